This is an optimization exercise on Yosys and OpenROAD, whose aim is small area and few clock cycles, not a production implementation. In this exercise RTL edits were held to simulation tests only and were not proved equivalent to the original. Order is by start time. A run may have started before the one above it ended, and the first run may already hold edits. Some runs may be left out. An edit can pass the tests and still lose a function that they never use. Power figures rest on the tool's default switching activity, not on a simulated workload.

File: flow/design.v
module GPR(
    input clk, reset,
    input [4:0] read1, read2, write,
    input [31:0] write_data,
    input write_enable,
    output [31:0] read_data1, read_data2
);
    reg [31:0] registers [0:31];  
    assign read_data1 = (reset) ? 32'b0 : registers[read1];
    assign read_data2 = (reset) ? 32'b0 : registers[read2];
    integer i;
    always @(posedge clk or posedge reset) begin
        if (reset) begin
            for (i = 0; i < 32; i = i + 1) begin
                registers[i] <= 32'b0;
            end
        end else if (write_enable && write != 5'b0) begin
            registers[write] <= write_data;
        end
    end
endmodule
module FPR(
    input clk, reset,
    input [4:0] read1, read2, write,
    input [31:0] write_data,
    input write_enable,
    output [31:0] read_data1, read_data2
);
    reg [31:0] registers [0:31];  
    assign read_data1 = (reset) ? 32'b0 : registers[read1];
    assign read_data2 = (reset) ? 32'b0 : registers[read2];
    integer i;
    always @(posedge clk or posedge reset) begin
        if (reset) begin
            for (i = 0; i < 32; i = i + 1) begin
                registers[i] <= 32'b0;
            end
        end else if (write_enable && write != 5'b0) begin
            registers[write] <= write_data;
        end
    end
endmodule
module ALU (
    input  [31:0] A,       
    input  [31:0] B,       
    input  [4:0]  ALUOp,   
    output reg [31:0] result,  
    output reg branch          
);
  localparam ALU_ADD   = 5'b00000;   
  localparam ALU_SUB   = 5'b00001;   
  localparam ALU_AND   = 5'b00010;   
  localparam ALU_OR    = 5'b00011;   
  localparam ALU_XOR   = 5'b00100;   
  localparam ALU_NOT   = 5'b00101;   
  localparam ALU_SLL   = 5'b00110;   
  localparam ALU_SRL   = 5'b00111;   
  localparam ALU_SRA   = 5'b01000;   
  localparam ALU_BEQ   = 5'b01001;   
  localparam ALU_BNE   = 5'b01010;   
  localparam ALU_BGT   = 5'b01011;   
  localparam ALU_BGTE   = 5'b01100;   
  localparam ALU_BLE   = 5'b01101;   
  localparam ALU_BLEQ   = 5'b01110;   
  localparam ALU_BLEU  = 5'b01111;   
  localparam ALU_BGTU  = 5'b10000;   
  localparam ALU_SLT   = 5'b10001;   
  localparam ALU_SEQ   = 5'b10010;   
  localparam ALU_LUI   = 5'b10011;   
  always @(*) begin
    result = 32'b0;
    branch = 1'b0;
    case (ALUOp)
      ALU_ADD:     result = A + B;
      ALU_SUB:     result = A - B;
      ALU_AND:     result = A & B;
      ALU_OR:      result = A | B;
      ALU_XOR:     result = A ^ B;
      ALU_NOT:     result = ~A;  
      ALU_SLL:     result = A << B[4:0];
      ALU_SRL:     result = A >> B[4:0];          
      ALU_SRA:     result = $signed(A) >>> B[4:0];  
      ALU_BEQ:     branch = (A == B);
      ALU_BNE:     branch = (A != B);
      ALU_BGT:     branch = ($signed(A) > $signed(B));
      ALU_BGTE:    branch = ($signed(A) >= $signed(B));
      ALU_BLE:     branch = ($signed(A) < $signed(B));
      ALU_BLEQ:    branch = ($signed(A) <= $signed(B));
      ALU_BLEU:    branch = (A < B);    
      ALU_BGTU:    branch = (A > B);    
      ALU_SLT:     result = ($signed(A) < $signed(B)) ? 32'b1 : 32'b0;
      ALU_SEQ:     result = (A == B) ? 32'b1 : 32'b0;
      ALU_LUI:     result = {B[15:0], A[15:0]};
      default: begin
        result = 32'b0;
        branch = 1'b0;
      end
    endcase
  end
endmodule
module FPU_Add (
    input  [31:0] A,     
    input  [31:0] B,     
    output reg [31:0] result
);
  reg         signA, signB, signRes;
  reg  [7:0]  expA, expB, expRes;
  reg  [22:0] fracA, fracB;
  reg  [23:0] normA, normB;
  reg  [24:0] mantA, mantB, mantSum, mantRes;
  reg  [4:0]  leadingZeros;
  integer     shift;
  function [4:0] countLeadingZeros;
    input [24:0] value;
    begin
      casex (value)
        25'b1xxxxxxxxxxxxxxxxxxxxxxxx: countLeadingZeros = 5'd0;
        25'b01xxxxxxxxxxxxxxxxxxxxxx: countLeadingZeros = 5'd1;
        25'b001xxxxxxxxxxxxxxxxxxxxx: countLeadingZeros = 5'd2;
        25'b0001xxxxxxxxxxxxxxxxxxxx: countLeadingZeros = 5'd3;
        25'b00001xxxxxxxxxxxxxxxxxxx: countLeadingZeros = 5'd4;
        25'b000001xxxxxxxxxxxxxxxxxx: countLeadingZeros = 5'd5;
        25'b0000001xxxxxxxxxxxxxxxxx: countLeadingZeros = 5'd6;
        25'b00000001xxxxxxxxxxxxxxxx: countLeadingZeros = 5'd7;
        25'b000000001xxxxxxxxxxxxxxx: countLeadingZeros = 5'd8;
        25'b0000000001xxxxxxxxxxxxxx: countLeadingZeros = 5'd9;
        25'b00000000001xxxxxxxxxxxxx: countLeadingZeros = 5'd10;
        25'b000000000001xxxxxxxxxxxx: countLeadingZeros = 5'd11;
        25'b0000000000001xxxxxxxxxxx: countLeadingZeros = 5'd12;
        25'b00000000000001xxxxxxxxxx: countLeadingZeros = 5'd13;
        25'b000000000000001xxxxxxxxx: countLeadingZeros = 5'd14;
        25'b0000000000000001xxxxxxxx: countLeadingZeros = 5'd15;
        25'b00000000000000001xxxxxxx: countLeadingZeros = 5'd16;
        25'b000000000000000001xxxxxx: countLeadingZeros = 5'd17;
        25'b0000000000000000001xxxxx: countLeadingZeros = 5'd18;
        25'b00000000000000000001xxxx: countLeadingZeros = 5'd19;
        25'b000000000000000000001xxx: countLeadingZeros = 5'd20;
        25'b0000000000000000000001xx: countLeadingZeros = 5'd21;
        25'b00000000000000000000001x: countLeadingZeros = 5'd22;
        25'b000000000000000000000001: countLeadingZeros = 5'd23;
        default: countLeadingZeros = 5'd24;  
      endcase
    end
  endfunction
  always @(*) begin
    shift = 0;
    leadingZeros = 5'd0;
    signA = A[31]; expA = A[30:23]; fracA = A[22:0]; normA = {1'b1, fracA};
    signB = B[31]; expB = B[30:23]; fracB = B[22:0]; normB = {1'b1, fracB};
    if(expA >= expB) begin
      shift = expA - expB;
      mantA = {1'b0, normA};
      mantB = {1'b0, normB} >> shift;
      expRes = expA;
    end else begin
      shift = expB - expA;
      mantA = {1'b0, normA} >> shift;
      mantB = {1'b0, normB};
      expRes = expB;
    end
    if(signA == signB) begin
      mantSum = mantA + mantB;
      signRes = signA;
    end else begin
      if(mantA >= mantB) begin
        mantSum = mantA - mantB;
        signRes = signA;
      end else begin
        mantSum = mantB - mantA;
        signRes = signB;
      end
    end
    if(mantSum[24]) begin
      mantRes = mantSum >> 1;
      expRes = expRes + 1;
    end else begin
      leadingZeros = countLeadingZeros(mantSum);
      mantRes = mantSum << leadingZeros;
      expRes = (expRes > leadingZeros) ? expRes - leadingZeros : 0;
    end
    result = (mantSum == 0) ? 32'b0 : {signRes, expRes, mantRes[22:0]};
  end
endmodule
module FPU_Sub (
    input  [31:0] A,     
    input  [31:0] B,     
    output [31:0] result
);
  wire [31:0] B_neg;
  assign B_neg = {~B[31], B[30:0]};   
  FPU_Add add_inst (
    .A(A),
    .B(B_neg),
    .result(result)
  );
endmodule
module FPU_Compare (
    input  [31:0] A,
    input  [31:0] B,
    input  [2:0]  COMP_TYPE,  
    output reg    cc        
);
  reg        signA, signB;
  reg [7:0]  expA, expB;
  reg [22:0] fracA, fracB;
  reg        isZeroA, isZeroB;
  reg        isNaNA, isNaNB;
  integer cmp;  
  always @(*) begin
    signA = A[31];
    expA  = A[30:23];
    fracA = A[22:0];
    signB = B[31];
    expB  = B[30:23];
    fracB = B[22:0];
    isZeroA = (expA == 8'd0) && (fracA == 23'd0);
    isZeroB = (expB == 8'd0) && (fracB == 23'd0);
    isNaNA = (expA == 8'hFF) && (fracA != 0);
    isNaNB = (expB == 8'hFF) && (fracB != 0);
    if (isNaNA || isNaNB) begin
      cmp = 2;  
    end
    else if (isZeroA && isZeroB) begin
      cmp = 0;  
    end
    else if (signA != signB) begin
      cmp = (signA) ? -1 : 1;
    end
    else begin
      if (expA > expB)
        cmp = (signA == 0) ? 1 : -1;   
      else if (expA < expB)
        cmp = (signA == 0) ? -1 : 1;
      else begin
        if (fracA > fracB)
          cmp = (signA == 0) ? 1 : -1;
        else if (fracA < fracB)
          cmp = (signA == 0) ? -1 : 1;
        else
          cmp = 0;
      end
    end
    if (cmp == 2) begin
      cc = 1'b0;
    end
    else begin
      case (COMP_TYPE)
        3'd0: cc = (cmp == 0);           
        3'd1: cc = (cmp <= 0);           
        3'd2: cc = (cmp < 0);            
        3'd3: cc = (cmp >= 0);           
        3'd4: cc = (cmp > 0);            
        default: cc = 1'b0;
      endcase
    end
  end
endmodule
module FPU_Mov (
    input  [31:0] A,   
    output [31:0] result   
);
  assign result = A;
endmodule
module FPU (
    input  [31:0] A,
    input  [31:0] B,
    input  [3:0]  FPUOp,   
    output reg [31:0] result,
    output reg cc         
);
  wire [31:0] add_out, sub_out, mov_out;
  FPU_Add add_inst (
    .A(A),
    .B(B),
    .result(add_out)
  );
  FPU_Sub sub_inst (
    .A(A),
    .B(B),
    .result(sub_out)
  );
  FPU_Mov mov_inst (
    .A(A),
    .result(mov_out)
  );
  reg [2:0] comp_mode;
  wire compare_cc;
  FPU_Compare cmp_inst_eq (.A(A), .B(B), .COMP_TYPE(comp_mode) ,.cc(compare_cc));
  always @(*) begin
    comp_mode = 3'b000;
    cc = 1'b0;
    result = 32'b0;
    case (FPUOp)
      4'b0000: begin  
        result = add_out;
      end
      4'b0001: begin  
        result = sub_out;
      end
      4'b0010: begin  
        comp_mode = 3'b000; 
        cc = compare_cc;
        result = A;
      end
      4'b0011: begin  
        comp_mode = 3'b001;
        cc = compare_cc; 
        result = A;
      end
      4'b0100: begin  
        comp_mode = 3'b010; 
        cc = compare_cc; 
        result = A;
      end
      4'b0101: begin  
        comp_mode = 3'b011;
        cc = compare_cc; 
        result = A;
      end
      4'b0110: begin  
        comp_mode = 3'b100;
        cc = compare_cc; 
        result = A;
      end
      4'b0111: begin  
        result = mov_out;
      end
      default: begin
      end
    endcase
  end
endmodule
module control(
    input clk,
    input reset,
    input [5:0] opcode,
    input [5:0] funct,
    output reg [4:0] ALUOp,
    output reg ALUSrc,
    output reg MAUen,
    output reg [1:0] MAUOp,
    output reg RegDst,
    output reg RegWrite,
    output reg [1:0] MemToReg,
    output reg MemRead,
    output reg MemWrite,
    output reg Branch,
    output reg [1:0] Jump,
    output reg [3:0] FPUOp,
    output reg FPWrite,
    output reg FPWriteData,
    output reg Shift,
    output reg done
);
    always @(*) begin
        if (reset) begin
            ALUOp <= 5'b00000;
            ALUSrc <= 1'b0;
            MAUen <= 1'b0;
            MAUOp <= 2'b00;
            RegWrite <= 1'b0;
            RegDst <= 1'b0;
            MemToReg <= 2'b00;
            MemRead <= 1'b0;
            MemWrite <= 1'b0;
            Branch <= 1'b0;
            Jump <= 2'b00;
            FPUOp <= 4'b0000;
            FPWrite <= 1'b0;
            FPWriteData <= 1'b0;
            Shift <= 1'b0;
            done <= 0;
        end else begin
            ALUOp <= 5'b00000;
            ALUSrc <= 1'b0;
            MAUen <= 1'b0;
            MAUOp <= 2'b00;
            RegWrite <= 1'b0;
            RegDst <= 1'b0;
            MemToReg <= 2'b00;
            MemRead <= 1'b0;
            MemWrite <= 1'b0;
            Branch <= 1'b0;
            Jump <= 2'b00;
            FPUOp <= 4'b0000;
            FPWrite <= 1'b0;
            FPWriteData <= 1'b0;
            Shift <= 1'b0;
            done <= 1'b0;
            case (opcode)
                6'd0: begin
                    case (funct)
                        6'd0: begin  
                            ALUOp <= 5'b00110;  
                            ALUSrc <= 1'b1;
                            MAUen <= 1'b0;
                            RegWrite <= 1'b1;
                            RegDst <= 1'b1;  
                            MemToReg <= 2'b00;  
                            MemRead <= 1'b0;
                            MemWrite <= 1'b0;
                            Branch <= 1'b0;
                            Jump <= 2'b00;
                            FPUOp <= 4'b0000;
                            FPWrite <= 1'b0;
                            Shift <= 1'b1;  
                        end
                        6'd1: begin  
                            ALUOp <= 5'b00111;
                            ALUSrc <= 1'b1;
                            MAUen <= 1'b0;
                            RegWrite <= 1'b1;
                            RegDst <= 1'b1;  
                            MemToReg <= 2'b00;  
                            MemRead <= 1'b0;
                            MemWrite <= 1'b0;
                            Branch <= 1'b0;
                            Jump <= 2'b00;
                            FPUOp <= 4'b0000;
                            FPWrite <= 1'b0;
                            Shift <= 1'b1;  
                        end
                        6'd2: begin  
                            ALUOp <= 5'b00110;
                            ALUSrc <= 1'b1;
                            MAUen <= 1'b0;
                            RegWrite <= 1'b1;
                            RegDst <= 1'b1;  
                            MemToReg <= 2'b00;  
                            MemRead <= 1'b0;
                            MemWrite <= 1'b0;
                            Branch <= 1'b0;
                            Jump <= 2'b00;
                            FPUOp <= 4'b0000;
                            FPWrite <= 1'b0;
                            Shift <= 1'b1;  
                        end
                        6'd3: begin  
                            ALUOp <= 5'b01000;
                            ALUSrc <= 1'b1;
                            MAUen <= 1'b0;
                            RegWrite <= 1'b1;
                            RegDst <= 1'b1;  
                            MemToReg <= 2'b00;  
                            MemRead <= 1'b0;
                            MemWrite <= 1'b0;
                            Branch <= 1'b0;
                            Jump <= 2'b00;
                            FPUOp <= 4'b0000;
                            FPWrite <= 1'b0;
                            Shift <= 1'b1;  
                        end
                        6'd8: begin  
                            ALUOp <= 5'b00000;
                            ALUSrc <= 1'b0;
                            MAUen <= 1'b0;
                            RegWrite <= 1'b0;
                            MemRead <= 1'b0;
                            MemWrite <= 1'b0;
                            Branch <= 1'b0;
                            Jump <= 2'b10;  
                            FPUOp <= 4'b0000;
                            FPWrite <= 1'b0;
                            Shift <= 1'b0;
                        end
                        6'd28: begin  
                            ALUOp <= 5'b00000;
                            ALUSrc <= 1'b0;
                            MAUen <= 1'b1;
                            MAUOp <= 2'b00;  
                            RegWrite <= 1'b0;
                            MemRead <= 1'b0;
                            MemWrite <= 1'b0;
                            Branch <= 1'b0;
                            Jump <= 2'b00;
                            FPUOp <= 4'b0000;
                            FPWrite <= 1'b0;
                            Shift <= 1'b0;
                        end
                        6'd29: begin  
                            ALUOp <= 5'b00000;
                            ALUSrc <= 1'b0;
                            MAUen <= 1'b1;
                            MAUOp <= 2'b01;  
                            RegWrite <= 1'b0;
                            MemRead <= 1'b0;
                            MemWrite <= 1'b0;
                            Branch <= 1'b0;
                            Jump <= 2'b00;
                            FPUOp <= 4'b0000;
                            FPWrite <= 1'b0;
                            Shift <= 1'b0;
                        end
                        6'd30: begin  
                            ALUOp <= 5'b00000;
                            ALUSrc <= 1'b0;
                            MAUen <= 1'b1;
                            MAUOp <= 2'b10;  
                             RegWrite <= 1'b0;
                            MemRead <= 1'b0;
                            MemWrite <= 1'b0;
                            Branch <= 1'b0;
                            Jump <= 2'b00;
                            FPUOp <= 4'b0000;
                            FPWrite <= 1'b0;
                            Shift <= 1'b0;
                        end
                        6'd32: begin  
                            ALUOp <= 5'b00000;  
                            ALUSrc <= 1'b0;
                            MAUen <= 1'b0;
                            RegWrite <= 1'b1;   
                            RegDst <= 1'b1;  
                            MemToReg <= 2'b00;  
                            MemRead <= 1'b0;
                            MemWrite <= 1'b0;
                            Branch <= 1'b0;
                            Jump <= 2'b00;
                            FPUOp <= 4'b0000;
                            FPWrite <= 1'b0;
                            Shift <= 1'b0;
                        end
                        6'd33: begin  
                            ALUOp <= 5'b00000;  
                            ALUSrc <= 1'b0;
                            MAUen <= 1'b0;
                            RegWrite <= 1'b1;
                            RegDst <= 1'b1;  
                            MemToReg <= 2'b00;  
                            MemRead <= 1'b0;
                            MemWrite <= 1'b0;
                            Branch <= 1'b0;
                            Jump <= 2'b00;
                            FPUOp <= 4'b0000;
                            FPWrite <= 1'b0;
                            Shift <= 1'b1;  
                        end
                        6'd34: begin  
                            ALUOp <= 5'b00001;  
                            ALUSrc <= 1'b0;
                            MAUen <= 1'b0;
                            RegWrite <= 1'b1;
                            RegDst <= 1'b1;  
                            MemToReg <= 2'b00;  
                            MemRead <= 1'b0;
                            MemWrite <= 1'b0;
                            Branch <= 1'b0;
                            Jump <= 2'b00;
                            FPUOp <= 4'b0000;
                            FPWrite <= 1'b0;
                            Shift <= 1'b1;  
                        end
                        6'd35: begin  
                            ALUOp <= 5'b00001;  
                            ALUSrc <= 1'b0;
                            MAUen <= 1'b0;
                            RegWrite <= 1'b1;
                            RegDst <= 1'b1;  
                            MemToReg <= 2'b00;  
                            MemRead <= 1'b0;
                            MemWrite <= 1'b0;
                            Branch <= 1'b0;
                            Jump <= 2'b00;
                            FPUOp <= 4'b0000;
                            FPWrite <= 1'b0;
                            Shift <= 1'b1;  
                        end
                        6'd36: begin  
                            ALUOp <= 5'b00010;  
                            ALUSrc <= 1'b0;
                            MAUen <= 1'b0;
                            RegWrite <= 1'b1;
                            RegDst <= 1'b1;  
                            MemToReg <= 2'b00;  
                            MemRead <= 1'b0;
                            MemWrite <= 1'b0;
                            Branch <= 1'b0;
                            Jump <= 2'b00;
                            FPUOp <= 4'b0000;
                            FPWrite <= 1'b0;
                            Shift <= 1'b1;  
                        end
                        6'd37: begin  
                            ALUOp <= 5'b00011;  
                            ALUSrc <= 1'b0;
                            MAUen <= 1'b0;
                            RegWrite <= 1'b1;
                            RegDst <= 1'b1;  
                            MemToReg <= 2'b00;  
                            MemRead <= 1'b0;
                            MemWrite <= 1'b0;
                            Branch <= 1'b0;
                            Jump <= 2'b00;
                            FPUOp <= 4'b0000;
                            FPWrite <= 1'b0;
                            Shift <= 1'b1;  
                        end
                        6'd38: begin  
                            ALUOp <= 5'b00100;  
                            ALUSrc <= 1'b0;
                            MAUen <= 1'b0;
                            RegWrite <= 1'b1;
                            RegDst <= 1'b1;  
                            MemToReg <= 2'b00;  
                            MemRead <= 1'b0;
                            MemWrite <= 1'b0;
                            Branch <= 1'b0;
                            Jump <= 2'b00;
                            FPUOp <= 4'b0000;
                            FPWrite <= 1'b0;
                            Shift <= 1'b1;  
                        end
                        6'd39: begin  
                            ALUOp <= 5'b00101;  
                            ALUSrc <= 1'b0;
                            MAUen <= 1'b0;
                            RegWrite <= 1'b1;
                            RegDst <= 1'b1;  
                            MemToReg <= 2'b00;  
                            MemRead <= 1'b0;
                            MemWrite <= 1'b0;
                            Branch <= 1'b0;
                            Jump <= 2'b00;
                            FPUOp <= 4'b0000;
                            FPWrite <= 1'b0;
                            Shift <= 1'b1;  
                        end
                        6'd42: begin  
                            ALUOp <= 5'b10001;  
                            ALUSrc <= 1'b0;
                            MAUen <= 1'b0;
                            RegWrite <= 1'b1;
                            RegDst <= 1'b1;  
                            MemToReg <= 2'b00;  
                            MemRead <= 1'b0;
                            MemWrite <= 1'b0;
                            Branch <= 1'b0;
                            Jump <= 2'b00;
                            FPUOp <= 4'b0000;
                            FPWrite <= 1'b0;
                            Shift <= 1'b1;  
                        end
                    endcase
                end
                6'd1: begin
                    ALUOp <= 5'b00000;  
                    ALUSrc <= 1'b0;
                    MAUen <= 1'b0;
                    MemRead <= 1'b0;
                    MemWrite <= 1'b0;
                    Branch <= 1'b0;
                    Jump <= 2'b00;
                    Shift <= 1'b0;
                    if(funct != 6'd8) begin
                        RegWrite <= 1'b0;
                    end
                    else begin
                        RegWrite <= 1'b1;
                        RegDst <= 1'b1;  
                        MemToReg <= 2'b10;  
                    end
                    case (funct)
                        6'd0: begin  
                        FPUOp <= 4'b0000;  
                        FPWrite <= 1'b1;
                        FPWriteData <= 1'b0;  
                        end
                        6'd1: begin  
                        FPUOp <= 4'b0001;  
                        FPWrite <= 1'b1;
                        FPWriteData <= 1'b0;  
                        end
                        6'd6: begin  
                        FPUOp <= 4'b0111;  
                        FPWrite <= 1'b1;
                        FPWriteData <= 1'b0;  
                        end
                        6'd8: begin  
                        FPUOp <= 4'b0111;  
                        FPWrite <= 1'b0;  
                        end
                        6'd9: begin  
                        FPUOp <= 4'b0000;  
                        FPWrite <= 1'b1;
                        FPWriteData <= 1'b1;  
                        end
                        6'd24: begin  
                        FPUOp <= 4'b0010;  
                        FPWrite <= 1'b0;
                        end
                        6'd25: begin  
                        FPUOp <= 4'b0011;  
                        FPWrite <= 1'b0;
                        end
                        6'd26: begin  
                        FPUOp <= 4'b0100;  
                        FPWrite <= 1'b0;
                        end
                        6'd27: begin  
                        FPUOp <= 4'b0101;  
                        FPWrite <= 1'b0;
                        end
                        6'd28: begin  
                        FPUOp <= 4'b0110;  
                        FPWrite <= 1'b0;
                        end
                    endcase
                end
                6'd2: begin  
                    ALUOp <= 5'b00000;  
                    ALUSrc <= 1'b0;
                    MAUen <= 1'b0;
                    RegWrite <= 1'b0;
                    MemRead <= 1'b0;
                    MemWrite <= 1'b0;
                    Branch <= 1'b0;
                    Jump <= 2'b01;  
                    FPUOp <= 4'b0000;
                    FPWrite <= 1'b0;
                    Shift <= 1'b0;
                end
                6'd3: begin  
                    ALUOp <= 5'b00000;  
                    ALUSrc <= 1'b0;
                    MAUen <= 1'b0;
                    RegWrite <= 1'b1;
                    RegDst <= 1'b0;
                    MemToReg <= 2'b11;
                    MemRead <= 1'b0;
                    MemWrite <= 1'b0;
                    Branch <= 1'b0;
                    Jump <= 2'b01;  
                    FPUOp <= 4'b0000;
                    FPWrite <= 1'b0;
                    Shift <= 1'b0;
                end
                6'd8: begin  
                    ALUOp <= 5'b00000;  
                    ALUSrc <= 1'b1;
                    MAUen <= 1'b0;
                    RegWrite <= 1'b1;
                    RegDst <= 1'b0;
                    MemToReg <= 2'b00;
                    MemRead <= 1'b0;
                    MemWrite <= 1'b0;
                    Branch <= 1'b0;
                    Jump <= 2'b00;
                    FPUOp <= 4'b0000;
                    FPWrite <= 1'b0;
                    Shift <= 1'b0;
                end
                6'd9: begin  
                    ALUOp <= 5'b00000;  
                    ALUSrc <= 1'b1;
                    MAUen <= 1'b0;
                    RegWrite <= 1'b1;
                    RegDst <= 1'b0;
                    MemToReg <= 2'b00;
                    MemRead <= 1'b0;
                    MemWrite <= 1'b0;
                    Branch <= 1'b0;
                    Jump <= 2'b00;
                    FPUOp <= 4'b0000;
                    FPWrite <= 1'b0;
                    Shift <= 1'b0;
                end
                6'd10: begin  
                    ALUOp <= 5'b10001;  
                    ALUSrc <= 1'b1;
                    MAUen <= 1'b0;
                    RegWrite <= 1'b1;
                    RegDst <= 1'b0;
                    MemToReg <= 2'b00;
                    MemRead <= 1'b0;
                    MemWrite <= 1'b0;
                    Branch <= 1'b0;
                    Jump <= 2'b00;
                    FPUOp <= 4'b0000;
                    FPWrite <= 1'b0;
                    Shift <= 1'b0;
                end
                6'd11: begin  
                    ALUOp <= 5'b10010;  
                    ALUSrc <= 1'b1;
                    MAUen <= 1'b0;
                    RegWrite <= 1'b1;
                    RegDst <= 1'b0;
                    MemToReg <= 2'b00;
                    MemRead <= 1'b0;
                    MemWrite <= 1'b0;
                    Branch <= 1'b0;
                    Jump <= 2'b00;
                    FPUOp <= 4'b0000;
                    FPWrite <= 1'b0;
                    Shift <= 1'b0;
                end
                6'd12: begin  
                    ALUOp <= 5'b00010;  
                    ALUSrc <= 1'b1;
                    MAUen <= 1'b0;
                    RegWrite <= 1'b1;
                    RegDst <= 1'b0;
                    MemToReg <= 2'b00;
                    MemRead <= 1'b0;
                    MemWrite <= 1'b0;
                    Branch <= 1'b0;
                    Jump <= 2'b00;
                    FPUOp <= 4'b0000;
                    FPWrite <= 1'b0;
                    Shift <= 1'b0;
                end
                6'd13: begin  
                    ALUOp <= 5'b00011;  
                    ALUSrc <= 1'b1;
                    MAUen <= 1'b0;
                    RegWrite <= 1'b1;
                    RegDst <= 1'b0;
                    MemToReg <= 2'b00;
                    MemRead <= 1'b0;
                    MemWrite <= 1'b0;
                    Branch <= 1'b0;
                    Jump <= 2'b00;
                    FPUOp <= 4'b0000;
                    FPWrite <= 1'b0;
                    Shift <= 1'b0;
                end
                6'd14: begin  
                    ALUOp <= 5'b00100;  
                    ALUSrc <= 1'b1;
                    MAUen <= 1'b0;
                    RegWrite <= 1'b1;
                    RegDst <= 1'b0;
                    MemToReg <= 2'b00;
                    MemRead <= 1'b0;
                    MemWrite <= 1'b0;
                    Branch <= 1'b0;
                    Jump <= 2'b00;
                    FPUOp <= 4'b0000;
                    FPWrite <= 1'b0;
                    Shift <= 1'b0;
                end
                6'd15: begin  
                    ALUOp <= 5'b10011;  
                    ALUSrc <= 1'b1;
                    MAUen <= 1'b0;
                    RegWrite <= 1'b1;
                    RegDst <= 1'b0;
                    MemToReg <= 2'b00;
                    MemRead <= 1'b0;
                    MemWrite <= 1'b0;
                    Branch <= 1'b0;
                    Jump <= 2'b00;
                    FPUOp <= 4'b0000;
                    FPWrite <= 1'b0;
                    Shift <= 1'b0;
                end
                6'd24: begin  
                    ALUOp <= 5'b01001;  
                    ALUSrc <= 1'b0;
                    MAUen <= 1'b0;
                    RegWrite <= 1'b0;
                    MemRead <= 1'b0;
                    MemWrite <= 1'b0;
                    Branch <= 1'b1;
                    Jump <= 2'b00;
                    FPUOp <= 4'b0000;
                    FPWrite <= 1'b0;
                    Shift <= 1'b0;
                end
                6'd25: begin  
                    ALUOp <= 5'b01010;  
                    ALUSrc <= 1'b0;
                    MAUen <= 1'b0;
                    RegWrite <= 1'b0;
                    MemRead <= 1'b0;
                    MemWrite <= 1'b0;
                    Branch <= 1'b1;
                    Jump <= 2'b00;
                    FPUOp <= 4'b0000;
                    FPWrite <= 1'b0;
                    Shift <= 1'b0;
                end
                6'd26: begin  
                    ALUOp <= 5'b01011;  
                    ALUSrc <= 1'b0;
                    MAUen <= 1'b0;
                    RegWrite <= 1'b0;
                    MemRead <= 1'b0;
                    MemWrite <= 1'b0;
                    Branch <= 1'b1;
                    Jump <= 2'b00;
                    FPUOp <= 4'b0000;
                    FPWrite <= 1'b0;
                    Shift <= 1'b0;
                end
                6'd27: begin  
                    ALUOp <= 5'b01100;  
                    ALUSrc <= 1'b0;
                    MAUen <= 1'b0;
                    RegWrite <= 1'b0;
                    MemRead <= 1'b0;
                    MemWrite <= 1'b0;
                    Branch <= 1'b1;
                    Jump <= 2'b00;
                    FPUOp <= 4'b0000;
                    FPWrite <= 1'b0;
                    Shift <= 1'b0;
                end
                6'd28: begin  
                    ALUOp <= 5'b01101;  
                    ALUSrc <= 1'b0;
                    MAUen <= 1'b0;
                    RegWrite <= 1'b0;
                    MemRead <= 1'b0;
                    MemWrite <= 1'b0;
                    Branch <= 1'b1;
                    Jump <= 2'b00;
                    FPUOp <= 4'b0000;
                    FPWrite <= 1'b0;
                    Shift <= 1'b0;
                end
                6'd29: begin  
                    ALUOp <= 5'b01110;  
                    ALUSrc <= 1'b0;
                    MAUen <= 1'b0;
                    RegWrite <= 1'b0;
                    MemRead <= 1'b0;
                    MemWrite <= 1'b0;
                    Branch <= 1'b1;
                    Jump <= 2'b00;
                    FPUOp <= 4'b0000;
                    FPWrite <= 1'b0;
                    Shift <= 1'b0;
                end
                6'd30: begin  
                    ALUOp <= 5'b01111;  
                    ALUSrc <= 1'b0;
                    MAUen <= 1'b0;
                    RegWrite <= 1'b0;
                    MemRead <= 1'b0;
                    MemWrite <= 1'b0;
                    Branch <= 1'b1;
                    Jump <= 2'b00;
                    FPUOp <= 4'b0000;
                    FPWrite <= 1'b0;
                    Shift <= 1'b0;
                end
                6'd31: begin  
                    ALUOp <= 5'b10000;  
                    ALUSrc <= 1'b0;
                    MAUen <= 1'b0;
                    RegWrite <= 1'b0;
                    MemRead <= 1'b0;
                    MemWrite <= 1'b0;
                    Branch <= 1'b1;
                    Jump <= 2'b00;
                    FPUOp <= 4'b0000;
                    FPWrite <= 1'b0;
                    Shift <= 1'b0;
                end
                6'd35: begin  
                    ALUOp <= 5'b00000;  
                    ALUSrc <= 1'b1;
                    MAUen <= 1'b0;
                    RegWrite <= 1'b1;
                    RegDst <= 1'b0;
                    MemToReg <= 2'b01;
                    MemRead <= 1'b1;
                    MemWrite <= 1'b0;
                    Branch <= 1'b0;
                    Jump <= 2'b00;
                    FPUOp <= 4'b0000;
                    FPWrite <= 1'b0;
                    Shift <= 1'b0;
                end
                6'd43: begin  
                    ALUOp <= 5'b00000;  
                    ALUSrc <= 1'b1;
                    MAUen <= 1'b0;
                    RegWrite <= 1'b0;
                    MemRead <= 1'b0;
                    MemWrite <= 1'b1;
                    Branch <= 1'b0;
                    Jump <= 2'b00;
                    FPUOp <= 4'b0000;
                    FPWrite <= 1'b0;
                    Shift <= 1'b0;
                end
                6'd63: begin  
                    done <= 1;
                end
            endcase
         end
      end
endmodule
module datapath(
    input clk,
    input rst,
    output [9:0] imem_addr,
    input [31:0] imem_rdata,
    output [9:0] dmem_addr,
    output [31:0] dmem_wdata,
    output dmem_we,
    input [31:0] dmem_rdata,
    output done
);
    reg [31:0] PC;
    wire [31:0] Instruction;
    wire [31:0] PCNext;
    always @(posedge clk or posedge rst) begin
        if (rst) begin
            PC <= 32'b0;
        end else begin
            if (done) begin
                PC <= PC;
            end else begin
                PC <= PCNext;
            end
        end
    end
    assign imem_addr = PC[9:0];
    assign Instruction = imem_rdata;
    wire [4:0] ALUOp;
    wire ALUSrc, MAUen, RegDst, RegWrite, MemRead, MemWrite , Branch, FPWrite, FPWriteData, Shift;
    wire [1:0] MAUOp, MemToReg, Jump;
    wire [3:0] FPUOp;
    control ctrl(
        .clk(clk),
        .reset(rst),
        .opcode(Instruction[31:26]),
        .funct(Instruction[5:0]),
        .ALUOp(ALUOp),
        .ALUSrc(ALUSrc),
        .MAUen(MAUen),
        .MAUOp(MAUOp),
        .RegDst(RegDst),
        .RegWrite(RegWrite),
        .MemToReg(MemToReg),
        .MemRead(MemRead),
        .MemWrite(MemWrite),
        .Branch(Branch),
        .Jump(Jump),
        .FPUOp(FPUOp),
        .FPWrite(FPWrite),
        .FPWriteData(FPWriteData),
        .Shift(Shift),
        .done(done)
    );
    wire [31:0] GPRWrite;
    MUX2to1 mux1(
        .a({27'b0, Instruction[20:16]}),
        .b({27'b0, Instruction[15:11]}),
        .sel(RegDst),
        .out(GPRWrite)
    );
    wire [31:0] GPRRead1, GPRRead2, GPRWriteData;
    GPR gpr(
        .clk(clk),
        .reset(rst),
        .read1(Instruction[25:21]),
        .read2(Instruction[20:16]),
        .write(GPRWrite[4:0]),
        .write_data(GPRWriteData),
        .write_enable(RegWrite),
        .read_data1(GPRRead1),
        .read_data2(GPRRead2)
    );
    wire [31:0] ShiftSelect;
    MUX2to1 mux2(
        .a({16'b0, Instruction[15:0]}),
        .b({27'b0, Instruction[10:6]}),
        .sel(Shift),
        .out(ShiftSelect)
    );
    wire [31:0] ShiftExtended;
    SignExtender16to32 sign_extender(
        .in(ShiftSelect[15:0]),
        .out(ShiftExtended)
    );
    wire [31:0] ALUIn2;
    MUX2to1 mux3(
        .a(GPRRead2),
        .b(ShiftExtended),
        .sel(ALUSrc),
        .out(ALUIn2)
    );
    wire [31:0] ALUResult;
    wire branch;
    ALU alu(
        .A(GPRRead1),
        .B(ALUIn2),
        .ALUOp(ALUOp),
        .result(ALUResult),
        .branch(branch)
    );
    assign dmem_addr = ALUResult[9:0];
    assign dmem_wdata = GPRRead2;
    assign dmem_we = MemWrite;
    wire [31:0] MemReadData;
    assign MemReadData = dmem_rdata;
    wire [31:0] FPUResult;
    wire [31:0] PCPlus4;
    Adder adder1(
        .a(PC),
        .b(32'd1),
        .sum(PCPlus4)
    );
    MUX4to1 mux4(
        .a(ALUResult),
        .b(MemReadData),
        .c(FPUResult),
        .d(PCPlus4),
        .sel(MemToReg),
        .out(GPRWriteData)
    );
    wire [31:0] FPRRead1, FPRRead2;
    wire [31:0] FPRWriteData;
    MUX2to1 mux5(
        .a(FPUResult),
        .b(ALUResult),
        .sel(FPWriteData),
        .out(FPRWriteData)
    );
    FPR fpr(
        .clk(clk),
        .reset(rst),
        .read1(Instruction[25:21]),
        .read2(Instruction[20:16]),
        .write(Instruction[15:11]),
        .write_data(FPRWriteData),
        .write_enable(FPWrite),
        .read_data1(FPRRead1),
        .read_data2(FPRRead2)
    );
    wire cc;
    FPU fpu(
        .A(FPRRead1),
        .B(FPRRead2),
        .FPUOp(FPUOp),
        .cc(cc),
        .result(FPUResult)
    );
    wire [31:0] JumpAddress;
    assign JumpAddress = {PCPlus4[31:26], Instruction[25:0]};
    wire [31:0] BranchAddress;
    Adder adder2(
        .a(PCPlus4),
        .b(ShiftExtended),
        .sum(BranchAddress)
    );
    wire [31:0] BranchTarget;
    MUX2to1 mux6(
        .a(PCPlus4),
        .b(BranchAddress),
        .sel((Branch && branch)),
        .out(BranchTarget)
    );
    MUX4to1 mux7(
        .a(BranchTarget),
        .b(JumpAddress),
        .c(ALUResult),
        .d(PCPlus4),
        .sel(Jump),
        .out(PCNext)
    );
endmodule
module Adder(
    input [31:0] a, b,
    output [31:0] sum
);
    assign sum = a + b;
endmodule
module MUX2to1(
    input [31:0] a, b,
    input sel,
    output [31:0] out
);
    assign out = (sel) ? b : a;
endmodule
module MUX4to1(
    input [31:0] a, b, c, d,
    input [1:0] sel,
    output [31:0] out
);
    assign out = (sel == 2'b00) ? a :
                 (sel == 2'b01) ? b :
                 (sel == 2'b10) ? c : d;
endmodule
module SignExtender16to32(
    input [15:0] in,
    output [31:0] out
);
    assign out = { {16{in[15]}}, in };
endmodule
File: flow/run.sh
#!/bin/bash
# synth_recipe.tcl (not shown) runs the flow's synth.tcl, then flattens the netlist and writes it again
# the make line also repeats each setting of config.mk as NAME=value (left out here)
make -C /OpenROAD-flow-scripts/flow DESIGN_CONFIG=/design/flow/config.mk WORK_HOME=/design/flow/orfs CLKGATE_MAP_FILE= SYNTH_SCRIPT=/design/flow/synth_recipe.tcl finish
File: flow/config.mk
export PLATFORM = sky130hd
export DESIGN_NAME = datapath
export DESIGN_NICKNAME = datapath
export VERILOG_FILES = /design/flow/design.v
export SDC_FILE = /design/flow/constraint.sdc
export NUM_CORES = 8
export LEC_CHECK = 0
export CAP_MARGIN = 40
export CORE_MARGIN = 2
export CORE_UTILIZATION = 35
export SLEW_MARGIN = 30
File: flow/constraint.sdc
create_clock -name core_clock -period 25.0 [get_ports {clk}]
set_input_delay 5.0000 -clock core_clock [delete_from_list [all_inputs] [get_ports {clk}]]
set_output_delay 5.0000 -clock core_clock [all_outputs]
set_load 0.01 [all_outputs]
==> summary.md, run 1 <==
| Metric | Value |
|---|---|
| Status | `no timing/DRC/antenna violations` |
| Gpl congestion | `between 1 and 1.5` |
| I/O Buffers | `119` |
| Min Tclk post-route | `21.58 ns` |
| Post-Place Worst Slack | `approximately 3.2 ns` |
| Yosys warnings | `10` |
| Final setup violation count | `0` |
| Worst EP required | `around 26 ns` |
| Io pins | `120` |
| Setup bufs post-CTS | `0` |
| Final worst slack | `3.42 ns` |
| Vias | `between 100k and 150k` |
| Pin count of the biggest net entering global routing | `170` |
| Async SR Flop Fraction | `100%` |
| Fmax | `about 46 MHz` |
| Clock root buffer | `clkbuf_16` |
| Main synth FF type | `dfrtp_1` |
| Cell taking the most area after synthesis | `dfrtp_1` |
| Vias per cell | `6.93` |
| Hold buffers post-CTS | `0` |
| Most frequent cells in the layout | `3,073 x nand2_1, 2,080 x dfrtp_1, 1,900 x o21ai_0, 1,870 x a22oi_1, 733 x nor2_1` |
| Dpl hpwl | `475,000 um` |
| Die ar. | `367,000 um2` |
| CTS Buf Count | `222` |
| Die Ht | `606 um` |
| H-Tree Depth | `4` |
| Synthesized flop and latch total | `between 2,000 and 2,500` |
| GR Layer Usage met2 | `51.7%` |
| CP Launch Type | `primary input` |
| Sink Count | `2,080` |
| Final hold viol count | `0` |
| CP Class | `primary input to flip-flop` |
| RSZ-0062 raised after global routing | `no` |
| Cells after DPL | `roughly 20,000` |
| DRT antenna net count | `0` |
| Mapped Cells | `about 15,000` |
| Max_cap viols | `0` |
| Core Box Area | `360,000 um2` |
| Worst slew margin | `between 20% and 30%` |
| Die X | `slightly above 600 um` |
| Vias in the first global route | `126,000` |
| Share of layout cells above drive strength 1 | `a little under an eighth` |
| Filler cells | `36,200` |
| Row count | `220` |
| Worst-skew pair later-pin latency | `0.99 ns` |
| Post-synth top area share | `41.1%` |
| Worst clock skew | `0.0514 ns` |
| Synth area leaders | `dfrtp_1 41%, a22oi_1 11%, nand2_1 9.3%, o21ai_0 7.6%, clkbuf_1 3.1%` |
| HP Class | `flip-flop to flip-flop` |
| Cell Area, Synth | `127,000 um2` |
| Fin util | `roughly two fifths` |
| Post-synth EDFFs | `0` |
| Finished Layout Cells | `20,100` |
| Clk buf depth | `4` |
| Area Growth Syn to Fin | `14.2%` |
| Register area share after synthesis | `41.1%` |
| Commonest non-fill, non-tap cell in the layout | `nand2_1` |
| Net count, final | `15,400` |
| Initial Util | `35.2%` |
| Max Slew Vio Count | `0` |
| Max incr delay on CP | `0.89 ns` |
| PwrDens | `63.2 nW/um2` |
| Tightest Pin Transition | `1.06 ns` |
| Leakage | `0.0622 uW` |
| Met3 Usage GRT | `between 10% and 20%` |
| Max FO, Critical Path | `31` |
| Synth unique cells | `135` |
| Max IR drop VDD | `between 0.05 and 0.06 mV` |
| Worst hold slack | `around 0.40 ns` |
| DR DRC count | `0` |
| Antenna violations before repair | `60` |
| Syn_area_per_cell | `between 8 and 9 um2` |
| Busiest grt layer | `met2` |
| DRT iter0 DRCs | `27,200` |
| GR Layer Usage met1 | `slightly below 50%` |
| Most used cell, CP | `o21ai_0` |
| Worst setup EP type | `flip-flop` |
| WL per Instance | `roughly 37 um` |
| Worst Path Arrival | `22.39 ns` |
| First-pass DRT Iterations | `14` |
| CTS tree | `yes` |
| First-pass GRT wire length | `1,020,000 um` |
| Worst-path clk slew | `approximately 0.060 ns` |
| Syn_nets | `approximately 16,000` |
| GRT overflow | `0` |
| CTS resizes | `0` |
| Post-Route WL | `741,000 um` |
| CP max stage cell | `nor2_4` |
| Final worst path period share | `between 80% and 90%` |
| Tot GR Track Use | `39.0%` |
| Post-Route Setup TNS | `0 ns` |
state kept, by name, indices dropped and copies added (netlist names):
register,flops
gpr.registers,1024
fpr.registers,1024
PC,32
metal layers:
metal  routed length (um)  vias up
met5                  703        -
met4                72700       50
met3               121000     4035
met2               280000    13300
met1               266000    66300
li1                     -    55400
final timing paths:
| path | start | end | slack [ns] | cells after the start |
|---|---|---|---|---|
| hold / removal | fpr.registers[0][22] | fpr.registers[0][22] | 0.40 | 0 |
| hold reg to reg | fpr.registers[0][22] | fpr.registers[0][22] | 0.40 | 0 |
| min in group asynchronous | rst | PC[2] | 4.56 | 3 |
| setup reg to reg | fpr.registers[12][30] | gpr.registers[27][28] | 9.90 | 53 |
| max in group asynchronous | rst | fpr.registers[27][17] | 16.57 | 12 |
| setup / recovery | imem_rdata[22] | gpr.registers[27][28] | 3.42 | 58 |
stage by stage:
step           total power, uW  instance area (um2)
6_report                  9140               145000
5_1_grt                   9350               145000
4_1_cts                   9010               144000
3_5_place_dp              5490               136000
3_3_place_gp              5480               134000
2_1_floorplan             4790               127000
worst max-delay path: cells and delay by family:
family,cells,cell delay (ns)
simple gates,21,6.16
compound gates,22,5.57
buf+inv,9,2.77
fa+ha+maj,5,2.08
xor+xnor,1,0.69
cells by family after synthesis:
| group | synth area share (%) |
|---|---|
| AND/OR/NAND/NOR | 17.6 |
| buffers and inverters | 5.26 |
| multiplexers | 3.87 |
| AO/OA/AOI/OAI | 28.9 |
| adder cells (fa/ha/maj) | 2.38 |
| XOR/XNOR | 0.954 |
| flip-flops | 41.1 |
synth_stat cells (60+ instances only):
cell type / number
mux2_2: 237
a221oi_1: 60
a22oi_1: 1870
mux2i_1: 203
nand4_1: 140
buf_1: 195
o22ai_1: 69
a211oi_1: 189
a21o_1: 69
nand2b_1: 61
nor3_1: 262
inv_1: 250
buf_2: 81
dfrtp_1: 2080
o211ai_1: 74
nand3_1: 216
or3_1: 103
nor2_1: 795
a21oi_1: 534
a31oi_1: 62
o21ai_0: 1922
ha_1: 225
o21ai_1: 212
nor4_1: 151
nand2_1: 3140
clkbuf_1: 1042
and3_1: 64
xnor2_1: 103
power by group:
group | leakage, uW | switching (uW) | internal (uW) | total [uW]
clock | 0.00378 | 1550 | 2040 | 3600
combinational | 0.0295 | 1400 | 650 | 2050
sequential | 0.0289 | 68.7 | 3430 | 3490
total | 0.0622 | 3020 | 6120 | 9140
cell type report:
cell class              instances  area, um2  area share, %
multi-input cells           11600      69900           48.3
flip-flops and latches       2080      52000           36.0
repair buffers                844       7960           5.50
clock buffers                 308       6470           4.48
well taps                    4773       5970           4.13
clock inverters                87       1180          0.814
inverters                     266       1010          0.699
diodes                         72        180          0.125
Testbench counts, summed over its fixed seeds: cycles 77,863.
==> run 2: too many edits to list; what changed since run 1 <==
flow/design.v: 1194 -> 1663 lines; modules unchanged: 0
  datapath: edited, 171 -> 47 lines
  exec_unit: new, 1179 lines, shown in part
  fadd: new, 354 lines, not shown
  regfile: new, 55 lines
  rf_nand22: new, 3 lines
  k_inv: new, 1 line
  k_nand2: new, 1 line
  k_nand3: new, 1 line
  k_nand4: new, 1 line
  k_nor2: new, 1 line
  k_and2: new, 1 line
  k_and3: new, 1 line
  k_and4: new, 1 line
  k_or2: new, 1 line
  k_nand2b: new, 1 line
  k_a21o: new, 1 line
  k_a22o: new, 1 line
  k_a22oi: new, 1 line
  k_a222oi: new, 3 lines
  k_mux2i: new, 1 line
  k_xor2: new, 1 line
  k_xnor2: new, 1 line
  k_ha: new, 1 line
  k_fa: new, 4 lines
  k_dff: new, 1 line
  removed: GPR, FPR, ALU, FPU_Add, FPU_Sub, FPU_Compare, FPU_Mov, FPU, control, Adder, MUX2to1, MUX4to1, SignExtender16to32
==> module datapath as of run 2 <==
module datapath(
    input clk,
    input rst,
    output [9:0] imem_addr,
    input [31:0] imem_rdata,
    output [9:0] dmem_addr,
    output [31:0] dmem_wdata,
    output dmem_we,
    input [31:0] dmem_rdata,
    output done
);
    reg [31:0] IR;       
    reg [31:0] PC;
    reg        run;      
    reg        IRfp;     
    wire [31:0] A, B, wdata, wdatb, PCnext;
    wire [5:0]  ra, rb, waddr;
    wire        we;
    regfile rf(
        .clk(clk), .rst(rst),
        .ra(ra), .rb(rb),
        .we(we), .wa(waddr), .wda(wdata), .wdb(wdatb),
        .da(A), .db(B)
    );
    assign ra = {IRfp, IR[25:21]};
    assign rb = {IRfp, IR[20:16]};
    assign dmem_wdata = B;
    exec_unit ex(
        .IR(IR), .PC(PC), .run(run), .A(A), .B(B), .dmem_rdata(dmem_rdata),
        .we(we), .waddr(waddr), .wdata(wdata), .wdatb(wdatb), .PCnext(PCnext),
        .dmem_addr(dmem_addr), .dmem_we(dmem_we), .done(done)
    );
    always @(posedge clk or posedge rst) begin
        if (rst) begin
            PC  <= 32'd0;
            run <= 1'b0;
        end else begin
            PC  <= PCnext;
            run <= 1'b1;
        end
    end
    always @(posedge clk) begin
        IR   <= imem_rdata;
        IRfp <= (imem_rdata[31:26] == 6'd1) & (imem_rdata[5:0] != 6'd9);
    end
    assign imem_addr = PCnext[9:0];
endmodule
==> module exec_unit as of run 2, first 49 of 1179 lines <==
module exec_unit(
    input  [31:0] IR,
    input  [31:0] PC,
    input         run,
    input  [31:0] A,
    input  [31:0] B,
    input  [31:0] dmem_rdata,
    output        we,
    output [5:0]  waddr,
    output [31:0] wdata,       
    output [31:0] wdatb,       
    output [31:0] PCnext,
    output [9:0]  dmem_addr,
    output        dmem_we,
    output        done
);
    wire [5:0]  op    = IR[31:26];
    wire [4:0]  rs    = IR[25:21];
    wire [4:0]  rt    = IR[20:16];
    wire [4:0]  rd    = IR[15:11];
    wire [4:0]  sh    = IR[10:6];
    wire [5:0]  funct = IR[5:0];
    wire [15:0] imm   = IR[15:0];
    wire [31:0] simm  = {{16{imm[15]}}, imm};
    wire op_r    = (op == 6'd0);
    wire op_f    = (op == 6'd1);
    wire op_j    = (op == 6'd2);
    wire op_jal  = (op == 6'd3);
    wire op_immi = (op[5:3] == 3'b001);           
    wire op_br   = (op[5:3] == 3'b011);           
    wire op_lw   = (op == 6'd35);
    wire op_sw   = (op == 6'd43);
    wire op_halt = (op == 6'd63);
    wire r_shift = op_r & (funct[5:2] == 4'b0000);                     
    wire r_alu   = op_r & ((funct[5:3] == 3'b100) | (funct == 6'd42));  
    wire r_jr    = op_r & (funct == 6'd8);
    wire r_add   = op_r & (funct[5:2] == 4'b1000);                     
    wire r_and   = op_r & (funct == 6'd36);
    wire r_or    = op_r & (funct == 6'd37);
    wire r_xor   = op_r & (funct == 6'd38);
    wire r_not   = op_r & (funct == 6'd39);
    wire r_slt   = op_r & (funct == 6'd42);
    wire sh_left = ~funct[0];                     
    wire sh_ar   = funct[1] & funct[0];           
    wire i_add   = op_immi & (op[2:1] == 2'b00);  
    wire i_slt   = (op == 6'd10);
    wire i_seq   = (op == 6'd11);
    wire i_and   = (op == 6'd12);
    wire i_or    = (op == 6'd13);
==> module regfile as of run 2 <==
module regfile(
    input clk, rst,
    input [5:0] ra, rb,
    input we,
    input [5:0] wa,
    input [31:0] wda,        
    input [31:0] wdb,        
    output [31:0] da, db
);
    localparam N = 62;
    wire [N-1:0] sa, sb, sat, sbt, sw, swt, swn, swk;
    wire [31:0] q [0:N-1];
    wire rstn = ~rst;
    wire [7:0] whi, wlo, ahi, alo, bhi, blo;
    genvar r, b, k;
    generate for (k = 0; k < 8; k = k + 1) begin : pre
        assign whi[k] = we & rstn & (wa[5:3] == k);
        assign wlo[k] = (wa[2:0] == k);
        assign ahi[k] = (ra[5:3] == k);
        assign alo[k] = (ra[2:0] == k);
        assign bhi[k] = (rb[5:3] == k);
        assign blo[k] = (rb[2:0] == k);
    end endgenerate
    generate for (r = 0; r < N; r = r + 1) begin : row
        localparam [5:0] IDX = (r < 31) ? r + 1 : r + 2;
        k_nand2 en(.a(whi[IDX >> 3]), .b(wlo[IDX & 7]), .y(swt[r]));
        k_inv enb(.a(swt[r]), .y(sw[r]));              
        k_nand2 hld(.a(swt[r]), .b(rstn), .y(swk[r]));
        k_inv hldb(.a(swk[r]), .y(swn[r]));            
        k_nand2 ra_(.a(ahi[IDX >> 3]), .b(alo[IDX & 7]), .y(sat[r]));
        k_inv rab(.a(sat[r]), .y(sa[r]));
        k_nand2 rb_(.a(bhi[IDX >> 3]), .b(blo[IDX & 7]), .y(sbt[r]));
        k_inv rbb(.a(sbt[r]), .y(sb[r]));
        for (b = 0; b < 32; b = b + 1) begin : c
            wire d;
            k_a22o h(.a1(q[r][b]), .a2(swn[r]), .b1((r < 31) ? wda[b] : wdb[b]), .b2(sw[r]), .y(d));
            k_dff f(.clk(clk), .d(d), .q(q[r][b]));
        end
    end endgenerate
    generate for (b = 0; b < 32; b = b + 1) begin : col
        wire [21:0] ya, yb;
        for (k = 0; k < 20; k = k + 1) begin : g3
            k_a222oi pa(.a1(q[3*k][b]), .a2(sa[3*k]), .b1(q[3*k+1][b]), .b2(sa[3*k+1]),
                        .c1(q[3*k+2][b]), .c2(sa[3*k+2]), .y(ya[k]));
            k_a222oi pb(.a1(q[3*k][b]), .a2(sb[3*k]), .b1(q[3*k+1][b]), .b2(sb[3*k+1]),
                        .c1(q[3*k+2][b]), .c2(sb[3*k+2]), .y(yb[k]));
        end
        k_nand2 pa60(.a(q[60][b]), .b(sa[60]), .y(ya[20]));
        k_nand2 pa61(.a(q[61][b]), .b(sa[61]), .y(ya[21]));
        k_nand2 pb60(.a(q[60][b]), .b(sb[60]), .y(yb[20]));
        k_nand2 pb61(.a(q[61][b]), .b(sb[61]), .y(yb[21]));
        rf_nand22 oa(.y(ya), .o(da[b]));
        rf_nand22 ob(.y(yb), .o(db[b]));
    end endgenerate
endmodule
==> module rf_nand22 as of run 2 <==
module rf_nand22(input [21:0] y, output o);
    assign o = ~&y;
endmodule
==> module k_inv as of run 2 <==
module k_inv(input a, output y); assign y = ~a; endmodule
==> module k_nand2 as of run 2 <==
module k_nand2(input a, input b, output y); assign y = ~(a & b); endmodule
==> module k_nand3 as of run 2 <==
module k_nand3(input a, input b, input c, output y); assign y = ~(a & b & c); endmodule
==> module k_nand4 as of run 2 <==
module k_nand4(input a, input b, input c, input d, output y); assign y = ~(a & b & c & d); endmodule
==> module k_nor2 as of run 2 <==
module k_nor2(input a, input b, output y); assign y = ~(a | b); endmodule
==> module k_and2 as of run 2 <==
module k_and2(input a, input b, output y); assign y = a & b; endmodule
==> module k_and3 as of run 2 <==
module k_and3(input a, input b, input c, output y); assign y = a & b & c; endmodule
==> module k_and4 as of run 2 <==
module k_and4(input a, input b, input c, input d, output y); assign y = a & b & c & d; endmodule
==> module k_or2 as of run 2 <==
module k_or2(input a, input b, output y); assign y = a | b; endmodule
==> module k_nand2b as of run 2 <==
module k_nand2b(input an, input b, output y); assign y = an | ~b; endmodule
==> module k_a21o as of run 2 <==
module k_a21o(input a1, input a2, input b1, output y); assign y = (a1 & a2) | b1; endmodule
==> module k_a22o as of run 2 <==
module k_a22o(input a1, input a2, input b1, input b2, output y); assign y = (a1 & a2) | (b1 & b2); endmodule
==> module k_a22oi as of run 2 <==
module k_a22oi(input a1, input a2, input b1, input b2, output y); assign y = ~((a1 & a2) | (b1 & b2)); endmodule
==> module k_a222oi as of run 2 <==
module k_a222oi(input a1, input a2, input b1, input b2, input c1, input c2, output y);
    assign y = ~((a1 & a2) | (b1 & b2) | (c1 & c2));
endmodule
==> module k_mux2i as of run 2 <==
module k_mux2i(input a0, input a1, input s, output y); assign y = ~(s ? a1 : a0); endmodule
==> module k_xor2 as of run 2 <==
module k_xor2(input a, input b, output y); assign y = a ^ b; endmodule
==> module k_xnor2 as of run 2 <==
module k_xnor2(input a, input b, output y); assign y = ~(a ^ b); endmodule
==> module k_ha as of run 2 <==
module k_ha(input a, input b, output s, output co); assign s = a ^ b; assign co = a & b; endmodule
==> module k_fa as of run 2 <==
module k_fa(input a, input b, input c, output s, output co);
    assign s = a ^ b ^ c;
    assign co = (a & b) | (c & (a ^ b));
endmodule
==> module k_dff as of run 2 <==
module k_dff(input clk, input d, output reg q); always @(posedge clk) q <= d; endmodule
--- a/flow/config.mk
+++ b/flow/config.mk
@@ -6,6 +6,13 @@
 export NUM_CORES = 8
 export LEC_CHECK = 0
-export CAP_MARGIN = 40
+export CAP_MARGIN = 5
 export CORE_MARGIN = 2
-export CORE_UTILIZATION = 35
-export SLEW_MARGIN = 30
+export CORE_UTILIZATION = 58
+export CTS_BUF_LIST = sky130_fd_sc_hd__clkbuf_8
+export CTS_CLUSTER_DIAMETER = 50
+export CTS_CLUSTER_SIZE = 14
+export GPL_TIMING_DRIVEN = 0
+export PLACE_DENSITY = 0.63
+export SLEW_MARGIN = 5
+export SYNTH_HIERARCHICAL = 1
+export SYNTH_MINIMUM_KEEP_SIZE = 0
==> run 2 against run 1 <==
Compared with the run above:
- now fails the layout checks on capacitance limit, slew limit
- worst setup slack gained 0.43 ns
- global-route usage grew 14 points
- register-to-register slack lost 6.1 ns
- synthesized cell count shrank 49%
- hold slack gained 0.11 ns
- count of clock-buffer cells in the layout shrank 104
- first-iteration DRC count shrank 9.5%
- largest power group is now sequential cells
==> summary.md, run 2 <==
| Metric | Value |
|---|---|
| Core Box Area | `152,000 um2 (-58%)` |
| Post-Route Setup TNS | `0 ns (unchanged)` |
| CTS tree | `yes` |
| Clock root buffer | `clkbuf_8` |
| Max_cap viols | `14 (+14)` |
| Status | `failed layout checks` |
| Post-Route WL | `446,000 um (-40%)` |
| Commonest non-fill, non-tap cell in the layout | `a22o_1` |
| Power share of the clock group | `35.1% (-4.3 points)` |
| Highest routed layer | `met5` |
| Final worst path period share | `84.6% (-1.7 points)` |
| Max IR drop VDD | `0.0572 mV (+4.5%)` |
| Leakage | `0.0373 uW (-40%)` |
| Worst-skew pair later-pin latency | `1.01 ns (+0.02 ns)` |
| Max FO, Critical Path | `32 (+3.2%)` |
| Gpl congestion | `1.12 (+9.4%)` |
| CP bufs+invs | `6 (-3)` |
| Number of flip-flops in the largest register | `1,984` |
| Syn_nets | `8,074 (-49%)` |
| Vias | `92,200 (-34%)` |
| CTS resizes | `0 (unchanged)` |
| Cell taking the most area after synthesis | `dfxtp_1` |
| Yosys warnings | `11 (+1)` |
| Die ar. | `157,000 um2 (-57%)` |
| Switching share of power | `27.2% (-5.9 points)` |
| CP Launch Type | `flip-flop` |
| Worst setup EP type | `flip-flop` |
| Async SR Flop Fraction | `1.61% (-98 points)` |
| RSZ-0062 raised after global routing | `no` |
| GRT overflow | `0 (unchanged)` |
| Setup bufs post-CTS | `0 (unchanged)` |
| CP max stage cell | `nor4_1` |
| Worst EP required | `25.84 ns (+0.03 ns)` |
| DRT iter0 DRCs | `24,600 (-9.5%)` |
| Worst slew margin | `-10.3% (-39 points)` |
| DR DRC count | `0 (unchanged)` |
| DRT antenna net count | `0 (unchanged)` |
| Tot GR Track Use | `53.5% (+14 points)` |
| Hold Startpoint | `rf.row[61].c[9].f.q` |
| H-Tree Depth | `4 (unchanged)` |
| Synth area leaders | `dfxtp_1 45%, a22o_1 20%, a222oi_1 16%, mux2i_1 2.7%, nand4_1 2.3%` |
| Sequential share of power | `56.8% (+19 points)` |
| Vias in the first global route | `83,300 (-34%)` |
| Cell Area, Synth | `89,100 um2 (-30%)` |
| Most flops, register | `rf.row.c.f.q` |
| Fin util | `65.0% (+25 points)` |
| Io pins | `120 (unchanged)` |
| Metal-1 WL | `152,000 um (-43%)` |
| CTS Buf Count | `184 (-17%)` |
| Min Tclk post-route | `21.15 ns (-0.427 ns)` |
| Pin count of the biggest net entering global routing | `49 (-71%)` |
| Area Growth Syn to Fin | `11.2%` |
| WL per Instance | `42.8 um (+16%)` |
| PwrDens | `59.0 nW/um2 (-6.6%)` |
| Final hold viol count | `0 (unchanged)` |
| Die X | `396 um (-35%)` |
| Main synth FF type | `dfxtp_1` |
| Worst-path clk slew | `0.09 ns (+0.03 ns)` |
| Count leader, synth | `a22o_1` |
| Tightest Pin Transition | `1.64 ns (+0.577 ns)` |
| Post-synth top area share | `45.3% (+4.2 points)` |
| Net count, final | `8,510 (-45%)` |
| Max Slew Vio Count | `139 (+139)` |
| Flop-to-flop setup slack | `3.85 ns (-6.05 ns)` |
| Crit path from | `IR[19]` |
| I/O Buffers | `119 (unchanged)` |
| Syn_area_per_cell | `11.3 um2 (+37%)` |
| First-pass GRT wire length | `616,000 um (-39%)` |
| Met3 wire length | `89,100 um (-26%)` |
| Failing Checks | `capacitance limit, slew limit` |
| HP Class | `flip-flop to flip-flop` |
| Register area share after synthesis | `46.3% (+5.2 points)` |
| Max incr delay on CP | `1.25 ns (+0.36 ns)` |
| Most used cell, CP | `a21o_1` |
| Final setup violation count | `0 (unchanged)` |
| Mapped Cells | `7,869 (-49%)` |
| Total Power | `5850 uW (-36%)` |
| Sink Count | `2,050 (-1.4%)` |
| Synth unique cells | `70 (-48%)` |
| Routed wl met2 | `171,000 um (-39%)` |
| Post-synth EDFFs | `0 (unchanged)` |
| CP Class | `flip-flop to flip-flop` |
| Top flop regs | `rf.row.c.f.q (1984), IR (32), PC (32)` |
| Dpl hpwl | `267,000 um (-44%)` |
| Antenna violations before repair | `24 (-60%)` |
| Clk buf depth | `3 (-1)` |
| Top post-synthesis cells by count | `2,059 x a22o_1, 2,017 x dfxtp_1, 1,464 x a222oi_1, 472 x nand2_1, 358 x inv_1` |
| Top Family by Delay on Critical Path | `compound AO/OA/AOI/OAI gates` |
| Hold buffers post-CTS | `0 (unchanged)` |
| Psw | `1590 uW (-47%)` |
| Cell-internal power | `4260 uW (-30%)` |
| Worst clock skew | `0.0837 ns (+0.0323 ns)` |
| Initial Util | `58.5% (+23 points)` |
| Origin of the critical flop-to-flop path | `IR[19]` |
| Comb power frac | `8.2% (-14 points)` |
| Row count | `143 (-35%)` |
| Vias per cell | `8.84 (+28%)` |
| Die Ht | `396 um (-35%)` |
| Worst Path Arrival | `21.99 ns (-0.40 ns)` |
| First-pass DRT Iterations | `22 (+8)` |
| Share of layout cells above drive strength 1 | `9.77% (-2.0 points)` |
| Most frequent cells in the layout | `2,059 x a22o_1, 2,016 x dfxtp_1, 1,464 x a222oi_1, 472 x nand2_1, 331 x nand4_1` |
| Synthesized flop and latch total | `2,050 (-1.4%)` |
| Fmax | `47.3 MHz (+2.0%)` |
[run 2: changes by cell type after synthesis, sizes merged, moves of 285 or more]
cell    delta
a22oi   -1854
clkbuf  -1038
nand2   -2670
buf      -285
dfrtp   -2047
a21oi    -523
nor2     -742
a222oi  +1452
dfxtp   +2017
o21ai   -2148
a22o    +2022
[run 2: final cells by class]
| cell class | instances | area [um2] |
|---|---|---|
| Fill cell | 12200 | 53200 |
| Tap cell | 2030 | 2540 |
| Multi-Input combinational cell | 5409 | 46700 |
| Inverter | 359 | 1350 |
| Sequential cell | 2050 | 41200 |
| Buffer | 51 | 353 |
| Clock buffer | 204 | 2810 |
| Clock inverter | 74 | 682 |
| Timing Repair Buffer | 250 | 3370 |
| Antenna cell | 10 | 25.0 |
[run 2: through the flow]
step           cell area [um2]  setup slack (ns)  cells  hold WS [ns]
5_1_grt                  99000              3.93  10400         0.526
4_1_cts                  98400              5.43  10400         0.517
3_5_place_dp             94900              5.46  10100         0.492
2_1_floorplan            89100              5.83   7869         0.477
6_report                 99000              3.85  10400         0.516
3_3_place_gp             92800            -0.940  10000         0.487
[run 2: power by group through the flow]
stage | Sequential [uW] | Combinational, uW | Clock [uW]
finish | 3320 | 478 | 2050
global route | 3320 | 485 | 2140
CTS | 3320 | 442 | 2020
detailed placement | 3390 | 440 | 0
global placement | 3390 | 414 | 0
floorplan | 3380 | 239 | 0
[run 2: path summary, 6_finish.rpt]
path                                   endpoint  cells after the start
min reg2reg                 rf.row[61].c[9].f.q                      1
min in group asynchronous                PC[25]                      2
min                         rf.row[61].c[9].f.q                      1
max                        rf.row[59].c[18].f.q                     61
max reg2reg                rf.row[59].c[18].f.q                     61
max in group asynchronous                 PC[1]                      2
[run 2: kinds of logic after synthesis]
family                   share of synthesized area, %
AO/OA/AOI/OAI                                    38.2
AND/OR/NAND/NOR                                  7.02
flip-flops                                       46.3
XOR/XNOR                                         1.49
multiplexers                                     2.81
adder cells (fa/ha/maj)                          2.35
other                                         0.00421
buffers and inverters                            1.91
[run 2: per-module statistics from Yosys, one instance, submodules excluded, excerpt]
| module | times used | cells inside | cell area (um2) |
|---|---|---|---|
| k_inv | 336 | 1 | 3.75 |
| k_and3 | 24 | 1 | 6.26 |
| fadd | 1 | 186 | 1280 |
| k_a22oi | 16 | 1 | 12.5 |
| k_nor2 | 10 | 1 | 3.75 |
| k_mux2i | 237 | 1 | 10.0 |
| k_or2 | 6 | 1 | 6.26 |
[run 2: layer usage]
layer	global-route usage, %	up-vias
met5	2.34	-
met4	31.1	35
met3	31.2	1949
met2	71.2	9365
met1	65.8	44900
li1	-	36000
Testbench counts for the RTL of run 2, summed over its fixed seeds: cycles 77,903.
==> run 3: changes to the inputs <==
--- a/flow/config.mk
+++ b/flow/config.mk
@@ -6,5 +6,5 @@
 export NUM_CORES = 8
 export LEC_CHECK = 0
-export CAP_MARGIN = 5
+export CAP_MARGIN = 10
 export CORE_MARGIN = 2
 export CORE_UTILIZATION = 58
@@ -14,5 +14,5 @@
 export GPL_TIMING_DRIVEN = 0
 export PLACE_DENSITY = 0.63
-export SLEW_MARGIN = 5
+export SLEW_MARGIN = 10
 export SYNTH_HIERARCHICAL = 1
 export SYNTH_MINIMUM_KEEP_SIZE = 0
==> run 3 against run 2 <==
Compared with the run above:
- design area up 1.5%
- die area unchanged
- highest routed layer unchanged
- via count up 0.29%
- the layout still fails its checks (capacitance limit, slew limit)
- wire length up 0.17%
- fmax up 2.7%
- sequential power about the same
- worst setup slack better by 0.55 ns
==> summary.md, run 3 <==
| Metric | Value |
|---|---|
| Fmax | `48.6 MHz (+2.7%)` |
| Setup bufs post-CTS | `0 (unchanged)` |
| Clock root buffer | `clkbuf_8` |
| Worst setup EP type | `flip-flop` |
| Core Box Area | `152,000 um2 (unchanged)` |
| CTS resizes | `0 (unchanged)` |
| Worst-skew pair later-pin latency | `1.04 ns (+0.03 ns)` |
| Worst-path clk slew | `0.09 ns (about the same)` |
| Async SR Flop Fraction | `1.61% (unchanged)` |
| Sink Count | `2,050 (unchanged)` |
| CP Launch Type | `flip-flop` |
| Post-synth EDFFs | `0 (unchanged)` |
| Post-Route WL | `447,000 um (+0.17%)` |
| Synthesized flop and latch total | `2,050 (unchanged)` |
| Synth unique cells | `70 (unchanged)` |
| First-pass GRT wire length | `618,000 um (+0.36%)` |
| Final worst slack | `4.40 ns (+0.554 ns)` |
| Min-Delay Endpoint | `rf.row[61].c[3].f.q` |
| Die Ht | `396 um (unchanged)` |
| Post-Place Worst Slack | `6.00 ns (+0.548 ns)` |
| HP Class | `flip-flop to flip-flop` |
| CTS Buf Count | `184 (unchanged)` |
| Failing Checks | `capacitance limit, slew limit` |
| Most flops, register | `rf.row.c.f.q` |
| Hold buffers post-CTS | `0 (unchanged)` |
| Net count, final | `8,584 (+0.87%)` |
| Commonest non-fill, non-tap cell in the layout | `a22o_1` |
| Initial Util | `58.5% (unchanged)` |
| Worst hold slack | `0.518 ns (+0.00238 ns)` |
| Dpl hpwl | `278,000 um (+4.1%)` |
| Gpl congestion | `1.12 (unchanged)` |
| Status | `failed layout checks` |
| WL per Instance | `42.5 um (-0.57%)` |
| Syn_nets | `8,074 (unchanged)` |
| Most frequent cells in the layout | `2,059 x a22o_1, 2,016 x dfxtp_1, 1,464 x a222oi_1, 472 x nand2_1, 331 x nand4_1` |
| Number of flip-flops in the largest register | `1,984 (unchanged)` |
| Pin count of the biggest net entering global routing | `46 (-6.1%)` |
| Final worst path period share | `82.4% (-2.2 points)` |
| Worst clock skew | `0.0838 ns (+0.0000759 ns)` |
| Final setup violation count | `0 (unchanged)` |
| CTS tree | `yes` |
| Cell Area, Synth | `89,100 um2 (unchanged)` |
| Mapped Cells | `7,869 (unchanged)` |
| Worst slew margin | `-3.53% (+6.8 points)` |
| Final hold viol count | `0 (unchanged)` |
| Max FO, Critical Path | `32 (unchanged)` |
| Clk buf depth | `3 (unchanged)` |
| Top flop regs | `rf.row.c.f.q (1984), IR (32), PC (32)` |
| GRT overflow | `0 (unchanged)` |
| Leakage | `0.0379 uW (+1.7%)` |
| Post-synth top area share | `45.3% (unchanged)` |
| Worst Path Arrival | `21.48 ns (-0.51 ns)` |
| Count leader, synth | `a22o_1` |
| Finished Layout Cells | `10,500 (+0.75%)` |
| Worst r2r dst | `rf.row[44].c[27].f.q` |
| Worst EP required | `25.89 ns (+0.05 ns)` |
| Flop-to-flop setup slack | `4.40 ns (+0.55 ns)` |
| Max_cap viols | `2 (-12)` |
| Crit path from | `IR[19]` |
| Yosys warnings | `11 (unchanged)` |
| DR DRC count | `0 (unchanged)` |
| Hold Crit Depth | `1 (unchanged)` |
| Cells after DPL | `10,200 (+0.93%)` |
| Vias in the first global route | `84,400 (+1.2%)` |
| Top post-synthesis cells by count | `2,059 x a22o_1, 2,017 x dfxtp_1, 1,464 x a222oi_1, 472 x nand2_1, 358 x inv_1` |
| Syn_area_per_cell | `11.3 um2 (unchanged)` |
| Antenna violations before repair | `30 (+25%)` |
| H-Tree Depth | `4 (unchanged)` |
| First-pass DRT Iterations | `23 (+4.5%)` |
| Row count | `143 (unchanged)` |
| Vias | `92,500 (+0.29%)` |
| I/O Buffers | `119 (unchanged)` |
| CP max stage cell | `nor4_1` |
| CP Class | `flip-flop to flip-flop` |
| Reg2reg path depth | `65 (+6.6%)` |
| Share of layout cells above drive strength 1 | `10.9% (+1.1 points)` |
| Register area share after synthesis | `46.3% (unchanged)` |
| Tot GR Track Use | `53.7% (+0.22 points)` |
| DRT antenna net count | `0 (unchanged)` |
| Max incr delay on CP | `1.36 ns (+0.11 ns)` |
| Cell taking the most area after synthesis | `dfxtp_1` |
| Min Tclk post-route | `20.60 ns (-0.554 ns)` |
| DRT iter0 DRCs | `25,500 (+3.3%)` |
| RSZ-0062 raised after global routing | `no` |
| Io pins | `120 (unchanged)` |
| Die X | `396 um (unchanged)` |
| Hold Startpoint | `rf.row[61].c[3].f.q` |
| Synth area leaders | `dfxtp_1 45%, a22o_1 20%, a222oi_1 16%, mux2i_1 2.7%, nand4_1 2.3%` |
| Most used cell, CP | `a21o_1` |
| PwrDens | `58.6 nW/um2 (-0.74%)` |
| Vias per cell | `8.80 (-0.45%)` |
| Max Slew Vio Count | `2 (-99%)` |
| Die ar. | `157,000 um2 (unchanged)` |
| Origin of the critical flop-to-flop path | `IR[19]` |
| Area Growth Syn to Fin | `12.9%` |
| Tightest Pin Transition | `1.54 ns (-0.102 ns)` |
| Main synth FF type | `dfxtp_1` |
| Max IR drop VDD | `0.0562 mV (-1.8%)` |
## run 3: logic make-up after synthesis
logic type	count (synthesis)	synth area share [%]
flops	2050	46.3
mux	247	2.81
fa+ha+maj	140	2.35
simple gates	1180	7.02
compound gates	3693	38.2
xor+xnor	148	1.49
other cells	1	0.00421
buf+inv	410	1.91
## run 3: routing by layer
metal  wire length [um]  vias to the layer above  GRT usage [%]  share of wire (%)
met5               1010                        -           3.36               0.22
met4              35900                       38           33.2                8.0
met3              88200                     1919           30.9                 20
met2             171000                     9364           71.5                 38
met1             151000                    45000           65.5                 34
li1                   -                    36200              -                  -
## run 3: worst max path at each step
stage                                       to  slack [ns]  depth (start not counted)
after floorplan            rf.row[0].c[25].f.q        5.83                         57
after global placement    rf.row[13].c[25].f.q       -0.94                         58
after detailed placement   rf.row[8].c[26].f.q        6.00                         64
after CTS                  rf.row[8].c[26].f.q        5.94                         64
after global routing      rf.row[45].c[27].f.q        4.33                         65
final                     rf.row[44].c[27].f.q        4.40                         65
## run 3: worst max-delay path, delay by kind of cell, from the launching register on
family	cells	cell delay (ns)
AO/OA/AOI/OAI	34	8.77
XOR/XNOR	4	0.86
multiplexers	5	1.27
buffers and inverters	6	2.00
flip-flops	1	0.92
adder cells (fa/ha/maj)	5	1.28
AND/OR/NAND/NOR	11	5.24
## run 3: per-module statistics from Yosys (local to each module, per instance), excerpt
module	cells inside	copies in the design	cell area, um2
k_fa	1	45	20.0
k_inv	1	336	3.75
k_and3	1	24	6.26
k_nand3	1	26	5.00
k_dff	1	1984	20.0
k_xnor2	1	35	8.76
## run 3: final cells by class
class	instances	area (um2)
flip-flops and latches	2050	41200
fillers	12000	51700
clock buffers	201	2770
multi-input cells	5409	46700
well taps	2030	2540
repair buffers	324	4740
inverters	359	1350
plain buffers	51	353
clock inverters	70	806
diodes	21	52.6
## run 3: stage by stage
stage / area [um2] / setup TNS, ns / utilization (%) / power (uW)
after CTS: 100000 / 0 / 65.9 / 5840
after global routing: 101000 / 0 / 66.0 / 6000
after global placement: 92800 / -555.20 / 61.0 / 3810
after floorplan: 89100 / 0 / - / 3620
final: 101000 / 0 / 66.0 / 5890
after detailed placement: 96800 / 0 / 63.6 / 3850
## run 3: where the power goes
group / total [uW] / internal, uW / switching, uW
clock network: 2080 / 872 / 1210
logic: 490 / 150 / 340
registers: 3320 / 3280 / 34.0
==> run 4: changes to the inputs <==
==> flow/flow/run.sh (new file) <==
#!/bin/bash
set -euo pipefail
export BUFFER_PORTS_ARGS="-buffer_cell sky130_fd_sc_hd__buf_1"
sed -E 's/(CAP|SLEW)_MARGIN=[0-9.]+/\1_MARGIN=0/g' standard.sh > standard_m0.sh
bash standard_m0.sh cts > flow_to_cts.log 2>&1
bash standard.sh > flow_finish.log 2>&1
==> flow/standard.sh (new file) <==
#!/bin/bash
# synth_recipe.tcl (not shown) runs the flow's synth.tcl, then flattens the netlist and writes it again
# the make line also repeats each setting of config.mk as NAME=value (left out here)
make -C /OpenROAD-flow-scripts/flow DESIGN_CONFIG=/design/flow/config.mk WORK_HOME=/design/flow/orfs CLKGATE_MAP_FILE= SYNTH_SCRIPT=/design/flow/synth_recipe.tcl "${@:-finish}"
==> flow/config.mk (replaced) <==
export PLATFORM = sky130hd
export DESIGN_NAME = datapath
export DESIGN_NICKNAME = datapath
export VERILOG_FILES = /design/flow/design.v
export SDC_FILE = /design/flow/constraint.sdc
export NUM_CORES = 8
export LEC_CHECK = 0
export CAP_MARGIN = 15
export CORE_MARGIN = 2
export CORE_UTILIZATION = 58
export CTS_BUF_LIST = sky130_fd_sc_hd__clkbuf_8
export CTS_CLUSTER_DIAMETER = 70
export CTS_CLUSTER_SIZE = 16
export GPL_TIMING_DRIVEN = 0
export PLACE_DENSITY = 0.63
export SLEW_MARGIN = 15
export SYNTH_HIERARCHICAL = 1
export SYNTH_MINIMUM_KEEP_SIZE = 0
removed: flow/run.sh
==> run 4 against run 3 <==
Compared with the run above:
- fails the layout checks on capacitance limit
- largest cell class unchanged
- area after synthesis stayed put
- total power is 6.1% lower
- final cell count is 1.7% lower
- clock power is 16% lower
- first-iteration DRC count is 2.2% higher
- hold slack better by 0.0037 ns
- global-route usage is 0.23 points higher
- fmax is 0.16% lower
- worst setup slack worse by 0.033 ns
- sequential cell count stayed put
- synthesized cell count stayed put
- register-to-register slack worse by 0.03 ns
- critical path type unchanged
==> summary.md, run 4 <==
| Metric | Value |
|---|---|
| Die X | `396 um (unchanged)` |
| Final worst path period share | `82.5% (+0.13 points)` |
| Total Power | `5530 uW (-6.1%)` |
| Synth unique cells | `70 (unchanged)` |
| Antenna violations before repair | `30 (unchanged)` |
| Async SR Flop Fraction | `1.61% (unchanged)` |
| Area Growth Syn to Fin | `9.25%` |
| Worst-skew pair later-pin latency | `1.06 ns (+0.02 ns)` |
| First-pass DRT Iterations | `20 (-13%)` |
| Yosys warnings | `11 (unchanged)` |
| Most flops, register | `rf.row.c.f.q` |
| Syn_area_per_cell | `11.3 um2 (unchanged)` |
| Vias in the first global route | `84,300 (-0.089%)` |
| Max FO, Critical Path | `32 (unchanged)` |
| Io pins | `120 (unchanged)` |
| Post-Synth Simple-Gate Area | `7.02% (unchanged)` |
| Net count, final | `8,474 (-1.3%)` |
| DRT iter0 DRCs | `26,000 (+2.2%)` |
| Dpl hpwl | `270,000 um (-3.0%)` |
| Max IR drop VDD | `0.0598 mV (+6.6%)` |
| Mux share of post-synthesis cell area | `2.81% (unchanged)` |
| Tot GR Track Use | `53.9% (+0.23 points)` |
| Synth Area in Compound Gates | `38.2% (unchanged)` |
| Clock root buffer | `clkbuf_8` |
| Worst EP required | `25.86 ns (-0.03 ns)` |
| Cell taking the most area after synthesis | `dfxtp_1` |
| Adder-Cell Fraction of Synth Area | `2.35% (unchanged)` |
| Final hold viol count | `0 (unchanged)` |
| Worst setup EP type | `flip-flop` |
| CP Class | `flip-flop to flip-flop` |
| Top post-synthesis cells by count | `2,059 x a22o_1, 2,017 x dfxtp_1, 1,464 x a222oi_1, 472 x nand2_1, 358 x inv_1` |
| I/O Buffers | `119 (unchanged)` |
| DRT antenna net count | `0 (unchanged)` |
| Worst clock skew | `0.102 ns (+0.0184 ns)` |
| Worst Path Arrival | `21.49 ns (about the same)` |
| Post-Synth XOR/XNOR Area | `1.49% (unchanged)` |
| H-Tree Depth | `4 (unchanged)` |
| Failing Checks | `capacitance limit` |
| Most frequent cells in the layout | `2,059 x a22o_1, 2,016 x dfxtp_1, 1,464 x a222oi_1, 472 x nand2_1, 331 x nand4_1` |
| Sink Count | `2,050 (unchanged)` |
| Count leader, synth | `a22o_1` |
| Setup bufs post-CTS | `0 (unchanged)` |
| Leakage | `0.0365 uW (-3.7%)` |
| Main combinational cell family by area after synthesis | `compound AO/OA/AOI/OAI gates` |
| CTS resizes | `0 (unchanged)` |
| Pin count of the biggest net entering global routing | `51 (+11%)` |
| Share of layout cells above drive strength 1 | `9.23% (-1.7 points)` |
| Post-synth EDFFs | `0 (unchanged)` |
| Vias | `92,100 (-0.41%)` |
| Status | `failed layout checks` |
| Most used cell, CP | `a21o_1` |
| Fin area | `97,300 um2 (-3.2%)` |
| Power share of the clock group | `31.7% (-3.7 points)` |
| CTS Buf Count | `153 (-17%)` |
| Number of flip-flops in the largest register | `1,984 (unchanged)` |
| Row count | `143 (unchanged)` |
| Worst-path clk slew | `0.10 ns (about the same)` |
| Filler cells | `12,300 (+2.5%)` |
| Hold buffers post-CTS | `0 (unchanged)` |
| WL per Instance | `43.3 um (+1.8%)` |
| CP Launch Type | `flip-flop` |
| Main synth FF type | `dfxtp_1` |
| Top Family by Delay on Critical Path | `compound AO/OA/AOI/OAI gates` |
| Synth area leaders | `dfxtp_1 45%, a22o_1 20%, a222oi_1 16%, mux2i_1 2.7%, nand4_1 2.3%` |
| Psw | `1520 uW (-3.9%)` |
| Post-Route WL | `448,000 um (+0.16%)` |
| Max incr delay on CP | `1.08 ns (-0.28 ns)` |
| Max Slew Vio Count | `3 (+1)` |
| Post-synth top area share | `45.3% (unchanged)` |
| CP max stage cell | `nor4_2` |
| Placed cell areas | `94,400 um2 (-2.5%)` |
| First-pass GRT wire length | `620,000 um (+0.34%)` |
| Top flop regs | `rf.row.c.f.q (1984), IR (32), PC (32)` |
| Max_cap viols | `2 (unchanged)` |
| Initial Util | `58.5% (unchanged)` |
| Cell Area, Synth | `89,100 um2 (unchanged)` |
| Synthesized flop and latch total | `2,050 (unchanged)` |
| Register area share after synthesis | `46.3% (unchanged)` |
| Final setup violation count | `0 (unchanged)` |
| Worst slew margin | `-5.58% (-2.0 points)` |
| Core Box Area | `152,000 um2 (unchanged)` |
| Tightest Pin Transition | `1.57 ns (+0.0305 ns)` |
| Final worst slack | `4.37 ns (-0.0326 ns)` |
| CTS tree | `yes` |
| Fmax | `48.5 MHz (-0.16%)` |
| Worst hold slack | `0.522 ns (+0.00368 ns)` |
| Min Tclk post-route | `20.63 ns (+0.0326 ns)` |
| Die Ht | `396 um (unchanged)` |
| Cell-internal power | `4010 uW (-6.9%)` |
| PwrDens | `56.9 nW/um2 (-3.0%)` |
| Syn_nets | `8,074 (unchanged)` |
| Die ar. | `157,000 um2 (unchanged)` |
| Sequential share of power | `60.0% (+3.7 points)` |
| RSZ-0062 raised after global routing | `no` |
| GRT overflow | `0 (unchanged)` |
| HP Class | `flip-flop to flip-flop` |
| Commonest non-fill, non-tap cell in the layout | `a22o_1` |
| DR DRC count | `0 (unchanged)` |
| Mapped Cells | `7,869 (unchanged)` |
| Post-Place Worst Slack | `5.13 ns (-0.878 ns)` |
| Post-Route Setup TNS | `0 ns (unchanged)` |
| Comb power frac | `8.3% (about the same)` |
| Gpl congestion | `1.07 (-5.0%)` |
| Clk buf depth | `3 (unchanged)` |
| CP bufs+invs | `6 (unchanged)` |
| Switching share of power | `27.6% (+0.64 points)` |
| Vias per cell | `8.91 (+1.3%)` |
-- run 4: cell counts after synthesis --
No cell type changed its count.
-- run 4: logic make-up (layout without fill, tap and decap cells) --
kind of cell               after synthesis  count (layout)
muxes                                  247             247
and+or+nand+nor                       1180            1180
buffers and inverters                  410             843
other                                    1              10
AOI/OAI and AO/OA                     3693            3693
xor gates and xnor gates               148             148
adders and majority gates              140             140
DFF                                   2050            2050
-- run 4: path summary, 6_finish.rpt --
path                                      start              endpoint  slack [ns]  cells past startpoint
setup / recovery                         IR[19]  rf.row[41].c[25].f.q        4.37                     63
hold / removal             rf.row[60].c[21].f.q  rf.row[60].c[21].f.q        0.52                      1
setup reg to reg                         IR[19]  rf.row[41].c[25].f.q        4.37                     63
hold reg to reg            rf.row[60].c[21].f.q  rf.row[60].c[21].f.q        0.52                      1
max in group asynchronous                   rst                PC[29]       20.13                      2
min in group asynchronous                   rst                PC[13]        4.30                      2
-- run 4: worst reg2reg max path, delay by kind of cell (launching register included) --
kind | cells | cell delay [ns]
multiplexers | 5 | 1.40
buffers and inverters | 6 | 1.99
flip-flops | 1 | 0.91
AND/OR/NAND/NOR | 11 | 4.88
adder cells (fa/ha/maj) | 4 | 1.17
XOR/XNOR | 4 | 0.90
AO/OA/AOI/OAI | 33 | 9.24
-- run 4: per-layer routing --
metal | share of wire [%] | track usage [%] | vias up
met5 | 0.079 | 0.985 | -
met4 | 7.9 | 32.3 | 32
met3 | 20 | 28.7 | 1972
met2 | 38 | 72.1 | 9587
met1 | 34 | 67.6 | 44600
li1 | - | - | 35900
-- run 4: cell type report --
type	instances	area [um2]	share of cell area [%]
well taps	2030	2540	2.61
flip-flops and latches	2050	41200	42.3
clock buffers	153	2110	2.16
inverters	359	1350	1.39
clock inverters	35	379	0.390
plain buffers	51	353	0.363
multi-input cells	5409	46700	48.0
repair buffers	245	2620	2.69
diodes	9	22.5	0.0231
-- run 4: modules after synthesis (local to each module, per instance), a selection --
| module | flip-flops and latches | area [um2] | times used |
|---|---|---|---|
| datapath | 66 | 1530 | 1 |
| k_a222oi | 0 | 10.0 | 1464 |
| k_fa | 0 | 20.0 | 45 |
| k_mux2i | 0 | 10.0 | 237 |
| k_nand2 | 0 | 3.75 | 440 |
| k_nand2b | 0 | 6.26 | 5 |
| k_nand3 | 0 | 5.00 | 26 |
| k_nor2 | 0 | 3.75 | 10 |
| k_xnor2 | 0 | 8.76 | 35 |
| regfile | 0 | 370 | 1 |
| rf_nand22 | 0 | 46.3 | 64 |
-- run 4: power by group through the flow --
stage          Sequential, uW  Clock [uW]  Combinational (uW)
2_1_floorplan            3380           0                 239
3_3_place_gp             3390           0                 397
3_5_place_dp             3390           0                 424
4_1_cts                  3320        1720                 426
5_1_grt                  3320        1850                 465
6_report                 3320        1750                 459
-- run 4: stage by stage --
stage,utilization [%],instances
5_1_grt,63.9,10300
3_3_place_gp,60.5,10000
3_5_place_dp,62.0,10100
2_1_floorplan,-,7869
6_report,63.9,10300
4_1_cts,63.6,10300
==> run 5: changes to the inputs <==
--- a/flow/design.v
+++ b/flow/design.v
@@ -32,13 +32,9 @@
     );
     always @(posedge clk or posedge rst) begin
-        if (rst) begin
-            PC  <= 32'd0;
-            run <= 1'b0;
-        end else begin
-            PC  <= PCnext;
-            run <= 1'b1;
-        end
+        if (rst) run <= 1'b0;
+        else run <= 1'b1;
     end
     always @(posedge clk) begin
+        PC   <= PCnext;
         IR   <= imem_rdata;
         IRfp <= (imem_rdata[31:26] == 6'd1) & (imem_rdata[5:0] != 6'd9);
@@ -239,116 +235,46 @@
     k_a21o u_a21o_10(.a1(p[10]), .a2(c[10]), .b1(g[10]), .y(c[11]));
     k_xor2 u_xor2_10(.a(p[10]), .b(c[10]), .y(sum[10]));
-    assign c0[12] = g[11];
-    k_or2 u_or2_0(.a(p[11]), .b(g[11]), .y(c1[12]));
-    assign s0[11] = p[11];
-    k_inv u_inv_0(.a(p[11]), .y(s1[11]));
-    k_a21o u_a21o_11(.a1(p[12]), .a2(c0[12]), .b1(g[12]), .y(c0[13]));
-    k_a21o u_a21o_12(.a1(p[12]), .a2(c1[12]), .b1(g[12]), .y(c1[13]));
-    k_xor2 u_xor2_11(.a(p[12]), .b(c0[12]), .y(s0[12]));
-    k_xor2 u_xor2_12(.a(p[12]), .b(c1[12]), .y(s1[12]));
-    k_a21o u_a21o_13(.a1(p[13]), .a2(c0[13]), .b1(g[13]), .y(c0[14]));
-    k_a21o u_a21o_14(.a1(p[13]), .a2(c1[13]), .b1(g[13]), .y(c1[14]));
-    k_xor2 u_xor2_13(.a(p[13]), .b(c0[13]), .y(s0[13]));
-    k_xor2 u_xor2_14(.a(p[13]), .b(c1[13]), .y(s1[13]));
-    k_a21o u_a21o_15(.a1(p[14]), .a2(c0[14]), .b1(g[14]), .y(c0[15]));
-    k_a21o u_a21o_16(.a1(p[14]), .a2(c1[14]), .b1(g[14]), .y(c1[15]));
-    k_xor2 u_xor2_15(.a(p[14]), .b(c0[14]), .y(s0[14]));
-    k_xor2 u_xor2_16(.a(p[14]), .b(c1[14]), .y(s1[14]));
-    k_a21o u_a21o_17(.a1(p[15]), .a2(c0[15]), .b1(g[15]), .y(c0[16]));
-    k_a21o u_a21o_18(.a1(p[15]), .a2(c1[15]), .b1(g[15]), .y(c1[16]));
-    k_xor2 u_xor2_17(.a(p[15]), .b(c0[15]), .y(s0[15]));
-    k_xor2 u_xor2_18(.a(p[15]), .b(c1[15]), .y(s1[15]));
-    k_a21o u_a21o_19(.a1(p[16]), .a2(c0[16]), .b1(g[16]), .y(c0[17]));
-    k_a21o u_a21o_20(.a1(p[16]), .a2(c1[16]), .b1(g[16]), .y(c1[17]));
-    k_xor2 u_xor2_19(.a(p[16]), .b(c0[16]), .y(s0[16]));
-    k_xor2 u_xor2_20(.a(p[16]), .b(c1[16]), .y(s1[16]));
-    k_a21o u_a21o_21(.a1(p[17]), .a2(c0[17]), .b1(g[17]), .y(c0[18]));
-    k_a21o u_a21o_22(.a1(p[17]), .a2(c1[17]), .b1(g[17]), .y(c1[18]));
-    k_xor2 u_xor2_21(.a(p[17]), .b(c0[17]), .y(s0[17]));
-    k_xor2 u_xor2_22(.a(p[17]), .b(c1[17]), .y(s1[17]));
-    k_a21o u_a21o_23(.a1(p[18]), .a2(c0[18]), .b1(g[18]), .y(c0[19]));
-    k_a21o u_a21o_24(.a1(p[18]), .a2(c1[18]), .b1(g[18]), .y(c1[19]));
-    k_xor2 u_xor2_23(.a(p[18]), .b(c0[18]), .y(s0[18]));
-    k_xor2 u_xor2_24(.a(p[18]), .b(c1[18]), .y(s1[18]));
-    k_a21o u_a21o_25(.a1(p[19]), .a2(c0[19]), .b1(g[19]), .y(c0[20]));
-    k_a21o u_a21o_26(.a1(p[19]), .a2(c1[19]), .b1(g[19]), .y(c1[20]));
-    k_xor2 u_xor2_25(.a(p[19]), .b(c0[19]), .y(s0[19]));
-    k_xor2 u_xor2_26(.a(p[19]), .b(c1[19]), .y(s1[19]));
-    k_a21o u_a21o_27(.a1(p[20]), .a2(c0[20]), .b1(g[20]), .y(c0[21]));
-    k_a21o u_a21o_28(.a1(p[20]), .a2(c1[20]), .b1(g[20]), .y(c1[21]));
-    k_xor2 u_xor2_27(.a(p[20]), .b(c0[20]), .y(s0[20]));
-    k_xor2 u_xor2_28(.a(p[20]), .b(c1[20]), .y(s1[20]));
-    k_a21o u_a21o_29(.a1(p[21]), .a2(c0[21]), .b1(g[21]), .y(c0[22]));
-    k_a21o u_a21o_30(.a1(p[21]), .a2(c1[21]), .b1(g[21]), .y(c1[22]));
-    k_xor2 u_xor2_29(.a(p[21]), .b(c0[21]), .y(s0[21]));
-    k_xor2 u_xor2_30(.a(p[21]), .b(c1[21]), .y(s1[21]));
-    wire c11n;
-    k_inv u_inv_1(.a(c[11]), .y(c11n));
-    k_a22o u_a22o_0(.a1(s1[11]), .a2(c[11]), .b1(s0[11]), .b2(c11n), .y(sum[11]));
-    k_a22o u_a22o_1(.a1(s1[12]), .a2(c[11]), .b1(s0[12]), .b2(c11n), .y(sum[12]));
-    k_a22o u_a22o_2(.a1(s1[13]), .a2(c[11]), .b1(s0[13]), .b2(c11n), .y(sum[13]));
-    k_a22o u_a22o_3(.a1(s1[14]), .a2(c[11]), .b1(s0[14]), .b2(c11n), .y(sum[14]));
-    k_a22o u_a22o_4(.a1(s1[15]), .a2(c[11]), .b1(s0[15]), .b2(c11n), .y(sum[15]));
-    k_a22o u_a22o_5(.a1(s1[16]), .a2(c[11]), .b1(s0[16]), .b2(c11n), .y(sum[16]));
-    k_a22o u_a22o_6(.a1(s1[17]), .a2(c[11]), .b1(s0[17]), .b2(c11n), .y(sum[17]));
-    k_a22o u_a22o_7(.a1(s1[18]), .a2(c[11]), .b1(s0[18]), .b2(c11n), .y(sum[18]));
-    k_a22o u_a22o_8(.a1(s1[19]), .a2(c[11]), .b1(s0[19]), .b2(c11n), .y(sum[19]));
-    k_a22o u_a22o_9(.a1(s1[20]), .a2(c[11]), .b1(s0[20]), .b2(c11n), .y(sum[20]));
-    k_a22o u_a22o_10(.a1(s1[21]), .a2(c[11]), .b1(s0[21]), .b2(c11n), .y(sum[21]));
-    k_a22o u_a22o_11(.a1(c1[22]), .a2(c[11]), .b1(c0[22]), .b2(c11n), .y(c[22]));
-    assign c0[23] = g[22];
-    k_or2 u_or2_1(.a(p[22]), .b(g[22]), .y(c1[23]));
-    assign s0[22] = p[22];
-    k_inv u_inv_2(.a(p[22]), .y(s1[22]));
-    k_a21o u_a21o_31(.a1(p[23]), .a2(c0[23]), .b1(g[23]), .y(c0[24]));
-    k_a21o u_a21o_32(.a1(p[23]), .a2(c1[23]), .b1(g[23]), .y(c1[24]));
-    k_xor2 u_xor2_31(.a(p[23]), .b(c0[23]), .y(s0[23]));
-    k_xor2 u_xor2_32(.a(p[23]), .b(c1[23]), .y(s1[23]));
-    k_a21o u_a21o_33(.a1(p[24]), .a2(c0[24]), .b1(g[24]), .y(c0[25]));
-    k_a21o u_a21o_34(.a1(p[24]), .a2(c1[24]), .b1(g[24]), .y(c1[25]));
-    k_xor2 u_xor2_33(.a(p[24]), .b(c0[24]), .y(s0[24]));
-    k_xor2 u_xor2_34(.a(p[24]), .b(c1[24]), .y(s1[24]));
-    k_a21o u_a21o_35(.a1(p[25]), .a2(c0[25]), .b1(g[25]), .y(c0[26]));
-    k_a21o u_a21o_36(.a1(p[25]), .a2(c1[25]), .b1(g[25]), .y(c1[26]));
-    k_xor2 u_xor2_35(.a(p[25]), .b(c0[25]), .y(s0[25]));
-    k_xor2 u_xor2_36(.a(p[25]), .b(c1[25]), .y(s1[25]));
-    k_a21o u_a21o_37(.a1(p[26]), .a2(c0[26]), .b1(g[26]), .y(c0[27]));
-    k_a21o u_a21o_38(.a1(p[26]), .a2(c1[26]), .b1(g[26]), .y(c1[27]));
-    k_xor2 u_xor2_37(.a(p[26]), .b(c0[26]), .y(s0[26]));
-    k_xor2 u_xor2_38(.a(p[26]), .b(c1[26]), .y(s1[26]));
-    k_a21o u_a21o_39(.a1(p[27]), .a2(c0[27]), .b1(g[27]), .y(c0[28]));
-    k_a21o u_a21o_40(.a1(p[27]), .a2(c1[27]), .b1(g[27]), .y(c1[28]));
-    k_xor2 u_xor2_39(.a(p[27]), .b(c0[27]), .y(s0[27]));
-    k_xor2 u_xor2_40(.a(p[27]), .b(c1[27]), .y(s1[27]));
-    k_a21o u_a21o_41(.a1(p[28]), .a2(c0[28]), .b1(g[28]), .y(c0[29]));
-    k_a21o u_a21o_42(.a1(p[28]), .a2(c1[28]), .b1(g[28]), .y(c1[29]));
-    k_xor2 u_xor2_41(.a(p[28]), .b(c0[28]), .y(s0[28]));
-    k_xor2 u_xor2_42(.a(p[28]), .b(c1[28]), .y(s1[28]));
-    k_a21o u_a21o_43(.a1(p[29]), .a2(c0[29]), .b1(g[29]), .y(c0[30]));
-    k_a21o u_a21o_44(.a1(p[29]), .a2(c1[29]), .b1(g[29]), .y(c1[30]));
-    k_xor2 u_xor2_43(.a(p[29]), .b(c0[29]), .y(s0[29]));
-    k_xor2 u_xor2_44(.a(p[29]), .b(c1[29]), .y(s1[29]));
-    k_a21o u_a21o_45(.a1(p[30]), .a2(c0[30]), .b1(g[30]), .y(c0[31]));
-    k_a21o u_a21o_46(.a1(p[30]), .a2(c1[30]), .b1(g[30]), .y(c1[31]));
-    k_xor2 u_xor2_45(.a(p[30]), .b(c0[30]), .y(s0[30]));
-    k_xor2 u_xor2_46(.a(p[30]), .b(c1[30]), .y(s1[30]));
-    k_a21o u_a21o_47(.a1(p[31]), .a2(c0[31]), .b1(g[31]), .y(c0[32]));
-    k_a21o u_a21o_48(.a1(p[31]), .a2(c1[31]), .b1(g[31]), .y(c1[32]));
-    k_xor2 u_xor2_47(.a(p[31]), .b(c0[31]), .y(s0[31]));
-    k_xor2 u_xor2_48(.a(p[31]), .b(c1[31]), .y(s1[31]));
-    wire c22n;
-    k_inv u_inv_3(.a(c[22]), .y(c22n));
-    k_a22o u_a22o_12(.a1(s1[22]), .a2(c[22]), .b1(s0[22]), .b2(c22n), .y(sum[22]));
-    k_a22o u_a22o_13(.a1(s1[23]), .a2(c[22]), .b1(s0[23]), .b2(c22n), .y(sum[23]));
-    k_a22o u_a22o_14(.a1(s1[24]), .a2(c[22]), .b1(s0[24]), .b2(c22n), .y(sum[24]));
-    k_a22o u_a22o_15(.a1(s1[25]), .a2(c[22]), .b1(s0[25]), .b2(c22n), .y(sum[25]));
-    k_a22o u_a22o_16(.a1(s1[26]), .a2(c[22]), .b1(s0[26]), .b2(c22n), .y(sum[26]));
-    k_a22o u_a22o_17(.a1(s1[27]), .a2(c[22]), .b1(s0[27]), .b2(c22n), .y(sum[27]));
-    k_a22o u_a22o_18(.a1(s1[28]), .a2(c[22]), .b1(s0[28]), .b2(c22n), .y(sum[28]));
-    k_a22o u_a22o_19(.a1(s1[29]), .a2(c[22]), .b1(s0[29]), .b2(c22n), .y(sum[29]));
-    k_a22o u_a22o_20(.a1(s1[30]), .a2(c[22]), .b1(s0[30]), .b2(c22n), .y(sum[30]));
-    k_a22o u_a22o_21(.a1(s1[31]), .a2(c[22]), .b1(s0[31]), .b2(c22n), .y(sum[31]));
-    k_a22o u_a22o_22(.a1(c1[31]), .a2(c[22]), .b1(c0[31]), .b2(c22n), .y(c[31]));
-    k_a22o u_a22o_23(.a1(c1[32]), .a2(c[22]), .b1(c0[32]), .b2(c22n), .y(c[32]));
+    k_a21o u_a21o_11(.a1(p[11]), .a2(c[11]), .b1(g[11]), .y(c[12]));
+    k_xor2 u_xor2_11(.a(p[11]), .b(c[11]), .y(sum[11]));
+    k_a21o u_a21o_12(.a1(p[12]), .a2(c[12]), .b1(g[12]), .y(c[13]));
+    k_xor2 u_xor2_12(.a(p[12]), .b(c[12]), .y(sum[12]));
+    k_a21o u_a21o_13(.a1(p[13]), .a2(c[13]), .b1(g[13]), .y(c[14]));
+    k_xor2 u_xor2_13(.a(p[13]), .b(c[13]), .y(sum[13]));
+    k_a21o u_a21o_14(.a1(p[14]), .a2(c[14]), .b1(g[14]), .y(c[15]));
+    k_xor2 u_xor2_14(.a(p[14]), .b(c[14]), .y(sum[14]));
+    k_a21o u_a21o_15(.a1(p[15]), .a2(c[15]), .b1(g[15]), .y(c[16]));
+    k_xor2 u_xor2_15(.a(p[15]), .b(c[15]), .y(sum[15]));
+    k_a21o u_a21o_16(.a1(p[16]), .a2(c[16]), .b1(g[16]), .y(c[17]));
+    k_xor2 u_xor2_16(.a(p[16]), .b(c[16]), .y(sum[16]));
+    k_a21o u_a21o_17(.a1(p[17]), .a2(c[17]), .b1(g[17]), .y(c[18]));
+    k_xor2 u_xor2_17(.a(p[17]), .b(c[17]), .y(sum[17]));
+    k_a21o u_a21o_18(.a1(p[18]), .a2(c[18]), .b1(g[18]), .y(c[19]));
+    k_xor2 u_xor2_18(.a(p[18]), .b(c[18]), .y(sum[18]));
+    k_a21o u_a21o_19(.a1(p[19]), .a2(c[19]), .b1(g[19]), .y(c[20]));
+    k_xor2 u_xor2_19(.a(p[19]), .b(c[19]), .y(sum[19]));
+    k_a21o u_a21o_20(.a1(p[20]), .a2(c[20]), .b1(g[20]), .y(c[21]));
+    k_xor2 u_xor2_20(.a(p[20]), .b(c[20]), .y(sum[20]));
+    k_a21o u_a21o_21(.a1(p[21]), .a2(c[21]), .b1(g[21]), .y(c[22]));
+    k_xor2 u_xor2_21(.a(p[21]), .b(c[21]), .y(sum[21]));
+    k_a21o u_a21o_22(.a1(p[22]), .a2(c[22]), .b1(g[22]), .y(c[23]));
+    k_xor2 u_xor2_22(.a(p[22]), .b(c[22]), .y(sum[22]));
+    k_a21o u_a21o_23(.a1(p[23]), .a2(c[23]), .b1(g[23]), .y(c[24]));
+    k_xor2 u_xor2_23(.a(p[23]), .b(c[23]), .y(sum[23]));
+    k_a21o u_a21o_24(.a1(p[24]), .a2(c[24]), .b1(g[24]), .y(c[25]));
+    k_xor2 u_xor2_24(.a(p[24]), .b(c[24]), .y(sum[24]));
+    k_a21o u_a21o_25(.a1(p[25]), .a2(c[25]), .b1(g[25]), .y(c[26]));
+    k_xor2 u_xor2_25(.a(p[25]), .b(c[25]), .y(sum[25]));
+    k_a21o u_a21o_26(.a1(p[26]), .a2(c[26]), .b1(g[26]), .y(c[27]));
+    k_xor2 u_xor2_26(.a(p[26]), .b(c[26]), .y(sum[26]));
+    k_a21o u_a21o_27(.a1(p[27]), .a2(c[27]), .b1(g[27]), .y(c[28]));
+    k_xor2 u_xor2_27(.a(p[27]), .b(c[27]), .y(sum[27]));
+    k_a21o u_a21o_28(.a1(p[28]), .a2(c[28]), .b1(g[28]), .y(c[29]));
+    k_xor2 u_xor2_28(.a(p[28]), .b(c[28]), .y(sum[28]));
+    k_a21o u_a21o_29(.a1(p[29]), .a2(c[29]), .b1(g[29]), .y(c[30]));
+    k_xor2 u_xor2_29(.a(p[29]), .b(c[29]), .y(sum[29]));
+    k_a21o u_a21o_30(.a1(p[30]), .a2(c[30]), .b1(g[30]), .y(c[31]));
+    k_xor2 u_xor2_30(.a(p[30]), .b(c[30]), .y(sum[30]));
+    k_a21o u_a21o_31(.a1(p[31]), .a2(c[31]), .b1(g[31]), .y(c[32]));
+    k_xor2 u_xor2_31(.a(p[31]), .b(c[31]), .y(sum[31]));
     wire eq  = &p;
     wire lts = (A[31] ^ ~B2n[31]) ? A[31] : sum[31];
@@ -584,5 +510,5 @@
     wire [31:0] PCbr;
     wire [32:1] pci;
-    k_inv u_inv_4(.a(PC[0]), .y(PC1[0]));
+    k_inv u_inv_0(.a(PC[0]), .y(PC1[0]));
     assign pci[1] = PC[0];
     k_ha u_ha_32(.a(PC[1]), .b(pci[1]), .s(PC1[1]), .co(pci[2]));
@@ -619,5 +545,5 @@
     wire [32:1] pcb;
     k_xnor2 u_xnor2_32(.a(PC[0]), .b(simm[0]), .y(PCbr[0]));
-    k_or2 u_or2_2(.a(PC[0]), .b(simm[0]), .y(pcb[1]));
+    k_or2 u_or2_0(.a(PC[0]), .b(simm[0]), .y(pcb[1]));
     k_fa u_fa_0(.a(PC[1]), .b(simm[1]), .c(pcb[1]), .s(PCbr[1]), .co(pcb[2]));
     k_fa u_fa_1(.a(PC[2]), .b(simm[2]), .c(pcb[2]), .s(PCbr[2]), .co(pcb[3]));
@@ -676,6 +602,6 @@
     wire ao1_x;
     k_and4 u_and4_0(.a(ao1_0), .b(ao1_1), .c(ao1_2), .d(ao1_3), .y(ao1_x));
-    k_inv u_inv_5(.a(ao1_x), .y(wdata[0]));
-    k_inv u_inv_6(.a(ao1_x), .y(wdatb[0]));
+    k_inv u_inv_1(.a(ao1_x), .y(wdata[0]));
+    k_inv u_inv_2(.a(ao1_x), .y(wdatb[0]));
     wire ao2_0;
     k_a222oi u_a222oi_59(.a1(sum[1]), .a2(s_sum), .b1(p[1]), .b2(s_xlo), .c1(g[1]), .c2(s_g), .y(ao2_0));
@@ -686,6 +612,6 @@
     wire ao2_x;
     k_and3 u_and3_0(.a(ao2_0), .b(ao2_1), .c(ao2_2), .y(ao2_x));
-    k_inv u_inv_7(.a(ao2_x), .y(wdata[1]));
-    k_inv u_inv_8(.a(ao2_x), .y(wdatb[1]));
+    k_inv u_inv_3(.a(ao2_x), .y(wdata[1]));
+    k_inv u_inv_4(.a(ao2_x), .y(wdatb[1]));
     wire ao3_0;
     k_a222oi u_a222oi_62(.a1(sum[2]), .a2(s_sum), .b1(p[2]), .b2(s_xlo), .c1(g[2]), .c2(s_g), .y(ao3_0));
@@ -696,6 +622,6 @@
     wire ao3_x;
     k_and3 u_and3_1(.a(ao3_0), .b(ao3_1), .c(ao3_2), .y(ao3_x));
-    k_inv u_inv_9(.a(ao3_x), .y(wdata[2]));
-    k_inv u_inv_10(.a(ao3_x), .y(wdatb[2]));
+    k_inv u_inv_5(.a(ao3_x), .y(wdata[2]));
+    k_inv u_inv_6(.a(ao3_x), .y(wdatb[2]));
     wire ao4_0;
     k_a222oi u_a222oi_65(.a1(sum[3]), .a2(s_sum), .b1(p[3]), .b2(s_xlo), .c1(g[3]), .c2(s_g), .y(ao4_0));
@@ -706,6 +632,6 @@
     wire ao4_x;
     k_and3 u_and3_2(.a(ao4_0), .b(ao4_1), .c(ao4_2), .y(ao4_x));
-    k_inv u_inv_11(.a(ao4_x), .y(wdata[3]));
-    k_inv u_inv_12(.a(ao4_x), .y(wdatb[3]));
+    k_inv u_inv_7(.a(ao4_x), .y(wdata[3]));
+    k_inv u_inv_8(.a(ao4_x), .y(wdatb[3]));
     wire ao5_0;
     k_a222oi u_a222oi_68(.a1(sum[4]), .a2(s_sum), .b1(p[4]), .b2(s_xlo), .c1(g[4]), .c2(s_g), .y(ao5_0));
@@ -716,6 +642,6 @@
     wire ao5_x;
     k_and3 u_and3_3(.a(ao5_0), .b(ao5_1), .c(ao5_2), .y(ao5_x));
-    k_inv u_inv_13(.a(ao5_x), .y(wdata[4]));
-    k_inv u_inv_14(.a(ao5_x), .y(wdatb[4]));
+    k_inv u_inv_9(.a(ao5_x), .y(wdata[4]));
+    k_inv u_inv_10(.a(ao5_x), .y(wdatb[4]));
     wire ao6_0;
     k_a222oi u_a222oi_71(.a1(sum[5]), .a2(s_sum), .b1(p[5]), .b2(s_xlo), .c1(g[5]), .c2(s_g), .y(ao6_0));
@@ -726,6 +652,6 @@
     wire ao6_x;
     k_and3 u_and3_4(.a(ao6_0), .b(ao6_1), .c(ao6_2), .y(ao6_x));
-    k_inv u_inv_15(.a(ao6_x), .y(wdata[5]));
-    k_inv u_inv_16(.a(ao6_x), .y(wdatb[5]));
+    k_inv u_inv_11(.a(ao6_x), .y(wdata[5]));
+    k_inv u_inv_12(.a(ao6_x), .y(wdatb[5]));
     wire ao7_0;
     k_a222oi u_a222oi_74(.a1(sum[6]), .a2(s_sum), .b1(p[6]), .b2(s_xlo), .c1(g[6]), .c2(s_g), .y(ao7_0));
@@ -736,6 +662,6 @@
     wire ao7_x;
     k_and3 u_and3_5(.a(ao7_0), .b(ao7_1), .c(ao7_2), .y(ao7_x));
-    k_inv u_inv_17(.a(ao7_x), .y(wdata[6]));
-    k_inv u_inv_18(.a(ao7_x), .y(wdatb[6]));
+    k_inv u_inv_13(.a(ao7_x), .y(wdata[6]));
+    k_inv u_inv_14(.a(ao7_x), .y(wdatb[6]));
     wire ao8_0;
     k_a222oi u_a222oi_77(.a1(sum[7]), .a2(s_sum), .b1(p[7]), .b2(s_xlo), .c1(g[7]), .c2(s_g), .y(ao8_0));
@@ -746,6 +672,6 @@
     wire ao8_x;
     k_and3 u_and3_6(.a(ao8_0), .b(ao8_1), .c(ao8_2), .y(ao8_x));
-    k_inv u_inv_19(.a(ao8_x), .y(wdata[7]));
-    k_inv u_inv_20(.a(ao8_x), .y(wdatb[7]));
+    k_inv u_inv_15(.a(ao8_x), .y(wdata[7]));
+    k_inv u_inv_16(.a(ao8_x), .y(wdatb[7]));
     wire ao9_0;
     k_a222oi u_a222oi_80(.a1(sum[8]), .a2(s_sum), .b1(p[8]), .b2(s_xlo), .c1(g[8]), .c2(s_g), .y(ao9_0));
@@ -756,6 +682,6 @@
     wire ao9_x;
     k_and3 u_and3_7(.a(ao9_0), .b(ao9_1), .c(ao9_2), .y(ao9_x));
-    k_inv u_inv_21(.a(ao9_x), .y(wdata[8]));
-    k_inv u_inv_22(.a(ao9_x), .y(wdatb[8]));
+    k_inv u_inv_17(.a(ao9_x), .y(wdata[8]));
+    k_inv u_inv_18(.a(ao9_x), .y(wdatb[8]));
     wire ao10_0;
     k_a222oi u_a222oi_83(.a1(sum[9]), .a2(s_sum), .b1(p[9]), .b2(s_xlo), .c1(g[9]), .c2(s_g), .y(ao10_0));
@@ -766,6 +692,6 @@
     wire ao10_x;
     k_and3 u_and3_8(.a(ao10_0), .b(ao10_1), .c(ao10_2), .y(ao10_x));
-    k_inv u_inv_23(.a(ao10_x), .y(wdata[9]));
-    k_inv u_inv_24(.a(ao10_x), .y(wdatb[9]));
+    k_inv u_inv_19(.a(ao10_x), .y(wdata[9]));
+    k_inv u_inv_20(.a(ao10_x), .y(wdatb[9]));
     wire ao11_0;
     k_a222oi u_a222oi_86(.a1(sum[10]), .a2(s_sum), .b1(p[10]), .b2(s_xlo), .c1(g[10]), .c2(s_g), .y(ao11_0));
@@ -776,6 +702,6 @@
     wire ao11_x;
     k_and3 u_and3_9(.a(ao11_0), .b(ao11_1), .c(ao11_2), .y(ao11_x));
-    k_inv u_inv_25(.a(ao11_x), .y(wdata[10]));
-    k_inv u_inv_26(.a(ao11_x), .y(wdatb[10]));
+    k_inv u_inv_21(.a(ao11_x), .y(wdata[10]));
+    k_inv u_inv_22(.a(ao11_x), .y(wdatb[10]));
     wire ao12_0;
     k_a222oi u_a222oi_89(.a1(sum[11]), .a2(s_sum), .b1(p[11]), .b2(s_xlo), .c1(g[11]), .c2(s_g), .y(ao12_0));
@@ -786,6 +712,6 @@
     wire ao12_x;
     k_and3 u_and3_10(.a(ao12_0), .b(ao12_1), .c(ao12_2), .y(ao12_x));
-    k_inv u_inv_27(.a(ao12_x), .y(wdata[11]));
-    k_inv u_inv_28(.a(ao12_x), .y(wdatb[11]));
+    k_inv u_inv_23(.a(ao12_x), .y(wdata[11]));
+    k_inv u_inv_24(.a(ao12_x), .y(wdatb[11]));
     wire ao13_0;
     k_a222oi u_a222oi_92(.a1(sum[12]), .a2(s_sum), .b1(p[12]), .b2(s_xlo), .c1(g[12]), .c2(s_g), .y(ao13_0));
@@ -796,6 +722,6 @@
     wire ao13_x;
     k_and3 u_and3_11(.a(ao13_0), .b(ao13_1), .c(ao13_2), .y(ao13_x));
-    k_inv u_inv_29(.a(ao13_x), .y(wdata[12]));
-    k_inv u_inv_30(.a(ao13_x), .y(wdatb[12]));
+    k_inv u_inv_25(.a(ao13_x), .y(wdata[12]));
+    k_inv u_inv_26(.a(ao13_x), .y(wdatb[12]));
     wire ao14_0;
     k_a222oi u_a222oi_95(.a1(sum[13]), .a2(s_sum), .b1(p[13]), .b2(s_xlo), .c1(g[13]), .c2(s_g), .y(ao14_0));
@@ -806,6 +732,6 @@
     wire ao14_x;
     k_and3 u_and3_12(.a(ao14_0), .b(ao14_1), .c(ao14_2), .y(ao14_x));
-    k_inv u_inv_31(.a(ao14_x), .y(wdata[13]));
-    k_inv u_inv_32(.a(ao14_x), .y(wdatb[13]));
+    k_inv u_inv_27(.a(ao14_x), .y(wdata[13]));
+    k_inv u_inv_28(.a(ao14_x), .y(wdatb[13]));
     wire ao15_0;
     k_a222oi u_a222oi_98(.a1(sum[14]), .a2(s_sum), .b1(p[14]), .b2(s_xlo), .c1(g[14]), .c2(s_g), .y(ao15_0));
@@ -816,6 +742,6 @@
     wire ao15_x;
     k_and3 u_and3_13(.a(ao15_0), .b(ao15_1), .c(ao15_2), .y(ao15_x));
-    k_inv u_inv_33(.a(ao15_x), .y(wdata[14]));
-    k_inv u_inv_34(.a(ao15_x), .y(wdatb[14]));
+    k_inv u_inv_29(.a(ao15_x), .y(wdata[14]));
+    k_inv u_inv_30(.a(ao15_x), .y(wdatb[14]));
     wire ao16_0;
     k_a222oi u_a222oi_101(.a1(sum[15]), .a2(s_sum), .b1(p[15]), .b2(s_xlo), .c1(g[15]), .c2(s_g), .y(ao16_0));
@@ -826,6 +752,6 @@
     wire ao16_x;
     k_and3 u_and3_14(.a(ao16_0), .b(ao16_1), .c(ao16_2), .y(ao16_x));
-    k_inv u_inv_35(.a(ao16_x), .y(wdata[15]));
-    k_inv u_inv_36(.a(ao16_x), .y(wdatb[15]));
+    k_inv u_inv_31(.a(ao16_x), .y(wdata[15]));
+    k_inv u_inv_32(.a(ao16_x), .y(wdatb[15]));
     wire ao17_0;
     k_a222oi u_a222oi_104(.a1(sum[16]), .a2(s_sum), .b1(p[16]), .b2(s_xhi), .c1(g[16]), .c2(s_g), .y(ao17_0));
@@ -838,6 +764,6 @@
     wire ao17_x;
     k_and4 u_and4_1(.a(ao17_0), .b(ao17_1), .c(ao17_2), .d(ao17_3), .y(ao17_x));
-    k_inv u_inv_37(.a(ao17_x), .y(wdata[16]));
-    k_inv u_inv_38(.a(ao17_x), .y(wdatb[16]));
+    k_inv u_inv_33(.a(ao17_x), .y(wdata[16]));
+    k_inv u_inv_34(.a(ao17_x), .y(wdatb[16]));
     wire ao18_0;
     k_a222oi u_a222oi_107(.a1(sum[17]), .a2(s_sum), .b1(p[17]), .b2(s_xhi), .c1(g[17]), .c2(s_g), .y(ao18_0));
@@ -850,6 +776,6 @@
     wire ao18_x;
     k_and4 u_and4_2(.a(ao18_0), .b(ao18_1), .c(ao18_2), .d(ao18_3), .y(ao18_x));
-    k_inv u_inv_39(.a(ao18_x), .y(wdata[17]));
-    k_inv u_inv_40(.a(ao18_x), .y(wdatb[17]));
+    k_inv u_inv_35(.a(ao18_x), .y(wdata[17]));
+    k_inv u_inv_36(.a(ao18_x), .y(wdatb[17]));
     wire ao19_0;
     k_a222oi u_a222oi_110(.a1(sum[18]), .a2(s_sum), .b1(p[18]), .b2(s_xhi), .c1(g[18]), .c2(s_g), .y(ao19_0));
@@ -862,6 +788,6 @@
     wire ao19_x;
     k_and4 u_and4_3(.a(ao19_0), .b(ao19_1), .c(ao19_2), .d(ao19_3), .y(ao19_x));
-    k_inv u_inv_41(.a(ao19_x), .y(wdata[18]));
-    k_inv u_inv_42(.a(ao19_x), .y(wdatb[18]));
+    k_inv u_inv_37(.a(ao19_x), .y(wdata[18]));
+    k_inv u_inv_38(.a(ao19_x), .y(wdatb[18]));
     wire ao20_0;
     k_a222oi u_a222oi_113(.a1(sum[19]), .a2(s_sum), .b1(p[19]), .b2(s_xhi), .c1(g[19]), .c2(s_g), .y(ao20_0));
@@ -874,6 +800,6 @@
     wire ao20_x;
     k_and4 u_and4_4(.a(ao20_0), .b(ao20_1), .c(ao20_2), .d(ao20_3), .y(ao20_x));
-    k_inv u_inv_43(.a(ao20_x), .y(wdata[19]));
-    k_inv u_inv_44(.a(ao20_x), .y(wdatb[19]));
+    k_inv u_inv_39(.a(ao20_x), .y(wdata[19]));
+    k_inv u_inv_40(.a(ao20_x), .y(wdatb[19]));
     wire ao21_0;
     k_a222oi u_a222oi_116(.a1(sum[20]), .a2(s_sum), .b1(p[20]), .b2(s_xhi), .c1(g[20]), .c2(s_g), .y(ao21_0));
@@ -886,6 +812,6 @@
     wire ao21_x;
     k_and4 u_and4_5(.a(ao21_0), .b(ao21_1), .c(ao21_2), .d(ao21_3), .y(ao21_x));
-    k_inv u_inv_45(.a(ao21_x), .y(wdata[20]));
-    k_inv u_inv_46(.a(ao21_x), .y(wdatb[20]));
+    k_inv u_inv_41(.a(ao21_x), .y(wdata[20]));
+    k_inv u_inv_42(.a(ao21_x), .y(wdatb[20]));
     wire ao22_0;
     k_a222oi u_a222oi_119(.a1(sum[21]), .a2(s_sum), .b1(p[21]), .b2(s_xhi), .c1(g[21]), .c2(s_g), .y(ao22_0));
@@ -898,6 +824,6 @@
     wire ao22_x;
     k_and4 u_and4_6(.a(ao22_0), .b(ao22_1), .c(ao22_2), .d(ao22_3), .y(ao22_x));
-    k_inv u_inv_47(.a(ao22_x), .y(wdata[21]));
-    k_inv u_inv_48(.a(ao22_x), .y(wdatb[21]));
+    k_inv u_inv_43(.a(ao22_x), .y(wdata[21]));
+    k_inv u_inv_44(.a(ao22_x), .y(wdatb[21]));
     wire ao23_0;
     k_a222oi u_a222oi_122(.a1(sum[22]), .a2(s_sum), .b1(p[22]), .b2(s_xhi), .c1(g[22]), .c2(s_g), .y(ao23_0));
@@ -910,6 +836,6 @@
     wire ao23_x;
     k_and4 u_and4_7(.a(ao23_0), .b(ao23_1), .c(ao23_2), .d(ao23_3), .y(ao23_x));
-    k_inv u_inv_49(.a(ao23_x), .y(wdata[22]));
-    k_inv u_inv_50(.a(ao23_x), .y(wdatb[22]));
+    k_inv u_inv_45(.a(ao23_x), .y(wdata[22]));
+    k_inv u_inv_46(.a(ao23_x), .y(wdatb[22]));
     wire ao24_0;
     k_a222oi u_a222oi_125(.a1(sum[23]), .a2(s_sum), .b1(p[23]), .b2(s_xhi), .c1(g[23]), .c2(s_g), .y(ao24_0));
@@ -920,6 +846,6 @@
     wire ao24_x;
     k_and3 u_and3_15(.a(ao24_0), .b(ao24_1), .c(ao24_2), .y(ao24_x));
-    k_inv u_inv_51(.a(ao24_x), .y(wdata[23]));
-    k_inv u_inv_52(.a(ao24_x), .y(wdatb[23]));
+    k_inv u_inv_47(.a(ao24_x), .y(wdata[23]));
+    k_inv u_inv_48(.a(ao24_x), .y(wdatb[23]));
     wire ao25_0;
     k_a222oi u_a222oi_128(.a1(sum[24]), .a2(s_sum), .b1(p[24]), .b2(s_xhi), .c1(g[24]), .c2(s_g), .y(ao25_0));
@@ -930,6 +856,6 @@
     wire ao25_x;
     k_and3 u_and3_16(.a(ao25_0), .b(ao25_1), .c(ao25_2), .y(ao25_x));
-    k_inv u_inv_53(.a(ao25_x), .y(wdata[24]));
-    k_inv u_inv_54(.a(ao25_x), .y(wdatb[24]));
+    k_inv u_inv_49(.a(ao25_x), .y(wdata[24]));
+    k_inv u_inv_50(.a(ao25_x), .y(wdatb[24]));
     wire ao26_0;
     k_a222oi u_a222oi_131(.a1(sum[25]), .a2(s_sum), .b1(p[25]), .b2(s_xhi), .c1(g[25]), .c2(s_g), .y(ao26_0));
@@ -940,6 +866,6 @@
     wire ao26_x;
     k_and3 u_and3_17(.a(ao26_0), .b(ao26_1), .c(ao26_2), .y(ao26_x));
-    k_inv u_inv_55(.a(ao26_x), .y(wdata[25]));
-    k_inv u_inv_56(.a(ao26_x), .y(wdatb[25]));
+    k_inv u_inv_51(.a(ao26_x), .y(wdata[25]));
+    k_inv u_inv_52(.a(ao26_x), .y(wdatb[25]));
     wire ao27_0;
     k_a222oi u_a222oi_134(.a1(sum[26]), .a2(s_sum), .b1(p[26]), .b2(s_xhi), .c1(g[26]), .c2(s_g), .y(ao27_0));
@@ -950,6 +876,6 @@
     wire ao27_x;
     k_and3 u_and3_18(.a(ao27_0), .b(ao27_1), .c(ao27_2), .y(ao27_x));
-    k_inv u_inv_57(.a(ao27_x), .y(wdata[26]));
-    k_inv u_inv_58(.a(ao27_x), .y(wdatb[26]));
+    k_inv u_inv_53(.a(ao27_x), .y(wdata[26]));
+    k_inv u_inv_54(.a(ao27_x), .y(wdatb[26]));
     wire ao28_0;
     k_a222oi u_a222oi_137(.a1(sum[27]), .a2(s_sum), .b1(p[27]), .b2(s_xhi), .c1(g[27]), .c2(s_g), .y(ao28_0));
@@ -960,6 +886,6 @@
     wire ao28_x;
     k_and3 u_and3_19(.a(ao28_0), .b(ao28_1), .c(ao28_2), .y(ao28_x));
-    k_inv u_inv_59(.a(ao28_x), .y(wdata[27]));
-    k_inv u_inv_60(.a(ao28_x), .y(wdatb[27]));
+    k_inv u_inv_55(.a(ao28_x), .y(wdata[27]));
+    k_inv u_inv_56(.a(ao28_x), .y(wdatb[27]));
     wire ao29_0;
     k_a222oi u_a222oi_140(.a1(sum[28]), .a2(s_sum), .b1(p[28]), .b2(s_xhi), .c1(g[28]), .c2(s_g), .y(ao29_0));
@@ -970,6 +896,6 @@
     wire ao29_x;
     k_and3 u_and3_20(.a(ao29_0), .b(ao29_1), .c(ao29_2), .y(ao29_x));
-    k_inv u_inv_61(.a(ao29_x), .y(wdata[28]));
-    k_inv u_inv_62(.a(ao29_x), .y(wdatb[28]));
+    k_inv u_inv_57(.a(ao29_x), .y(wdata[28]));
+    k_inv u_inv_58(.a(ao29_x), .y(wdatb[28]));
     wire ao30_0;
     k_a222oi u_a222oi_143(.a1(sum[29]), .a2(s_sum), .b1(p[29]), .b2(s_xhi), .c1(g[29]), .c2(s_g), .y(ao30_0));
@@ -980,6 +906,6 @@
     wire ao30_x;
     k_and3 u_and3_21(.a(ao30_0), .b(ao30_1), .c(ao30_2), .y(ao30_x));
-    k_inv u_inv_63(.a(ao30_x), .y(wdata[29]));
-    k_inv u_inv_64(.a(ao30_x), .y(wdatb[29]));
+    k_inv u_inv_59(.a(ao30_x), .y(wdata[29]));
+    k_inv u_inv_60(.a(ao30_x), .y(wdatb[29]));
     wire ao31_0;
     k_a222oi u_a222oi_146(.a1(sum[30]), .a2(s_sum), .b1(p[30]), .b2(s_xhi), .c1(g[30]), .c2(s_g), .y(ao31_0));
@@ -990,6 +916,6 @@
     wire ao31_x;
     k_and3 u_and3_22(.a(ao31_0), .b(ao31_1), .c(ao31_2), .y(ao31_x));
-    k_inv u_inv_65(.a(ao31_x), .y(wdata[30]));
-    k_inv u_inv_66(.a(ao31_x), .y(wdatb[30]));
+    k_inv u_inv_61(.a(ao31_x), .y(wdata[30]));
+    k_inv u_inv_62(.a(ao31_x), .y(wdatb[30]));
     wire ao32_0;
     k_a222oi u_a222oi_149(.a1(sum[31]), .a2(s_sum), .b1(p[31]), .b2(s_xhi), .c1(g[31]), .c2(s_g), .y(ao32_0));
@@ -1000,12 +926,12 @@
     wire ao32_x;
     k_and3 u_and3_23(.a(ao32_0), .b(ao32_1), .c(ao32_2), .y(ao32_x));
-    k_inv u_inv_67(.a(ao32_x), .y(wdata[31]));
-    k_inv u_inv_68(.a(ao32_x), .y(wdatb[31]));
-    wire hold  = ~run | op_halt;
+    k_inv u_inv_63(.a(ao32_x), .y(wdata[31]));
+    k_inv u_inv_64(.a(ao32_x), .y(wdatb[31]));
+    wire hold  = run & op_halt;
     wire jmp   = op_j | op_jal;
-    wire s_br  = ~hold & op_br & taken;
-    wire s_jr  = ~hold & r_jr;
-    wire s_j   = ~hold & jmp;
-    wire s_inc = ~hold & ~jmp & ~r_jr & ~(op_br & taken);
+    wire s_br  = run & ~op_halt & op_br & taken;
+    wire s_jr  = run & ~op_halt & r_jr;
+    wire s_j   = run & ~op_halt & jmp;
+    wire s_inc = run & ~op_halt & ~jmp & ~r_jr & ~(op_br & taken);
     wire s_incj = s_inc | s_j;
     wire ao33_0;
@@ -1248,22 +1174,22 @@
     wire [22:0] xf;      
     wire [7:0]  ex;      
-    k_inv u_inv_69(.a(a[23]), .y(ean[0]));
-    k_inv u_inv_70(.a(b[23]), .y(ebn[0]));
-    k_inv u_inv_71(.a(a[24]), .y(ean[1]));
-    k_inv u_inv_72(.a(b[24]), .y(ebn[1]));
-    k_inv u_inv_73(.a(a[25]), .y(ean[2]));
-    k_inv u_inv_74(.a(b[25]), .y(ebn[2]));
-    k_inv u_inv_75(.a(a[26]), .y(ean[3]));
-    k_inv u_inv_76(.a(b[26]), .y(ebn[3]));
-    k_inv u_inv_77(.a(a[27]), .y(ean[4]));
-    k_inv u_inv_78(.a(b[27]), .y(ebn[4]));
-    k_inv u_inv_79(.a(a[28]), .y(ean[5]));
-    k_inv u_inv_80(.a(b[28]), .y(ebn[5]));
-    k_inv u_inv_81(.a(a[29]), .y(ean[6]));
-    k_inv u_inv_82(.a(b[29]), .y(ebn[6]));
-    k_inv u_inv_83(.a(a[30]), .y(ean[7]));
-    k_inv u_inv_84(.a(b[30]), .y(ebn[7]));
+    k_inv u_inv_65(.a(a[23]), .y(ean[0]));
+    k_inv u_inv_66(.a(b[23]), .y(ebn[0]));
+    k_inv u_inv_67(.a(a[24]), .y(ean[1]));
+    k_inv u_inv_68(.a(b[24]), .y(ebn[1]));
+    k_inv u_inv_69(.a(a[25]), .y(ean[2]));
+    k_inv u_inv_70(.a(b[25]), .y(ebn[2]));
+    k_inv u_inv_71(.a(a[26]), .y(ean[3]));
+    k_inv u_inv_72(.a(b[26]), .y(ebn[3]));
+    k_inv u_inv_73(.a(a[27]), .y(ean[4]));
+    k_inv u_inv_74(.a(b[27]), .y(ebn[4]));
+    k_inv u_inv_75(.a(a[28]), .y(ean[5]));
+    k_inv u_inv_76(.a(b[28]), .y(ebn[5]));
+    k_inv u_inv_77(.a(a[29]), .y(ean[6]));
+    k_inv u_inv_78(.a(b[29]), .y(ebn[6]));
+    k_inv u_inv_79(.a(a[30]), .y(ean[7]));
+    k_inv u_inv_80(.a(b[30]), .y(ebn[7]));
     k_xnor2 u_xnor2_33(.a(a[23]), .b(ebn[0]), .y(dab[0]));
-    k_or2 u_or2_3(.a(a[23]), .b(ebn[0]), .y(cab[1]));
+    k_or2 u_or2_1(.a(a[23]), .b(ebn[0]), .y(cab[1]));
     k_fa u_fa_31(.a(a[24]), .b(ebn[1]), .c(cab[1]), .s(dab[1]), .co(cab[2]));
     k_fa u_fa_32(.a(a[25]), .b(ebn[2]), .c(cab[2]), .s(dab[2]), .co(cab[3]));
@@ -1274,5 +1200,5 @@
     k_fa u_fa_37(.a(a[30]), .b(ebn[7]), .c(cab[7]), .s(dab[7]), .co(cab[8]));
     k_xnor2 u_xnor2_34(.a(b[23]), .b(ean[0]), .y(dba[0]));
-    k_or2 u_or2_4(.a(b[23]), .b(ean[0]), .y(cba[1]));
+    k_or2 u_or2_2(.a(b[23]), .b(ean[0]), .y(cba[1]));
     k_fa u_fa_38(.a(b[24]), .b(ean[1]), .c(cba[1]), .s(dba[1]), .co(cba[2]));
     k_fa u_fa_39(.a(b[25]), .b(ean[2]), .c(cba[2]), .s(dba[2]), .co(cba[3]));
@@ -1282,48 +1208,48 @@
     k_fa u_fa_43(.a(b[29]), .b(ean[6]), .c(cba[6]), .s(dba[6]), .co(cba[7]));
     k_fa u_fa_44(.a(b[30]), .b(ean[7]), .c(cba[7]), .s(dba[7]), .co(cba[8]));
-    k_inv u_inv_85(.a(cab[8]), .y(dsel));
+    k_inv u_inv_81(.a(cab[8]), .y(dsel));
     assign dseln = cab[8];
     wire [7:0] dd;
-    k_a22o u_a22o_24(.a1(dba[0]), .a2(dsel), .b1(dab[0]), .b2(dseln), .y(dd[0]));
-    k_a22o u_a22o_25(.a1(dba[1]), .a2(dsel), .b1(dab[1]), .b2(dseln), .y(dd[1]));
-    k_a22o u_a22o_26(.a1(dba[2]), .a2(dsel), .b1(dab[2]), .b2(dseln), .y(dd[2]));
-    k_a22o u_a22o_27(.a1(dba[3]), .a2(dsel), .b1(dab[3]), .b2(dseln), .y(dd[3]));
-    k_a22o u_a22o_28(.a1(dba[4]), .a2(dsel), .b1(dab[4]), .b2(dseln), .y(dd[4]));
-    k_a22o u_a22o_29(.a1(dba[5]), .a2(dsel), .b1(dab[5]), .b2(dseln), .y(dd[5]));
-    k_a22o u_a22o_30(.a1(dba[6]), .a2(dsel), .b1(dab[6]), .b2(dseln), .y(dd[6]));
-    k_a22o u_a22o_31(.a1(dba[7]), .a2(dsel), .b1(dab[7]), .b2(dseln), .y(dd[7]));
+    k_a22o u_a22o_0(.a1(dba[0]), .a2(dsel), .b1(dab[0]), .b2(dseln), .y(dd[0]));
+    k_a22o u_a22o_1(.a1(dba[1]), .a2(dsel), .b1(dab[1]), .b2(dseln), .y(dd[1]));
+    k_a22o u_a22o_2(.a1(dba[2]), .a2(dsel), .b1(dab[2]), .b2(dseln), .y(dd[2]));
+    k_a22o u_a22o_3(.a1(dba[3]), .a2(dsel), .b1(dab[3]), .b2(dseln), .y(dd[3]));
+    k_a22o u_a22o_4(.a1(dba[4]), .a2(dsel), .b1(dab[4]), .b2(dseln), .y(dd[4]));
+    k_a22o u_a22o_5(.a1(dba[5]), .a2(dsel), .b1(dab[5]), .b2(dseln), .y(dd[5]));
+    k_a22o u_a22o_6(.a1(dba[6]), .a2(dsel), .b1(dab[6]), .b2(dseln), .y(dd[6]));
+    k_a22o u_a22o_7(.a1(dba[7]), .a2(dsel), .b1(dab[7]), .b2(dseln), .y(dd[7]));
     assign d = dd[4:0];
     assign dbig = dd[7] | dd[6] | dd[5];
-    k_a22o u_a22o_32(.a1(b[0]), .a2(swap), .b1(a[0]), .b2(swapn), .y(xf[0]));
-    k_a22o u_a22o_33(.a1(b[1]), .a2(swap), .b1(a[1]), .b2(swapn), .y(xf[1]));
-    k_a22o u_a22o_34(.a1(b[2]), .a2(swap), .b1(a[2]), .b2(swapn), .y(xf[2]));
-    k_a22o u_a22o_35(.a1(b[3]), .a2(swap), .b1(a[3]), .b2(swapn), .y(xf[3]));
-    k_a22o u_a22o_36(.a1(b[4]), .a2(swap), .b1(a[4]), .b2(swapn), .y(xf[4]));
-    k_a22o u_a22o_37(.a1(b[5]), .a2(swap), .b1(a[5]), .b2(swapn), .y(xf[5]));
-    k_a22o u_a22o_38(.a1(b[6]), .a2(swap), .b1(a[6]), .b2(swapn), .y(xf[6]));
-    k_a22o u_a22o_39(.a1(b[7]), .a2(swap), .b1(a[7]), .b2(swapn), .y(xf[7]));
-    k_a22o u_a22o_40(.a1(b[8]), .a2(swap), .b1(a[8]), .b2(swapn), .y(xf[8]));
-    k_a22o u_a22o_41(.a1(b[9]), .a2(swap), .b1(a[9]), .b2(swapn), .y(xf[9]));
-    k_a22o u_a22o_42(.a1(b[10]), .a2(swap), .b1(a[10]), .b2(swapn), .y(xf[10]));
-    k_a22o u_a22o_43(.a1(b[11]), .a2(swap), .b1(a[11]), .b2(swapn), .y(xf[11]));
-    k_a22o u_a22o_44(.a1(b[12]), .a2(swap), .b1(a[12]), .b2(swapn), .y(xf[12]));
-    k_a22o u_a22o_45(.a1(b[13]), .a2(swap), .b1(a[13]), .b2(swapn), .y(xf[13]));
-    k_a22o u_a22o_46(.a1(b[14]), .a2(swap), .b1(a[14]), .b2(swapn), .y(xf[14]));
-    k_a22o u_a22o_47(.a1(b[15]), .a2(swap), .b1(a[15]), .b2(swapn), .y(xf[15]));
-    k_a22o u_a22o_48(.a1(b[16]), .a2(swap), .b1(a[16]), .b2(swapn), .y(xf[16]));
-    k_a22o u_a22o_49(.a1(b[17]), .a2(swap), .b1(a[17]), .b2(swapn), .y(xf[17]));
-    k_a22o u_a22o_50(.a1(b[18]), .a2(swap), .b1(a[18]), .b2(swapn), .y(xf[18]));
-    k_a22o u_a22o_51(.a1(b[19]), .a2(swap), .b1(a[19]), .b2(swapn), .y(xf[19]));
-    k_a22o u_a22o_52(.a1(b[20]), .a2(swap), .b1(a[20]), .b2(swapn), .y(xf[20]));
-    k_a22o u_a22o_53(.a1(b[21]), .a2(swap), .b1(a[21]), .b2(swapn), .y(xf[21]));
-    k_a22o u_a22o_54(.a1(b[22]), .a2(swap), .b1(a[22]), .b2(swapn), .y(xf[22]));
-    k_a22o u_a22o_55(.a1(b[23]), .a2(swap), .b1(a[23]), .b2(swapn), .y(ex[0]));
-    k_a22o u_a22o_56(.a1(b[24]), .a2(swap), .b1(a[24]), .b2(swapn), .y(ex[1]));
-    k_a22o u_a22o_57(.a1(b[25]), .a2(swap), .b1(a[25]), .b2(swapn), .y(ex[2]));
-    k_a22o u_a22o_58(.a1(b[26]), .a2(swap), .b1(a[26]), .b2(swapn), .y(ex[3]));
-    k_a22o u_a22o_59(.a1(b[27]), .a2(swap), .b1(a[27]), .b2(swapn), .y(ex[4]));
-    k_a22o u_a22o_60(.a1(b[28]), .a2(swap), .b1(a[28]), .b2(swapn), .y(ex[5]));
-    k_a22o u_a22o_61(.a1(b[29]), .a2(swap), .b1(a[29]), .b2(swapn), .y(ex[6]));
-    k_a22o u_a22o_62(.a1(b[30]), .a2(swap), .b1(a[30]), .b2(swapn), .y(ex[7]));
+    k_a22o u_a22o_8(.a1(b[0]), .a2(swap), .b1(a[0]), .b2(swapn), .y(xf[0]));
+    k_a22o u_a22o_9(.a1(b[1]), .a2(swap), .b1(a[1]), .b2(swapn), .y(xf[1]));
+    k_a22o u_a22o_10(.a1(b[2]), .a2(swap), .b1(a[2]), .b2(swapn), .y(xf[2]));
+    k_a22o u_a22o_11(.a1(b[3]), .a2(swap), .b1(a[3]), .b2(swapn), .y(xf[3]));
+    k_a22o u_a22o_12(.a1(b[4]), .a2(swap), .b1(a[4]), .b2(swapn), .y(xf[4]));
+    k_a22o u_a22o_13(.a1(b[5]), .a2(swap), .b1(a[5]), .b2(swapn), .y(xf[5]));
+    k_a22o u_a22o_14(.a1(b[6]), .a2(swap), .b1(a[6]), .b2(swapn), .y(xf[6]));
+    k_a22o u_a22o_15(.a1(b[7]), .a2(swap), .b1(a[7]), .b2(swapn), .y(xf[7]));
+    k_a22o u_a22o_16(.a1(b[8]), .a2(swap), .b1(a[8]), .b2(swapn), .y(xf[8]));
+    k_a22o u_a22o_17(.a1(b[9]), .a2(swap), .b1(a[9]), .b2(swapn), .y(xf[9]));
+    k_a22o u_a22o_18(.a1(b[10]), .a2(swap), .b1(a[10]), .b2(swapn), .y(xf[10]));
+    k_a22o u_a22o_19(.a1(b[11]), .a2(swap), .b1(a[11]), .b2(swapn), .y(xf[11]));
+    k_a22o u_a22o_20(.a1(b[12]), .a2(swap), .b1(a[12]), .b2(swapn), .y(xf[12]));
+    k_a22o u_a22o_21(.a1(b[13]), .a2(swap), .b1(a[13]), .b2(swapn), .y(xf[13]));
+    k_a22o u_a22o_22(.a1(b[14]), .a2(swap), .b1(a[14]), .b2(swapn), .y(xf[14]));
+    k_a22o u_a22o_23(.a1(b[15]), .a2(swap), .b1(a[15]), .b2(swapn), .y(xf[15]));
+    k_a22o u_a22o_24(.a1(b[16]), .a2(swap), .b1(a[16]), .b2(swapn), .y(xf[16]));
+    k_a22o u_a22o_25(.a1(b[17]), .a2(swap), .b1(a[17]), .b2(swapn), .y(xf[17]));
+    k_a22o u_a22o_26(.a1(b[18]), .a2(swap), .b1(a[18]), .b2(swapn), .y(xf[18]));
+    k_a22o u_a22o_27(.a1(b[19]), .a2(swap), .b1(a[19]), .b2(swapn), .y(xf[19]));
+    k_a22o u_a22o_28(.a1(b[20]), .a2(swap), .b1(a[20]), .b2(swapn), .y(xf[20]));
+    k_a22o u_a22o_29(.a1(b[21]), .a2(swap), .b1(a[21]), .b2(swapn), .y(xf[21]));
+    k_a22o u_a22o_30(.a1(b[22]), .a2(swap), .b1(a[22]), .b2(swapn), .y(xf[22]));
+    k_a22o u_a22o_31(.a1(b[23]), .a2(swap), .b1(a[23]), .b2(swapn), .y(ex[0]));
+    k_a22o u_a22o_32(.a1(b[24]), .a2(swap), .b1(a[24]), .b2(swapn), .y(ex[1]));
+    k_a22o u_a22o_33(.a1(b[25]), .a2(swap), .b1(a[25]), .b2(swapn), .y(ex[2]));
+    k_a22o u_a22o_34(.a1(b[26]), .a2(swap), .b1(a[26]), .b2(swapn), .y(ex[3]));
+    k_a22o u_a22o_35(.a1(b[27]), .a2(swap), .b1(a[27]), .b2(swapn), .y(ex[4]));
+    k_a22o u_a22o_36(.a1(b[28]), .a2(swap), .b1(a[28]), .b2(swapn), .y(ex[5]));
+    k_a22o u_a22o_37(.a1(b[29]), .a2(swap), .b1(a[29]), .b2(swapn), .y(ex[6]));
+    k_a22o u_a22o_38(.a1(b[30]), .a2(swap), .b1(a[30]), .b2(swapn), .y(ex[7]));
     assign sign = swap ? sb_ : a[31];
     wire eff_sub = a[31] ^ sb_;
@@ -1356,88 +1282,88 @@
     k_ha u_ha_84(.a(xf[21]), .b(mzx[21]), .s(mp[21]), .co(mg[21]));
     k_ha u_ha_85(.a(xf[22]), .b(mzx[22]), .s(mp[22]), .co(mg[22]));
-    k_a21o u_a21o_49(.a1(mp[0]), .a2(mc[0]), .b1(mg[0]), .y(mc[1]));
-    k_xor2 u_xor2_49(.a(mp[0]), .b(mc[0]), .y(s[0]));
-    k_a21o u_a21o_50(.a1(mp[1]), .a2(mc[1]), .b1(mg[1]), .y(mc[2]));
-    k_xor2 u_xor2_50(.a(mp[1]), .b(mc[1]), .y(s[1]));
-    k_a21o u_a21o_51(.a1(mp[2]), .a2(mc[2]), .b1(mg[2]), .y(mc[3]));
-    k_xor2 u_xor2_51(.a(mp[2]), .b(mc[2]), .y(s[2]));
-    k_a21o u_a21o_52(.a1(mp[3]), .a2(mc[3]), .b1(mg[3]), .y(mc[4]));
-    k_xor2 u_xor2_52(.a(mp[3]), .b(mc[3]), .y(s[3]));
-    k_a21o u_a21o_53(.a1(mp[4]), .a2(mc[4]), .b1(mg[4]), .y(mc[5]));
-    k_xor2 u_xor2_53(.a(mp[4]), .b(mc[4]), .y(s[4]));
-    k_a21o u_a21o_54(.a1(mp[5]), .a2(mc[5]), .b1(mg[5]), .y(mc[6]));
-    k_xor2 u_xor2_54(.a(mp[5]), .b(mc[5]), .y(s[5]));
-    k_a21o u_a21o_55(.a1(mp[6]), .a2(mc[6]), .b1(mg[6]), .y(mc[7]));
-    k_xor2 u_xor2_55(.a(mp[6]), .b(mc[6]), .y(s[6]));
-    k_a21o u_a21o_56(.a1(mp[7]), .a2(mc[7]), .b1(mg[7]), .y(mc[8]));
-    k_xor2 u_xor2_56(.a(mp[7]), .b(mc[7]), .y(s[7]));
-    k_a21o u_a21o_57(.a1(mp[8]), .a2(mc[8]), .b1(mg[8]), .y(mc[9]));
-    k_xor2 u_xor2_57(.a(mp[8]), .b(mc[8]), .y(s[8]));
-    k_a21o u_a21o_58(.a1(mp[9]), .a2(mc[9]), .b1(mg[9]), .y(mc[10]));
-    k_xor2 u_xor2_58(.a(mp[9]), .b(mc[9]), .y(s[9]));
-    k_a21o u_a21o_59(.a1(mp[10]), .a2(mc[10]), .b1(mg[10]), .y(mc[11]));
-    k_xor2 u_xor2_59(.a(mp[10]), .b(mc[10]), .y(s[10]));
-    k_a21o u_a21o_60(.a1(mp[11]), .a2(mc[11]), .b1(mg[11]), .y(mc[12]));
-    k_xor2 u_xor2_60(.a(mp[11]), .b(mc[11]), .y(s[11]));
+    k_a21o u_a21o_32(.a1(mp[0]), .a2(mc[0]), .b1(mg[0]), .y(mc[1]));
+    k_xor2 u_xor2_32(.a(mp[0]), .b(mc[0]), .y(s[0]));
+    k_a21o u_a21o_33(.a1(mp[1]), .a2(mc[1]), .b1(mg[1]), .y(mc[2]));
+    k_xor2 u_xor2_33(.a(mp[1]), .b(mc[1]), .y(s[1]));
+    k_a21o u_a21o_34(.a1(mp[2]), .a2(mc[2]), .b1(mg[2]), .y(mc[3]));
+    k_xor2 u_xor2_34(.a(mp[2]), .b(mc[2]), .y(s[2]));
+    k_a21o u_a21o_35(.a1(mp[3]), .a2(mc[3]), .b1(mg[3]), .y(mc[4]));
+    k_xor2 u_xor2_35(.a(mp[3]), .b(mc[3]), .y(s[3]));
+    k_a21o u_a21o_36(.a1(mp[4]), .a2(mc[4]), .b1(mg[4]), .y(mc[5]));
+    k_xor2 u_xor2_36(.a(mp[4]), .b(mc[4]), .y(s[4]));
+    k_a21o u_a21o_37(.a1(mp[5]), .a2(mc[5]), .b1(mg[5]), .y(mc[6]));
+    k_xor2 u_xor2_37(.a(mp[5]), .b(mc[5]), .y(s[5]));
+    k_a21o u_a21o_38(.a1(mp[6]), .a2(mc[6]), .b1(mg[6]), .y(mc[7]));
+    k_xor2 u_xor2_38(.a(mp[6]), .b(mc[6]), .y(s[6]));
+    k_a21o u_a21o_39(.a1(mp[7]), .a2(mc[7]), .b1(mg[7]), .y(mc[8]));
+    k_xor2 u_xor2_39(.a(mp[7]), .b(mc[7]), .y(s[7]));
+    k_a21o u_a21o_40(.a1(mp[8]), .a2(mc[8]), .b1(mg[8]), .y(mc[9]));
+    k_xor2 u_xor2_40(.a(mp[8]), .b(mc[8]), .y(s[8]));
+    k_a21o u_a21o_41(.a1(mp[9]), .a2(mc[9]), .b1(mg[9]), .y(mc[10]));
+    k_xor2 u_xor2_41(.a(mp[9]), .b(mc[9]), .y(s[9]));
+    k_a21o u_a21o_42(.a1(mp[10]), .a2(mc[10]), .b1(mg[10]), .y(mc[11]));
+    k_xor2 u_xor2_42(.a(mp[10]), .b(mc[10]), .y(s[10]));
+    k_a21o u_a21o_43(.a1(mp[11]), .a2(mc[11]), .b1(mg[11]), .y(mc[12]));
+    k_xor2 u_xor2_43(.a(mp[11]), .b(mc[11]), .y(s[11]));
     wire [23:13] mc0, mc1;
     wire [22:12] ms0, ms1;
     wire mcsn;
     assign mc0[13] = mg[12];
-    k_or2 u_or2_5(.a(mp[12]), .b(mg[12]), .y(mc1[13]));
+    k_or2 u_or2_3(.a(mp[12]), .b(mg[12]), .y(mc1[13]));
     assign ms0[12] = mp[12];
-    k_inv u_inv_86(.a(mp[12]), .y(ms1[12]));
-    k_a21o u_a21o_61(.a1(mp[13]), .a2(mc0[13]), .b1(mg[13]), .y(mc0[14]));
-    k_a21o u_a21o_62(.a1(mp[13]), .a2(mc1[13]), .b1(mg[13]), .y(mc1[14]));
-    k_xor2 u_xor2_61(.a(mp[13]), .b(mc0[13]), .y(ms0[13]));
-    k_xor2 u_xor2_62(.a(mp[13]), .b(mc1[13]), .y(ms1[13]));
-    k_a21o u_a21o_63(.a1(mp[14]), .a2(mc0[14]), .b1(mg[14]), .y(mc0[15]));
-    k_a21o u_a21o_64(.a1(mp[14]), .a2(mc1[14]), .b1(mg[14]), .y(mc1[15]));
-    k_xor2 u_xor2_63(.a(mp[14]), .b(mc0[14]), .y(ms0[14]));
-    k_xor2 u_xor2_64(.a(mp[14]), .b(mc1[14]), .y(ms1[14]));
-    k_a21o u_a21o_65(.a1(mp[15]), .a2(mc0[15]), .b1(mg[15]), .y(mc0[16]));
-    k_a21o u_a21o_66(.a1(mp[15]), .a2(mc1[15]), .b1(mg[15]), .y(mc1[16]));
-    k_xor2 u_xor2_65(.a(mp[15]), .b(mc0[15]), .y(ms0[15]));
-    k_xor2 u_xor2_66(.a(mp[15]), .b(mc1[15]), .y(ms1[15]));
-    k_a21o u_a21o_67(.a1(mp[16]), .a2(mc0[16]), .b1(mg[16]), .y(mc0[17]));
-    k_a21o u_a21o_68(.a1(mp[16]), .a2(mc1[16]), .b1(mg[16]), .y(mc1[17]));
-    k_xor2 u_xor2_67(.a(mp[16]), .b(mc0[16]), .y(ms0[16]));
-    k_xor2 u_xor2_68(.a(mp[16]), .b(mc1[16]), .y(ms1[16]));
-    k_a21o u_a21o_69(.a1(mp[17]), .a2(mc0[17]), .b1(mg[17]), .y(mc0[18]));
-    k_a21o u_a21o_70(.a1(mp[17]), .a2(mc1[17]), .b1(mg[17]), .y(mc1[18]));
-    k_xor2 u_xor2_69(.a(mp[17]), .b(mc0[17]), .y(ms0[17]));
-    k_xor2 u_xor2_70(.a(mp[17]), .b(mc1[17]), .y(ms1[17]));
-    k_a21o u_a21o_71(.a1(mp[18]), .a2(mc0[18]), .b1(mg[18]), .y(mc0[19]));
-    k_a21o u_a21o_72(.a1(mp[18]), .a2(mc1[18]), .b1(mg[18]), .y(mc1[19]));
-    k_xor2 u_xor2_71(.a(mp[18]), .b(mc0[18]), .y(ms0[18]));
-    k_xor2 u_xor2_72(.a(mp[18]), .b(mc1[18]), .y(ms1[18]));
-    k_a21o u_a21o_73(.a1(mp[19]), .a2(mc0[19]), .b1(mg[19]), .y(mc0[20]));
-    k_a21o u_a21o_74(.a1(mp[19]), .a2(mc1[19]), .b1(mg[19]), .y(mc1[20]));
-    k_xor2 u_xor2_73(.a(mp[19]), .b(mc0[19]), .y(ms0[19]));
-    k_xor2 u_xor2_74(.a(mp[19]), .b(mc1[19]), .y(ms1[19]));
-    k_a21o u_a21o_75(.a1(mp[20]), .a2(mc0[20]), .b1(mg[20]), .y(mc0[21]));
-    k_a21o u_a21o_76(.a1(mp[20]), .a2(mc1[20]), .b1(mg[20]), .y(mc1[21]));
-    k_xor2 u_xor2_75(.a(mp[20]), .b(mc0[20]), .y(ms0[20]));
-    k_xor2 u_xor2_76(.a(mp[20]), .b(mc1[20]), .y(ms1[20]));
-    k_a21o u_a21o_77(.a1(mp[21]), .a2(mc0[21]), .b1(mg[21]), .y(mc0[22]));
-    k_a21o u_a21o_78(.a1(mp[21]), .a2(mc1[21]), .b1(mg[21]), .y(mc1[22]));
-    k_xor2 u_xor2_77(.a(mp[21]), .b(mc0[21]), .y(ms0[21]));
-    k_xor2 u_xor2_78(.a(mp[21]), .b(mc1[21]), .y(ms1[21]));
-    k_a21o u_a21o_79(.a1(mp[22]), .a2(mc0[22]), .b1(mg[22]), .y(mc0[23]));
-    k_a21o u_a21o_80(.a1(mp[22]), .a2(mc1[22]), .b1(mg[22]), .y(mc1[23]));
-    k_xor2 u_xor2_79(.a(mp[22]), .b(mc0[22]), .y(ms0[22]));
-    k_xor2 u_xor2_80(.a(mp[22]), .b(mc1[22]), .y(ms1[22]));
-    k_inv u_inv_87(.a(mc[12]), .y(mcsn));
-    k_a22o u_a22o_63(.a1(ms1[12]), .a2(mc[12]), .b1(ms0[12]), .b2(mcsn), .y(s[12]));
-    k_a22o u_a22o_64(.a1(ms1[13]), .a2(mc[12]), .b1(ms0[13]), .b2(mcsn), .y(s[13]));
-    k_a22o u_a22o_65(.a1(ms1[14]), .a2(mc[12]), .b1(ms0[14]), .b2(mcsn), .y(s[14]));
-    k_a22o u_a22o_66(.a1(ms1[15]), .a2(mc[12]), .b1(ms0[15]), .b2(mcsn), .y(s[15]));
-    k_a22o u_a22o_67(.a1(ms1[16]), .a2(mc[12]), .b1(ms0[16]), .b2(mcsn), .y(s[16]));
-    k_a22o u_a22o_68(.a1(ms1[17]), .a2(mc[12]), .b1(ms0[17]), .b2(mcsn), .y(s[17]));
-    k_a22o u_a22o_69(.a1(ms1[18]), .a2(mc[12]), .b1(ms0[18]), .b2(mcsn), .y(s[18]));
-    k_a22o u_a22o_70(.a1(ms1[19]), .a2(mc[12]), .b1(ms0[19]), .b2(mcsn), .y(s[19]));
-    k_a22o u_a22o_71(.a1(ms1[20]), .a2(mc[12]), .b1(ms0[20]), .b2(mcsn), .y(s[20]));
-    k_a22o u_a22o_72(.a1(ms1[21]), .a2(mc[12]), .b1(ms0[21]), .b2(mcsn), .y(s[21]));
-    k_a22o u_a22o_73(.a1(ms1[22]), .a2(mc[12]), .b1(ms0[22]), .b2(mcsn), .y(s[22]));
-    k_a22o u_a22o_74(.a1(mc1[23]), .a2(mc[12]), .b1(mc0[23]), .b2(mcsn), .y(mc[23]));
+    k_inv u_inv_82(.a(mp[12]), .y(ms1[12]));
+    k_a21o u_a21o_44(.a1(mp[13]), .a2(mc0[13]), .b1(mg[13]), .y(mc0[14]));
+    k_a21o u_a21o_45(.a1(mp[13]), .a2(mc1[13]), .b1(mg[13]), .y(mc1[14]));
+    k_xor2 u_xor2_44(.a(mp[13]), .b(mc0[13]), .y(ms0[13]));
+    k_xor2 u_xor2_45(.a(mp[13]), .b(mc1[13]), .y(ms1[13]));
+    k_a21o u_a21o_46(.a1(mp[14]), .a2(mc0[14]), .b1(mg[14]), .y(mc0[15]));
+    k_a21o u_a21o_47(.a1(mp[14]), .a2(mc1[14]), .b1(mg[14]), .y(mc1[15]));
+    k_xor2 u_xor2_46(.a(mp[14]), .b(mc0[14]), .y(ms0[14]));
+    k_xor2 u_xor2_47(.a(mp[14]), .b(mc1[14]), .y(ms1[14]));
+    k_a21o u_a21o_48(.a1(mp[15]), .a2(mc0[15]), .b1(mg[15]), .y(mc0[16]));
+    k_a21o u_a21o_49(.a1(mp[15]), .a2(mc1[15]), .b1(mg[15]), .y(mc1[16]));
+    k_xor2 u_xor2_48(.a(mp[15]), .b(mc0[15]), .y(ms0[15]));
+    k_xor2 u_xor2_49(.a(mp[15]), .b(mc1[15]), .y(ms1[15]));
+    k_a21o u_a21o_50(.a1(mp[16]), .a2(mc0[16]), .b1(mg[16]), .y(mc0[17]));
+    k_a21o u_a21o_51(.a1(mp[16]), .a2(mc1[16]), .b1(mg[16]), .y(mc1[17]));
+    k_xor2 u_xor2_50(.a(mp[16]), .b(mc0[16]), .y(ms0[16]));
+    k_xor2 u_xor2_51(.a(mp[16]), .b(mc1[16]), .y(ms1[16]));
+    k_a21o u_a21o_52(.a1(mp[17]), .a2(mc0[17]), .b1(mg[17]), .y(mc0[18]));
+    k_a21o u_a21o_53(.a1(mp[17]), .a2(mc1[17]), .b1(mg[17]), .y(mc1[18]));
+    k_xor2 u_xor2_52(.a(mp[17]), .b(mc0[17]), .y(ms0[17]));
+    k_xor2 u_xor2_53(.a(mp[17]), .b(mc1[17]), .y(ms1[17]));
+    k_a21o u_a21o_54(.a1(mp[18]), .a2(mc0[18]), .b1(mg[18]), .y(mc0[19]));
+    k_a21o u_a21o_55(.a1(mp[18]), .a2(mc1[18]), .b1(mg[18]), .y(mc1[19]));
+    k_xor2 u_xor2_54(.a(mp[18]), .b(mc0[18]), .y(ms0[18]));
+    k_xor2 u_xor2_55(.a(mp[18]), .b(mc1[18]), .y(ms1[18]));
+    k_a21o u_a21o_56(.a1(mp[19]), .a2(mc0[19]), .b1(mg[19]), .y(mc0[20]));
+    k_a21o u_a21o_57(.a1(mp[19]), .a2(mc1[19]), .b1(mg[19]), .y(mc1[20]));
+    k_xor2 u_xor2_56(.a(mp[19]), .b(mc0[19]), .y(ms0[19]));
+    k_xor2 u_xor2_57(.a(mp[19]), .b(mc1[19]), .y(ms1[19]));
+    k_a21o u_a21o_58(.a1(mp[20]), .a2(mc0[20]), .b1(mg[20]), .y(mc0[21]));
+    k_a21o u_a21o_59(.a1(mp[20]), .a2(mc1[20]), .b1(mg[20]), .y(mc1[21]));
+    k_xor2 u_xor2_58(.a(mp[20]), .b(mc0[20]), .y(ms0[20]));
+    k_xor2 u_xor2_59(.a(mp[20]), .b(mc1[20]), .y(ms1[20]));
+    k_a21o u_a21o_60(.a1(mp[21]), .a2(mc0[21]), .b1(mg[21]), .y(mc0[22]));
+    k_a21o u_a21o_61(.a1(mp[21]), .a2(mc1[21]), .b1(mg[21]), .y(mc1[22]));
+    k_xor2 u_xor2_60(.a(mp[21]), .b(mc0[21]), .y(ms0[21]));
+    k_xor2 u_xor2_61(.a(mp[21]), .b(mc1[21]), .y(ms1[21]));
+    k_a21o u_a21o_62(.a1(mp[22]), .a2(mc0[22]), .b1(mg[22]), .y(mc0[23]));
+    k_a21o u_a21o_63(.a1(mp[22]), .a2(mc1[22]), .b1(mg[22]), .y(mc1[23]));
+    k_xor2 u_xor2_62(.a(mp[22]), .b(mc0[22]), .y(ms0[22]));
+    k_xor2 u_xor2_63(.a(mp[22]), .b(mc1[22]), .y(ms1[22]));
+    k_inv u_inv_83(.a(mc[12]), .y(mcsn));
+    k_a22o u_a22o_39(.a1(ms1[12]), .a2(mc[12]), .b1(ms0[12]), .b2(mcsn), .y(s[12]));
+    k_a22o u_a22o_40(.a1(ms1[13]), .a2(mc[12]), .b1(ms0[13]), .b2(mcsn), .y(s[13]));
+    k_a22o u_a22o_41(.a1(ms1[14]), .a2(mc[12]), .b1(ms0[14]), .b2(mcsn), .y(s[14]));
+    k_a22o u_a22o_42(.a1(ms1[15]), .a2(mc[12]), .b1(ms0[15]), .b2(mcsn), .y(s[15]));
+    k_a22o u_a22o_43(.a1(ms1[16]), .a2(mc[12]), .b1(ms0[16]), .b2(mcsn), .y(s[16]));
+    k_a22o u_a22o_44(.a1(ms1[17]), .a2(mc[12]), .b1(ms0[17]), .b2(mcsn), .y(s[17]));
+    k_a22o u_a22o_45(.a1(ms1[18]), .a2(mc[12]), .b1(ms0[18]), .b2(mcsn), .y(s[18]));
+    k_a22o u_a22o_46(.a1(ms1[19]), .a2(mc[12]), .b1(ms0[19]), .b2(mcsn), .y(s[19]));
+    k_a22o u_a22o_47(.a1(ms1[20]), .a2(mc[12]), .b1(ms0[20]), .b2(mcsn), .y(s[20]));
+    k_a22o u_a22o_48(.a1(ms1[21]), .a2(mc[12]), .b1(ms0[21]), .b2(mcsn), .y(s[21]));
+    k_a22o u_a22o_49(.a1(ms1[22]), .a2(mc[12]), .b1(ms0[22]), .b2(mcsn), .y(s[22]));
+    k_a22o u_a22o_50(.a1(mc1[23]), .a2(mc[12]), .b1(mc0[23]), .b2(mcsn), .y(mc[23]));
     assign s[23] = ~(mzx[23] ^ mc[23]);
     assign mc[24] = mzx[23] | mc[23];
--- a/flow/config.mk
+++ b/flow/config.mk
@@ -6,5 +6,5 @@
 export NUM_CORES = 8
 export LEC_CHECK = 0
-export CAP_MARGIN = 15
+export CAP_MARGIN = 25
 export CORE_MARGIN = 2
 export CORE_UTILIZATION = 58
@@ -14,5 +14,5 @@
 export GPL_TIMING_DRIVEN = 0
 export PLACE_DENSITY = 0.63
-export SLEW_MARGIN = 15
+export SLEW_MARGIN = 25
 export SYNTH_HIERARCHICAL = 1
 export SYNTH_MINIMUM_KEEP_SIZE = 0
==> run 5 against run 4 <==
Compared with the run above:
- the run now finishes clean
- clock power about the same
- clock skew shrank 0.034 ns
- highest routed layer unchanged
- first-iteration DRC count shrank 5.4%
- design area down 0.87%
- total power shrank 2.5%
- via count rose by 0.23%
- critical path type unchanged
- largest power group unchanged
==> summary.md, run 5 <==
| Metric | Value |
|---|---|
| Synth area leaders | `dfxtp_1 46%, a22o_1 20%, a222oi_1 17%, mux2i_1 2.7%, nand4_1 2.4%` |
| Net count, final | `8,386 (-1.0%)` |
| Top post-synthesis cells by count | `2,049 x dfxtp_1, 2,035 x a22o_1, 1,464 x a222oi_1, 466 x nand2_1, 354 x inv_1` |
| GRT overflow | `0 (unchanged)` |
| Max IR drop VDD | `0.0543 mV (-9.2%)` |
| Filler cells | `12,600 (+2.2%)` |
| Async SR Flop Fraction | `0.0488% (-1.6 points)` |
| Flop-to-flop setup slack | `1.05 ns (-3.32 ns)` |
| Post-Synth XOR/XNOR Area | `1.34% (-0.15 points)` |
| Min Tclk post-route | `23.95 ns (+3.32 ns)` |
| Syn_nets | `8,002 (-0.89%)` |
| Post-Route Setup TNS | `0 ns (unchanged)` |
| Vias in the first global route | `84,400 (+0.089%)` |
| WL per Instance | `44.7 um (+3.3%)` |
| Share of layout cells above drive strength 1 | `9.03% (-0.19 points)` |
| Post-synth top area share | `46.4% (+1.1 points)` |
| Post-Synth Simple-Gate Area | `7.06% (+0.037 points)` |
| Number of flip-flops in the largest register | `1,984 (unchanged)` |
| CTS Buf Count | `152 (-0.65%)` |
| Commonest non-fill, non-tap cell in the layout | `dfxtp_1` |
| Initial Util | `58.3% (-0.24 points)` |
| Synthesized flop and latch total | `2,050 (unchanged)` |
| Tot GR Track Use | `55.7% (+1.8 points)` |
| Pin count of the biggest net entering global routing | `44 (-14%)` |
| Final setup violation count | `0 (unchanged)` |
| Cell taking the most area after synthesis | `dfxtp_1` |
| CP Launch Type | `flip-flop` |
| Sink Count | `2,050 (unchanged)` |
| Final hold viol count | `0 (unchanged)` |
| PwrDens | `55.9 nW/um2 (-1.6%)` |
| Synth Area in Compound Gates | `38.1% (-0.090 points)` |
| Vias | `92,300 (+0.23%)` |
| Die ar. | `156,000 um2 (-0.76%)` |
| I/O Buffers | `119 (unchanged)` |
| H-Tree Depth | `4 (unchanged)` |
| Hold buffers post-CTS | `0 (unchanged)` |
| Reg2reg path depth | `76 (+21%)` |
| Io pins | `120 (unchanged)` |
| Count leader, synth | `dfxtp_1` |
| Status | `no timing/DRC/antenna violations` |
| Main synth FF type | `dfxtp_1` |
| Worst Path Arrival | `24.82 ns (+3.33 ns)` |
| First-pass DRT Iterations | `23 (+15%)` |
| Area Growth Syn to Fin | `9.14%` |
| Mux share of post-synthesis cell area | `2.82% (+0.013 points)` |
| Leakage | `0.0358 uW (-1.8%)` |
| Worst setup EP type | `flip-flop` |
| Final worst path period share | `95.8% (+13 points)` |
| Origin of the critical flop-to-flop path | `IR[19]` |
| First-pass GRT wire length | `632,000 um (+1.9%)` |
| Worst slew margin | `8.74% (+14 points)` |
| Gpl congestion | `1.09 (+2.6%)` |
| Register area share after synthesis | `46.4% (+0.17 points)` |
| Post-synth EDFFs | `0 (unchanged)` |
| Most frequent cells in the layout | `2,046 x dfxtp_1, 2,035 x a22o_1, 1,464 x a222oi_1, 465 x nand2_1, 335 x nand4_1` |
| Clk buf depth | `3 (unchanged)` |
| Fmax | `41.8 MHz (-14%)` |
| Setup bufs post-CTS | `0 (unchanged)` |
| DRT antenna net count | `0 (unchanged)` |
| Clock root buffer | `clkbuf_8` |
| Top flop regs | `rf.row.c.f.q (1984), IR (32), PC (32)` |
| Row count | `143 (unchanged)` |
| CTS resizes | `0 (unchanged)` |
| Mapped Cells | `7,797 (-0.91%)` |
| CP Class | `flip-flop to flip-flop` |
| Placed cell areas | `93,200 um2 (-1.3%)` |
| Worst hold slack | `0.501 ns (-0.0205 ns)` |
| Worst-skew pair later-pin latency | `1.01 ns (-0.05 ns)` |
| Max incr delay on CP | `1.27 ns (+0.19 ns)` |
| Die X | `394 um (-0.38%)` |
| Core Box Area | `152,000 um2 (-0.35%)` |
| Synth unique cells | `69 (-1.4%)` |
| Die Ht | `394 um (-0.38%)` |
| Most used cell, CP | `a21o_1` |
| Hold Crit Depth | `2 (+1)` |
| Main combinational cell family by area after synthesis | `compound AO/OA/AOI/OAI gates` |
| RSZ-0062 raised after global routing | `no` |
| Total Power | `5400 uW (-2.5%)` |
| Yosys warnings | `11 (unchanged)` |
| Syn_area_per_cell | `11.3 um2 (+0.15%)` |
| DR DRC count | `0 (unchanged)` |
| Worst clock skew | `0.0682 ns (-0.0340 ns)` |
| Most flops, register | `rf.row.c.f.q` |
| Max FO, Critical Path | `32 (unchanged)` |
| Min-Delay Endpoint | `PC[29]` |
| Adder-Cell Fraction of Synth Area | `2.37% (+0.018 points)` |
| Antenna violations before repair | `43 (+43%)` |
| Vias per cell | `8.98 (+0.80%)` |
| Max Slew Vio Count | `0 (-3)` |
| CTS tree | `yes` |
| Fin util | `63.6% (-0.33 points)` |
| DRT iter0 DRCs | `24,600 (-5.4%)` |
| Dpl hpwl | `277,000 um (+2.5%)` |
| HP Class | `flip-flop to flip-flop` |
| Max_cap viols | `0 (-2)` |
| CP max stage cell | `nor4_1` |
| Hold Startpoint | `PC[29]` |
| Post-Route WL | `460,000 um (+2.7%)` |
| Worst r2r dst | `rf.row[59].c[24].f.q` |
| Cell Area, Synth | `88,400 um2 (-0.76%)` |
| Fin area | `96,500 um2 (-0.87%)` |
| Worst EP required | `25.87 ns (about the same)` |
| Worst-path clk slew | `0.10 ns (about the same)` |
| Tightest Pin Transition | `1.36 ns (-0.213 ns)` |
run 5: cell types whose count changed in the layout (fill, tap and decap cells not counted), sizes merged, moves of 6 or more:
cell | before | now
xor2 | 84 | 68
nand2 | 473 | 467
diode | 9 | 39
clkinv | 8 | 15
a22o | 2059 | 2035
dfxtp | 2017 | 2049
buf | 277 | 269
a21o | 82 | 66
nor2 | 65 | 57
dfrtp | 33 | 1
inv | 380 | 366
run 5: worst max-delay path: cells and delay by family (launching register included):
kind	cells	cell delay [ns]
AOI/OAI and AO/OA	50	12.06
and+or+nand+nor	12	6.06
buffers and inverters	3	1.57
muxes	5	1.50
adders and majority gates	4	1.14
DFF	1	0.97
xor gates and xnor gates	2	0.29
run 5: kinds of logic after synthesis:
kind of cell / Yosys count
AOI/OAI and AO/OA: 3654
xor gates and xnor gates: 132
adders and majority gates: 140
buffers and inverters: 405
DFF: 2050
muxes: 247
other: 1
and+or+nand+nor: 1168
run 5: metal layers:
metal  vias to the layer above  routed length, um  GRT usage, %
li1                      35600                  -             -
met1                     44600             149000          64.0
met2                      9731             174000          73.7
met3                      2346              90100          33.0
met4                        52              46000          43.9
met5                         -               1200          3.85
run 5: worst max-delay path by stage:
stage	from	end
after floorplan	IR[28]	rf.row[0].c[25].f.q
after global placement	IR[28]	rf.row[37].c[27].f.q
after detailed placement	IRfp	rf.row[5].c[20].f.q
after CTS	IRfp	rf.row[17].c[20].f.q
after global routing	IR[19]	rf.row[59].c[24].f.q
final	IR[19]	rf.row[59].c[24].f.q
run 5: area by class of cell:
class                           count  area (um2)  area share (%)
Multi-Input combinational cell   5342       46100            47.8
Sequential cell                  2050       41000            42.5
Antenna cell                       39        97.6           0.101
Clock buffer                      158        2170            2.25
Inverter                          355        1340            1.39
Clock inverter                     29         283           0.293
Tap cell                         2030        2540            2.63
Buffer                             50         349           0.362
Timing Repair Buffer              230        2530            2.62
run 5: report_power, final:
part	total [uW]	switching [uW]	internal [uW]
combinational	359	281	78.6
clock	1750	1160	597
sequential	3280	15.6	3270
total	5400	1450	3940
run 5: Yosys stat by module (local to each module, per instance), excerpt:
module	cells	cell area (um2)	times used	flip-flops and latches
k_and4	1	8.76	8	0
k_nand3	1	5.00	26	0
k_nand2b	1	6.26	5	0
fadd	186	1280	1	0
k_xnor2	1	8.76	35	0
k_nor2	1	3.75	10	0
k_dff	1	20.0	1984	1
k_a22o	1	8.76	2035	0
k_a22oi	1	12.5	16	0
datapath	73	1380	1	66
k_mux2i	1	10.0	237	0
k_ha	1	12.5	86	0
run 5: stage by stage:
stage | worst slack [ns] | instances
6_report | 1.05 | 10300
2_1_floorplan | 3.03 | 7797
3_5_place_dp | 2.39 | 10000
3_3_place_gp | -7.18 | 9946
4_1_cts | 2.27 | 10200
5_1_grt | 0.810 | 10200
Testbench counts for the RTL of run 5, summed over its fixed seeds: cycles 77,903.
==> run 6: changes to the inputs <==
--- a/flow/design.v
+++ b/flow/design.v
@@ -1556,10 +1556,20 @@
         k_nand2 pb60(.a(q[60][b]), .b(sb[60]), .y(yb[20]));
         k_nand2 pb61(.a(q[61][b]), .b(sb[61]), .y(yb[21]));
-        rf_nand22 oa(.y(ya), .o(da[b]));
-        rf_nand22 ob(.y(yb), .o(db[b]));
+        rf_or22 oa(.y(ya), .o(da[b]));
+        rf_or22 ob(.y(yb), .o(db[b]));
     end endgenerate
 endmodule
-module rf_nand22(input [21:0] y, output o);
-    assign o = ~&y;
+module rf_or22(input [21:0] y, output o);
+    wire [5:0] t;
+    wire [2:0] u;
+    genvar i;
+    generate for (i = 0; i < 5; i = i + 1) begin : l1
+        k_nand4 n(.a(y[4*i]), .b(y[4*i+1]), .c(y[4*i+2]), .d(y[4*i+3]), .y(t[i]));
+    end endgenerate
+    k_nand2 n5(.a(y[20]), .b(y[21]), .y(t[5]));
+    k_nor2 m0(.a(t[0]), .b(t[1]), .y(u[0]));
+    k_nor2 m1(.a(t[2]), .b(t[3]), .y(u[1]));
+    k_nor2 m2(.a(t[4]), .b(t[5]), .y(u[2]));
+    k_nand3 f(.a(u[0]), .b(u[1]), .c(u[2]), .y(o));
 endmodule
 module k_inv(input a, output y); assign y = ~a; endmodule
==> flow/flow/run.sh (replaced) <==
#!/bin/bash
set -euo pipefail
export BUFFER_PORTS_ARGS="-buffer_cell sky130_fd_sc_hd__buf_1"
sed -E 's/(CAP|SLEW)_MARGIN=[0-9.]+/\1_MARGIN=0/g' standard.sh > standard_m0.sh
bash standard_m0.sh synth > flow_synth.log 2>&1
export DONT_USE_CELLS="sky130_fd_sc_hd__buf_8 sky130_fd_sc_hd__buf_12 sky130_fd_sc_hd__buf_16 sky130_fd_sc_hd__bufbuf_8 sky130_fd_sc_hd__bufbuf_16 sky130_fd_sc_hd__clkbuf_16"
bash standard_m0.sh cts > flow_to_cts.log 2>&1
bash standard.sh > flow_finish.log 2>&1
==> run 6 against run 5 <==
Compared with the run above:
- sequential cell count unchanged
- combinational power hardly changed
- worst setup slack gained 1.5 ns
- total power fell by 0.31%
- clock skew increased by 0.028 ns
- critical path type unchanged
- highest routed layer unchanged
==> summary.md, run 6 <==
| Metric | Value |
|---|---|
| Origin of the critical flop-to-flop path | `IRfp` |
| Worst slew margin | `20.1% (+11 points)` |
| Io pins | `120 (unchanged)` |
| Core Box Area | `152,000 um2 (+0.12%)` |
| First-pass GRT wire length | `613,000 um (-3.1%)` |
| Max_cap viols | `0 (unchanged)` |
| Tot GR Track Use | `53.2% (-2.5 points)` |
| Vias | `91,800 (-0.64%)` |
| H-Tree Depth | `4 (unchanged)` |
| Gpl congestion | `1.08 (-1.1%)` |
| Die X | `395 um (+0.18%)` |
| Fmax | `44.5 MHz (+6.6%)` |
| DRT iter0 DRCs | `24,100 (-2.1%)` |
| Yosys warnings | `11 (unchanged)` |
| Tightest Pin Transition | `1.17 ns (-0.191 ns)` |
| Final setup violation count | `0 (unchanged)` |
| Cell Area, Synth | `88,700 um2 (+0.36%)` |
| Net count, final | `8,581 (+2.3%)` |
| Hold Startpoint | `PC[31]` |
| Worst Path Arrival | `23.33 ns (-1.49 ns)` |
| Cell taking the most area after synthesis | `dfxtp_1` |
| Worst clock skew | `0.0958 ns (+0.0275 ns)` |
| Vias in the first global route | `85,200 (+1.0%)` |
| Min Tclk post-route | `22.48 ns (-1.47 ns)` |
| Reg2reg path depth | `80 (+5.3%)` |
| Max IR drop VDD | `0.0534 mV (-1.7%)` |
| Die ar. | `156,000 um2 (+0.36%)` |
| Main synth FF type | `dfxtp_1` |
| Post-Route WL | `442,000 um (-3.8%)` |
| CTS Buf Count | `153 (+0.66%)` |
| Synth area leaders | `dfxtp_1 46%, a22o_1 20%, a222oi_1 17%, mux2i_1 2.7%, nand4_1 2.4%` |
| Top post-synthesis cells by count | `2,049 x dfxtp_1, 2,035 x a22o_1, 1,464 x a222oi_1, 530 x nand2_1, 354 x inv_1` |
| Initial Util | `58.4% (+0.14 points)` |
| DR DRC count | `0 (unchanged)` |
| Vias per cell | `8.78 (-2.3%)` |
| RSZ-0062 raised after global routing | `no` |
| Most used cell, CP | `a21o_1` |
| Max FO, Critical Path | `32 (unchanged)` |
| Min-Delay Endpoint | `PC[31]` |
| Async SR Flop Fraction | `0.0488% (unchanged)` |
| CP max stage cell | `o31ai_4` |
| Syn_area_per_cell | `11.1 um2 (-2.0%)` |
| Cell-internal power | `3950 uW (+0.13%)` |
| Mapped Cells | `7,989 (+2.5%)` |
| I/O Buffers | `119 (unchanged)` |
| CP Class | `flip-flop to flip-flop` |
| Top flop regs | `rf.row.c.f.q (1984), IR (32), PC (32)` |
| Worst EP required | `25.85 ns (-0.02 ns)` |
| Synth unique cells | `69 (unchanged)` |
| Syn_nets | `8,194 (+2.4%)` |
| Sequential share of power | `61.0% (about the same)` |
| PwrDens | `55.6 nW/um2 (-0.68%)` |
| GRT overflow | `0 (unchanged)` |
| Comb power frac | `6.6% (about the same)` |
| Psw | `1430 uW (-1.5%)` |
| Area Growth Syn to Fin | `9.15% (about the same)` |
| Share of layout cells above drive strength 1 | `8.42% (-0.61 points)` |
| Clk buf depth | `3 (unchanged)` |
| Die Ht | `395 um (+0.18%)` |
| Post-synth top area share | `46.2% (-0.17 points)` |
| CP Launch Type | `flip-flop` |
| CTS tree | `yes` |
| Power share of the clock group | `32.3% (-0.2 points)` |
| WL per Instance | `42.3 um (-5.4%)` |
| Commonest non-fill, non-tap cell in the layout | `dfxtp_1` |
| Most frequent cells in the layout | `2,048 x dfxtp_1, 2,035 x a22o_1, 1,464 x a222oi_1, 529 x nand2_1, 335 x nand4_1` |
| Pin count of the biggest net entering global routing | `44 (unchanged)` |
| Register area share after synthesis | `46.3% (-0.17 points)` |
| Antenna violations before repair | `27 (-37%)` |
| Filler cells | `12,300 (-2.5%)` |
| Worst-skew pair later-pin latency | `0.99 ns (-0.02 ns)` |
| Status | `no timing/DRC/antenna violations` |
| DRT antenna net count | `0 (unchanged)` |
| Max Slew Vio Count | `0 (unchanged)` |
| Worst-path clk slew | `0.09 ns (about the same)` |
| Flop-to-flop setup slack | `2.52 ns (+1.47 ns)` |
| Crit path from | `IRfp` |
| HP Class | `flip-flop to flip-flop` |
| Hold Crit Depth | `2 (unchanged)` |
| CTS resizes | `0 (unchanged)` |
| First-pass DRT Iterations | `22 (-4.3%)` |
| Row count | `143 (unchanged)` |
| Sink Count | `2,050 (unchanged)` |
| Switching share of power | `26.6% (-0.33 points)` |
| Final worst path period share | `89.9% (-5.9 points)` |
| Final hold viol count | `0 (unchanged)` |
| Number of flip-flops in the largest register | `1,984 (unchanged)` |
| Hold buffers post-CTS | `0 (unchanged)` |
| Clock root buffer | `clkbuf_8` |
| Post-Route Setup TNS | `0 ns (unchanged)` |
| Post-synth EDFFs | `0 (unchanged)` |
| Most flops, register | `rf.row.c.f.q` |
| Synthesized flop and latch total | `2,050 (unchanged)` |
| Worst setup EP type | `flip-flop` |
| Leakage | `0.0367 uW (+2.5%)` |
| Fin util | `63.7% (+0.16 points)` |
| Count leader, synth | `dfxtp_1` |
| Worst r2r dst | `rf.row[45].c[25].f.q` |
| Dpl hpwl | `260,000 um (-6.0%)` |
| Max incr delay on CP | `0.93 ns (-0.34 ns)` |
| Setup bufs post-CTS | `0 (unchanged)` |
==> run 6: cell count changes after synthesis, sizes merged <==
cell	previous run	this run
nand3	36	100
nor4	74	10
nand2	467	531
nor2	57	249
and4	72	8
==> run 6: cells by family (layout without fill, tap and decap cells) <==
logic type	count (synthesis)	count (layout)	synth area share, %
adders and majority gates	140	140	2.36
DFF	2050	2050	46.3
xor gates and xnor gates	132	132	1.34
buffers and inverters	405	824	1.90
muxes	247	247	2.81
other	1	19	0.00423
and+or+nand+nor	1360	1360	7.39
AOI/OAI and AO/OA	3654	3654	37.9
==> run 6: stage by stage <==
step / instance area [um2] / std cells / total power (uW) / hold WS, ns / setup WS (ns)
floorplan: 88700 / 7989 / 3520 / 0.470 / 3.03
global placement: 91700 / 10100 / 3660 / 0.478 / -6.93
detailed placement: 93200 / 10200 / 3670 / 0.489 / 3.30
CTS: 95700 / 10400 / 5320 / 0.503 / 3.21
global route: 96800 / 10400 / 5470 / 0.532 / 2.40
finish: 96800 / 10500 / 5380 / 0.502 / 2.52
==> run 6: power groups by stage <==
stage	clock [uW]	sequential, uW	combinational [uW]
6_report	1740	3280	357
5_1_grt	1840	3280	352
4_1_cts	1720	3280	318
3_5_place_dp	0	3360	317
3_3_place_gp	0	3360	303
2_1_floorplan	0	3350	171
==> run 6: Yosys stat by module (local to each module, per instance), a selection <==
module / flops+latches / cell area [um2]
k_dff: 1 / 20.0
datapath: 66 / 1380
k_a222oi: 0 / 10.0
k_nand3: 0 / 5.00
k_and4: 0 / 8.76
k_inv: 0 / 3.75
k_nand4: 0 / 6.26
k_nand2: 0 / 3.75
regfile: 0 / 370
k_a22oi: 0 / 12.5
k_nor2: 0 / 3.75
==> run 6: cell type report <==
| type | instances | area [um2] | share of cell area (%) |
|---|---|---|---|
| Multi-Input combinational cell | 5534 | 46200 | 47.7 |
| Sequential cell | 2050 | 41000 | 42.4 |
| Clock buffer | 157 | 2160 | 2.23 |
| Tap cell | 2030 | 2540 | 2.62 |
| Clock inverter | 30 | 344 | 0.355 |
| Inverter | 355 | 1340 | 1.38 |
| Antenna cell | 18 | 45.0 | 0.0465 |
| Timing Repair Buffer | 232 | 2780 | 2.87 |
| Buffer | 50 | 349 | 0.360 |
==> run 6: metal layers <==
layer | share of wire [%] | routed length [um] | global-route usage, % | vias up
met4 | 10 | 44700 | 42.3 | 28
met3 | 18 | 77800 | 23.9 | 2239
met5 | 0.078 | 344 | 1.02 | -
met2 | 39 | 172000 | 73.4 | 9291
met1 | 33 | 148000 | 63.6 | 44200
li1 | - | - | - | 36000
==> run 6: worst max-delay path by stage <==
stage,depth (start not counted),end,slack [ns]
after floorplan,76,rf.row[0].c[25].f.q,3.03
after global placement,76,rf.row[7].c[25].f.q,-6.93
after detailed placement,79,rf.row[6].c[26].f.q,3.30
after CTS,79,rf.row[19].c[26].f.q,3.21
after global routing,81,rf.row[37].c[25].f.q,2.40
final,80,rf.row[45].c[25].f.q,2.52
==> run 6: worst max-delay path: cells and delay by family (launching register included) <==
kind,cells,cell delay (ns)
AND/OR/NAND/NOR,8,3.29
XOR/XNOR,4,0.90
flip-flops,1,0.83
buffers and inverters,5,1.50
AO/OA/AOI/OAI,54,12.82
adder cells (fa/ha/maj),4,1.35
multiplexers,5,1.59
Testbench counts for the RTL of run 6, summed over its fixed seeds: cycles 77,903.
==> run 7: changes to the inputs <==
--- a/flow/design.v
+++ b/flow/design.v
@@ -1556,20 +1556,10 @@
         k_nand2 pb60(.a(q[60][b]), .b(sb[60]), .y(yb[20]));
         k_nand2 pb61(.a(q[61][b]), .b(sb[61]), .y(yb[21]));
-        rf_or22 oa(.y(ya), .o(da[b]));
-        rf_or22 ob(.y(yb), .o(db[b]));
+        rf_nand22 oa(.y(ya), .o(da[b]));
+        rf_nand22 ob(.y(yb), .o(db[b]));
     end endgenerate
 endmodule
-module rf_or22(input [21:0] y, output o);
-    wire [5:0] t;
-    wire [2:0] u;
-    genvar i;
-    generate for (i = 0; i < 5; i = i + 1) begin : l1
-        k_nand4 n(.a(y[4*i]), .b(y[4*i+1]), .c(y[4*i+2]), .d(y[4*i+3]), .y(t[i]));
-    end endgenerate
-    k_nand2 n5(.a(y[20]), .b(y[21]), .y(t[5]));
-    k_nor2 m0(.a(t[0]), .b(t[1]), .y(u[0]));
-    k_nor2 m1(.a(t[2]), .b(t[3]), .y(u[1]));
-    k_nor2 m2(.a(t[4]), .b(t[5]), .y(u[2]));
-    k_nand3 f(.a(u[0]), .b(u[1]), .c(u[2]), .y(o));
+module rf_nand22(input [21:0] y, output o);
+    assign o = ~&y;
 endmodule
 module k_inv(input a, output y); assign y = ~a; endmodule
==> flow/flow/run.sh (replaced) <==
#!/bin/bash
set -euo pipefail
here=$(pwd)
export BUFFER_PORTS_ARGS="-buffer_cell sky130_fd_sc_hd__buf_1"
cat > config_du.mk <<C
include $here/config.mk
export DONT_USE_CELLS += sky130_fd_sc_hd__buf_8 sky130_fd_sc_hd__buf_12 sky130_fd_sc_hd__buf_16 sky130_fd_sc_hd__bufbuf_8 sky130_fd_sc_hd__bufbuf_16 sky130_fd_sc_hd__clkbuf_16 sky130_fd_sc_hd__bufinv_8 sky130_fd_sc_hd__bufinv_16
C
sed -E 's/(CAP|SLEW)_MARGIN=[0-9.]+/\1_MARGIN=0/g' standard.sh > standard_m0.sh
sed -E "s#DESIGN_CONFIG=[^ ]+#DESIGN_CONFIG=$here/config_du.mk#" standard_m0.sh > standard_m0_du.sh
sed -E "s#DESIGN_CONFIG=[^ ]+#DESIGN_CONFIG=$here/config_du.mk#" standard.sh > standard_du.sh
bash standard_m0.sh synth > flow_synth.log 2>&1
bash standard_m0_du.sh cts > flow_to_cts.log 2>&1
bash standard_du.sh > flow_finish.log 2>&1
--- a/flow/config.mk
+++ b/flow/config.mk
@@ -6,5 +6,5 @@
 export NUM_CORES = 8
 export LEC_CHECK = 0
-export CAP_MARGIN = 25
+export CAP_MARGIN = 20
 export CORE_MARGIN = 2
 export CORE_UTILIZATION = 58
@@ -14,5 +14,5 @@
 export GPL_TIMING_DRIVEN = 0
 export PLACE_DENSITY = 0.63
-export SLEW_MARGIN = 25
+export SLEW_MARGIN = 20
 export SYNTH_HIERARCHICAL = 1
 export SYNTH_MINIMUM_KEEP_SIZE = 0
==> run 7 against run 6 <==
Compared with the run above:
- the layout now fails its checks (capacitance limit, slew limit)
- critical path type unchanged
- critical path depth fell by 2
- area after synthesis fell by 0.36%
- register-to-register slack got worse by 1.3 ns
- count of clock-buffer cells in the layout fell by 4
- global-route usage rose by 2.5 points
- fmax fell by 5.5%
- clock skew fell by 0.012 ns
- sequential share of layout area rose by 0.70 points
- final cell count fell by 1.9%
==> summary.md, run 7 <==
| Metric | Value |
|---|---|
| DR DRC count | `0 (unchanged)` |
| Max FO, Critical Path | `32 (unchanged)` |
| Cell-internal power | `3920 uW (-0.87%)` |
| Final worst path period share | `95.2% (+5.3 points)` |
| Final hold viol count | `0 (unchanged)` |
| Die Ht | `394 um (-0.18%)` |
| Tot GR Track Use | `55.7% (+2.5 points)` |
| CP Class | `flip-flop to flip-flop` |
| HP Class | `flip-flop to flip-flop` |
| Most flops, register | `rf.row.c.f.q` |
| Failing Checks | `capacitance limit, slew limit` |
| Comb power frac | `6.5% (about the same)` |
| Tightest Pin Transition | `1.67 ns (+0.504 ns)` |
| Fin area | `95,300 um2 (-1.6%)` |
| Fmax | `42.0 MHz (-5.5%)` |
| Yosys warnings | `11 (unchanged)` |
| Max Slew Vio Count | `3 (+3)` |
| Most frequent cells in the layout | `2,047 x dfxtp_1, 2,035 x a22o_1, 1,464 x a222oi_1, 465 x nand2_1, 335 x nand4_1` |
| Clk buf depth | `3 (unchanged)` |
| Initial Util | `58.3% (-0.14 points)` |
| Row count | `143 (unchanged)` |
| WL per Instance | `44.8 um (+5.9%)` |
| Worst setup EP type | `flip-flop` |
| Net count, final | `8,371 (-2.4%)` |
| Power share of the clock group | `32.3% (about the same)` |
| Top flop regs | `rf.row.c.f.q (1984), IR (32), PC (32)` |
| Synth area leaders | `dfxtp_1 46%, a22o_1 20%, a222oi_1 17%, mux2i_1 2.7%, nand4_1 2.4%` |
| Max incr delay on CP | `1.08 ns (+0.15 ns)` |
| DRT antenna net count | `0 (unchanged)` |
| Finished Layout Cells | `10,300 (-1.9%)` |
| CTS resizes | `0 (unchanged)` |
| Syn_nets | `8,002 (-2.3%)` |
| Dpl hpwl | `276,000 um (+6.2%)` |
| CP max stage cell | `dfxtp_1` |
| Worst EP required | `25.90 ns (+0.05 ns)` |
| Async SR Flop Fraction | `0.0488% (unchanged)` |
| Synth unique cells | `69 (unchanged)` |
| Vias | `92,200 (+0.48%)` |
| CTS tree | `yes` |
| Sink Count | `2,050 (unchanged)` |
| Number of flip-flops in the largest register | `1,984 (unchanged)` |
| Post-synth EDFFs | `0 (unchanged)` |
| Worst slew margin | `-12.3% (-32 points)` |
| Placed cell areas | `92,400 um2 (-0.78%)` |
| Top post-synthesis cells by count | `2,049 x dfxtp_1, 2,035 x a22o_1, 1,464 x a222oi_1, 466 x nand2_1, 354 x inv_1` |
| Sequential share of power | `61.2% (+0.2 points)` |
| Switching share of power | `27.1% (+0.50 points)` |
| Main synth FF type | `dfxtp_1` |
| Cell Area, Synth | `88,400 um2 (-0.36%)` |
| Leakage | `0.0354 uW (-3.6%)` |
| Cells after DPL | `10,000 (-1.7%)` |
| Clock root buffer | `clkbuf_8` |
| Die X | `394 um (-0.18%)` |
| Fin util | `62.8% (-0.96 points)` |
| Worst Path Arrival | `24.69 ns (+1.36 ns)` |
| Psw | `1450 uW (+1.7%)` |
| Post-synth top area share | `46.4% (+0.17 points)` |
| Share of layout cells above drive strength 1 | `8.77% (+0.35 points)` |
| Worst-path clk slew | `0.10 ns (about the same)` |
| PwrDens | `56.4 nW/um2 (+1.5%)` |
| H-Tree Depth | `4 (unchanged)` |
| Hold buffers post-CTS | `0 (unchanged)` |
| Area Growth Syn to Fin | `7.77%` |
| Commonest non-fill, non-tap cell in the layout | `dfxtp_1` |
| First-pass GRT wire length | `631,000 um (+3.1%)` |
| Status | `failed layout checks` |
| Min Tclk post-route | `23.79 ns (+1.31 ns)` |
| Most used cell, CP | `a21o_1` |
| Vias per cell | `8.99 (+2.5%)` |
| Post-Route WL | `460,000 um (+3.9%)` |
| Count leader, synth | `dfxtp_1` |
| Worst-skew pair later-pin latency | `1.06 ns (+0.07 ns)` |
| Io pins | `120 (unchanged)` |
| Worst clock skew | `0.0833 ns (-0.0125 ns)` |
| Cell taking the most area after synthesis | `dfxtp_1` |
| Synthesized flop and latch total | `2,050 (unchanged)` |
| DRT iter0 DRCs | `24,700 (+2.3%)` |
| Mapped Cells | `7,797 (-2.4%)` |
| I/O Buffers | `119 (unchanged)` |
| Register area share after synthesis | `46.4% (+0.17 points)` |
| Max_cap viols | `2 (+2)` |
| Max IR drop VDD | `0.0587 mV (+10%)` |
| Post-Route Setup TNS | `0 ns (unchanged)` |
| GRT overflow | `0 (unchanged)` |
| CTS Buf Count | `152 (-0.65%)` |
| Syn_area_per_cell | `11.3 um2 (+2.1%)` |
| Die ar. | `156,000 um2 (-0.36%)` |
| First-pass DRT Iterations | `22 (unchanged)` |
| Final setup violation count | `0 (unchanged)` |
| Vias in the first global route | `84,200 (-1.2%)` |
| Pin count of the biggest net entering global routing | `44 (unchanged)` |
| Antenna violations before repair | `44 (+63%)` |
| CP Launch Type | `flip-flop` |
| RSZ-0062 raised after global routing | `no` |
| Setup bufs post-CTS | `0 (unchanged)` |
| Core Box Area | `152,000 um2 (-0.12%)` |
| Gpl congestion | `1.09 (+1.1%)` |
==> run 7: changes by cell type after synthesis <==
cell,before,now
and4_1,8,72
nand2_1,530,466
nand3_1,99,35
nor2_1,249,57
nor4_1,8,72
==> run 7: cells by family after synthesis <==
logic type / Yosys count / synth area share [%]
compound gates: 3654 / 38.1
xor+xnor: 132 / 1.34
fa+ha+maj: 140 / 2.37
buf+inv: 405 / 1.91
flops: 2050 / 46.4
mux: 247 / 2.82
other cells: 1 / 0.00424
simple gates: 1168 / 7.06
==> run 7: cell type report <==
class | count | area, um2
clock inverter | 34 | 329
buffer | 50 | 349
tap | 2030 | 2540
inverter | 355 | 1340
antenna | 25 | 62.6
clock buffer | 153 | 2110
sequential | 2050 | 41000
timing repair buffer | 215 | 1390
multi-input combinational | 5342 | 46100
fill | 12600 | 56500
==> run 7: modules after synthesis, one instance, submodules excluded, excerpt <==
| module | times used | area, um2 | cells | flops+latches |
|---|---|---|---|---|
| k_a222oi | 1464 | 10.0 | 1 | 0 |
| k_a22o | 2035 | 8.76 | 1 | 0 |
| k_ha | 86 | 12.5 | 1 | 0 |
| k_mux2i | 237 | 10.0 | 1 | 0 |
| k_nand3 | 26 | 5.00 | 1 | 0 |
| k_xnor2 | 35 | 8.76 | 1 | 0 |
| k_xor2 | 64 | 8.76 | 1 | 0 |
| regfile | 1 | 370 | 59 | 0 |
==> run 7: metrics by stage <==
| stage | hold slack, ns | power (uW) | worst slack [ns] |
|---|---|---|---|
| floorplan | 0.470 | 3520 | 3.03 |
| global placement | 0.484 | 3660 | -7.18 |
| detailed placement | 0.492 | 3680 | 2.39 |
| CTS | 0.505 | 5300 | 2.25 |
| global route | 0.529 | 5450 | 1.44 |
| finish | 0.499 | 5370 | 1.21 |
==> run 7: critical path: cells and delay by family, from the launching register on <==
kind	cells	cell delay, ns
and+or+nand+nor	10	5.23
DFF	1	1.08
AOI/OAI and AO/OA	51	12.14
buffers and inverters	4	1.66
adders and majority gates	2	0.71
muxes	9	2.43
xor gates and xnor gates	2	0.29
==> run 7: layer usage <==
| layer | track usage [%] | vias up | wire length, um |
|---|---|---|---|
| met5 | 5.20 | - | 1540 |
| met4 | 41.3 | 56 | 45200 |
| met3 | 33.2 | 2257 | 89900 |
| met2 | 74.7 | 9469 | 174000 |
| met1 | 63.9 | 44800 | 149000 |
| li1 | - | 35600 | - |
==> run 7: path summary, 6_finish.rpt <==
kind	start	endpoint	slack, ns	cells after the start
max	IR[19]	rf.row[35].c[12].f.q	1.21	78
min	PC[31]	PC[31]	0.50	2
max reg2reg	IR[19]	rf.row[35].c[12].f.q	1.21	78
min reg2reg	PC[31]	PC[31]	0.50	2
max in group asynchronous	rst	run	20.90	2
min in group asynchronous	rst	run	3.99	2
==> run 7: power by group through the flow <==
stage          logic, uW  clock network [uW]  registers, uW
6_report             350                1730           3280
5_1_grt              344                1820           3290
4_1_cts              319                1700           3280
3_5_place_dp         318                   0           3360
3_3_place_gp         305                   0           3360
2_1_floorplan        171                   0           3350
Testbench counts for the RTL of run 7, summed over its fixed seeds: cycles 77,903.
==> run 8: changes to the inputs <==
--- a/flow/design.v
+++ b/flow/design.v
@@ -1556,10 +1556,20 @@
         k_nand2 pb60(.a(q[60][b]), .b(sb[60]), .y(yb[20]));
         k_nand2 pb61(.a(q[61][b]), .b(sb[61]), .y(yb[21]));
-        rf_nand22 oa(.y(ya), .o(da[b]));
-        rf_nand22 ob(.y(yb), .o(db[b]));
+        rf_or22 oa(.y(ya), .o(da[b]));
+        rf_or22 ob(.y(yb), .o(db[b]));
     end endgenerate
 endmodule
-module rf_nand22(input [21:0] y, output o);
-    assign o = ~&y;
+module rf_or22(input [21:0] y, output o);
+    wire [5:0] t;
+    wire [2:0] u;
+    genvar i;
+    generate for (i = 0; i < 5; i = i + 1) begin : l1
+        k_nand4 n(.a(y[4*i]), .b(y[4*i+1]), .c(y[4*i+2]), .d(y[4*i+3]), .y(t[i]));
+    end endgenerate
+    k_nand2 n5(.a(y[20]), .b(y[21]), .y(t[5]));
+    k_nor2 m0(.a(t[0]), .b(t[1]), .y(u[0]));
+    k_nor2 m1(.a(t[2]), .b(t[3]), .y(u[1]));
+    k_nor2 m2(.a(t[4]), .b(t[5]), .y(u[2]));
+    k_nand3 f(.a(u[0]), .b(u[1]), .c(u[2]), .y(o));
 endmodule
 module k_inv(input a, output y); assign y = ~a; endmodule
--- a/flow/flow/run.sh
+++ b/flow/flow/run.sh
@@ -5,5 +5,5 @@
 cat > config_du.mk <<C
 include $here/config.mk
-export DONT_USE_CELLS += sky130_fd_sc_hd__buf_8 sky130_fd_sc_hd__buf_12 sky130_fd_sc_hd__buf_16 sky130_fd_sc_hd__bufbuf_8 sky130_fd_sc_hd__bufbuf_16 sky130_fd_sc_hd__clkbuf_16 sky130_fd_sc_hd__bufinv_8 sky130_fd_sc_hd__bufinv_16
+export DONT_USE_CELLS += sky130_fd_sc_hd__buf_8 sky130_fd_sc_hd__buf_12 sky130_fd_sc_hd__buf_16 sky130_fd_sc_hd__bufbuf_8 sky130_fd_sc_hd__bufbuf_16 sky130_fd_sc_hd__clkbuf_16
 C
 sed -E 's/(CAP|SLEW)_MARGIN=[0-9.]+/\1_MARGIN=0/g' standard.sh > standard_m0.sh
==> flow/config.mk (replaced) <==
export PLATFORM = sky130hd
export DESIGN_NAME = datapath
export DESIGN_NICKNAME = datapath
export VERILOG_FILES = /design/flow/design.v
export SDC_FILE = /design/flow/constraint.sdc
export NUM_CORES = 8
export LEC_CHECK = 0
export CAP_MARGIN = 25
export CORE_MARGIN = 2
export CORE_UTILIZATION = 58
export CTS_BUF_LIST = sky130_fd_sc_hd__clkbuf_8
export CTS_CLUSTER_DIAMETER = 60
export CTS_CLUSTER_SIZE = 14
export GPL_TIMING_DRIVEN = 0
export PLACE_DENSITY = 0.63
export SLEW_MARGIN = 25
export SYNTH_HIERARCHICAL = 1
export SYNTH_MINIMUM_KEEP_SIZE = 0
==> run 8 against run 7 <==
Compared with the run above:
- register-to-register slack gained 1.4 ns
- clock power grew 7%
- die area increased by 0.36%
- largest cell class unchanged
- first-iteration DRC count shrank 0.96%
- the run now finishes clean
==> summary.md, run 8 <==
| Metric | Value |
|---|---|
| Gpl congestion | `1.08 (-1.1%)` |
| Commonest non-fill, non-tap cell in the layout | `dfxtp_1` |
| Worst setup EP type | `flip-flop` |
| Clk buf depth | `3 (unchanged)` |
| CTS Buf Count | `173 (+14%)` |
| Flop-to-flop setup slack | `2.65 ns (+1.44 ns)` |
| Synth unique cells | `69 (unchanged)` |
| Max incr delay on CP | `0.90 ns (-0.18 ns)` |
| Setup bufs post-CTS | `0 (unchanged)` |
| HP Class | `flip-flop to flip-flop` |
| Die X | `395 um (+0.18%)` |
| Async SR Flop Fraction | `0.0488% (unchanged)` |
| Top Family by Delay on Critical Path | `compound AO/OA/AOI/OAI gates` |
| Area Growth Syn to Fin | `8.17%` |
| Final setup violation count | `0 (unchanged)` |
| Syn_nets | `8,194 (+2.4%)` |
| Pin count of the biggest net entering global routing | `44 (unchanged)` |
| GRT overflow | `0 (unchanged)` |
| CP Class | `flip-flop to flip-flop` |
| Yosys warnings | `11 (unchanged)` |
| Reg2reg path depth | `80 (+2.6%)` |
| Row count | `143 (unchanged)` |
| Top post-synthesis cells by count | `2,049 x dfxtp_1, 2,035 x a22o_1, 1,464 x a222oi_1, 530 x nand2_1, 354 x inv_1` |
| Post-Route Setup TNS | `0 ns (unchanged)` |
| DRT iter0 DRCs | `24,400 (-0.96%)` |
| Final hold viol count | `0 (unchanged)` |
| Vias in the first global route | `85,400 (+1.5%)` |
| Dpl hpwl | `259,000 um (-6.0%)` |
| CTS tree | `yes` |
| CP max stage cell | `o31ai_4` |
| Max FO, Critical Path | `32 (unchanged)` |
| Worst EP required | `25.85 ns (-0.05 ns)` |
| Synthesized flop and latch total | `2,050 (unchanged)` |
| Worst-skew pair later-pin latency | `1.01 ns (-0.05 ns)` |
| Mapped Cells | `7,989 (+2.5%)` |
| Worst Path Arrival | `23.20 ns (-1.49 ns)` |
| Sink Count | `2,050 (unchanged)` |
| Finished Layout Cells | `10,500 (+2.1%)` |
| Antenna violations before repair | `23 (-48%)` |
| Worst slew margin | `16.4% (+29 points)` |
| DR DRC count | `0 (unchanged)` |
| Final worst slack | `2.65 ns (+1.44 ns)` |
| Min Tclk post-route | `22.35 ns (-1.44 ns)` |
| Tot GR Track Use | `53.2% (-2.5 points)` |
| Post-Place Worst Slack | `3.47 ns (+1.08 ns)` |
| Die ar. | `156,000 um2 (+0.36%)` |
| Final worst path period share | `89.4% (-5.8 points)` |
| Reg area | `41,000 um2 (about the same)` |
| Most used cell, CP | `a21o_1` |
| Syn_area_per_cell | `11.1 um2 (-2.0%)` |
| I/O Buffers | `119 (unchanged)` |
| Tightest Pin Transition | `1.25 ns (-0.420 ns)` |
| Multi-input gate area | `46,300 um2 (+0.31%)` |
| Worst-path clk slew | `0.10 ns (about the same)` |
| WL per Instance | `42.3 um (-5.6%)` |
| Max IR drop VDD | `0.0706 mV (+20%)` |
| Post-synth top area share | `46.2% (-0.17 points)` |
| Initial Util | `58.4% (+0.14 points)` |
| Leakage | `0.0366 uW (+3.2%)` |
| Top flop regs | `rf.row.c.f.q (1984), IR (32), PC (32)` |
| Core Box Area | `152,000 um2 (+0.12%)` |
| Status | `no timing/DRC/antenna violations` |
| CTS resizes | `0 (unchanged)` |
| Post-synth EDFFs | `0 (unchanged)` |
| Post-Route WL | `443,000 um (-3.6%)` |
| Register area share after synthesis | `46.3% (-0.17 points)` |
| Io pins | `120 (unchanged)` |
| Clock root buffer | `clkbuf_8` |
| Share of layout cells above drive strength 1 | `8.62% (-0.15 points)` |
| Filler cells | `12,400 (-1.5%)` |
| Number of flip-flops in the largest register | `1,984 (unchanged)` |
| Max_cap viols | `0 (-2)` |
| First-pass DRT Iterations | `22 (unchanged)` |
| Min-Delay Endpoint | `PC[26]` |
| CP bufs+invs | `5 (+1)` |
| Fmax | `44.8 MHz (+6.5%)` |
| Most frequent cells in the layout | `2,048 x dfxtp_1, 2,035 x a22o_1, 1,464 x a222oi_1, 529 x nand2_1, 335 x nand4_1` |
| Cell Area, Synth | `88,700 um2 (+0.36%)` |
| Cell taking the most area after synthesis | `dfxtp_1` |
| Cells after DPL | `10,200 (+1.7%)` |
| H-Tree Depth | `4 (unchanged)` |
| Most flops, register | `rf.row.c.f.q` |
| DRT antenna net count | `0 (unchanged)` |
| Net count, final | `8,594 (+2.7%)` |
| Crit path from | `IRfp` |
| Vias | `91,900 (-0.27%)` |
| First-pass GRT wire length | `612,000 um (-3.1%)` |
| Die Ht | `395 um (+0.18%)` |
| Hold Startpoint | `PC[26]` |
| PwrDens | `57.1 nW/um2 (+1.3%)` |
| CP Launch Type | `flip-flop` |
| Worst clock skew | `0.0779 ns (-0.00544 ns)` |
| RSZ-0062 raised after global routing | `no` |
| Max Slew Vio Count | `0 (-3)` |
| Origin of the critical flop-to-flop path | `IRfp` |
| Hold buffers post-CTS | `0 (unchanged)` |
| Main synth FF type | `dfxtp_1` |
| Synth area leaders | `dfxtp_1 46%, a22o_1 20%, a222oi_1 17%, mux2i_1 2.7%, nand4_1 2.4%` |
| Hold Crit Depth | `2 (unchanged)` |
| Count leader, synth | `dfxtp_1` |
| Worst r2r dst | `rf.row[9].c[27].f.q` |
| Vias per cell | `8.78 (-2.4%)` |
[run 8: cell count changes in the layout (fill, tap and decap cells not counted), sizes merged, moves of 13 or more]
| cell | before | now |
|---|---|---|
| buf | 252 | 269 |
| diode | 25 | 12 |
| nor4 | 74 | 10 |
| nand3 | 36 | 100 |
| clkbuf | 166 | 186 |
| and4 | 72 | 8 |
| nand2 | 467 | 531 |
| nor2 | 57 | 249 |
[run 8: per-module statistics from Yosys, one instance, submodules excluded, excerpt]
module	cell area [um2]	cells
k_a222oi	10.0	1
k_fa	20.0	1
regfile	370	59
k_nand2b	6.26	1
k_ha	12.5	1
k_inv	3.75	1
k_mux2i	10.0	1
fadd	1280	186
k_or2	6.26	1
exec_unit	972	152
[run 8: worst max-delay path by stage]
stage	endpoint	slack [ns]	cells after the start
4_1_cts	rf.row[58].c[23].f.q	3.40	79
2_1_floorplan	rf.row[0].c[25].f.q	3.03	76
3_5_place_dp	rf.row[39].c[23].f.q	3.47	79
6_report	rf.row[9].c[27].f.q	2.65	80
3_3_place_gp	rf.row[7].c[25].f.q	-6.93	76
5_1_grt	rf.row[8].c[27].f.q	2.60	80
[run 8: tightest hold or removal path, stage by stage, from the launching register on]
cell and delay, ns:
dfxtp_1 0.35, nand2_1 0.07, nand2_1 0.04
[run 8: kinds of logic after synthesis]
| logic type | Yosys count | share of synthesized area [%] |
|---|---|---|
| compound gates | 3654 | 37.9 |
| xor+xnor | 132 | 1.34 |
| fa+ha+maj | 140 | 2.36 |
| buf+inv | 405 | 1.90 |
| flops | 2050 | 46.3 |
| mux | 247 | 2.81 |
| other cells | 1 | 0.00423 |
| simple gates | 1360 | 7.39 |
[run 8: routing by layer]
metal / global-route usage (%) / wire, um
met1: 64.4 / 148000
met5: 0.185 / 189
met3: 23.4 / 77800
met4: 42.5 / 45300
met2: 72.7 / 171000
[run 8: power by group]
group	internal [uW]	total [uW]	switching (uW)	leakage (uW)
clock network	671	1850	1180	0.00148
registers	3270	3280	14.2	0.0165
logic	71.7	346	275	0.0186
[run 8: metrics by stage]
stage	area (um2)	total power, uW	utilization, %	hold WS (ns)
after floorplan	88700	3520	-	0.470
after global placement	91700	3660	60.4	0.478
after global routing	95900	5570	63.2	0.526
after detailed placement	92500	3670	60.9	0.489
after CTS	95400	5420	62.8	0.503
final	96000	5480	63.2	0.503
[run 8: layout make-up]
cell class / count / share of cell area (%)
multi-input cells: 5534 / 48.2
inverters: 355 / 1.39
well taps: 2030 / 2.65
clock buffers: 180 / 2.58
plain buffers: 50 / 0.364
clock inverters: 37 / 0.392
diodes: 12 / 0.0313
flip-flops and latches: 2050 / 42.8
repair buffers: 225 / 1.63
Testbench counts for the RTL of run 8, summed over its fixed seeds: cycles 77,903.
==> run 9: changes to the inputs <==
--- a/flow/config.mk
+++ b/flow/config.mk
@@ -10,6 +10,6 @@
 export CORE_UTILIZATION = 58
 export CTS_BUF_LIST = sky130_fd_sc_hd__clkbuf_8
-export CTS_CLUSTER_DIAMETER = 60
-export CTS_CLUSTER_SIZE = 14
+export CTS_CLUSTER_DIAMETER = 50
+export CTS_CLUSTER_SIZE = 12
 export GPL_TIMING_DRIVEN = 0
 export PLACE_DENSITY = 0.63
==> run 9 against run 8 <==
Compared with the run above:
- still clean
- clock skew decreased by 0.014 ns
- hold slack improved by 0.00055 ns
- design area increased by 0.61%
- utilization increased by 0.39 points
- largest power group unchanged
==> summary.md, run 9 <==
| Metric | Value |
|---|---|
| Max_cap viols | `0 (unchanged)` |
| Hold buffers post-CTS | `0 (unchanged)` |
| Die Ht | `395 um (unchanged)` |
| Pin count of the biggest net entering global routing | `44 (unchanged)` |
| Most used cell, CP | `a21o_1` |
| CP max stage cell | `o31ai_4` |
| Most flops, register | `rf.row.c.f.q` |
| Commonest non-fill, non-tap cell in the layout | `dfxtp_1` |
| CP Class | `flip-flop to flip-flop` |
| Post-Route Setup TNS | `0 ns (unchanged)` |
| DRT antenna net count | `0 (unchanged)` |
| Min Tclk post-route | `22.26 ns (-0.0899 ns)` |
| Tightest Pin Transition | `1.24 ns (-0.0144 ns)` |
| Worst-path clk slew | `0.09 ns (about the same)` |
| CTS tree | `yes` |
| Finished Layout Cells | `10,500 (+0.52%)` |
| Final worst path period share | `89.0% (-0.36 points)` |
| Row count | `143 (unchanged)` |
| Clk buf depth | `3 (unchanged)` |
| Leakage | `0.0369 uW (+0.78%)` |
| Yosys warnings | `11 (unchanged)` |
| Cell Area, Synth | `88,700 um2 (unchanged)` |
| HP Class | `flip-flop to flip-flop` |
| PwrDens | `58.5 nW/um2 (+2.5%)` |
| I/O Buffers | `119 (unchanged)` |
| Vias in the first global route | `85,800 (+0.50%)` |
| H-Tree Depth | `4 (unchanged)` |
| CTS resizes | `0 (unchanged)` |
| CP Launch Type | `flip-flop` |
| Max Slew Vio Count | `0 (unchanged)` |
| WL per Instance | `42.1 um (-0.47%)` |
| Synthesized flop and latch total | `2,050 (unchanged)` |
| Io pins | `120 (unchanged)` |
| Worst setup EP type | `flip-flop` |
| Number of flip-flops in the largest register | `1,984 (unchanged)` |
| Post-synth top area share | `46.2% (unchanged)` |
| Final hold viol count | `0 (unchanged)` |
| Antenna violations before repair | `25 (+8.7%)` |
| Max FO, Critical Path | `32 (unchanged)` |
| Sink Count | `2,050 (unchanged)` |
| Die X | `395 um (unchanged)` |
| Fmax | `44.9 MHz (+0.40%)` |
| Worst clock skew | `0.0635 ns (-0.0144 ns)` |
| Area Growth Syn to Fin | `8.83%` |
| First-pass DRT Iterations | `22 (unchanged)` |
| Top post-synthesis cells by count | `2,049 x dfxtp_1, 2,035 x a22o_1, 1,464 x a222oi_1, 530 x nand2_1, 354 x inv_1` |
| Main synth FF type | `dfxtp_1` |
| Multi-input gate area | `46,200 um2 (about the same)` |
| Syn_area_per_cell | `11.1 um2 (unchanged)` |
| Synth area leaders | `dfxtp_1 46%, a22o_1 20%, a222oi_1 17%, mux2i_1 2.7%, nand4_1 2.4%` |
| Max incr delay on CP | `0.90 ns (about the same)` |
| Setup bufs post-CTS | `0 (unchanged)` |
| Share of layout cells above drive strength 1 | `9.13% (+0.51 points)` |
| First-pass GRT wire length | `613,000 um (+0.17%)` |
| Dpl hpwl | `259,000 um (unchanged)` |
| Register area share after synthesis | `46.3% (unchanged)` |
| Max IR drop VDD | `0.0583 mV (-17%)` |
| Core Box Area | `152,000 um2 (unchanged)` |
| RSZ-0062 raised after global routing | `no` |
| Status | `no timing/DRC/antenna violations` |
| Cells after DPL | `10,200 (unchanged)` |
| Vias per cell | `8.75 (-0.29%)` |
| Count leader, synth | `dfxtp_1` |
| Worst-skew pair later-pin latency | `1.04 ns (+0.03 ns)` |
| Gpl congestion | `1.08 (unchanged)` |
| Clock root buffer | `clkbuf_8` |
| Worst Path Arrival | `23.16 ns (-0.04 ns)` |
| Cell taking the most area after synthesis | `dfxtp_1` |
| Reg area | `41,000 um2 (unchanged)` |
| DR DRC count | `0 (unchanged)` |
| Top flop regs | `rf.row.c.f.q (1984), IR (32), PC (32)` |
| Net count, final | `8,627 (+0.38%)` |
| Die ar. | `156,000 um2 (unchanged)` |
| Final setup violation count | `0 (unchanged)` |
| GRT overflow | `0 (unchanged)` |
| Initial Util | `58.4% (unchanged)` |
| Post-synth EDFFs | `0 (unchanged)` |
| Syn_nets | `8,194 (unchanged)` |
| Synth unique cells | `69 (unchanged)` |
| DRT iter0 DRCs | `24,500 (+0.38%)` |
| Most frequent cells in the layout | `2,048 x dfxtp_1, 2,035 x a22o_1, 1,464 x a222oi_1, 529 x nand2_1, 335 x nand4_1` |
| Worst EP required | `25.91 ns (+0.06 ns)` |
| Worst slew margin | `17.3% (+0.96 points)` |
| Vias | `92,100 (+0.22%)` |
| Mapped Cells | `7,989 (unchanged)` |
| Total Power | `5650 uW (+3.2%)` |
| Post-Route WL | `443,000 um (about the same)` |
| Tot GR Track Use | `53.4% (+0.19 points)` |
| CTS Buf Count | `202 (+17%)` |
| Async SR Flop Fraction | `0.0488% (unchanged)` |
| Filler cells | `12,400 (-0.065%)` |
## run 9: changes by cell type in the layout (fill, tap and decap cells not counted), sizes merged
cell      delta
buf          +4
bufinv       +4
clkbuf      +35
clkinv       -2
clkinvlp     +5
diode        +7
inv          +1
## run 9: cell type report
cell class,instances,area share [%]
antenna,19,0.0492
inverter,355,1.38
clock inverter,45,0.446
multi-input combinational,5534,47.9
sequential,2050,42.5
clock buffer,215,3.06
buffer,50,0.362
tap,2030,2.63
timing repair buffer,229,1.66
## run 9: per-layer routing
metal | track usage (%) | part of all wire (%) | routed length, um | vias up
met3 | 25.2 | 18 | 77900 | 2333
met2 | 73.0 | 39 | 172000 | 9451
met5 | 0.493 | 0.032 | 141 | -
li1 | - | - | - | 36100
met1 | 63.6 | 33 | 148000 | 44200
met4 | 42.4 | 10 | 44600 | 12
## run 9: path summary, 6_finish.rpt
kind	start	to	slack [ns]	cells after the start
max reg2reg	IRfp	rf.row[3].c[27].f.q	2.74	80
max	IRfp	rf.row[3].c[27].f.q	2.74	80
min	PC[26]	PC[26]	0.50	2
min in group asynchronous	rst	run	4.03	2
max in group asynchronous	rst	run	20.86	2
min reg2reg	PC[26]	PC[26]	0.50	2
## run 9: logic make-up after synthesis
kind of cell / count (synthesis) / synth area share (%)
AO/OA/AOI/OAI: 3654 / 37.9
XOR/XNOR: 132 / 1.34
adder cells (fa/ha/maj): 140 / 2.36
buffers and inverters: 405 / 1.90
flip-flops: 2050 / 46.3
multiplexers: 247 / 2.81
other: 1 / 0.00423
AND/OR/NAND/NOR: 1360 / 7.39
## run 9: Yosys stat by module (local to each module, per instance), a selection
module,cells,flops+latches
exec_unit,152,0
k_fa,1,0
k_dff,1,1
k_ha,1,0
k_a22oi,1,0
k_mux2i,1,0
k_xnor2,1,0
k_xor2,1,0
k_a22o,1,0
k_and3,1,0
k_nand4,1,0
k_or2,1,0
k_nand3,1,0
k_nand2,1,0
k_inv,1,0
## run 9: stage by stage
step / hold slack (ns) / area, um2 / utilization [%] / setup slack (ns)
2_1_floorplan: 0.470 / 88700 / - / 3.03
3_3_place_gp: 0.478 / 91700 / 60.4 / -6.93
3_5_place_dp: 0.489 / 92500 / 60.9 / 3.47
4_1_cts: 0.502 / 95900 / 63.1 / 3.38
5_1_grt: 0.524 / 96500 / 63.5 / 2.54
6_report: 0.504 / 96600 / 63.6 / 2.74
## run 9: worst max-delay path, delay by kind of cell (launching register included)
kind	cells	cell delay, ns
xor gates and xnor gates	4	0.88
adders and majority gates	4	1.32
DFF	1	0.82
and+or+nand+nor	8	3.13
muxes	5	1.59
buffers and inverters	5	1.54
AOI/OAI and AO/OA	54	12.76
## run 9: where the power goes
group | leakage [uW] | switching (uW) | total, uW | internal, uW
Combinational | 0.0186 | 275 | 347 | 72.0
Sequential | 0.0165 | 14.0 | 3280 | 3270
Clock | 0.00176 | 1200 | 2020 | 824

==> what the ideal ports hide <==
How much do the figures lean on ideal ports? The routed layouts below were timed once more, with nothing changed but the port constraints.
Step 1 (the two cells are an assumption about what drives the block):
set clk [get_ports {clk}]
set_driving_cell -lib_cell sky130_fd_sc_hd__clkbuf_16 $clk
set_driving_cell -lib_cell sky130_fd_sc_hd__buf_2 [delete_from_list [all_inputs] $clk]
Step 2 moves the port delays by t, midway between the first and last clock arrival at a register: inputs arrive t later, outputs are due t later. That takes back most of the time a late clock gives input paths.
Slacks: ideal / step 1 / step 2; pairs: ideal / step 1.
run	t, ns	setup WS [ns]	clock arrival spread, ns
run 1	1.080	3.422 / 3.502 / 2.422	0.051 / 0.052
run 2	1.055	3.849 / 3.849 / 3.849	0.084 / 0.084
run 3	1.094	4.403 / 4.403 / 4.403	0.084 / 0.083
run 4	1.097	4.370 / 4.370 / 4.370	0.102 / 0.102
run 5	1.071	1.049 / 1.049 / 1.049	0.068 / 0.068
run 6	1.029	2.523 / 2.523 / 2.523	0.096 / 0.096
run 7	1.110	1.210 / 1.210 / 1.210	0.084 / 0.084
run 8	1.057	2.654 / 2.654 / 2.654	0.078 / 0.078
run 9	1.099	2.744 / 2.744 / 2.744	0.064 / 0.063
The setup slack of run 1, which loses most, moves by +0.080 ns with the drivers and by -1.000 ns with both steps.
